Background: an optimization exercise with open tools, aiming at small area, a short achievable clock period and few clock cycles. Do not read the settings as production practice. At most, simulation tests tie the RTL to the original design; equivalence was not proved. Runs are listed by start time; runs that overlapped did not see each other's results, and the first one shown may already differ from the original design. Some runs may be left out. An edit can pass the tests and still lose a function that they never use. The RTL of runs 2, 4, 6, 8, 12, 14, 15, 22, 23 and 26 was laid out without a check of its function.

## flow/design.v

```verilog
module Mult (
    input wire clk,                     
    input wire reset_total,            
    input wire reset_local,            
    input wire [31:0] operand_A_in,    
    input wire [31:0] operand_B_in,    
    output reg [31:0] product_Hi_out,  
    output reg [31:0] product_Lo_out,  
    output wire done                   
);
    reg [32:0] reg_M;                 
    reg [32:0] reg_A;                 
    reg [31:0] reg_Q;                 
    reg bit_Q0;                       
    reg [5:0] iteration_count;        
    reg [32:0] M_complement_two;      
    always @ (posedge clk) begin
        if (reset_total == 1'b1 || reset_local == 1'b1) begin
            reg_M = {operand_A_in[31], operand_A_in};               
            reg_Q = operand_B_in;                
            reg_A = 33'b0;                       
            bit_Q0 = 1'b0;                       
            iteration_count = 6'd32;             
            M_complement_two = ~reg_M + 1'b1;    
            product_Hi_out = 32'b0;              
            product_Lo_out = 32'b0;              
        end 
        else if (iteration_count != 6'd0) begin
            if (bit_Q0 == 1'b1 && reg_Q[0] == 1'b0) begin
                reg_A = reg_A + reg_M;
            end else if (bit_Q0 == 1'b0 && reg_Q[0] == 1'b1) begin
                reg_A = M_complement_two + reg_A;
            end
            {reg_A, reg_Q, bit_Q0} = {reg_A, reg_Q, bit_Q0} >>> 1'b1;
            if (reg_A[31] == 1'b1) begin
                reg_A[32] = 1'b1;
            end
            iteration_count = iteration_count - 1'b1;  
            if (iteration_count == 6'd0) begin
                product_Hi_out = reg_A[31:0];     
                product_Lo_out = reg_Q;      
            end
        end
    end
    assign done = (iteration_count == 6'd0);
endmodule
```

## flow/config.mk

```make
export PLATFORM = sky130hd
export DESIGN_NAME = Mult
export DESIGN_NICKNAME = Mult
export VERILOG_FILES = /design/flow/design.v
export SDC_FILE = /design/flow/constraint.sdc
export NUM_CORES = 4
export LEC_CHECK = 0
export CAP_MARGIN = 20
export CORE_MARGIN = 2
export CORE_UTILIZATION = 40
export SLEW_MARGIN = 20
```

## flow/constraint.sdc

```tcl
create_clock -name core_clock -period 4.0 [get_ports {clk}]
set_input_delay 0.8000 -clock core_clock [delete_from_list [all_inputs] [get_ports {clk}]]
set_output_delay 0.8000 -clock core_clock [all_outputs]
set_load 0.01 [all_outputs]
```

## flow/run.sh

```bash
#!/bin/bash
# synth_recipe.tcl (not shown) runs the flow's synth.tcl, then flattens the netlist and writes it again
# the make line also repeats each setting of config.mk as NAME=value (left out here)
make -C /OpenROAD-flow-scripts/flow DESIGN_CONFIG=/design/flow/config.mk WORK_HOME=/design/flow/orfs CLKGATE_MAP_FILE= SYNTH_SCRIPT=/design/flow/synth_recipe.tcl finish
```

==> impl_results.md, run 1 <==
- Max-slew headroom: 0.398
- Crit path max-delay family: compound AO/OA/AOI/OAI gates
- Via count: slightly below 10000
- FF+latch count, synth: approximately 200
- I/O pins: roughly 130
- Gr ovfl total: 0
- TritonRoute pass-1 iters: 5
- Top_reg_cell synth: dfxtp_1
- Max frequency: about 310 MHz
- Worst min-delay path category: reg2reg
- Slew Limit Fails: 0
- Status: no timing/DRC/antenna violations
- Max H-tree Level: 4
- R2R setup slack: ~770 ps
- Required time worst endpoint: 4310 ps
- Die area: 30200 um^2
- Max Cap Viol: 0
- Buffers and inverters on the worst path: 0
- Post-synthesis compound-gate area fraction: 0.209
- Fin crit share: 0.807
- CP Max Fanout: 4
- Mapped Cells: between 1000 and 1500
- Setup Crit Path Kind: reg2reg
- Largest family of logic cells by synthesized area: compound AO/OA/AOI/OAI gates
- Mux cell area share after synthesis: 0.00174
- Worst R2R Path Depth: 10
- Final nets: about 1600
- Hold_sp: product_Lo_out[16]$_SDFFE_PN0P_
- Final WL: 32500 um
- Antenna Cells: 0
- GRT Util Overall: 0.215
- # clock sinks: 199
- GPL Wtd Cong: ~0.90
- Drt via density: around 5.4
- Setup crit start: reg_M[1]$_DFFE_PN_
- Post-Synth Adder-Cell Area: 0.0728
- First-pass GRT wire length: between 50000 and 60000 um
- Synth Area per Inst: 8.64 um^2
- Residual DRC: 0
- Synth warnings: 1
- Core footprint: roughly 29000 um^2
- Starting DRT DRC Count: ~730
- Slew of the pin with the lowest slew margin: 903 ps
- Min Clock Period, post-route: about 3200 ps
- Clk latency of the worst-skew pair: between 400 and 500 ps
- Hold-critical path endpoint: product_Lo_out[16]$_SDFFE_PN0P_
- Largest net degree at the start of global routing: roughly 120
- Via count of the first global-routing pass: 9477
- Fraction of layout cells with a size suffix above 1: 0.0558
- Hold buffers post-CTS: 0
- Post-synthesis simple-gate area fraction: 0.188
- Asr flop ratio synth: 0
- Setup TNS: 0 ps
- Post-route antenna net violation count: 0
- RSZ-0062 raised after global routing: false
- Reg-to-reg endpoint: product_Hi_out[26]$_SDFFE_PN0P_
- Initial Util: 0.403
- IO Port Bufs: between 100 and 150
- CP arrival: 3540 ps
- CP endpoint kind: flip-flop
- P&R area growth vs syn: 20.8%
- Clock Skews: approximately 16 ps
- Setup Viol. Count Final: 0
- Startpoint types: flip-flop
- Crit-path slowest cell: a222oi_1
- Die W: ~170 um
- Die height: 174 um
- Clk slew on worst S/H paths: about 100 ps
- Synth cell types: roughly 80
- Delay of the slowest critical-path stage: about 510 ps
- Clock buffer count from CTS: 17
- Number of enable flip-flop cells after synthesis: 96
- RR Startpoint: reg_M[1]$_DFFE_PN_
- Row count: just over 60
- Seq/Total Area, Yosys: 0.429
- Synth Area in XOR/XNOR: 0.0685
- DR WL/cell: about 18 um
- Mapped Area: ~12000 um^2
- Final Hold Fails: 0
- Post_cts resized: 0
- Clock Path Buffers: 2
- Initial antenna violation count: 0
- Hpwl dp: about 24000 um
- Clk root buf: clkbuf_16
- Crit path cell chain: ha_1, a21o_1, nand3_1, a211o_1, a31oi_2, a31oi_4, o21ai_2, xor2_1, a222oi_1, a21oi_1
- CTS tree: built
- Number of cells on the worst hold path: 2
- Postcts setup bufs: 0
-- synthesized netlist by cell type (3+ instances only) --
| master | n | area, um^2 |
|---|---|---|
| or4_1 | 5 | 37.5 |
| a21oi_2 | 4 | 35.0 |
| a221o_1 | 3 | 30.0 |
| nand3_1 | 30 | 150 |
| edfxtp_1 | 96 | 2880 |
| or3_1 | 4 | 25.0 |
| nor4_1 | 7 | 43.8 |
| nand2_1 | 296 | 1110 |
| and3_1 | 8 | 50.1 |
| a221oi_1 | 11 | 96.3 |
| o41ai_1 | 4 | 35.0 |
| o21ai_0 | 51 | 255 |
| o211ai_1 | 6 | 45.0 |
| a311oi_1 | 3 | 26.3 |
| xnor2_1 | 60 | 526 |
| xor2_1 | 30 | 263 |
| a31oi_1 | 15 | 93.8 |
| clkbuf_1 | 60 | 225 |
| a21oi_1 | 154 | 771 |
| nand2b_1 | 4 | 25.0 |
| nor2_1 | 87 | 327 |
| inv_1 | 32 | 120 |
| dfxtp_1 | 103 | 2060 |
| o221ai_1 | 4 | 35.0 |
| nor3_1 | 27 | 135 |
| a21o_1 | 27 | 203 |
| and2_1 | 4 | 25.0 |
| a221oi_2 | 3 | 45.0 |
| o21a_1 | 6 | 45.0 |
| a211oi_1 | 7 | 52.6 |
| o21ai_1 | 18 | 90.1 |
| nor3b_1 | 4 | 30.0 |
| o22ai_1 | 9 | 56.3 |
| o21bai_1 | 9 | 67.6 |
| a41oi_1 | 4 | 35.0 |
| and4_1 | 3 | 26.3 |
| nor2b_1 | 6 | 37.5 |
| ha_1 | 67 | 838 |
| nand4_1 | 7 | 43.8 |
| or2_2 | 3 | 18.8 |
| a22oi_1 | 5 | 37.5 |
-- state kept, by name (all words and copies together), names as in the netlist --
name and cells:
M_complement_two 33, product_Hi_out 32, product_Lo_out 32, reg_A 32, reg_Q 32, reg_M 31, iteration_count 6, bit_Q0 1
-- metal layers --
metal / up-vias / GRT usage / share of wire
met5: - / 0 / 0
met4: 0 / 0.0553 / 0.016
met3: 32 / 0.0390 / 0.051
met2: 275 / 0.345 / 0.46
met1: 4641 / 0.301 / 0.47
li1: 5000 / - / -
-- layout make-up --
| type | count | area (um^2) |
|---|---|---|
| clock inverter | 15 | 231 |
| sequential | 199 | 4940 |
| fill | 2768 | 14600 |
| tap | 384 | 480 |
| timing repair buffer | 149 | 1470 |
| multi-input combinational | 1039 | 6230 |
| inverter | 33 | 129 |
| clock buffer | 17 | 425 |
-- logic make-up (layout without fill, tap and decap cells) --
family / count (synthesis) / after routing
simple gates: 504 / 504
flops: 199 / 199
buf+inv: 95 / 214
mux: 2 / 2
xor+xnor: 90 / 90
fa+ha+maj: 67 / 67
compound gates: 376 / 376
-- worst max path at each step --
| stage | endpoint | slack, ps | cells after the start |
|---|---|---|---|
| after CTS | M_complement_two[30]$_DFFE_PN_ | 760 | 8 |
| final | product_Hi_out[26]$_SDFFE_PN0P_ | 770 | 10 |
| after detailed placement | M_complement_two[30]$_DFFE_PN_ | 280 | 8 |
| after floorplan | M_complement_two[0]$_DFFE_PN_ | 380 | 4 |
| after global routing | product_Hi_out[30]$_SDFFE_PN0P_ | 550 | 10 |
| after global placement | M_complement_two[30]$_DFFE_PN_ | 290 | 8 |
-- placed cells by master (no fill, tap or decap), drive strengths merged, types with 7 or more instances in the layout --
cell type,synthesis,routed
nand4,7,7
and3,8,8
a221oi,14,14
o21bai,9,9
dfxtp,103,103
inv,32,42
a211oi,8,8
nor3,28,28
o21ai,70,70
nand3,30,30
ha,67,67
a21o,27,27
buf,2,18
a21oi,158,158
nand2,296,296
a31oi,18,18
edfxtp,96,96
nor2,88,88
nor4,8,8
xor2,30,30
o22ai,9,9
clkdlybuf4s50,0,131
xnor2,60,60
clkbuf,60,17
-- worst min-delay path, delay by kind of cell (launching register included) --
family | cells | cell delay [ps]
flip-flops | 1 | 320
AND/OR/NAND/NOR | 1 | 50
AO/OA/AOI/OAI | 1 | 50
-- per-stage QoR --
| step | instance area (um^2) | setup slack, ps | cells | hold WS [ps] | util |
|---|---|---|---|---|---|
| floorplan | 11500 | 379 | 1333 | 462 | - |
| CTS | 13900 | 761 | 1836 | 458 | 0.487 |
| global route | 13900 | 555 | 1836 | 479 | 0.487 |
| finish | 13900 | 771 | 1836 | 457 | 0.487 |
| global placement | 13300 | 293 | 1804 | 441 | 0.464 |
| detailed placement | 13300 | 278 | 1804 | 446 | 0.464 |
Testbench counts, summed over its fixed seeds: cycles 105,600.
Power of run 1 is not shown: the default activity estimate is doubtful for this run.
==> run 2, diff against run 1 <==
==> flow/design.v (replaced) <==
module Mult (
    input wire clk,
    input wire reset_total,
    input wire reset_local,
    input wire [31:0] operand_A_in,
    input wire [31:0] operand_B_in,
    output wire [31:0] product_Hi_out,
    output wire [31:0] product_Lo_out,
    output wire done
);
    localparam G  = 4;                 
    localparam W  = 2 * G;             
    localparam NG = (32 + W - 1) / W;  
    localparam NW = W + 33;            
    localparam NU = 64 - NW;           
    localparam NS = NW + 3;            
    reg  [NU-1:0] U;                   
    reg  [NS-1:0] S, C;                
    reg  [NG-1:0] R;                   
    reg           fin;                 
    reg           swap;                
    reg  [31:0]   M;                   
    reg  [G-1:0]  d_one, d_two, d_neg;  
    wire start = reset_local;
    wire busy  = |R;
    wire last  = ~busy & fin;
    wire [NG-1:0] TA, TB;
    assign TA[0] = |operand_A_in;
    assign TB[0] = |operand_B_in;
    genvar j, k;
    generate
        for (j = 1; j < NG; j = j + 1) begin : g_t
            wire [32-W*j:0] ha = operand_A_in[31:W*j-1];
            wire [32-W*j:0] hb = operand_B_in[31:W*j-1];
            assign TA[j] = ~(&ha | ~|ha);
            assign TB[j] = ~(&hb | ~|hb);
        end
    endgenerate
    wire [NG-1:0] T0    = TA & TB;
    wire          swap0 = |(TB & ~TA);
    wire [NG-1:0] Rn  = R >> 1;
    wire [NG-1:0] oh  = start ? (T0 & ~(T0 >> 1)) : (Rn & ~(Rn >> 1));
    wire [W*NG:0] ae  = {{(W*NG-32){operand_A_in[31]}}, operand_A_in, 1'b0};
    wire [W*NG:0] be  = {{(W*NG-32){operand_B_in[31]}}, operand_B_in, 1'b0};
    reg  [W:0]    ga, gb;
    integer i;
    always @(*) begin
        ga = {(W+1){1'b0}};
        gb = {(W+1){1'b0}};
        for (i = 0; i < NG; i = i + 1) begin
            ga = ga | ({(W+1){oh[i]}} & ae[W*i +: W+1]);
            gb = gb | ({(W+1){oh[i]}} & be[W*i +: W+1]);
        end
    end
    wire       sw  = start ? swap0 : swap;
    wire [W:0] grp = sw ? ga : gb;
    wire [G-1:0] n_one, n_two, n_neg;
    generate
        for (k = 0; k < G; k = k + 1) begin : g_dec
            wire b0 = grp[2*k], b1 = grp[2*k+1], b2 = grp[2*k+2];
            assign n_one[k] = b1 ^ b0;
            assign n_two[k] = (b2 & ~b1 & ~b0) | (~b2 & b1 & b0);
            assign n_neg[k] = b2;
        end
    endgenerate
    wire [33:0] m1 = {{2{M[31]}}, M};
    wire [33:0] m2 = {M[31], M, 1'b0};
    wire [NS-1:0] xs [0:G-1];
    reg  [W-1:0]  negbits;
    generate
        for (k = 0; k < G; k = k + 1) begin : g_pp
            wire [33:0] x = (({34{d_one[k]}} & m1) | ({34{d_two[k]}} & m2)) ^ {34{d_neg[k]}};
            wire [NS-1:0] xe = {{(NS-34){x[33]}}, x};
            assign xs[k] = xe << (2 * k);
        end
    endgenerate
    always @(*) begin
        negbits = {W{1'b0}};
        for (i = 0; i < G; i = i + 1) negbits[2*i] = d_neg[i];
    end
    wire [NS-1:0] a0 = {{3{1'b0}}, S[NW-W-1:0], negbits};
    wire [NS-1:0] a1 = {{3{1'b0}}, C[NW-W-1:0], {W{1'b0}}};
    reg  [NS-1:0] ns, nc;
    function [2*NS-1:0] csa;
        input [NS-1:0] x, y, z;
        csa = {x ^ y ^ z, ((x & y) | (x & z) | (y & z)) << 1};
    endfunction
    generate
        if (G == 4) begin : g_t4
            always @(*) begin : b_t4
                reg [NS-1:0] s1, c1, s2, c2, s3, c3;
                {s1, c1} = csa(xs[0], xs[1], xs[2]);
                {s2, c2} = csa(xs[3], a0, a1);
                {s3, c3} = csa(s1, c1, s2);
                {ns, nc} = csa(s3, c3, c2);
            end
        end else if (G == 3) begin : g_t3
            always @(*) begin : b_t3
                reg [NS-1:0] s1, c1, s2, c2;
                {s1, c1} = csa(xs[0], xs[1], xs[2]);
                {s2, c2} = csa(s1, c1, a0);
                {ns, nc} = csa(s2, c2, a1);
            end
        end else begin : g_t2
            always @(*) begin : b_t2
                reg [NS-1:0] s1, c1;
                {s1, c1} = csa(a0, a1, xs[0]);
                {ns, nc} = csa(s1, c1, xs[1]);
            end
        end
    endgenerate
    wire [2:0]    q3  = S[NS-1:NW] + C[NS-1:NW];
    wire [NU-1:0] uq0 = U + {{(NU-3){q3[2]}}, q3};
    wire [NU-1:0] uq1 = uq0 + 1'b1;
    wire [W:0]    hs  = S[NW-1:NW-W] + C[NW-1:NW-W];
    wire [NU-1:0] u_it = {(hs[W] ? uq1[NU-W-1:0] : uq0[NU-W-1:0]), hs[W-1:0]};
    wire [NW:0]   z   = S[NW-1:0] + C[NW-1:0];
    wire [NU-1:0] u_fn = z[NW] ? uq1 : uq0;
    always @(posedge clk) begin
        if (reset_total) begin
            R   <= {NG{1'b0}};
            fin <= 1'b0;
        end else if (start) begin
            R   <= T0;
            fin <= |T0;
        end else if (busy) begin
            R   <= Rn;
        end else if (fin) begin
            fin <= 1'b0;
        end
        if (start) begin
            U    <= {NU{1'b0}};
            S    <= {NS{1'b0}};
            C    <= {NS{1'b0}};
            swap <= swap0;
            M    <= swap0 ? operand_B_in : operand_A_in;
        end else if (busy) begin
            U    <= u_it;
            S    <= ns;
            C    <= nc;
        end else if (fin) begin
            U    <= u_fn;
            S    <= {3'b000, z[NW-1:0]};
            C    <= {NS{1'b0}};
        end
        if (start | busy) begin
            d_one <= n_one;
            d_two <= n_two;
            d_neg <= n_neg;
        end
    end
    assign done = ~busy & ~fin;
    wire [63:0] P = {U, S[NW-1:0]};
    assign product_Hi_out = P[63:32];
    assign product_Lo_out = P[31:0];
endmodule
==> run 2 against run 1 <==
Against the previous run:
- the layout now fails its checks (setup timing)
- critical endpoint is now U[20]$_SDFFE_PP0N_
- utilization increased by 1.4 points
- synthesized cell count up 50%
- setup slack worse by 1100 ps
- sequential cell count fell by 42
- wire length rose by 86%
==> impl_results.md, run 2 <==
- Status: finished with violations
- Layout check failures: setup timing
- Required time worst endpoint: 4360 ps (+50 ps)
- Drt via density: 5.80 (+7.0%)
- Post-synthesis compound-gate area fraction: 0.227 (+0.0182)
- Synth top area share: 0.157 (-0.0936)
- Synth warnings: 1 (unchanged)
- Commonest cells in the netlist: inv_1 (164), xnor2_1 (140), fa_1 (137), a22oi_1 (129), dfxtp_1 (113)
- CTS tree: built
- Hpwl dp: 47300 um (+100%)
- Most common cell after layout, fill and taps aside: buf_4
- Synth cell types: 85 (+9.0%)
- Synth Area per Inst: 8.77 um^2 (+1.6%)
- Largest family of logic cells by synthesized area: compound AO/OA/AOI/OAI gates
- Mapped Cells: 1994 (+50%)
- RR Startpoint: C[41]$_SDFFE_PP0N_
- Worst min-delay path category: reg2reg
- Final setup margin: -341 ps (-1110 ps)
- TritonRoute pass-1 iters: 6 (+1)
- Initial antenna violation count: 0 (unchanged)
- Mux cell area share after synthesis: 0.0362 (+0.0344)
- Setup Viol. Count Final: 8 (+8)
- Worst R2R Path Depth: 17 (+7)
- DR WL/cell: 21.4 um (+21%)
- GPL Wtd Cong: 1.00 (+12%)
- P&R area growth vs syn: 23.7%
- Slew of the pin with the lowest slew margin: 994 ps (+91.0 ps)
- Die area: 45400 um^2 (+51%)
- Residual DRC: 0 (unchanged)
- Core footprint: 43200 um^2 (+51%)
- Min Clock Period, post-route: 4340 ps (+1110 ps)
- Die W: 213 um (+23%)
- Post-Synth Adder-Cell Area: 0.213 (+0.140)
- Hold_sp: fin$_SDFFE_PP0P_
- Initial Util: 0.405 (+0.00193)
- Synth Area in XOR/XNOR: 0.102 (+0.0336)
- Setup Crit Path Kind: reg2reg
- IO Port Bufs: 131 (unchanged)
- Final Hold Fails: 0 (unchanged)
- Final design instance area without fill: 21700 um^2 (+56%)
- Most frequent cells in the layout: buf_4 (252), inv_1 (163), xnor2_1 (136), fa_1 (136), clkdlybuf4s50_1 (130)
- Setup crit start: C[41]$_SDFFE_PP0N_
- # clock sinks: 157 (-21%)
- Setup TNS: -1970 ps (-1970 ps)
- CP Max Fanout: 11 (+7)
- Max H-tree Level: 4 (unchanged)
- Area post-placement: 20600 um^2 (+56%)
- Clk root buf: clkbuf_16
- Post-synthesis simple-gate area fraction: 0.130 (-0.0579)
- FF+latch count, synth: 157 (-21%)
- Largest regs: S x43, C x41, M x32
- Row count: 76 (+23%)
- CP endpoint kind: flip-flop
- Clock Path Buffers: 2 (unchanged)
- Final hold slack: 480 ps (+23.4 ps)
- Slew Limit Fails: 0 (unchanged)
- Asr flop ratio synth: 0 (unchanged)
- Post-route antenna net violation count: 0 (unchanged)
- First-pass GRT wire length: 93400 um (+81%)
- Final WL: 60300 um (+86%)
- Die height: 213 um (+23%)
- RSZ-0062 raised after global routing: true
- Via count of the first global-routing pass: 15900 (+68%)
- Yosys top cell by area: fa_1
- Clock buffer count from CTS: 17 (unchanged)
- Mapped Area: 17500 um^2 (+52%)
- Number of cells on the worst hold path: 2 (unchanged)
- Area contributors post-synth: fa_1 (16%), dfxtp_1 (13%), edfxtp_1 (7.6%), xnor2_1 (7.0%), ha_1 (5.6%)
- Gr ovfl total: 0 (unchanged)
- Max-slew headroom: 0.337 (-0.0607)
- Most frequent cell after synthesis: inv_1
- Final nets: 2497 (+59%)
- I/O pins: 132 (unchanged)
- Seq/Total Area, Yosys: 0.205 (-0.225)
- Placed cell count: 2762 (+53%)
- Top_reg_cell synth: dfxtp_1
- Clock Skews: 15.2 ps (-1.21 ps)
- GRT Util Overall: 0.268 (+0.0528)
- Via count: 16300 (+64%)
- Startpoint types: flip-flop
- Clk latency of the worst-skew pair: 470 ps (about the same)
- Max Cap Viol: 0 (unchanged)
- Clk slew on worst S/H paths: 70 ps (-30 ps)
- Non-filler cells in the finished layout: 2812 (+53%)
- Starting DRT DRC Count: 1561 (+110%)
- Fraction of layout cells with a size suffix above 1: 0.181 (+0.125)
- Antenna Cells: 0 (unchanged)
- Largest net degree at the start of global routing: 72 (-38%)
- Fin crit share: 1.09 (+0.278)
- Max reg flops: 43 (+30%)
- Number of enable flip-flop cells after synthesis: 44 (-54%)
- Max frequency: 230 MHz (-26%)
- CP arrival: 4700 ps (+1160 ps)
run 2: cell types whose count changed after synthesis, sizes merged, moves of 33 or more:
cell    previous run  this run
buf                2        65
fa                 0       137
clkbuf            60       121
nand2            296        97
xor2              30        63
xnor2             60       140
a22oi              5       129
inv               32       164
a21oi            158        86
edfxtp            96        44
a22o               0        45
mux2               0        34
run 2: kinds of logic (layout without fill, tap and decap cells):
kind of cell / after synthesis / after routing
DFF: 157 / 157
adders and majority gates: 216 / 216
AOI/OAI and AO/OA: 558 / 558
xor gates and xnor gates: 203 / 203
buffers and inverters: 353 / 586
muxes: 59 / 59
and+or+nand+nor: 448 / 448
run 2: area by class of cell:
cell class / instances / area (um^2)
Tap cell: 585 / 732
Fill cell: 4146 / 21500
Sequential cell: 157 / 3590
Multi-Input combinational cell: 1484 / 12800
Inverter: 167 / 629
Timing Repair Buffer: 387 / 3290
Clock inverter: 14 / 123
Clock buffer: 18 / 439
run 2: worst max-delay path, stage by stage (launching register included):
cell	delay, ps
dfxtp_2	340
ha_4	150
fa_2	340
xor2_2	160
xnor2_2	240
inv_4	130
buf_12	160
ha_1	190
or3_4	400
or4_4	440
o21ai_4	80
o31ai_2	90
xnor2_1	170
buf_4	180
nor4_4	290
nand4_1	230
or4_1	440
and3_1	170
run 2: path summary, 6_finish.rpt:
path	endpoint	slack [ps]
setup / recovery	U[20]$_SDFFE_PP0N_	-340
hold / removal	fin$_SDFFE_PP0P_	480
setup reg to reg	U[20]$_SDFFE_PP0N_	-340
hold reg to reg	fin$_SDFFE_PP0P_	480
run 2: through the flow:
stage	utilization	setup WS (ps)
after floorplan	-	-384
after global placement	0.478	-415
after detailed placement	0.478	-500
after CTS	0.495	-257
after global routing	0.502	-433
final	0.502	-341
run 2: metal layers:
layer,up-vias,GRT usage,wire length [um]
met4,0,0.0812,1560
li1,7567,-,-
met1,8052,0.385,27700
met5,-,0,0
met2,602,0.421,27200
met3,80,0.0332,3770
run 2: what timing repair did:
item / 4_1_cts / 5_1_grt
gates resized for setup: 30 / 34
gates cloned: 0 / 0
pin swaps: 10 / 21
hold buffers: 0 / 0
setup buffers: 7 / 10
endpoints found under the setup margin: 11 / 19
Power of run 2 is not shown: the default activity estimate is doubtful for this run.
==> run 3, diff against run 2 <==
==> flow/design.v (replaced) <==
module Mult (
    input wire clk,
    input wire reset_total,
    input wire reset_local,
    input wire [31:0] operand_A_in,
    input wire [31:0] operand_B_in,
    output wire [31:0] product_Hi_out,
    output wire [31:0] product_Lo_out,
    output wire done
);
    localparam G  = 1;               
    localparam W  = 2 * G;           
    localparam NG = (32 + W - 1) / W;  
    localparam NW = W + 33;          
    localparam NU = 64 - NW;         
    reg  [63:0]   P;                 
    reg  [NG-1:0] R;                 
    reg           swap;              
    reg  [G-1:0]  d_one, d_two, d_neg;  
    wire start = reset_local;
    wire busy  = |R;
    wire [NG-1:0] TA, TB;
    assign TA[0] = |operand_A_in;
    assign TB[0] = |operand_B_in;
    genvar j, k;
    generate
        for (j = 1; j < NG; j = j + 1) begin : g_t
            wire [32-W*j:0] ha = operand_A_in[31:W*j-1];
            wire [32-W*j:0] hb = operand_B_in[31:W*j-1];
            assign TA[j] = ~(&ha | ~|ha);
            assign TB[j] = ~(&hb | ~|hb);
        end
    endgenerate
    wire [NG-1:0] T0    = TA & TB;
    wire          swap0 = |(TB & ~TA);
    wire [NG-1:0] Rn  = R >> 1;
    wire [NG-1:0] oh  = start ? (T0 & ~(T0 >> 1)) : (Rn & ~(Rn >> 1));
    wire [W*NG:0] ae  = {{(W*NG-32){operand_A_in[31]}}, operand_A_in, 1'b0};
    wire [W*NG:0] be  = {{(W*NG-32){operand_B_in[31]}}, operand_B_in, 1'b0};
    reg  [W:0]    ga, gb;
    integer i;
    always @(*) begin
        ga = {(W+1){1'b0}};
        gb = {(W+1){1'b0}};
        for (i = 0; i < NG; i = i + 1) begin
            ga = ga | ({(W+1){oh[i]}} & ae[W*i +: W+1]);
            gb = gb | ({(W+1){oh[i]}} & be[W*i +: W+1]);
        end
    end
    wire       sw  = start ? swap0 : swap;
    wire [W:0] grp = sw ? ga : gb;
    wire [G-1:0] n_one, n_two, n_neg;
    generate
        for (k = 0; k < G; k = k + 1) begin : g_dec
            wire b0 = grp[2*k], b1 = grp[2*k+1], b2 = grp[2*k+2];
            assign n_one[k] = b1 ^ b0;
            assign n_two[k] = (b2 & ~b1 & ~b0) | (~b2 & b1 & b0);
            assign n_neg[k] = b2;
        end
    endgenerate
    reg  [31:0] mcand;               
    wire [33:0] m1 = {{2{mcand[31]}}, mcand};
    wire [33:0] m2 = {mcand[31], mcand, 1'b0};
    wire [NW+1:0] xs [0:G-1];
    reg  [W-1:0]  negbits;
    generate
        for (k = 0; k < G; k = k + 1) begin : g_pp
            wire [33:0] x = (({34{d_one[k]}} & m1) | ({34{d_two[k]}} & m2)) ^ {34{d_neg[k]}};
            wire [NW+1:0] xe = {{(NW+2-34){x[33]}}, x};
            assign xs[k] = xe << (2 * k);
        end
    endgenerate
    always @(*) begin
        negbits = {W{1'b0}};
        for (i = 0; i < G; i = i + 1) negbits[2*i] = d_neg[i];
    end
    wire [NW+1:0] pl = {2'b00, P[NW-W-1:0], negbits};
    wire [NW+1:0] wsum;
    generate
        if (G == 1) begin : g_add1
            assign wsum = pl + xs[0];
        end else if (G == 2) begin : g_add2
            wire [NW+1:0] s = pl ^ xs[0] ^ xs[1];
            wire [NW+1:0] c = (pl & xs[0]) | (pl & xs[1]) | (xs[0] & xs[1]);
            assign wsum = s + {c[NW:0], 1'b0};
        end else begin : g_addn
            reg [NW+1:0] ops [0:G];
            reg [NW+1:0] s, c, t;
            integer n;
            always @(*) begin
                s = pl;
                c = xs[0];
                for (n = 1; n < G; n = n + 1) begin
                    t = s ^ c ^ xs[n];
                    c = ((s & c) | (s & xs[n]) | (c & xs[n])) << 1;
                    s = t;
                end
            end
            assign wsum = s + c;
        end
    endgenerate
    wire [NU-1:0] pu = P[63-W:NW-W];
    wire [1:0]    cw = wsum[NW+1:NW];
    wire [NU-1:0] pu_p1 = pu + 1'b1;
    wire [NU-1:0] pu_m1 = pu - 1'b1;
    reg  [NU-1:0] pu_n;
    always @(*) begin
        case (cw)
            2'b01:   pu_n = pu_p1;
            2'b11:   pu_n = pu_m1;
            default: pu_n = pu;
        endcase
    end
    always @(posedge clk) begin
        if (reset_total) begin
            R <= {NG{1'b0}};
        end else if (start) begin
            R <= T0;
        end else if (busy) begin
            R <= Rn;
        end
        if (start) begin
            P    <= 64'd0;
            swap <= swap0;
            mcand <= swap0 ? operand_B_in : operand_A_in;
        end else if (busy) begin
            P    <= {pu_n, wsum[NW-1:0]};
        end
        if (start | busy) begin
            d_one <= n_one;
            d_two <= n_two;
            d_neg <= n_neg;
        end
    end
    assign done = ~busy;
    assign product_Hi_out = P[63:32];
    assign product_Lo_out = P[31:0];
endmodule
==> run 3 against run 2 <==
Against the previous run:
- the layout still fails its checks (setup timing)
- synthesized cell count is 31% lower
- sequential share of layout area shrank 0.61 points
- die area is 39% lower
- register-to-register slack got worse by 640 ps
- cell count decreased by 22%
- synthesized area decreased by 40%
- clock skew down 2.8 ps
- non-clock buffer count increased by 157
- fmax decreased by 13%
- critical path depth increased by 6
- global-route usage is 2.1 points higher
==> impl_results.md, run 3 <==
- Delay of the slowest critical-path stage: 420 ps (-20 ps)
- CP arrival: 5300 ps (+600 ps)
- P&R area growth vs syn: 59.0%
- Slew Limit Fails: 0 (unchanged)
- Synth top area share: 0.154 (-0.00281)
- Top_reg_cell synth: dfxtp_1
- Max Cap Viol: 0 (unchanged)
- TritonRoute pass-1 iters: 8 (+2)
- Row count: 59 (-22%)
- Residual DRC: 0 (unchanged)
- Final WL: 42200 um (-30%)
- RSZ-0062 raised after global routing: true
- Mapped Cells: 1368 (-31%)
- Starting DRT DRC Count: 1074 (-31%)
- Crit path cell chain: buf_6, buf_12, a22oi_2, xnor2_2, ha_1, a21oi_2, o21ai_2, a211oi_2, o311ai_4, a211o_1, nor4_4, nor2_4, xnor2_2, ha_2, nand3_4, nor2_4, and2_4, nand2_4, or3_4, nand2_4, a21oi_2, or3_1, a32o_1
- Slew of the pin with the lowest slew margin: 908 ps (-86.7 ps)
- Setup Crit Path Kind: reg2reg
- Most frequent cells in the layout: buf_4 (394), nand2_1 (142), clkdlybuf4s50_1 (109), nor2_1 (107), dfxtp_1 (81)
- Area post-placement: 14800 um^2 (-28%)
- Setup Viol. Count Final: 27 (+19)
- Layout check failures: setup timing
- Largest net degree at the start of global routing: 54 (-25%)
- Die W: 166 um (-22%)
- CTS tree: built
- Max frequency: 201 MHz (-13%)
- Most frequent cell after synthesis: nand2_1
- Yosys top cell by area: dfxtp_1
- CP endpoint kind: flip-flop
- Synth warnings: 1 (unchanged)
- Status: finished with violations
- # clock sinks: 116 (-26%)
- Fin crit share: 1.24 (+0.160)
- Placed cell count: 2115 (-23%)
- Startpoint types: flip-flop
- Final setup margin: -979 ps (-638 ps)
- Commonest cells in the netlist: nand2_1 (146), nor2_1 (111), a21oi_1 (87), dfxtp_1 (81), o21ai_0 (69)
- Hpwl dp: 31400 um (-33%)
- Asr flop ratio synth: 0 (unchanged)
- Clk slew on worst S/H paths: 60 ps (about the same)
- Largest regs: P x64, mcand x32, R x16
- Die area: 27600 um^2 (-39%)
- Initial antenna violation count: 0 (unchanged)
- Area contributors post-synth: dfxtp_1 (15%), edfxtp_1 (10%), nand2_1 (5.2%), xnor2_1 (4.5%), ha_1 (4.4%)
- Core footprint: 26000 um^2 (-40%)
- Final nets: 1951 (-22%)
- Die height: 166 um (-22%)
- Crit-path slowest cell: edfxtp_1
- DR WL/cell: 19.2 um (-10%)
- Clk latency of the worst-skew pair: 430 ps (-40 ps)
- Min Clock Period, post-route: 4980 ps (+638 ps)
- First-pass GRT wire length: 64800 um (-31%)
- GRT Util Overall: 0.289 (+0.0212)
- Mapped Area: 10500 um^2 (-40%)
- IO Port Bufs: 131 (unchanged)
- Synth Area per Inst: 7.70 um^2 (-12%)
- Final Hold Fails: 0 (unchanged)
- Non-filler cells in the finished layout: 2195 (-22%)
- Synth cell types: 98 (+15%)
- Clk root buf: clkbuf_16
- Number of enable flip-flop cells after synthesis: 35 (-20%)
- Clock Skews: 12.3 ps (-2.85 ps)
- Post-route antenna net violation count: 0 (unchanged)
- Final design instance area without fill: 16700 um^2 (-23%)
- Gr ovfl total: 0 (unchanged)
- Drt via density: 5.87 (+1.3%)
- Via count of the first global-routing pass: 12300 (-22%)
- Required time worst endpoint: 4320 ps (-40 ps)
- Clock buffer count from CTS: 17 (unchanged)
- Antenna Cells: 0 (unchanged)
- Max reg flops: 64 (+49%)
- Most common cell after layout, fill and taps aside: buf_4
- Fraction of layout cells with a size suffix above 1: 0.344 (+0.163)
- Max H-tree Level: 4 (unchanged)
- Seq/Total Area, Yosys: 0.254 (+0.0489)
- Clock Path Buffers: 2 (unchanged)
- FF+latch count, synth: 116 (-26%)
- I/O pins: 132 (unchanged)
- CP Max Fanout: 5 (-6)
- GPL Wtd Cong: 0.960 (-4.0%)
- Via count: 12900 (-21%)
- Max-slew headroom: 0.393 (+0.0555)
- Initial Util: 0.405 (about the same)
- Worst min-delay path category: reg2reg
==> run 3: cell count changes after synthesis, moves of 16 or more <==
| cell | change |
|---|---|
| clkbuf_1 | -28 |
| clkbuf_2 | -26 |
| inv_1 | -123 |
| mux2i_1 | -17 |
| ha_1 | -42 |
| nand2_1 | +49 |
| a22o_1 | -39 |
| xor2_1 | -44 |
| buf_4 | -41 |
| fa_1 | -137 |
| a22oi_1 | -93 |
| nand3_1 | +16 |
| dfxtp_1 | -32 |
| xnor2_1 | -86 |
==> run 3: path summary, 6_finish.rpt <==
kind,from,end,slack (ps),depth (start not counted)
worst max-delay path,d_one$_DFFE_PP_,P[53]$_SDFFE_PP0N_,-980,23
worst min-delay path,R[12]$_SDFFE_PP0P_,R[11]$_SDFFE_PP0P_,470,2
worst min register to register,R[12]$_SDFFE_PP0P_,R[11]$_SDFFE_PP0P_,470,2
worst max register to register,d_one$_DFFE_PP_,P[53]$_SDFFE_PP0N_,-980,23
==> run 3: layout make-up <==
cell class              instances  area, um^2
multi-input cells            1127        8250
repair buffers                544        4590
flip-flops and latches        116        2670
clock inverters                12         204
clock buffers                  20         447
inverters                      41         154
fillers                      2307        9240
well taps                     335         419
==> run 3: what timing repair did <==
action                                 CTS  global route
hold buffers                             0             0
cloned                                   2             1
setup endpoints to repair               55            66
buffers inserted                        27            21
gates resized for setup                 82           129
pin swaps                               44            72
endpoints found under the hold margin    0             0
==> run 3: critical path, delay by kind of cell, from the launching register on <==
kind            cells  cell delay [ps]
simple gates        9             1710
compound gates      8             1630
fa+ha+maj           2              580
flops               1              420
buf+inv             2              310
xor+xnor            2              230
==> run 3: metal layers <==
layer / vias to the layer above / global-route usage / share of wire
met5: - / 0 / 0
li1: 6223 / - / -
met4: 0 / 0.125 / 0.041
met1: 6122 / 0.358 / 0.42
met3: 108 / 0.0317 / 0.041
met2: 432 / 0.509 / 0.49
==> run 3: logic make-up (layout without fill, tap and decap cells) <==
group | count (synthesis) | after routing | synth area share
and+or+nand+nor | 566 | 566 | 0.278
xor gates and xnor gates | 72 | 72 | 0.0599
buffers and inverters | 125 | 617 | 0.0458
muxes | 35 | 35 | 0.0368
adders and majority gates | 37 | 37 | 0.0439
DFF | 116 | 116 | 0.254
AOI/OAI and AO/OA | 417 | 417 | 0.282
==> run 3: stage by stage <==
stage           util  setup slack (ps)  hold slack [ps]  TNS (ps)
6_report       0.644              -979              473    -17870
5_1_grt        0.644             -1220              508    -24090
4_1_cts        0.618              -749              475    -10860
3_5_place_dp   0.570              -994              465    -33400
3_3_place_gp   0.570              -843              465    -30600
2_1_floorplan      -             -1050              449    -10660
Testbench counts for the RTL of run 3, summed over its fixed seeds: cycles 21,784.
Power of run 3 is not shown: the default activity estimate is doubtful for this run.
==> run 4, diff against run 3 <==
==> flow/design.v (replaced) <==
module Mult (
    input wire clk,
    input wire reset_total,
    input wire reset_local,
    input wire [31:0] operand_A_in,
    input wire [31:0] operand_B_in,
    output wire [31:0] product_Hi_out,
    output wire [31:0] product_Lo_out,
    output wire done
);
    localparam G  = 4;                 
    localparam W  = 2 * G;             
    localparam NG = (32 + W - 1) / W;  
    localparam NW = W + 33;            
    localparam NU = 64 - NW;           
    localparam NS = NW + 3;            
    reg  [NU-1:0] U;                   
    reg  [NS-1:0] S, C;                
    reg  [NG-1:0] R;                   
    reg           fin;                 
    reg           swap;                
    reg  [31:0]   M;                   
    reg  [G-1:0]  d_one, d_two, d_neg;  
    wire start = reset_local;
    wire busy  = |R;
    wire last  = ~busy & fin;
    wire [NG-1:0] TA, TB;
    assign TA[0] = |operand_A_in;
    assign TB[0] = |operand_B_in;
    genvar j, k;
    generate
        for (j = 1; j < NG; j = j + 1) begin : g_t
            wire [32-W*j:0] ha = operand_A_in[31:W*j-1];
            wire [32-W*j:0] hb = operand_B_in[31:W*j-1];
            assign TA[j] = ~(&ha | ~|ha);
            assign TB[j] = ~(&hb | ~|hb);
        end
    endgenerate
    wire [NG-1:0] T0    = TA & TB;
    wire          swap0 = |(TB & ~TA);
    wire [NG-1:0] Rn  = R >> 1;
    wire [NG-1:0] oh  = start ? (T0 & ~(T0 >> 1)) : (Rn & ~(Rn >> 1));
    wire [W*NG:0] ae  = {{(W*NG-32){operand_A_in[31]}}, operand_A_in, 1'b0};
    wire [W*NG:0] be  = {{(W*NG-32){operand_B_in[31]}}, operand_B_in, 1'b0};
    reg  [W:0]    ga, gb;
    integer i;
    always @(*) begin
        ga = {(W+1){1'b0}};
        gb = {(W+1){1'b0}};
        for (i = 0; i < NG; i = i + 1) begin
            ga = ga | ({(W+1){oh[i]}} & ae[W*i +: W+1]);
            gb = gb | ({(W+1){oh[i]}} & be[W*i +: W+1]);
        end
    end
    wire       sw  = start ? swap0 : swap;
    wire [W:0] grp = sw ? ga : gb;
    wire [G-1:0] n_one, n_two, n_neg;
    generate
        for (k = 0; k < G; k = k + 1) begin : g_dec
            wire b0 = grp[2*k], b1 = grp[2*k+1], b2 = grp[2*k+2];
            assign n_one[k] = b1 ^ b0;
            assign n_two[k] = (b2 & ~b1 & ~b0) | (~b2 & b1 & b0);
            assign n_neg[k] = b2;
        end
    endgenerate
    localparam [63:0] KC64 = 64'd0 - ((((64'd1 << (2 * G)) + 64'd8) / 64'd3) << 33);
    localparam [NS-1:0] KC = KC64[NS-1:0];
    wire [33:0] m1 = {{2{M[31]}}, M};
    wire [33:0] m2 = {M[31], M, 1'b0};
    wire [NS-1:0] xs [0:G-1];
    reg  [W-1:0]  negbits;
    generate
        for (k = 0; k < G; k = k + 1) begin : g_pp
            wire [33:0] x = (({34{d_one[k]}} & m1) | ({34{d_two[k]}} & m2)) ^ {34{d_neg[k]}};
            if (k == 0) begin : g_first
                assign xs[k] = KC | {{(NS-36){1'b0}}, ~x[33], x[33], x[33], x[32:0]};
            end else begin : g_rest
                wire [NS-1:0] xe = {{(NS-34){1'b0}}, ~x[33], x[32:0]};
                assign xs[k] = xe << (2 * k);
            end
        end
    endgenerate
    always @(*) begin
        negbits = {W{1'b0}};
        for (i = 0; i < G; i = i + 1) negbits[2*i] = d_neg[i];
    end
    wire [NS-1:0] a0 = {{3{1'b0}}, S[NW-W-1:0], negbits};
    wire [NS-1:0] a1 = {{3{1'b0}}, C[NW-W-1:0], {W{1'b0}}};
    reg  [NS-1:0] ns, nc;
    function [2*NS-1:0] csa;
        input [NS-1:0] x, y, z;
        csa = {x ^ y ^ z, ((x & y) | (x & z) | (y & z)) << 1};
    endfunction
    generate
        if (G == 4) begin : g_t4
            always @(*) begin : b_t4
                reg [NS-1:0] s1, c1, s2, c2, s3, c3;
                {s1, c1} = csa(xs[0], xs[1], xs[2]);
                {s2, c2} = csa(xs[3], a0, a1);
                {s3, c3} = csa(s1, c1, s2);
                {ns, nc} = csa(s3, c3, c2);
            end
        end else if (G == 3) begin : g_t3
            always @(*) begin : b_t3
                reg [NS-1:0] s1, c1, s2, c2;
                {s1, c1} = csa(xs[0], xs[1], xs[2]);
                {s2, c2} = csa(s1, c1, a0);
                {ns, nc} = csa(s2, c2, a1);
            end
        end else begin : g_t2
            always @(*) begin : b_t2
                reg [NS-1:0] s1, c1;
                {s1, c1} = csa(a0, a1, xs[0]);
                {ns, nc} = csa(s1, c1, xs[1]);
            end
        end
    endgenerate
    wire [2:0]    q3  = S[NS-1:NW] + C[NS-1:NW];
    wire [NU-5:0] uh  = U[NU-1:4];
    wire [NU-5:0] uhp = uh + 1'b1;
    wire [NU-5:0] uhm = uh - 1'b1;
    wire [NU-1:0] cand [0:5];
    generate
        for (k = 0; k < 6; k = k + 1) begin : g_cand
            wire [5:0] t = {2'b00, U[3:0]} + (k - 2);
            assign cand[k] = {(t[5] ? uhm : t[4] ? uhp : uh), t[3:0]};
        end
    endgenerate
    reg [NU-1:0] uq0, uq1;
    always @(*) begin
        case (q3)
            3'b110:  begin uq0 = cand[0]; uq1 = cand[1]; end
            3'b111:  begin uq0 = cand[1]; uq1 = cand[2]; end
            3'b001:  begin uq0 = cand[3]; uq1 = cand[4]; end
            3'b010:  begin uq0 = cand[4]; uq1 = cand[5]; end
            default: begin uq0 = cand[2]; uq1 = cand[3]; end
        endcase
    end
    wire [W:0]    hs;
    ks_add #(.N(W)) u_hs (.a(S[NW-1:NW-W]), .b(C[NW-1:NW-W]), .y(hs));
    wire [NU-1:0] u_it = {(hs[W] ? uq1[NU-W-1:0] : uq0[NU-W-1:0]), hs[W-1:0]};
    wire [NW:0]   z;
    ks_add #(.N(NW)) u_z (.a(S[NW-1:0]), .b(C[NW-1:0]), .y(z));
    wire [NU-1:0] u_fn = z[NW] ? uq1 : uq0;
    always @(posedge clk) begin
        if (reset_total) begin
            R   <= {NG{1'b0}};
            fin <= 1'b0;
        end else if (start) begin
            R   <= T0;
            fin <= |T0;
        end else if (busy) begin
            R   <= Rn;
        end else if (fin) begin
            fin <= 1'b0;
        end
        if (start) begin
            U    <= {NU{1'b0}};
            S    <= {NS{1'b0}};
            C    <= {NS{1'b0}};
            swap <= swap0;
            M    <= swap0 ? operand_B_in : operand_A_in;
        end else if (busy) begin
            U    <= u_it;
            S    <= ns;
            C    <= nc;
        end else if (fin) begin
            U    <= u_fn;
            S    <= {3'b000, z[NW-1:0]};
            C    <= {NS{1'b0}};
        end
        if (start | busy) begin
            d_one <= n_one;
            d_two <= n_two;
            d_neg <= n_neg;
        end
    end
    assign done = ~busy & ~fin;
    wire [63:0] P = {U, S[NW-1:0]};
    assign product_Hi_out = P[63:32];
    assign product_Lo_out = P[31:0];
endmodule
module ks_add #(parameter N = 8) (
    input  wire [N-1:0] a,
    input  wire [N-1:0] b,
    output wire [N:0]   y
);
    reg [N-1:0] g, p, g2, p2;
    integer i, d;
    always @(*) begin
        g = a & b;
        p = a | b;
        for (d = 1; d < N; d = d * 2) begin
            g2 = g;
            p2 = p;
            for (i = d; i < N; i = i + 1) begin
                g2[i] = g[i] | (p[i] & g[i-d]);
                p2[i] = p[i] & p[i-d];
            end
            g = g2;
            p = p2;
        end
    end
    assign y = {g[N-1], (a ^ b) ^ {g[N-2:0], 1'b0}};
endmodule
==> run 4 against run 3 <==
Against the previous run:
- critical path type unchanged
- wire length grew 78%
- the run now finishes clean
- critical path depth decreased by 8
- cell count rose by 40%
- setup slack better by 1300 ps
- critical endpoint is now U[19]$_SDFFE_PP0P_
- design area up 34%
==> impl_results.md, run 4 <==
- Delay of the slowest critical-path stage: 690 ps (+270 ps)
- Clock Path Buffers: 2 (unchanged)
- Hpwl dp: 57900 um (+84%)
- RSZ-0062 raised after global routing: false
- Via count: 18700 (+46%)
- Synth warnings: 3 (+2)
- DR WL/cell: 24.4 um (+27%)
- Synth top area share: 0.131 (-0.0233)
- Hold_sp: S[0]$_SDFFE_PP0P_
- Startpoint types: flip-flop
- Die W: 225 um (+35%)
- Most common cell after layout, fill and taps aside: inv_1
- Slew Limit Fails: 0 (unchanged)
- Drt via density: 6.11 (+4.1%)
- Crit path max-delay family: compound AO/OA/AOI/OAI gates
- Clk root buf: clkbuf_16
- Most frequent cell after synthesis: inv_1
- Postcts setup bufs: 0 (-100%)
- Fin crit share: 0.926 (-0.319)
- Required time worst endpoint: 4380 ps (+60 ps)
- CP endpoint kind: flip-flop
- Setup TNS: 0 ps (+17870 ps)
- Most frequent cells in the layout: inv_1 (182), nor2_1 (164), xnor2_1 (159), buf_4 (158), a21oi_1 (155)
- Residual DRC: 0 (unchanged)
- Clock buffer count from CTS: 17 (unchanged)
- First-pass GRT wire length: 114000 um (+76%)
- Post-route antenna net violation count: 0 (unchanged)
- Mapped Area: 19500 um^2 (+85%)
- Max H-tree Level: 4 (unchanged)
- I/O pins: 132 (unchanged)
- Crit path cell chain: ha_1, fa_1, nor2b_1, buf_4, nand2_1, buf_4, o21ai_0, buf_4, a21oi_1, a21oi_1, a221o_1, nor2_1, a21oi_1, a211oi_1, a211oi_2
- Setup crit start: C[41]$_SDFFE_PP0N_
- Synth cell types: 89 (-9.2%)
- Crit-path slowest cell: fa_1
- Die height: 225 um (+35%)
- Antenna Cells: 0 (unchanged)
- Area contributors post-synth: fa_1 (13%), dfxtp_1 (12%), xnor2_1 (7.2%), edfxtp_1 (6.8%), ha_1 (6.6%)
- P&R area growth vs syn: 15.6%
- Initial Util: 0.407 (+0.00147)
- Commonest cells in the netlist: inv_1 (182), nor2_1 (166), xnor2_1 (159), a21oi_1 (156), a22oi_1 (152)
- Final nets: 2738 (+40%)
- Min Clock Period, post-route: 3700 ps (-1280 ps)
- Final Hold Fails: 0 (unchanged)
- Setup Crit Path Kind: reg2reg
- Seq/Total Area, Yosys: 0.183 (-0.0707)
- Asr flop ratio synth: 0 (unchanged)
- CP Max Fanout: 9 (+4)
- Starting DRT DRC Count: 1837 (+71%)
- Final core utilization: 0.470 (-0.174)
- Clock Skews: 15.6 ps (+3.26 ps)
- Gr ovfl total: 0 (unchanged)
- RR Startpoint: C[41]$_SDFFE_PP0N_
- Max frequency: 270 MHz (+34%)
- Max-slew headroom: 0.381 (-0.0119)
- Yosys top cell by area: fa_1
- Clk latency of the worst-skew pair: 470 ps (+40 ps)
- Clk slew on worst S/H paths: 70 ps (about the same)
- Final WL: 75000 um (+78%)
- Row count: 80 (+36%)
- Via count of the first global-routing pass: 18600 (+51%)
- Largest net degree at the start of global routing: 85 (+57%)
- Core footprint: 47800 um^2 (+84%)
- Setup Viol. Count Final: 0 (-100%)
- FF+latch count, synth: 156 (+34%)
- GRT Util Overall: 0.297 (+0.00741)
- CP arrival: 4090 ps (-1210 ps)
- Slew of the pin with the lowest slew margin: 929 ps (+21.1 ps)
- IO Port Bufs: 131 (unchanged)
- Worst min-delay path category: reg2reg
- Initial antenna violation count: 0 (unchanged)
- Max Cap Viol: 0 (unchanged)
- TritonRoute pass-1 iters: 6 (-2)
- Status: no timing/DRC/antenna violations
- Die area: 50400 um^2 (+82%)
- Fraction of layout cells with a size suffix above 1: 0.109 (-0.235)
- # clock sinks: 156 (+34%)
- GPL Wtd Cong: 0.960 (about the same)
- Number of enable flip-flop cells after synthesis: 44 (+26%)
- Mapped Cells: 2359 (+72%)
- Buffers and inverters on the worst path: 3 (+1)
- Fill count: 4716 (+100%)
- CTS tree: built
- Top_reg_cell synth: dfxtp_1
- Max reg flops: 43 (-33%)
- Synth Area per Inst: 8.25 um^2 (+7.2%)
- Largest regs: S x43, C x40, M x32
run 4: area by class of cell:
class | instances | area [um^2] | area share
multi-input combinational | 1783 | 14200 | 0.629
sequential | 156 | 3570 | 0.159
timing repair buffer | 299 | 2710 | 0.120
tap | 615 | 769 | 0.0342
inverter | 185 | 694 | 0.0309
clock buffer | 22 | 497 | 0.0221
clock inverter | 9 | 106 | 0.00473
run 4: cells by family (layout without fill, tap and decap cells):
kind of cell / after synthesis / in the layout / share of synthesized area
AO/OA/AOI/OAI: 707 / 707 / 0.249
XOR/XNOR: 227 / 227 / 0.102
adder cells (fa/ha/maj): 231 / 231 / 0.197
buffers and inverters: 420 / 515 / 0.0919
flip-flops: 156 / 156 / 0.183
multiplexers: 79 / 79 / 0.0431
AND/OR/NAND/NOR: 539 / 539 / 0.134
run 4: per-stage QoR:
step | area (um^2) | instances | hold WS (ps) | setup slack [ps]
after floorplan | 19500 | 2359 | 429 | 778
after global placement | 21900 | 3037 | 446 | 3.21
after detailed placement | 21900 | 3038 | 451 | 82.3
after CTS | 22500 | 3069 | 480 | 209
after global routing | 22500 | 3069 | 504 | 81.1
final | 22500 | 3069 | 481 | 297
run 4: routing by layer:
layer | part of all wire | global-route usage | vias to the layer above
met5 | 0 | 0 | -
met4 | 0.040 | 0.127 | 0
met3 | 0.067 | 0.0426 | 141
met2 | 0.47 | 0.485 | 824
met1 | 0.43 | 0.392 | 9222
li1 | - | - | 8562
run 4: worst min-delay path, cell delays in order, from the launching register on:
cell	delay (ps)
dfxtp_1	330
nand2_1	60
a21oi_1	50
run 4: final timing paths:
check / to / slack (ps) / cells after the start
min reg2reg: S[0]$_SDFFE_PP0P_ / 480 / 2
min: S[0]$_SDFFE_PP0P_ / 480 / 2
max reg2reg: U[19]$_SDFFE_PP0P_ / 300 / 15
max: U[19]$_SDFFE_PP0P_ / 300 / 15
run 4: timing repair:
action	in CTS	in global routing
hold buffers	0	0
endpoints found under the hold margin	0	0
setup endpoints to repair	0	1
gates resized for setup	0	2
Power of run 4 is not shown: the default activity estimate is doubtful for this run.
==> run 5, diff against run 4 <==
--- a/flow/design.v
+++ b/flow/design.v
@@ -65,4 +65,2 @@
     endgenerate
-    localparam [63:0] KC64 = 64'd0 - ((((64'd1 << (2 * G)) + 64'd8) / 64'd3) << 33);
-    localparam [NS-1:0] KC = KC64[NS-1:0];
     wire [33:0] m1 = {{2{M[31]}}, M};
@@ -74,8 +72,4 @@
             wire [33:0] x = (({34{d_one[k]}} & m1) | ({34{d_two[k]}} & m2)) ^ {34{d_neg[k]}};
-            if (k == 0) begin : g_first
-                assign xs[k] = KC | {{(NS-36){1'b0}}, ~x[33], x[33], x[33], x[32:0]};
-            end else begin : g_rest
-                wire [NS-1:0] xe = {{(NS-34){1'b0}}, ~x[33], x[32:0]};
-                assign xs[k] = xe << (2 * k);
-            end
+            wire [NS-1:0] xe = {{(NS-34){x[33]}}, x};
+            assign xs[k] = xe << (2 * k);
         end
==> run 5 against run 4 <==
Against the previous run:
- still clean on timing, DRC and antenna
- utilization down 0.66 points
- sequential cell count up 1
- fmax down 3.4%
- design area up 0.24%
- synthesized area up 0.48%
- critical path depth down 2
- worst hold slack worse by 3.5 ps
- sequential share of layout area up 0.050 points
- cell count down 0.68%
- clock skew down 0.77 ps
- wire length down 2.0%
- critical path type unchanged
==> impl_results.md, run 5 <==
- Status: no timing/DRC/antenna violations
- Final setup margin: 167 ps (-131 ps)
- Most frequent cells in the layout: inv_1 (193), buf_4 (168), nand2_1 (148), nor2_1 (143), a22oi_1 (143)
- Via count of the first global-routing pass: 18600 (-0.25%)
- Mux cell area share after synthesis: 0.0438 (+0.000627)
- Area contributors post-synth: fa_1 (14%), dfxtp_1 (12%), edfxtp_1 (6.8%), ha_1 (6.5%), xnor2_1 (6.3%)
- Row count: 81 (+1.3%)
- Hold-critical path endpoint: S[41]$_SDFFE_PP0N_
- Final nets: 2717 (-0.77%)
- Die area: 50700 um^2 (+0.47%)
- Asr flop ratio synth: 0 (unchanged)
- Hpwl dp: 56500 um (-2.5%)
- Die W: 225 um (+0.23%)
- Synth cell types: 94 (+5.6%)
- Max-slew headroom: 0.374 (-0.00696)
- CP endpoint kind: flip-flop
- FF+latch count, synth: 157 (+0.64%)
- Mapped Area: 19600 um^2 (+0.48%)
- CTS tree: built
- Min Clock Period, post-route: 3830 ps (+131 ps)
- Top_reg_cell synth: dfxtp_1
- Starting DRT DRC Count: 2023 (+10%)
- TritonRoute pass-1 iters: 11 (+5)
- Max frequency: 261 MHz (-3.4%)
- Core footprint: 48600 um^2 (+1.7%)
- Largest regs: S x43, C x41, M x32
- Clk latency of the worst-skew pair: 470 ps (about the same)
- Required time worst endpoint: 4330 ps (-50 ps)
- Fraction of layout cells with a size suffix above 1: 0.116 (+0.00703)
- Clock Skews: 14.8 ps (-0.770 ps)
- Antenna Cells: 0 (unchanged)
- Clock buffer count from CTS: 17 (unchanged)
- GPL Wtd Cong: 0.991 (+3.2%)
- CP arrival: 4160 ps (+70 ps)
- Drt via density: 6.15 (+0.65%)
- Synth Area in XOR/XNOR: 0.0964 (-0.00573)
- Largest family of logic cells by synthesized area: compound AO/OA/AOI/OAI gates
- # clock sinks: 157 (+0.64%)
- Worst R2R Path Depth: 13 (-2)
- CP Max Fanout: 7 (-2)
- Initial Util: 0.402 (-0.00479)
- RSZ-0062 raised after global routing: false
- Commonest cells in the netlist: inv_1 (193), nand2_1 (148), nor2_1 (144), a22oi_1 (143), xnor2_1 (140)
- Most common cell after layout, fill and taps aside: inv_1
- Final core utilization: 0.464 (-0.00661)
- Largest net degree at the start of global routing: 80 (-5.9%)
- Worst min-delay path category: reg2reg
- DR WL/cell: 24.1 um (-1.3%)
- Clock Path Buffers: 2 (unchanged)
- Max H-tree Level: 4 (unchanged)
- Final Hold Fails: 0 (unchanged)
- Number of enable flip-flop cells after synthesis: 44 (unchanged)
- Seq/Total Area, Yosys: 0.183 (about the same)
- Synth warnings: 3 (unchanged)
- Clk root buf: clkbuf_16
- Post-synthesis simple-gate area fraction: 0.133 (-0.00115)
- Reg-to-reg endpoint: U[17]$_SDFFE_PP0P_
- RR Startpoint: S[26]$_SDFFE_PP0N_
- Yosys top cell by area: fa_1
- Setup TNS: 0 ps (unchanged)
- I/O pins: 132 (unchanged)
- Slew of the pin with the lowest slew margin: 936 ps (+6.98 ps)
- Fill count: 4763 (+1.0%)
- Most frequent cell after synthesis: inv_1
- Clk slew on worst S/H paths: 70 ps (about the same)
- Hold buffers post-CTS: 0 (unchanged)
- Via count: 18700 (-0.037%)
- Residual DRC: 0 (unchanged)
- Post-route antenna net violation count: 0 (unchanged)
- Setup Crit Path Kind: reg2reg
- Slew Limit Fails: 0 (unchanged)
- P&R area growth vs syn: 15.3%
- Hold_sp: S[41]$_SDFFE_PP0N_
- First-pass GRT wire length: 114000 um (about the same)
- Post-synthesis compound-gate area fraction: 0.246 (-0.00265)
- IO Port Bufs: 131 (unchanged)
- Max Cap Viol: 0 (unchanged)
- Synth Area per Inst: 8.40 um^2 (+1.8%)
- Gr ovfl total: 0 (unchanged)
- Die height: 225 um (+0.23%)
- Final WL: 73500 um (-2.0%)
- Fin crit share: 0.958 (+0.0326)
- Post-Synth Adder-Cell Area: 0.204 (+0.00662)
- Number of cells on the worst hold path: 2 (unchanged)
- Max reg flops: 43 (unchanged)
- Synth top area share: 0.139 (+0.00859)
- Initial antenna violation count: 1 (+1)
- R2R setup slack: 170 ps (-130 ps)
- DP Worst Slack: 34.0 ps (-48.3 ps)
- Mapped Cells: 2328 (-1.3%)
- Startpoint types: flip-flop
- Setup Viol. Count Final: 0 (unchanged)
- GRT Util Overall: 0.293 (-0.00406)
[run 5: changes by cell type after synthesis, sizes merged, moves of 9 or more]
cell,previous run,this run
xnor2,159,140
inv,182,194
o221ai,5,14
nor2,166,145
a222oi,8,19
nand2,132,148
nor2b,24,12
fa,127,136
a22oi,152,143
a211oi,53,36
a21oi,158,119
[run 5: layer usage]
metal / vias to the layer above / track usage / wire length [um]
met5: - / 0 / 59
met4: 2 / 0.0850 / 1850
met1: 9225 / 0.420 / 33100
li1: 8478 / - / -
met3: 128 / 0.0422 / 5280
met2: 909 / 0.456 / 33200
[run 5: through the flow]
stage	cells	hold WS [ps]	instance area [um^2]
after detailed placement	3015	467	21900
final	3048	478	22600
after global placement	3015	446	21900
after CTS	3047	482	22500
after floorplan	2328	429	19600
after global routing	3048	521	22600
[run 5: how the worst max path moves through the flow]
stage / depth (start not counted) / startpoint / endpoint
finish: 13 / S[26]$_SDFFE_PP0N_ / U[17]$_SDFFE_PP0P_
global route: 14 / S[25]$_SDFFE_PP0N_ / U[3]$_SDFFE_PP0N_
CTS: 9 / M[31]$_DFFE_PP_ / S[36]$_SDFFE_PP0N_
detailed placement: 12 / operand_B_in[28] / d_two[2]$_DFFE_PP_
global placement: 12 / operand_B_in[28] / d_two[2]$_DFFE_PP_
floorplan: 9 / d_neg[3]$_DFFE_PP_ / S[38]$_SDFFE_PP0N_
[run 5: timing repair]
action                     4_1_cts  5_1_grt
setup buffers                    0        1
setup endpoints to repair        0        6
resized for setup                0        4
[run 5: kinds of logic (layout without fill, tap and decap cells)]
kind of cell	after synthesis	count (layout)
XOR/XNOR	212	212
flip-flops	157	157
adder cells (fa/ha/maj)	237	237
AND/OR/NAND/NOR	535	535
buffers and inverters	430	528
AO/OA/AOI/OAI	676	676
multiplexers	81	81
[run 5: area by class of cell]
| cell class | instances | area [um^2] | area share |
|---|---|---|---|
| multi-input cells | 1741 | 14200 | 0.629 |
| repair buffers | 301 | 2620 | 0.116 |
| inverters | 195 | 732 | 0.0325 |
| clock inverters | 15 | 230 | 0.0102 |
| clock buffers | 17 | 425 | 0.0189 |
| well taps | 622 | 778 | 0.0345 |
| flip-flops and latches | 157 | 3590 | 0.159 |
[run 5: critical path: stages, from the launching register on]
cell	delay, ps
dfxtp_1	410
inv_1	140
ha_1	240
or3_1	420
or4_1	540
nor2_1	300
o21ai_2	180
a31oi_1	210
buf_4	160
o21a_2	140
buf_4	110
o211ai_1	330
a32oi_1	400
a211oi_2	100
Testbench counts for the RTL of run 5, summed over its fixed seeds: cycles 11,993.
Power of run 5 is not shown: the default activity estimate is doubtful for this run.
==> run 6, diff against run 5 <==
--- a/flow/design.v
+++ b/flow/design.v
@@ -19,3 +19,2 @@
     reg  [NG-1:0] R;                   
-    reg           fin;                 
     reg           swap;                
@@ -25,3 +24,2 @@
     wire busy  = |R;
-    wire last  = ~busy & fin;
     wire [NG-1:0] TA, TB;
@@ -65,2 +63,4 @@
     endgenerate
+    localparam [63:0] KC64 = 64'd0 - ((((64'd1 << (2 * G)) + 64'd8) / 64'd3) << 33);
+    localparam [NS-1:0] KC = KC64[NS-1:0];
     wire [33:0] m1 = {{2{M[31]}}, M};
@@ -72,4 +72,8 @@
             wire [33:0] x = (({34{d_one[k]}} & m1) | ({34{d_two[k]}} & m2)) ^ {34{d_neg[k]}};
-            wire [NS-1:0] xe = {{(NS-34){x[33]}}, x};
-            assign xs[k] = xe << (2 * k);
+            if (k == 0) begin : g_first
+                assign xs[k] = KC | {{(NS-36){1'b0}}, ~x[33], x[33], x[33], x[32:0]};
+            end else begin : g_rest
+                wire [NS-1:0] xe = {{(NS-34){1'b0}}, ~x[33], x[32:0]};
+                assign xs[k] = xe << (2 * k);
+            end
         end
@@ -141,10 +145,6 @@
             R   <= {NG{1'b0}};
-            fin <= 1'b0;
         end else if (start) begin
             R   <= T0;
-            fin <= |T0;
         end else if (busy) begin
             R   <= Rn;
-        end else if (fin) begin
-            fin <= 1'b0;
         end
@@ -160,6 +160,2 @@
             C    <= nc;
-        end else if (fin) begin
-            U    <= u_fn;
-            S    <= {3'b000, z[NW-1:0]};
-            C    <= {NS{1'b0}};
         end
@@ -171,4 +167,4 @@
     end
-    assign done = ~busy & ~fin;
-    wire [63:0] P = {U, S[NW-1:0]};
+    assign done = ~busy;
+    wire [63:0] P = {u_fn, z[NW-1:0]};
     assign product_Hi_out = P[63:32];
==> run 6 against run 5 <==
Against the previous run:
- the layout now fails its checks (setup timing)
- worst hold slack got worse by 13 ps
- via count rose by 7.4%
- count of clock-buffer cells in the layout rose by 4
- critical path depth rose by 2
- clock skew fell by 7.1 ps
- synthesized cell count rose by 3.5%
- non-clock buffer count rose by 341
- die area fell by 2.5%
- register-to-register slack improved by 140 ps
- synthesized area fell by 2.5%
- critical endpoint is now product_Hi_out[7]
==> impl_results.md, run 6 <==
- Status: finished with violations
- Layout check failures: setup timing
- DR WL/cell: 21.1 um (-12%)
- Max reg flops: 43 (unchanged)
- Initial Util: 0.408 (+0.00566)
- Area contributors post-synth: fa_1 (13%), dfxtp_1 (12%), edfxtp_1 (6.9%), ha_1 (6.7%), xor2_1 (6.5%)
- Slew of the pin with the lowest slew margin: 931 ps (-4.80 ps)
- FF+latch count, synth: 155 (-1.3%)
- Commonest cells in the netlist: nand2_1 (322), inv_1 (236), a21oi_1 (193), xor2_1 (141)
- Drt via density: 5.76 (-6.4%)
- Fill count: 4198 (-12%)
- Gr ovfl total: 0 (unchanged)
- GRT Util Overall: 0.293 (+0.000667)
- Fin crit share: 1.06 (+0.105)
- Setup Crit Path Kind: reg2out
- Synth cell types: 105 (+12%)
- Clock Path Buffers: 2 (unchanged)
- Die area: 49400 um^2 (-2.5%)
- IO Port Bufs: 131 (unchanged)
- Non-filler cells in the finished layout: 3497 (+15%)
- Max H-tree Level: 4 (unchanged)
- # clock sinks: 155 (-1.3%)
- Final core utilization: 0.565 (+0.102)
- Yosys top cell by area: fa_1
- Via count: 20100 (+7.4%)
- P&R area growth vs syn: 38.6%
- Synth Area per Inst: 7.91 um^2 (-5.8%)
- Hold-critical path endpoint: C[8]$_SDFFE_PP0N_
- Required time worst endpoint: 3200 ps (-1130 ps)
- R2R setup slack: 310 ps (+140 ps)
- Via count of the first global-routing pass: 20200 (+8.9%)
- GPL Wtd Cong: 1.02 (+2.7%)
- Clk slew on worst S/H paths: 70 ps (about the same)
- Min Clock Period, post-route: 4250 ps (+421 ps)
- Reg-to-reg endpoint: U[15]$_SDFFE_PP0N_
- Largest regs: S x43, C x40, M x32
- Mapped Cells: 2409 (+3.5%)
- CP endpoint kind: output port
- Core footprint: 46800 um^2 (-3.9%)
- Fraction of layout cells with a size suffix above 1: 0.317 (+0.201)
- Mapped Area: 19100 um^2 (-2.5%)
- Clk root buf: clkbuf_16
- Top sig layer: met4
- Final WL: 73900 um (+0.56%)
- Clock Skews: 7.68 ps (-7.12 ps)
- Setup Viol. Count Final: 17 (+17)
- Final Hold Fails: 0 (unchanged)
- Startpoint types: flip-flop
- I/O pins: 132 (unchanged)
- Max frequency: 235 MHz (-9.9%)
- Die W: 222 um (-1.3%)
- Metal-1 WL: 30800 um (-7.0%)
- Asr flop ratio synth: 0 (unchanged)
- Register area: 3590 um^2 (+0.21%)
- Worst min-delay path category: reg2reg
- Die height: 222 um (-1.3%)
- CP arrival: 3450 ps (-710 ps)
- CP Max Fanout: 3 (-4)
- Final setup margin: -254 ps (-421 ps)
- Most frequent cells in the layout: buf_4 (469), nand2_1 (313), inv_1 (209), a21oi_1 (172), xor2_1 (133)
- Number of enable flip-flop cells after synthesis: 44 (unchanged)
- Clk latency of the worst-skew pair: 470 ps (about the same)
- Synth top area share: 0.133 (-0.00582)
- Most common cell after layout, fill and taps aside: buf_4
- Wire length on met3: 4700 um (-11%)
- Max Cap Viol: 0 (unchanged)
- Hold_sp: C[8]$_SDFFE_PP0N_
- Number of cells on the worst hold path: 2 (unchanged)
- Final nets: 3173 (+17%)
- Post-route antenna net violation count: 0 (unchanged)
- Setup TNS: -1980 ps (-1980 ps)
- Clock buffer count from CTS: 17 (unchanged)
- First-pass GRT wire length: 114000 um (+0.15%)
- Seq/Total Area, Yosys: 0.186 (+0.00267)
- Max-slew headroom: 0.379 (+0.00551)
- Row count: 79 (-2.5%)
- Starting DRT DRC Count: 1924 (-4.9%)
- Area of the multi-input gates: 15300 um^2 (+7.7%)
- Final design instance area without fill: 26400 um^2 (+17%)
- Largest net degree at the start of global routing: 132 (+65%)
- TritonRoute pass-1 iters: 8 (-3)
- Residual DRC: 0 (unchanged)
- Area post-placement: 23700 um^2 (+8.4%)
- RR Startpoint: S[33]$_SDFFE_PP0N_
- Antenna Cells: 0 (unchanged)
- Slew Limit Fails: 0 (unchanged)
- Worst R2R Path Depth: 13 (unchanged)
- Wire length on met2: 34800 um (+5.0%)
- Synth warnings: 3 (unchanged)
- Most frequent cell after synthesis: nand2_1
- RSZ-0062 raised after global routing: true
- Placed cell count: 3385 (+12%)
- Hpwl dp: 55200 um (-2.2%)
- Initial antenna violation count: 0 (-1)
- CTS tree: built
- Top_reg_cell synth: dfxtp_1
run 6: changes by cell type in the layout (fill, tap and decap cells not counted), moves of 30 or more:
| cell | delta |
|---|---|
| clkdlybuf4s50_1 | -48 |
| o21ai_0 | -42 |
| dfxtp_1 | -36 |
| buf_4 | +301 |
| ha_1 | -30 |
| dfxtp_2 | +32 |
| xor2_1 | +63 |
| a22o_1 | -42 |
| nand2_1 | +165 |
| mux2i_1 | -35 |
| a21oi_1 | +53 |
| xnor2_1 | -64 |
run 6: metrics by stage:
stage | hold WS [ps] | worst slack, ps
after floorplan | 436 | 241
after global placement | 444 | -363
after detailed placement | 456 | -451
after CTS | 466 | -268
after global routing | 488 | -418
final | 465 | -254
run 6: cells by family after synthesis:
logic type,synth area share
adders and majority gates,0.201
xor gates and xnor gates,0.105
muxes,0.0265
buffers and inverters,0.0900
DFF,0.186
and+or+nand+nor,0.170
AOI/OAI and AO/OA,0.223
run 6: worst max-delay path by stage:
stage                          to               start  depth (start not counted)  slack (ps)
3_3_place_gp    product_Hi_out[8]  C[10]$_SDFFE_PP0N_                         13        -360
6_report        product_Hi_out[7]   C[4]$_SDFFE_PP0N_                         15        -250
5_1_grt         product_Hi_out[7]   C[4]$_SDFFE_PP0N_                         15        -420
3_5_place_dp    product_Hi_out[6]   C[2]$_SDFFE_PP0N_                         13        -450
4_1_cts         product_Hi_out[5]  S[18]$_SDFFE_PP0N_                         16        -270
2_1_floorplan  product_Hi_out[22]   U[1]$_SDFFE_PP0N_                         13         240
run 6: metal layers:
metal / global-route usage / up-vias
met5: 0 / -
met4: 0.140 / 0
met3: 0.0336 / 195
li1: - / 9273
met2: 0.491 / 903
met1: 0.377 / 9757
run 6: worst max-delay path, stage by stage (launching register included):
cell,delay [ps]
dfxtp_2,330
inv_2,70
ha_4,130
and3b_2,210
o21ai_2,180
a2111o_1,220
nand3_2,140
a211o_4,410
buf_6,130
a31oi_4,210
o31ai_4,80
buf_4,150
a221oi_4,280
nor4b_2,90
a211oi_2,190
buf_2,150
run 6: layout make-up:
| cell class | instances | share of cell area |
|---|---|---|
| multi-input combinational | 1821 | 0.578 |
| sequential | 155 | 0.136 |
| tap | 607 | 0.0287 |
| clock inverter | 11 | 0.00417 |
| timing repair buffer | 642 | 0.201 |
| inverter | 240 | 0.0343 |
| clock buffer | 21 | 0.0178 |
run 6: timing repair:
action | CTS | global route
hold buffers | 0 | 0
buffers inserted | 54 | 37
gates cloned | 1 | 1
pin swaps | 80 | 96
gates resized for setup | 410 | 167
endpoints found under the setup margin | 50 | 45
Power of run 6 is not shown: the default activity estimate is doubtful for this run.
==> run 7, diff against run 6 <==
--- a/flow/design.v
+++ b/flow/design.v
@@ -139,4 +139,10 @@
     wire [NU-1:0] u_it = {(hs[W] ? uq1[NU-W-1:0] : uq0[NU-W-1:0]), hs[W-1:0]};
-    wire [NW:0]   z;
-    ks_add #(.N(NW)) u_z (.a(S[NW-1:0]), .b(C[NW-1:0]), .y(z));
+    localparam NL = NW / 2;
+    localparam NH = NW - NL;
+    wire [NL:0]   zl;
+    wire [NH:0]   zh0, zh1;
+    ks_add #(.N(NL)) u_zl (.a(S[NL-1:0]), .b(C[NL-1:0]), .y(zl));
+    ks_add #(.N(NH)) u_zh0 (.a(S[NW-1:NL]), .b(C[NW-1:NL]), .y(zh0));
+    ks_add1 #(.N(NH)) u_zh1 (.a(S[NW-1:NL]), .b(C[NW-1:NL]), .y(zh1));
+    wire [NW:0]   z = {(zl[NL] ? zh1 : zh0), zl[NL-1:0]};
     wire [NU-1:0] u_fn = z[NW] ? uq1 : uq0;
@@ -195 +201,24 @@
 endmodule
+module ks_add1 #(parameter N = 8) (
+    input  wire [N-1:0] a,
+    input  wire [N-1:0] b,
+    output wire [N:0]   y
+);
+    reg [N-1:0] g, p, g2, p2;
+    integer i, d;
+    always @(*) begin
+        g = (a & b) | {{(N-1){1'b0}}, a[0] | b[0]};
+        p = a | b;
+        for (d = 1; d < N; d = d * 2) begin
+            g2 = g;
+            p2 = p;
+            for (i = d; i < N; i = i + 1) begin
+                g2[i] = g[i] | (p[i] & g[i-d]);
+                p2[i] = p[i] & p[i-d];
+            end
+            g = g2;
+            p = p2;
+        end
+    end
+    assign y = {g[N-1], (a ^ b) ^ {g[N-2:0], 1'b1}};
+endmodule
--- a/flow/config.mk
+++ b/flow/config.mk
@@ -7,2 +7,3 @@
 export LEC_CHECK = 0
+export ABC_AREA = 1
 export CAP_MARGIN = 20
==> run 7 against run 6 <==
Against the previous run:
- now clean on timing, DRC and antenna
- die area is 0.98% higher
- sequential share of layout area is 2.1 points higher
- utilization is 9.0 points lower
- first-iteration DRC count is 18% lower
- register-to-register slack better by 300 ps
- sequential cell count stayed put
- setup slack better by 340 ps
- critical path depth is 3 higher
==> impl_results.md, run 7 <==
- Mapped Area: 19300 um^2 (+1.0%)
- DR WL/cell: 19.5 um (-7.5%)
- Most common cell after layout, fill and taps aside: nand2_1
- Largest net degree at the start of global routing: 105 (-20%)
- First-pass GRT wire length: 107000 um (-5.9%)
- Hpwl dp: 53800 um (-2.6%)
- Number of cells on the worst hold path: 2 (unchanged)
- Placed cell count: 3462 (+2.3%)
- Die W: 223 um (+0.49%)
- TritonRoute pass-1 iters: 5 (-3)
- Die area: 49900 um^2 (+0.98%)
- Initial antenna violation count: 1 (+1)
- Seq/Total Area, Yosys: 0.184 (-0.00184)
- Clk root buf: clkbuf_16
- Clk slew on worst S/H paths: 70 ps (about the same)
- Row count: 80 (+1.3%)
- Most frequent cell after synthesis: nand2_1
- Area contributors post-synth: fa_1 (13%), dfxtp_1 (12%), nand2_1 (11%), xor2_1 (8.6%), inv_1 (7.8%)
- Crit path cell chain: ha_1, ha_1, nand3_1, nand2_2, a21oi_4, inv_2, nand2_1, nand2_4, nand2_8, nand2_8, nand2_2, nand4_2, nand2_4, buf_12, buf_6, o211ai_1, nand2_1, dlygate4sd2_1
- Synth top area share: 0.132 (-0.00132)
- Slew Limit Fails: 0 (unchanged)
- Starting DRT DRC Count: 1582 (-18%)
- Startpoint types: flip-flop
- Residual DRC: 0 (unchanged)
- Fraction of layout cells with a size suffix above 1: 0.108 (-0.209)
- Asr flop ratio synth: 0 (unchanged)
- Die height: 223 um (+0.49%)
- Largest family of logic cells by synthesized area: simple AND/OR/NAND/NOR gates
- Wire length on met2: 32700 um (-6.1%)
- CP Max Fanout: 11 (+8)
- Non-filler cells in the finished layout: 3520 (+0.66%)
- Number of enable flip-flop cells after synthesis: 44 (unchanged)
- Final WL: 68800 um (-6.9%)
- Commonest cells in the netlist: nand2_1 (580), inv_1 (401), nor2_1 (221), o21ai_0 (188), xor2_1 (188)
- Mux cell area share after synthesis: 0.00877 (-0.0177)
- Crit-path slowest cell: dfxtp_1
- Largest regs: S x43, C x40, M x32
- Worst R2R Path Depth: 10 (-3)
- Slew of the pin with the lowest slew margin: 677 ps (-254 ps)
- GRT Util Overall: 0.277 (-0.0167)
- Setup Crit Path Kind: reg2out
- Wire length on met3: 4380 um (-6.8%)
- GPL Wtd Cong: 0.994 (-2.3%)
- Clk latency of the worst-skew pair: 470 ps (about the same)
- IO Port Bufs: 131 (unchanged)
- Delay of the slowest critical-path stage: 310 ps (-100 ps)
- Gr ovfl total: 0 (unchanged)
- Top sig layer: met4
- Most frequent cells in the layout: nand2_1 (579), inv_1 (397), nor2_1 (213), xor2_1 (185), o21ai_0 (178)
- Max reg flops: 43 (unchanged)
- Setup Viol. Count Final: 0 (-17)
- FF+latch count, synth: 155 (unchanged)
- Via count: 19300 (-3.9%)
- Fill count: 4852 (+16%)
- Fin crit share: 0.979 (-0.0842)
- R2R setup slack: 610 ps (+300 ps)
- Initial Util: 0.404 (-0.00364)
- Clock buffer count from CTS: 17 (unchanged)
- Post-route antenna net violation count: 0 (unchanged)
- Mapped Cells: 2759 (+15%)
- Synth warnings: 5 (+2)
- Min Clock Period, post-route: 3920 ps (-337 ps)
- Top_reg_cell synth: dfxtp_1
- Drt via density: 5.50 (-4.5%)
- Clock Skews: 17.3 ps (+9.67 ps)
- Yosys top cell by area: fa_1
- Required time worst endpoint: 3200 ps (about the same)
- Clock Path Buffers: 2 (unchanged)
- CTS tree: built
- P&R area growth vs syn: 17.5%
- Max Cap Viol: 0 (unchanged)
- Final Hold Fails: 0 (unchanged)
- Max-slew headroom: 0.548 (+0.169)
- Post-Synth Adder-Cell Area: 0.198 (-0.00250)
- Synth Area per Inst: 6.98 um^2 (-12%)
- Post-synthesis compound-gate area fraction: 0.163 (-0.0593)
- RSZ-0062 raised after global routing: true
- Max H-tree Level: 4 (unchanged)
- CP endpoint kind: output port
- Post-synthesis simple-gate area fraction: 0.235 (+0.0657)
- Core footprint: 47600 um^2 (+1.9%)
- Status: no timing/DRC/antenna violations
- Worst min-delay path category: reg2reg
- Final nets: 3187 (+0.44%)
- CP arrival: 3120 ps (-330 ps)
- Metal-1 WL: 29100 um (-5.5%)
- Max frequency: 255 MHz (+8.6%)
- Final hold slack: 491 ps (+26.8 ps)
- I/O pins: 132 (unchanged)
- Synth cell types: 60 (-43%)
- Via count of the first global-routing pass: 19000 (-6.2%)
- Synth Area in XOR/XNOR: 0.0923 (-0.0125)
- # clock sinks: 155 (unchanged)
-- run 7: cell count changes in the layout (fill, tap and decap cells not counted), moves of 78 or more --
cell | before | now
buf_4 | 469 | 87
nand2_1 | 313 | 579
inv_1 | 209 | 397
o22ai_1 | 17 | 141
a22oi_1 | 130 | 7
o21ai_0 | 55 | 178
nor2_1 | 118 | 213
nand3_1 | 42 | 120
-- run 7: cells by family (layout without fill, tap and decap cells) --
logic type,after synthesis,in the layout
compound gates,545,545
xor+xnor,202,202
fa+ha+maj,229,229
buf+inv,563,707
flops,155,155
mux,15,15
other cells,0,1
simple gates,1050,1051
-- run 7: area by class of cell --
cell class	count	area, um^2	area share
Antenna cell	1	2.50	0.000111
Clock buffer	23	531	0.0235
Clock inverter	9	128	0.00564
Inverter	438	1700	0.0749
Multi-Input combinational cell	2042	13700	0.606
Sequential cell	155	3550	0.157
Tap cell	615	769	0.0340
Timing Repair Buffer	237	2240	0.0992
-- run 7: metrics by stage --
stage / setup TNS [ps] / util / setup slack [ps] / area (um^2)
finish: 0 / 0.475 / 82.8 / 22600
global route: -926 / 0.475 / -142 / 22600
CTS: -190 / 0.468 / -116 / 22300
detailed placement: 0 / 0.449 / 91.9 / 21400
global placement: 0 / 0.449 / 161 / 21400
floorplan: 0 / - / 886 / 19300
-- run 7: final timing paths --
check | startpoint | end
worst max-delay path | C[2]$_SDFFE_PP0N_ | product_Hi_out[29]
worst min-delay path | S[41]$_SDFFE_PP0N_ | S[41]$_SDFFE_PP0N_
worst max register to register | d_one[2]$_DFFE_PP_ | S[21]$_SDFFE_PP0N_
worst min register to register | S[41]$_SDFFE_PP0N_ | S[41]$_SDFFE_PP0N_
-- run 7: routing by layer --
metal | up-vias | global-route usage
li1 | 9169 | -
met1 | 9194 | 0.358
met2 | 839 | 0.472
met3 | 147 | 0.0367
met4 | 0 | 0.100
met5 | - | 0
-- run 7: repair_timing --
item,CTS,global route
buffers inserted,8,14
hold endpoints to repair,0,0
pin swaps,9,14
cloned,2,1
hold buffers,0,0
endpoints found under the setup margin,36,38
gates resized for setup,82,78
-- run 7: worst max-delay path: cells and delay by family (launching register included) --
kind	cells	cell delay, ps
compound gates	2	280
flops	1	310
fa+ha+maj	2	430
buf+inv	4	600
simple gates	10	1030
Testbench counts for the RTL of run 7, summed over its fixed seeds: cycles 9,022.
Power of run 7 is not shown: the default activity estimate is doubtful for this run.
==> run 8, diff against run 7 <==
--- a/flow/design.v
+++ b/flow/design.v
@@ -17,6 +17,6 @@
     reg  [NU-1:0] U;                   
-    reg  [NS-1:0] S, C;                
+    reg  [NW-1:0] S, C;                
+    reg  [2:0]    q;                   
     reg  [NG-1:0] R;                   
     reg           swap;                
-    reg  [31:0]   M;                   
     reg  [G-1:0]  d_one, d_two, d_neg;  
@@ -65,2 +65,3 @@
     localparam [NS-1:0] KC = KC64[NS-1:0];
+    wire [31:0] M  = swap ? operand_B_in : operand_A_in;  
     wire [33:0] m1 = {{2{M[31]}}, M};
@@ -86,2 +87,4 @@
     wire [NS-1:0] a1 = {{3{1'b0}}, C[NW-W-1:0], {W{1'b0}}};
+    wire [2:0]    nq;                  
+    assign        nq = ns[NS-1:NW] + nc[NS-1:NW];
     reg  [NS-1:0] ns, nc;
@@ -115,3 +118,2 @@
     endgenerate
-    wire [2:0]    q3  = S[NS-1:NW] + C[NS-1:NW];
     wire [NU-5:0] uh  = U[NU-1:4];
@@ -119,19 +121,6 @@
     wire [NU-5:0] uhm = uh - 1'b1;
-    wire [NU-1:0] cand [0:5];
-    generate
-        for (k = 0; k < 6; k = k + 1) begin : g_cand
-            wire [5:0] t = {2'b00, U[3:0]} + (k - 2);
-            assign cand[k] = {(t[5] ? uhm : t[4] ? uhp : uh), t[3:0]};
-        end
-    endgenerate
-    reg [NU-1:0] uq0, uq1;
-    always @(*) begin
-        case (q3)
-            3'b110:  begin uq0 = cand[0]; uq1 = cand[1]; end
-            3'b111:  begin uq0 = cand[1]; uq1 = cand[2]; end
-            3'b001:  begin uq0 = cand[3]; uq1 = cand[4]; end
-            3'b010:  begin uq0 = cand[4]; uq1 = cand[5]; end
-            default: begin uq0 = cand[2]; uq1 = cand[3]; end
-        endcase
-    end
+    wire [5:0]    t0  = {2'b00, U[3:0]} + {{3{q[2]}}, q};
+    wire [5:0]    t1  = {2'b00, U[3:0]} + {{3{q[2]}}, q} + 6'd1;
+    wire [NU-1:0] uq0 = {(t0[5] ? uhm : t0[4] ? uhp : uh), t0[3:0]};
+    wire [NU-1:0] uq1 = {(t1[5] ? uhm : t1[4] ? uhp : uh), t1[3:0]};
     wire [W:0]    hs;
@@ -158,10 +147,11 @@
             U    <= {NU{1'b0}};
-            S    <= {NS{1'b0}};
-            C    <= {NS{1'b0}};
+            S    <= {NW{1'b0}};
+            C    <= {NW{1'b0}};
+            q    <= 3'd0;
             swap <= swap0;
-            M    <= swap0 ? operand_B_in : operand_A_in;
         end else if (busy) begin
             U    <= u_it;
-            S    <= ns;
-            C    <= nc;
+            S    <= ns[NW-1:0];
+            C    <= nc[NW-1:0];
+            q    <= nq;
         end
==> run 8 against run 7 <==
Against the previous run:
- global-route usage is 1.4 points lower
- cell count fell by 9.6%
- highest routed layer unchanged
- still clean
- first-iteration DRC count shrank 34%
==> impl_results.md, run 8 <==
- Status: no timing/DRC/antenna violations
- Clock Path Buffers: 2 (unchanged)
- Final Hold Fails: 0 (unchanged)
- Non-filler cells in the finished layout: 3181 (-9.6%)
- Residual DRC: 0 (unchanged)
- Post-synthesis compound-gate area fraction: 0.179 (+0.0157)
- Initial antenna violation count: 0 (-1)
- Gr ovfl total: 0 (unchanged)
- CTS tree: built
- Slew Limit Fails: 0 (unchanged)
- Hold buffers post-CTS: 0 (unchanged)
- Largest family of logic cells by synthesized area: adder cells
- Fill count: 4238 (-13%)
- CP arrival: 3100 ps (-20 ps)
- Slew of the pin with the lowest slew margin: 1030 ps (+351 ps)
- Mapped Area: 16800 um^2 (-13%)
- Final nets: 2926 (-8.2%)
- Clk root buf: clkbuf_16
- Most frequent cell after synthesis: inv_1
- Starting DRT DRC Count: 1045 (-34%)
- GRT Util Overall: 0.262 (-0.0141)
- Clock buffer count from CTS: 17 (unchanged)
- Yosys top cell by area: fa_1
- Post-synthesis simple-gate area fraction: 0.195 (-0.0400)
- I/O pins: 132 (unchanged)
- Row count: 75 (-6.3%)
- Post-Synth Adder-Cell Area: 0.227 (+0.0291)
- Worst R2R Path Depth: 11 (+1)
- Synth Area in XOR/XNOR: 0.112 (+0.0197)
- Min Clock Period, post-route: 3900 ps (-17.4 ps)
- Final WL: 56700 um (-18%)
- Largest net degree at the start of global routing: 109 (+3.8%)
- Synth warnings: 5 (unchanged)
- DR WL/cell: 17.8 um (-8.7%)
- Die height: 209 um (-6.5%)
- Area contributors post-synth: fa_1 (15%), dfxtp_1 (13%), xor2_1 (10%), inv_1 (10%), nand2_1 (8.7%)
- Most frequent cells in the layout: inv_1 (440), nand2_1 (378), nor2_1 (199), xor2_1 (193), a21oi_1 (152)
- Area post-placement: 19400 um^2 (-9.3%)
- Max Cap Viol: 0 (unchanged)
- Initial Util: 0.403 (-0.00107)
- IO Port Bufs: 131 (unchanged)
- RR Startpoint: swap$_DFF_P_
- Max reg flops: 41 (-4.7%)
- Setup Crit Path Kind: reg2out
- Largest regs: S x41, C x38, U x23
- Synth cell types: 59 (-1.7%)
- Mux cell area share after synthesis: 0.000596 (-0.00818)
- Max frequency: 256 MHz (+0.45%)
- First-pass GRT wire length: 90600 um (-16%)
- CP Max Fanout: 6 (-5)
- Synth Area per Inst: 6.93 um^2 (-0.69%)
- GPL Wtd Cong: 0.980 (-1.5%)
- Die area: 43600 um^2 (-13%)
- Seq/Total Area, Yosys: 0.151 (-0.0326)
- P&R area growth vs syn: 21.6%
- TritonRoute pass-1 iters: 5 (unchanged)
- Clk latency of the worst-skew pair: 440 ps (-30 ps)
- Required time worst endpoint: 3200 ps (about the same)
- Max-slew headroom: 0.314 (-0.233)
- # clock sinks: 121 (-22%)
- Antenna Cells: 0 (-1)
- Top_reg_cell synth: dfxtp_1
- Via count of the first global-routing pass: 16700 (-12%)
- Asr flop ratio synth: 0 (unchanged)
- Placed cell count: 3124 (-9.8%)
- Die W: 209 um (-6.5%)
- Commonest cells in the netlist: inv_1 (448), nand2_1 (391), nor2_1 (199), xor2_1 (196), a21oi_1 (155)
- Fin crit share: 0.975 (-0.00435)
- Via count: 16400 (-15%)
- Clk slew on worst S/H paths: 60 ps (about the same)
- Core footprint: 41700 um^2 (-13%)
- Setup Viol. Count Final: 0 (unchanged)
- Hpwl dp: 45600 um (-15%)
- Number of enable flip-flop cells after synthesis: 12 (-73%)
- Post-route antenna net violation count: 0 (unchanged)
- Synth top area share: 0.151 (+0.0194)
- Mapped Cells: 2423 (-12%)
- Worst min-delay path category: reg2reg
- Fraction of layout cells with a size suffix above 1: 0.123 (+0.0152)
- Most common cell after layout, fill and taps aside: inv_1
- Reg-to-reg endpoint: S[36]$_SDFFE_PP0N_
- CP endpoint kind: output port
- Final design instance area without fill: 20400 um^2 (-9.8%)
- Drt via density: 5.17 (-5.9%)
- R2R setup slack: 320 ps (-290 ps)
- Startpoint types: flip-flop
- CP endpoint: product_Hi_out[16]
- Max H-tree Level: 4 (unchanged)
- FF+latch count, synth: 121 (-22%)
- Clock Skews: 12.4 ps (-4.91 ps)
- Setup crit start: q[0]$_SDFFE_PP0N_
-- run 8: layout make-up --
type,instances,area [um^2],area share
clock buffers,21,450,0.0221
clock inverters,10,101,0.00497
inverters,462,1750,0.0857
multi-input cells,1734,12200,0.599
flip-flops and latches,121,2550,0.125
well taps,539,674,0.0330
repair buffers,293,2660,0.130
repair inverters,1,8.76,0.000429
-- run 8: critical path, stage by stage, from the launching register on --
cell and delay, ps:
dfxtp_2 350, ha_4 140, inv_2 40, fa_2 410, xnor2_2 190, inv_2 80, nor3_4 220, nand2_1 90
o21ai_2 150, nand2_2 150, buf_6 170, inv_6 80, buf_4 130, nand2_1 60, nand2_2 100, nand2_1 70
nand2_2 80, buf_2 140
-- run 8: per-layer routing --
| metal | vias up | wire, um | track usage |
|---|---|---|---|
| met4 | 0 | 1270 | 0.0700 |
| met5 | - | 0 | 0 |
| met3 | 78 | 2340 | 0.0224 |
| met1 | 7748 | 24600 | 0.333 |
| met2 | 480 | 28500 | 0.477 |
| li1 | 8141 | - | - |
-- run 8: cell families (layout without fill, tap and decap cells) --
family,count (synthesis),count (layout)
muxes,1,1
buffers and inverters,569,787
xor gates and xnor gates,213,213
adders and majority gates,229,229
DFF,121,121
AOI/OAI and AO/OA,526,526
and+or+nand+nor,764,765
-- run 8: repair_timing --
action                                  4_1_cts  5_1_grt
setup buffers                                11       12
endpoints found under the setup margin       39       40
pin swaps                                     4       24
gates resized for setup                      67       89
cloned                                        3        0
-- run 8: metrics by stage --
step           worst slack [ps]  setup TNS [ps]  hold slack [ps]   util
5_1_grt                   -49.2            -353              523  0.490
4_1_cts                    -158            -546              487  0.484
3_3_place_gp              -42.8            -216              468  0.465
3_5_place_dp              -81.5            -471              479  0.465
6_report                    100               0              484  0.490
2_1_floorplan               407               0              451      -
-- run 8: worst min-delay path by stage --
stage,from,to,slack [ps],cells past startpoint
2_1_floorplan,S[32]$_SDFFE_PP0N_,S[32]$_SDFFE_PP0N_,450,2
4_1_cts,C[39]$_SDFFE_PP0N_,C[39]$_SDFFE_PP0N_,490,2
3_5_place_dp,C[39]$_SDFFE_PP0N_,C[39]$_SDFFE_PP0N_,480,2
3_3_place_gp,S[37]$_SDFFE_PP0N_,S[37]$_SDFFE_PP0N_,470,2
6_report,C[39]$_SDFFE_PP0N_,C[39]$_SDFFE_PP0N_,480,2
5_1_grt,S[39]$_SDFFE_PP0N_,S[39]$_SDFFE_PP0N_,520,2
Power of run 8 is not shown: the default activity estimate is doubtful for this run.
==> run 9, diff against run 8 <==
--- a/flow/design.v
+++ b/flow/design.v
@@ -121,6 +121,16 @@
     wire [NU-5:0] uhm = uh - 1'b1;
-    wire [5:0]    t0  = {2'b00, U[3:0]} + {{3{q[2]}}, q};
-    wire [5:0]    t1  = {2'b00, U[3:0]} + {{3{q[2]}}, q} + 6'd1;
-    wire [NU-1:0] uq0 = {(t0[5] ? uhm : t0[4] ? uhp : uh), t0[3:0]};
-    wire [NU-1:0] uq1 = {(t1[5] ? uhm : t1[4] ? uhp : uh), t1[3:0]};
+    wire [3:0]    ul  = U[3:0];
+    wire          qm2 = (q == 3'b110);
+    wire          qm1 = (q == 3'b111);
+    wire          qz  = (q == 3'b000);
+    wire          qp1 = (q == 3'b001);
+    wire          qp2 = (q == 3'b010);
+    wire          b0  = (qm1 & (ul == 4'd0)) | (qm2 & (ul <= 4'd1));
+    wire          c0  = (qp1 & (ul == 4'd15)) | (qp2 & (ul >= 4'd14));
+    wire          b1  = qm2 & (ul == 4'd0);
+    wire          c1  = (qz & (ul == 4'd15)) | (qp1 & (ul >= 4'd14)) | (qp2 & (ul >= 4'd13));
+    wire [3:0]    l0  = ul + {q[2], q};
+    wire [3:0]    l1  = ul + {q[2], q} + 4'd1;
+    wire [NU-1:0] uq0 = {(b0 ? uhm : c0 ? uhp : uh), l0};
+    wire [NU-1:0] uq1 = {(b1 ? uhm : c1 ? uhp : uh), l1};
     wire [W:0]    hs;
--- a/flow/config.mk
+++ b/flow/config.mk
@@ -11,2 +11,3 @@
 export CORE_UTILIZATION = 40
+export SETUP_SLACK_MARGIN = 0.3
 export SLEW_MARGIN = 20
==> run 9 against run 8 <==
Against the previous run:
- critical path type unchanged
- non-clock buffer count shrank 6
- largest cell class unchanged
- design area shrank 0.59%
- cell count down 2.2%
==> impl_results.md, run 9 <==
- GRT Util Overall: 0.274 (+0.0111)
- Setup Viol. Count Final: 0 (unchanged)
- Antenna Cells: 0 (unchanged)
- Asr flop ratio synth: 0 (unchanged)
- # clock sinks: 121 (unchanged)
- Final nets: 2861 (-2.2%)
- Number of enable flip-flop cells after synthesis: 12 (unchanged)
- Starting DRT DRC Count: 1019 (-2.5%)
- Slew Limit Fails: 0 (unchanged)
- Max-slew headroom: 0.270 (-0.0440)
- Die area: 42600 um^2 (-2.5%)
- Clock Skews: 12.9 ps (+0.473 ps)
- Most frequent cells in the layout: inv_1 (414), nand2_1 (401), nor2_1 (204), xor2_1 (184)
- Largest net degree at the start of global routing: 107 (-1.8%)
- Most common cell after layout, fill and taps aside: inv_1
- Initial antenna violation count: 0 (unchanged)
- Max Cap Viol: 0 (unchanged)
- Via count of the first global-routing pass: 16200 (-2.9%)
- Setup Crit Path Kind: reg2out
- DR WL/cell: 18.4 um (+2.9%)
- Clock Path Buffers: 2 (unchanged)
- Row count: 74 (-1.3%)
- Seq/Total Area, Yosys: 0.155 (+0.00392)
- I/O pins: 132 (unchanged)
- Worst min-delay path category: reg2reg
- Drt via density: 5.18 (+0.10%)
- Clk slew on worst S/H paths: 60 ps (about the same)
- Die height: 206 um (-1.2%)
- TritonRoute pass-1 iters: 6 (+1)
- Via count: 16100 (-2.1%)
- Area contributors post-synth: fa_1 (16%), dfxtp_1 (13%), xor2_1 (10%), inv_1 (10%), nand2_1 (9.5%)
- P&R area growth vs syn: 24.0%
- Largest regs: S x41, C x38, U x23
- Synth Area per Inst: 6.95 um^2 (+0.29%)
- Synth warnings: 5 (unchanged)
- Gr ovfl total: 0 (unchanged)
- Hpwl dp: 45200 um (-0.92%)
- Placed cell count: 3037 (-2.8%)
- CP endpoint kind: output port
- Met2 usage: 0.472 (-0.00469)
- Initial Util: 0.403 (about the same)
- Met3 GRT Util: 0.0306 (+0.00820)
- Commonest cells in the netlist: inv_1 (437), nand2_1 (413), nor2_1 (214), xor2_1 (188), o22ai_1 (143)
- First-pass GRT wire length: 89600 um (-1.1%)
- Synth cell types: 54 (-8.5%)
- Mapped Cells: 2355 (-2.8%)
- Slew of the pin with the lowest slew margin: 1090 ps (+66.0 ps)
- Final WL: 57100 um (+0.66%)
- Fraction of layout cells with a size suffix above 1: 0.151 (+0.0281)
- Post-route antenna net violation count: 0 (unchanged)
- Fin crit share: 0.931 (-0.0442)
- Most frequent cell after synthesis: inv_1
- Residual DRC: 0 (unchanged)
- Die W: 206 um (-1.2%)
- Required time worst endpoint: 3200 ps (about the same)
- GPL Wtd Cong: 0.955 (-2.5%)
- Clk latency of the worst-skew pair: 440 ps (about the same)
- GR peak layer: met2
- Max frequency: 269 MHz (+4.7%)
- Final hold slack: 499 ps (+14.7 ps)
- CP Max Fanout: 7 (+1)
- CP arrival: 2920 ps (-180 ps)
- IO Port Bufs: 131 (unchanged)
- Startpoint types: flip-flop
- M1 GR Usage: 0.348 (+0.0149)
- Core footprint: 40600 um^2 (-2.4%)
- CTS tree: built
- Min Clock Period, post-route: 3720 ps (-177 ps)
- Max H-tree Level: 4 (unchanged)
- Synth top area share: 0.155 (+0.00392)
- FF+latch count, synth: 121 (unchanged)
- Non-filler cells in the finished layout: 3112 (-2.2%)
- Mapped Area: 16400 um^2 (-2.5%)
- Status: no timing/DRC/antenna violations
- Final Hold Fails: 0 (unchanged)
- Max reg flops: 41 (unchanged)
- Clock buffer count from CTS: 17 (unchanged)
- Top_reg_cell synth: dfxtp_1
- Clk root buf: clkbuf_16
- Yosys top cell by area: fa_1
- RSZ-0062 raised after global routing: true
run 9: worst max-delay path, cell delays in order, from the launching register on:
cell and delay (ps):
dfxtp_2 320, inv_2 80, ha_4 160, inv_4 40
a21oi_2 130, nand2_2 90, a21oi_4 160, inv_2 50
nand2_2 70, nand2_4 70, nand2_4 80, nand2_8 50
buf_12 150, o211ai_4 90, nand4_4 120, buf_12 170
buf_12 120, buf_16 130, buf_6 110, nand3b_1 60
nand2_1 70, buf_2 140
run 9: final timing paths:
| kind | startpoint | cells past startpoint | slack [ps] | endpoint |
|---|---|---|---|---|
| setup / recovery | S[5]$_SDFFE_PP0N_ | 21 | 280 | product_Hi_out[13] |
| hold / removal | C[35]$_SDFFE_PP0N_ | 2 | 500 | C[35]$_SDFFE_PP0N_ |
| setup reg to reg | d_neg[3]$_DFFE_PP_ | 9 | 590 | S[34]$_SDFFE_PP0N_ |
| hold reg to reg | C[35]$_SDFFE_PP0N_ | 2 | 500 | C[35]$_SDFFE_PP0N_ |
run 9: cell families after synthesis:
logic type | Yosys count | share of synthesized area
and+or+nand+nor | 804 | 0.210
DFF | 121 | 0.155
AOI/OAI and AO/OA | 440 | 0.158
muxes | 7 | 0.00428
adders and majority gates | 227 | 0.232
buffers and inverters | 552 | 0.132
xor gates and xnor gates | 204 | 0.109
run 9: area by class of cell:
cell class,instances,area [um^2]
fillers,4092,20400
inverters,456,1730
flip-flops and latches,121,2560
well taps,532,666
clock inverters,12,194
multi-input cells,1684,12100
repair buffers,287,2550
clock buffers,20,468
run 9: metrics by stage:
stage               instance area (um^2)  utilization  TNS, ps  setup slack [ps]
global route                       20300        0.499        0               139
finish                             20300        0.499        0               277
global placement                   18800        0.463     -926              -189
detailed placement                 18800        0.463    -1250              -228
CTS                                20000        0.492        0               217
floorplan                          16400            -        0               477
run 9: layer usage:
layer	routed length, um	share of wire
met2	27500	0.48
met3	2690	0.047
met1	24700	0.43
met4	2180	0.038
met5	0	0
run 9: what timing repair did:
action                                  in CTS  in global routing
hold buffers                                 0                  0
resized for setup                          205                 88
endpoints found under the setup margin      52                 57
pin swaps                                   15                 27
setup buffers                               25                 13
cloned                                       5                  0
Testbench counts for the RTL of run 9, summed over its fixed seeds: cycles 9,022.
Power of run 9 is not shown: the default activity estimate is doubtful for this run.
==> run 10, diff against run 9 <==
--- a/flow/config.mk
+++ b/flow/config.mk
@@ -11,3 +11,2 @@
 export CORE_UTILIZATION = 40
-export SETUP_SLACK_MARGIN = 0.3
 export SLEW_MARGIN = 20
==> run 10 against run 9 <==
Against the previous run:
- first-iteration DRC count unchanged
- clock skew fell by 0.73 ps
- sequential cell count unchanged
- cell count down 1.3%
- die area is the same
- critical path type unchanged
- global-route usage fell by 0.47 points
- wire length shrank 1.9%
- sequential share of layout area is 0.35 points higher
- register-to-register slack worse by 170 ps
- worst hold slack improved by 1.0 ps
- still clean
- synthesized cell count unchanged
- setup slack lost 110 ps
- largest cell class unchanged
==> impl_results.md, run 10 <==
- Crit path cell chain: ha_2, ha_1, nand3_1, nand2_2, a21oi_4, inv_2, nand2_1, nand2_4, nand2_4, nand2_8, clkinv_4, o211ai_4, nand4_4, buf_12, buf_12, nand3_1, nand2_1, dlygate4sd2_1
- Row count: 74 (unchanged)
- Startpoint types: flip-flop
- First-pass GRT wire length: 88200 um (-1.6%)
- Register area: 2550 um^2 (-0.44%)
- Synth top area share: 0.155 (unchanged)
- Max frequency: 261 MHz (-2.8%)
- Antenna Cells: 0 (unchanged)
- Slew of the pin with the lowest slew margin: 1090 ps (-8.56 ps)
- CP arrival: 3030 ps (+110 ps)
- Mapped Area: 16400 um^2 (unchanged)
- Clk slew on worst S/H paths: 60 ps (about the same)
- GPL Wtd Cong: 0.955 (unchanged)
- Die height: 206 um (unchanged)
- DR WL/cell: 18.2 um (-0.63%)
- Required time worst endpoint: 3200 ps (about the same)
- Hold_sp: C[35]$_SDFFE_PP0N_
- Final design instance area without fill: 19700 um^2 (-3.2%)
- CP endpoint kind: output port
- Delay of the slowest critical-path stage: 320 ps (about the same)
- Post-route antenna net violation count: 0 (unchanged)
- Min Clock Period, post-route: 3830 ps (+108 ps)
- Clk root buf: clkbuf_16
- RR Startpoint: swap$_DFF_P_
- GRT Util Overall: 0.269 (-0.00472)
- TritonRoute pass-1 iters: 6 (unchanged)
- Clock buffer count from CTS: 17 (unchanged)
- Area of the multi-input gates: 11800 um^2 (-2.7%)
- Largest regs: S x41, C x38, U x23
- # clock sinks: 121 (unchanged)
- FF+latch count, synth: 121 (unchanged)
- Max-slew headroom: 0.276 (+0.00571)
- Setup Viol. Count Final: 0 (unchanged)
- Worst min-delay path category: reg2reg
- IO Port Bufs: 131 (unchanged)
- Synth warnings: 5 (unchanged)
- Die area: 42600 um^2 (unchanged)
- Via count of the first global-routing pass: 16000 (-1.6%)
- Most common cell after layout, fill and taps aside: inv_1
- Max reg flops: 41 (unchanged)
- Starting DRT DRC Count: 1019 (unchanged)
- Synth Area per Inst: 6.95 um^2 (unchanged)
- Initial antenna violation count: 0 (unchanged)
- Fraction of layout cells with a size suffix above 1: 0.0925 (-0.0587)
- Via count: 15900 (-1.1%)
- Crit path max-delay family: simple AND/OR/NAND/NOR gates
- Commonest cells in the netlist: inv_1 (437), nand2_1 (413), nor2_1 (214), xor2_1 (188), o22ai_1 (143)
- Mapped Cells: 2355 (unchanged)
- Fill count: 4155 (+1.5%)
- Gr ovfl total: 0 (unchanged)
- Clock Path Buffers: 2 (unchanged)
- CP Max Fanout: 12 (+5)
- Buffers and inverters on the worst path: 5 (-4)
- Core footprint: 40600 um^2 (unchanged)
- Residual DRC: 0 (unchanged)
- Setup Crit Path Kind: reg2out
- P&R area growth vs syn: 20.1%
- Area contributors post-synth: fa_1 (16%), dfxtp_1 (13%), xor2_1 (10%), inv_1 (10%), nand2_1 (9.5%)
- Most frequent cell after synthesis: inv_1
- RSZ-0062 raised after global routing: true
- Max Cap Viol: 0 (unchanged)
- CTS tree: built
- Fin crit share: 0.958 (+0.0270)
- I/O pins: 132 (unchanged)
- Clock Skews: 12.2 ps (-0.726 ps)
- Die W: 206 um (unchanged)
- Max H-tree Level: 4 (unchanged)
- Top_reg_cell synth: dfxtp_1
- Seq/Total Area, Yosys: 0.155 (unchanged)
- Yosys top cell by area: fa_1
- Status: no timing/DRC/antenna violations
- Clk latency of the worst-skew pair: 440 ps (about the same)
- Crit-path slowest cell: dfxtp_1
- Synth cell types: 54 (unchanged)
- Final nets: 2822 (-1.4%)
- Initial Util: 0.403 (unchanged)
- Hpwl dp: 45200 um (unchanged)
- Drt via density: 5.18 (+0.16%)
- Slew Limit Fails: 0 (unchanged)
- Area post-placement: 18800 um^2 (unchanged)
- Setup crit start: C[2]$_SDFFE_PP0N_
- Asr flop ratio synth: 0 (unchanged)
- Largest net degree at the start of global routing: 107 (unchanged)
- Final Hold Fails: 0 (unchanged)
- Number of enable flip-flop cells after synthesis: 12 (unchanged)
- Final WL: 56000 um (-1.9%)
- Most frequent cells in the layout: inv_1 (432), nand2_1 (411), nor2_1 (212), xor2_1 (188), o22ai_1 (143)
## run 10: changes by cell type in the layout (fill, tap and decap cells not counted), sizes merged
cell and change:
clkbuf -8, buf -65, clkdlybuf4s50 +8, nand2 -1
dlygate4sd2 +23, dlymetal6s2s +4
## run 10: path summary, 6_finish.rpt
| check | slack [ps] | cells past startpoint | end |
|---|---|---|---|
| worst min-delay path | 500 | 2 | C[35]$_SDFFE_PP0N_ |
| worst min register to register | 500 | 2 | C[35]$_SDFFE_PP0N_ |
| worst max register to register | 420 | 14 | S[33]$_SDFFE_PP0N_ |
| worst max-delay path | 170 | 18 | product_Hi_out[20] |
## run 10: area by class of cell
| class | count | area share |
|---|---|---|
| clock inverter | 12 | 0.00987 |
| tap | 532 | 0.0339 |
| multi-input combinational | 1683 | 0.600 |
| inverter | 456 | 0.0874 |
| clock buffer | 20 | 0.0238 |
| timing repair buffer | 249 | 0.115 |
| sequential | 121 | 0.130 |
## run 10: cell families (layout without fill, tap and decap cells)
family                   count (synthesis)  after routing  synth area share
adder cells (fa/ha/maj)                227            227             0.232
flip-flops                             121            121             0.155
buffers and inverters                  552            737             0.132
AO/OA/AOI/OAI                          440            440             0.158
multiplexers                             7              7           0.00428
AND/OR/NAND/NOR                        804            805             0.210
XOR/XNOR                               204            204             0.109
## run 10: per-stage QoR
step	util	hold slack, ps	instances	setup WS, ps	setup TNS [ps]
floorplan	-	457	2355	477	0
global placement	0.463	478	3037	-189	-926
detailed placement	0.463	489	3037	-228	-1250
CTS	0.482	500	3073	14.4	0
global route	0.483	517	3073	-35.8	-35.8
finish	0.483	500	3073	169	0
## run 10: repair_timing
item | in CTS | in global routing
buffers inserted | 2 | 0
hold buffers | 0 | 0
gates resized for setup | 52 | 19
pin swaps | 2 | 3
setup endpoints to repair | 43 | 35
gates cloned | 2 | 0
## run 10: routing by layer
metal / GRT usage / vias up / wire length (um)
met5: 0 / - / 0
met4: 0.0974 / 0 / 1840
met1: 0.344 / 7469 / 24300
met3: 0.0293 / 72 / 2960
met2: 0.466 / 563 / 26900
li1: - / 7827 / -
## run 10: worst register-to-register path, stage by stage, from the launching register on
cell,delay [ps]
dfxtp_2,320
buf_4,370
nand2_1,100
o21ai_0,160
inv_1,150
o21ai_0,120
xor2_1,370
buf_4,210
fa_1,410
inv_1,130
fa_1,430
inv_1,80
fa_1,400
nand2_1,70
o21ai_0,80
Power of run 10 is not shown: the default activity estimate is doubtful for this run.
==> run 11, diff against run 10 <==
--- a/flow/config.mk
+++ b/flow/config.mk
@@ -10,3 +10,3 @@
 export CORE_MARGIN = 2
-export CORE_UTILIZATION = 40
+export CORE_UTILIZATION = 60
 export SLEW_MARGIN = 20
==> run 11 against run 10 <==
Against the previous run:
- critical path depth stayed put
- first-iteration DRC count grew 55%
- clock skew fell by 1.0 ps
- via count grew 3.0%
- utilization increased by 24 points
- sequential share of layout area rose by 0.22 points
- still clean on timing, DRC and antenna
==> impl_results.md, run 11 <==
- Residual DRC: 0 (unchanged)
- CTS tree: built
- Area contributors post-synth: fa_1 (16%), dfxtp_1 (13%), xor2_1 (10%), inv_1 (10%), nand2_1 (9.5%)
- CP Max Fanout: 11 (-1)
- Synth Area per Inst: 6.95 um^2 (unchanged)
- I/O pins: 132 (unchanged)
- Yosys top cell by area: fa_1
- Hpwl dp: 40800 um (-9.9%)
- Die area: 28600 um^2 (-33%)
- Fraction of layout cells with a size suffix above 1: 0.0935 (+0.000971)
- Mapped Cells: 2355 (unchanged)
- GRT Util Overall: 0.365 (+0.0960)
- Clock buffer count from CTS: 17 (unchanged)
- Final Hold Fails: 0 (unchanged)
- GPL Wtd Cong: 1.08 (+13%)
- FF+latch count, synth: 121 (unchanged)
- Max reg flops: 41 (unchanged)
- Clk latency of the worst-skew pair: 440 ps (about the same)
- Post-Synth Adder-Cell Area: 0.232 (unchanged)
- Largest family of logic cells by synthesized area: adder cells
- Antenna Cells: 0 (unchanged)
- Worst min-delay path category: reg2reg
- P&R area growth vs syn: 18.1%
- Setup TNS: 0 ps (unchanged)
- DR WL/cell: 18.2 um (-0.43%)
- Seq/Total Area, Yosys: 0.155 (unchanged)
- Largest net degree at the start of global routing: 101 (-5.6%)
- Top_reg_cell synth: dfxtp_1
- Core footprint: 26900 um^2 (-34%)
- Placed cell count: 2834 (-6.7%)
- First-pass GRT wire length: 83200 um (-5.7%)
- Clock Skews: 11.2 ps (-1.02 ps)
- Most frequent cell after synthesis: inv_1
- Largest regs: S x41, C x38, U x23
- Gr ovfl total: 0 (unchanged)
- Fill count: 2300 (-45%)
- Most frequent cells in the layout: inv_1 (432), nand2_1 (409), nor2_1 (212), xor2_1 (188), o22ai_1 (143)
- Mapped Area: 16400 um^2 (unchanged)
- Fin crit share: 0.971 (+0.0128)
- Final hold slack: 495 ps (-4.57 ps)
- Hold buffers post-CTS: 0 (unchanged)
- Row count: 60 (-19%)
- Via count: 16400 (+3.0%)
- Clk root buf: clkbuf_16
- Max-slew headroom: 0.507 (+0.231)
- Synth cell types: 54 (unchanged)
- Max frequency: 258 MHz (-1.3%)
- Register area: 2550 um^2 (about the same)
- # clock sinks: 121 (unchanged)
- CP endpoint kind: output port
- Area of the multi-input gates: 11800 um^2 (+0.40%)
- Min Clock Period, post-route: 3880 ps (+51.1 ps)
- Clock Path Buffers: 2 (unchanged)
- Startpoint types: flip-flop
- Die W: 169 um (-18%)
- Commonest cells in the netlist: inv_1 (437), nand2_1 (413), nor2_1 (214), xor2_1 (188), o22ai_1 (143)
- Synth top area share: 0.155 (unchanged)
- Final nets: 2817 (-0.18%)
- Final WL: 52200 um (-6.8%)
- TritonRoute pass-1 iters: 6 (unchanged)
- Setup Viol. Count Final: 0 (unchanged)
- Drt via density: 5.71 (+10%)
- Post-synthesis simple-gate area fraction: 0.210 (unchanged)
- Most common cell after layout, fill and taps aside: inv_1
- Post-synthesis compound-gate area fraction: 0.158 (unchanged)
- Required time worst endpoint: 3200 ps (about the same)
- Max H-tree Level: 4 (unchanged)
- Area post-placement: 18500 um^2 (-1.7%)
- Final design instance area without fill: 19300 um^2 (-1.6%)
- Post-route antenna net violation count: 0 (unchanged)
- Slew Limit Fails: 0 (unchanged)
- Initial Util: 0.609 (+0.206)
- Setup Crit Path Kind: reg2out
- Initial antenna violation count: 0 (unchanged)
- Synth warnings: 5 (unchanged)
- Clk slew on worst S/H paths: 60 ps (about the same)
- IO Port Bufs: 131 (unchanged)
- Mux cell area share after synthesis: 0.00428 (unchanged)
- Starting DRT DRC Count: 1579 (+55%)
- Asr flop ratio synth: 0 (unchanged)
- Number of enable flip-flop cells after synthesis: 12 (unchanged)
- Slew of the pin with the lowest slew margin: 738 ps (-348 ps)
- CP arrival: 3080 ps (+50 ps)
- Synth Area in XOR/XNOR: 0.109 (unchanged)
- Non-filler cells in the finished layout: 2877 (-6.4%)
- Via count of the first global-routing pass: 16100 (+0.50%)
- Die height: 169 um (-18%)
- Max Cap Viol: 0 (unchanged)
- Status: no timing/DRC/antenna violations
[run 11: cell counts after synthesis]
No cell type changed its count.
[run 11: metal layers]
metal  up-vias  wire length [um]  global-route usage
met5         -                 0                   0
met4         0              2120               0.140
met3       154              3580              0.0459
met2       795             25400               0.629
met1      7646             21100               0.468
li1       7819                 -                   -
[run 11: timing repair]
action,4_1_cts,5_1_grt
pin swaps,2,5
resized for setup,56,39
gates cloned,3,0
setup buffers,5,3
endpoints found under the setup margin,38,34
[run 11: final cells by class]
cell class,instances,area share
clock buffer,20,0.0231
tap,341,0.0221
clock inverter,12,0.00641
sequential,121,0.132
timing repair buffer,243,0.115
inverter,456,0.0888
multi-input combinational,1684,0.613
[run 11: kinds of logic after synthesis]
logic type	after synthesis
compound gates	440
xor+xnor	204
fa+ha+maj	227
buf+inv	552
flops	121
mux	7
simple gates	804
[run 11: path summary, 6_finish.rpt]
| kind | cells after the start | start | to | slack (ps) |
|---|---|---|---|---|
| worst max-delay path | 18 | C[2]$_SDFFE_PP0N_ | product_Hi_out[16] | 120 |
| worst min-delay path | 2 | C[38]$_SDFFE_PP0N_ | C[38]$_SDFFE_PP0N_ | 500 |
| worst max register to register | 12 | swap$_DFF_P_ | S[18]$_SDFFE_PP0N_ | 540 |
| worst min register to register | 2 | C[38]$_SDFFE_PP0N_ | C[38]$_SDFFE_PP0N_ | 500 |
[run 11: metrics by stage]
stage / setup WS [ps] / util
floorplan: 477 / -
global placement: 91.3 / 0.689
detailed placement: 71.2 / 0.689
CTS: -115 / 0.716
global route: -31.2 / 0.720
finish: 118 / 0.720
[run 11: critical path, cell delays in order (launching register included)]
cell and delay, ps:
dfxtp_1 370, ha_4 170, ha_2 180, nand3_1 90
nand2_2 120, a21oi_4 80, inv_2 60, nand2_2 60
nand2_4 110, nand2_4 80, nand2_8 110, clkinv_4 90
o211ai_4 110, nand4_4 140, buf_4 180, bufbuf_16 280
nand3b_1 80, nand2_1 50, dlygate4sd2_1 270
Power of run 11 is not shown: the default activity estimate is doubtful for this run.
==> run 12, diff against run 11 <==
--- a/flow/design.v
+++ b/flow/design.v
@@ -17,3 +17,4 @@
     reg  [NU-1:0] U;                   
-    reg  [NW-1:0] S, C;                
+    reg  [NW-1:0] Sn, Cn;              
+    wire [NW-1:0] S = ~Sn, C = ~Cn;    
     reg  [2:0]    q;                   
@@ -157,4 +158,4 @@
             U    <= {NU{1'b0}};
-            S    <= {NW{1'b0}};
-            C    <= {NW{1'b0}};
+            Sn   <= {NW{1'b1}};
+            Cn   <= {NW{1'b1}};
             q    <= 3'd0;
@@ -163,4 +164,4 @@
             U    <= u_it;
-            S    <= ns[NW-1:0];
-            C    <= nc[NW-1:0];
+            Sn   <= ~ns[NW-1:0];
+            Cn   <= ~nc[NW-1:0];
             q    <= nq;
--- a/flow/config.mk
+++ b/flow/config.mk
@@ -10,3 +10,3 @@
 export CORE_MARGIN = 2
-export CORE_UTILIZATION = 60
+export CORE_UTILIZATION = 40
 export SLEW_MARGIN = 20
==> run 12 against run 11 <==
Against the previous run:
- fmax up 1.2%
- global-route usage down 8.8 points
- utilization down 22 points
- cell count up 4.5%
- critical path type unchanged
- sequential cell count up 1
==> impl_results.md, run 12 <==
- DR WL/cell: 18.7 um (+3.2%)
- Worst R2R Path Depth: 15 (+3)
- CP Max Fanout: 6 (-5)
- Commonest cells in the netlist: inv_1 (369), nand2_1 (359), nor2_1 (240), xor2_1 (196), o22ai_1 (144)
- Max H-tree Level: 4 (unchanged)
- Initial Util: 0.405 (-0.204)
- Starting DRT DRC Count: 1280 (-19%)
- Startpoint types: flip-flop
- Reg-to-reg endpoint: Sn[35]$_SDFFE_PP1N_
- Final nets: 2764 (-1.9%)
- Largest net degree at the start of global routing: 72 (-29%)
- Via count: 15900 (-2.8%)
- Fraction of layout cells with a size suffix above 1: 0.116 (+0.0230)
- Delay of the slowest critical-path stage: 430 ps (+60 ps)
- CP arrival: 3040 ps (-40 ps)
- Worst min-delay path category: reg2reg
- Seq/Total Area, Yosys: 0.159 (+0.00384)
- P&R area growth vs syn: 22.4%
- Area of the multi-input gates: 11800 um^2 (about the same)
- R2R setup slack: 550 ps (about the same)
- RR Startpoint: swap$_DFF_P_
- CTS tree: built
- Gr ovfl total: 0 (unchanged)
- Setup Crit Path Kind: reg2out
- Antenna Cells: 0 (unchanged)
- Setup TNS: 0 ps (unchanged)
- Min Clock Period, post-route: 3840 ps (-44.2 ps)
- WP depth: 13 (-5)
- Asr flop ratio synth: 0 (unchanged)
- Fill count: 4058 (+76%)
- Hold buffers post-CTS: 0 (unchanged)
- Setup Viol. Count Final: 0 (unchanged)
- Top_reg_cell synth: dfxtp_1
- Max frequency: 261 MHz (+1.2%)
- Final Hold Fails: 0 (unchanged)
- Setup crit start: Sn[25]$_SDFFE_PP1N_
- Buffers and inverters on the worst path: 5 (unchanged)
- Final hold slack: 485 ps (-10.0 ps)
- Die W: 205 um (+21%)
- Clk root buf: clkbuf_16
- Clk slew on worst S/H paths: 60 ps (about the same)
- Mapped Area: 16100 um^2 (-1.6%)
- Clock Skews: 17.0 ps (+5.89 ps)
- Core footprint: 39700 um^2 (+48%)
- Most frequent cells in the layout: inv_1 (366), nand2_1 (355), nor2_1 (238), xor2_1 (195), o22ai_1 (144)
- Max reg flops: 41 (unchanged)
- Row count: 73 (+22%)
- Max Cap Viol: 0 (unchanged)
- Drt via density: 5.31 (-7.0%)
- Slew Limit Fails: 0 (unchanged)
- Fin crit share: 0.959 (-0.0111)
- Yosys top cell by area: fa_1
- Crit-path slowest cell: dfxtp_1
- Die area: 41900 um^2 (+46%)
- Register area: 2580 um^2 (+1.4%)
- First-pass GRT wire length: 89800 um (+8.0%)
- CP endpoint: product_Hi_out[27]
- GPL Wtd Cong: 1.01 (-6.3%)
- Slew of the pin with the lowest slew margin: 733 ps (-5.22 ps)
- Number of enable flip-flop cells after synthesis: 12 (unchanged)
- Most common cell after layout, fill and taps aside: inv_1
- Initial antenna violation count: 0 (unchanged)
- Synth top area share: 0.158 (+0.00260)
- Max-slew headroom: 0.508 (+0.000746)
- IO Port Bufs: 131 (unchanged)
- Area contributors post-synth: fa_1 (16%), dfxtp_1 (14%), xor2_1 (11%), inv_1 (8.6%), nand2_1 (8.4%)
- Clock buffer count from CTS: 17 (unchanged)
- Synth warnings: 5 (unchanged)
- Via count of the first global-routing pass: 16300 (+1.6%)
- Most frequent cell after synthesis: inv_1
- Status: no timing/DRC/antenna violations
- GRT Util Overall: 0.277 (-0.0875)
- Die height: 205 um (+21%)
- Synth Area per Inst: 7.13 um^2 (+2.6%)
- Largest regs: Sn x41, Cn x38, U x23
- Required time worst endpoint: 3200 ps (about the same)
- FF+latch count, synth: 122 (+0.83%)
- Clock Path Buffers: 2 (unchanged)
- Mapped Cells: 2257 (-4.2%)
- Post-route antenna net violation count: 0 (unchanged)
- Residual DRC: 0 (unchanged)
- Hpwl dp: 45200 um (+11%)
- Synth cell types: 53 (-1.9%)
- CP endpoint kind: output port
- Crit path max-delay family: compound AO/OA/AOI/OAI gates
- # clock sinks: 122 (+0.83%)
- I/O pins: 132 (unchanged)
- Final WL: 56400 um (+7.9%)
- Crit path cell chain: inv_1, ha_1, a21oi_1, inv_1, a21oi_1, o21ai_0, a21oi_4, buf_12, buf_12, nand2_4, nand2_1, nand2_1, dlygate4sd2_1
- Clk latency of the worst-skew pair: 450 ps (about the same)
- TritonRoute pass-1 iters: 6 (unchanged)
==> run 12: cell count changes after synthesis, sizes merged, moves of 8 or more <==
cell / previous run / this run
nand2: 433 / 374
a22oi: 4 / 29
nor3: 9 / 21
a21oi: 94 / 134
o21ai: 146 / 77
xor2: 188 / 196
nor2: 223 / 252
inv: 453 / 380
==> run 12: through the flow <==
stage	util	area, um^2	worst slack (ps)	instances
6_report	0.496	19700	162	3006
5_1_grt	0.496	19700	-0.462	3006
4_1_cts	0.493	19600	8.36	3004
3_5_place_dp	0.473	18800	-14.3	2963
3_3_place_gp	0.473	18800	44.7	2963
2_1_floorplan	-	16100	488	2257
==> run 12: worst min path at each step <==
stage,startpoint,depth (start not counted),endpoint
after global routing,Sn[37]$_SDFFE_PP1N_,2,Sn[37]$_SDFFE_PP1N_
after floorplan,Cn[32]$_SDFFE_PP1N_,2,Cn[32]$_SDFFE_PP1N_
final,Sn[39]$_SDFFE_PP1N_,2,Sn[39]$_SDFFE_PP1N_
after global placement,Sn[39]$_SDFFE_PP1N_,2,Sn[39]$_SDFFE_PP1N_
after CTS,Sn[39]$_SDFFE_PP1N_,2,Sn[39]$_SDFFE_PP1N_
after detailed placement,Sn[39]$_SDFFE_PP1N_,2,Sn[39]$_SDFFE_PP1N_
==> run 12: repair_timing <==
item | in CTS | in global routing
gates cloned | 5 | 0
pin swaps | 7 | 5
buffers inserted | 4 | 2
gates resized for setup | 59 | 45
setup endpoints to repair | 45 | 44
==> run 12: area by class of cell <==
cell class	instances	share of cell area
clock inverter	15	0.00991
tap	525	0.0334
multi-input combinational	1660	0.601
timing repair buffer	280	0.129
clock buffer	17	0.0216
inverter	387	0.0738
sequential	122	0.131
==> run 12: logic make-up after synthesis <==
family / after synthesis / synth area share
AOI/OAI and AO/OA: 429 / 0.159
and+or+nand+nor: 773 / 0.203
buffers and inverters: 478 / 0.117
muxes: 13 / 0.00808
adders and majority gates: 229 / 0.237
xor gates and xnor gates: 213 / 0.116
DFF: 122 / 0.159
==> run 12: worst register-to-register path, stage by stage, from the launching register on <==
cell,delay (ps)
dfxtp_1,350
buf_12,210
clkinv_1,100
buf_4,200
nand2_1,80
o21ai_1,60
buf_4,170
o22ai_1,210
xor2_1,120
fa_1,510
inv_1,60
fa_1,550
inv_1,50
fa_1,480
nor2_1,50
a21oi_1,160
==> run 12: routing by layer <==
layer | global-route usage | part of all wire | vias to the layer above
li1 | - | - | 7689
met1 | 0.358 | 0.43 | 7481
met2 | 0.464 | 0.47 | 654
met3 | 0.0356 | 0.058 | 124
met4 | 0.119 | 0.042 | 0
met5 | 0 | 0 | -
Power of run 12 is not shown: the default activity estimate is doubtful for this run.
==> run 13, diff against run 12 <==
--- a/flow/design.v
+++ b/flow/design.v
@@ -17,4 +17,3 @@
     reg  [NU-1:0] U;                   
-    reg  [NW-1:0] Sn, Cn;              
-    wire [NW-1:0] S = ~Sn, C = ~Cn;    
+    reg  [NW-1:0] S, C;                
     reg  [2:0]    q;                   
@@ -158,4 +157,4 @@
             U    <= {NU{1'b0}};
-            Sn   <= {NW{1'b1}};
-            Cn   <= {NW{1'b1}};
+            S    <= {NW{1'b0}};
+            C    <= {NW{1'b0}};
             q    <= 3'd0;
@@ -164,4 +163,4 @@
             U    <= u_it;
-            Sn   <= ~ns[NW-1:0];
-            Cn   <= ~nc[NW-1:0];
+            S    <= ns[NW-1:0];
+            C    <= nc[NW-1:0];
             q    <= nq;
--- a/flow/config.mk
+++ b/flow/config.mk
@@ -7,3 +7,2 @@
 export LEC_CHECK = 0
-export ABC_AREA = 1
 export CAP_MARGIN = 20
==> run 13 against run 12 <==
Against the previous run:
- the layout now fails its checks (setup timing)
- worst hold slack lost 14 ps
- highest routed layer is now met5
- sequential share of layout area shrank 0.53 points
- count of clock-buffer cells in the layout grew 5
==> impl_results.md, run 13 <==
- Status: finished with violations
- Layout check failures: setup timing
- Largest net degree at the start of global routing: 72 (unchanged)
- Synth cell types: 80 (+51%)
- Hpwl dp: 38700 um (-14%)
- First-pass GRT wire length: 78500 um (-13%)
- Synth top area share: 0.168 (+0.0105)
- RR Startpoint: swap$_DFF_P_
- Max-slew headroom: 0.494 (-0.0138)
- Worst min-delay path category: reg2reg
- Row count: 71 (-2.7%)
- FF+latch count, synth: 121 (-0.82%)
- Placed cell count: 2664 (-10%)
- Synth Area per Inst: 8.17 um^2 (+15%)
- Asr flop ratio synth: 0 (unchanged)
- Initial Util: 0.403 (-0.00167)
- Post-route antenna net violation count: 0 (unchanged)
- Mapped Area: 15100 um^2 (-6.3%)
- Synth warnings: 5 (unchanged)
- Seq/Total Area, Yosys: 0.168 (+0.00930)
- Non-filler cells in the finished layout: 2736 (-9.0%)
- GPL Wtd Cong: 0.966 (-4.2%)
- Setup crit start: S[7]$_SDFFE_PP0N_
- Initial antenna violation count: 1 (+1)
- Most frequent cells in the layout: buf_4 (305), inv_1 (254), nand2_1 (218), a22oi_1 (137), fa_1 (127)
- Clock buffer count from CTS: 17 (unchanged)
- Residual DRC: 0 (unchanged)
- TritonRoute pass-1 iters: 8 (+2)
- Startpoint types: flip-flop
- Final nets: 2506 (-9.3%)
- Setup Viol. Count Final: 37 (+37)
- Slew Limit Fails: 0 (unchanged)
- Clk root buf: clkbuf_16
- Mapped Cells: 1846 (-18%)
- Setup TNS: -18720 ps (-18720 ps)
- Register area: 2550 um^2 (-1.2%)
- GRT Util Overall: 0.255 (-0.0220)
- CP arrival: 3900 ps (+860 ps)
- Final design instance area without fill: 20300 um^2 (+3.0%)
- P&R area growth vs syn: 34.5%
- DR WL/cell: 18.0 um (-3.7%)
- Yosys top cell by area: fa_1
- Top_reg_cell synth: dfxtp_1
- Most frequent cell after synthesis: inv_1
- Starting DRT DRC Count: 976 (-24%)
- Antenna Cells: 0 (unchanged)
- Die W: 198 um (-3.1%)
- Via count of the first global-routing pass: 14900 (-8.4%)
- Most common cell after layout, fill and taps aside: buf_4
- CTS tree: built
- Slew of the pin with the lowest slew margin: 753 ps (+20.5 ps)
- Max frequency: 213 MHz (-18%)
- Fin crit share: 1.17 (+0.215)
- CP Max Fanout: 4 (-2)
- Required time worst endpoint: 3200 ps (about the same)
- RSZ-0062 raised after global routing: true
- Final Hold Fails: 0 (unchanged)
- Hold_sp: S[4]$_SDFFE_PP0N_
- Fraction of layout cells with a size suffix above 1: 0.244 (+0.128)
- Gr ovfl total: 0 (unchanged)
- Clock Path Buffers: 2 (unchanged)
- Min Clock Period, post-route: 4700 ps (+859 ps)
- Via count: 14300 (-10%)
- Setup Crit Path Kind: reg2out
- Max reg flops: 41 (unchanged)
- Final setup margin: -697 ps (-859 ps)
- Area post-placement: 18800 um^2 (+0.12%)
- Final WL: 49400 um (-12%)
- Largest regs: S x41, C x38, U x23
- Area contributors post-synth: fa_1 (17%), dfxtp_1 (14%), ha_1 (8.3%), xnor2_1 (7.5%), a22oi_1 (6.8%)
- Number of enable flip-flop cells after synthesis: 12 (unchanged)
- I/O pins: 132 (unchanged)
- Die height: 198 um (-3.1%)
- CP endpoint kind: output port
- Area of the multi-input gates: 11600 um^2 (-1.6%)
- IO Port Bufs: 131 (unchanged)
- # clock sinks: 121 (-0.82%)
- Clock Skews: 8.17 ps (-8.88 ps)
- Commonest cells in the netlist: inv_1 (262), nand2_1 (218), a22oi_1 (137), a21oi_1 (132), xnor2_1 (129)
- Max H-tree Level: 4 (unchanged)
- Core footprint: 37400 um^2 (-5.9%)
- Fill count: 3504 (-14%)
- Die area: 39300 um^2 (-6.1%)
- Clk latency of the worst-skew pair: 440 ps (about the same)
- Max Cap Viol: 0 (unchanged)
- Drt via density: 5.24 (-1.3%)
- Clk slew on worst S/H paths: 60 ps (about the same)
[run 13: cell types whose count changed after synthesis, moves of 42 or more]
cell and delta:
nor2_1 -152, nand2_1 -141, o22ai_1 -127, xor2_1 -113, xnor2_1 +112, a22oi_1 +108
inv_1 -107, nand3_1 -66, clkbuf_1 +44, mux2_2 +42
[run 13: what timing repair did]
| action | in CTS | in global routing |
|---|---|---|
| hold buffers | 0 | 0 |
| pin swaps | 40 | 27 |
| endpoints found under the setup margin | 51 | 54 |
| cloned | 1 | 0 |
| setup buffers | 24 | 18 |
| endpoints found under the hold margin | 0 | 0 |
| resized for setup | 276 | 75 |
[run 13: area by class of cell]
cell class | count | area share
Multi-Input combinational cell | 1350 | 0.574
Timing Repair Buffer | 460 | 0.185
Sequential cell | 121 | 0.126
Inverter | 262 | 0.0485
Tap cell | 511 | 0.0315
Clock buffer | 22 | 0.0244
Clock inverter | 10 | 0.0103
[run 13: per-stage QoR]
step	util	hold WS (ps)	setup slack [ps]
2_1_floorplan	-	449	55.4
3_3_place_gp	0.503	457	-933
3_5_place_dp	0.503	466	-990
4_1_cts	0.533	472	-620
5_1_grt	0.543	491	-804
6_report	0.543	471	-697
[run 13: path summary, 6_finish.rpt]
check / slack (ps) / to / cells after the start
max: -700 / product_Hi_out[28] / 16
min: 470 / S[4]$_SDFFE_PP0N_ / 2
max reg2reg: 570 / S[12]$_SDFFE_PP0N_ / 10
min reg2reg: 470 / S[4]$_SDFFE_PP0N_ / 2
[run 13: metal layers]
metal | routed length, um | track usage | share of wire
met1 | 20700 | 0.313 | 0.42
met2 | 24600 | 0.450 | 0.50
met3 | 2350 | 0.0354 | 0.048
met4 | 1780 | 0.102 | 0.036
met5 | 18 | 0 | 0.00036
[run 13: critical path, cell delays in order, from the launching register on]
cell and delay [ps]:
dfxtp_2 330, inv_2 50, ha_4 150, or3_4 380, o211a_4 250, o31ai_4 330
a21oi_2 110, o2111a_2 340, buf_4 160, o21ai_4 190, a211oi_4 100, nor3_4 200
buf_12 160, buf_8 110, mux2i_2 220, xor2_1 210, buf_2 160
[run 13: cells by family after synthesis]
kind of cell	synth area share
flops	0.168
buf+inv	0.0944
xor+xnor	0.123
fa+ha+maj	0.252
mux	0.0493
compound gates	0.183
simple gates	0.130
Testbench counts for the RTL of run 13, summed over its fixed seeds: cycles 9,022.
Power of run 13 is not shown: the default activity estimate is doubtful for this run.
==> run 14, diff against run 13 <==
--- a/flow/design.v
+++ b/flow/design.v
@@ -138,10 +138,16 @@
     wire [NU-1:0] u_it = {(hs[W] ? uq1[NU-W-1:0] : uq0[NU-W-1:0]), hs[W-1:0]};
-    localparam NL = NW / 2;
-    localparam NH = NW - NL;
-    wire [NL:0]   zl;
-    wire [NH:0]   zh0, zh1;
-    ks_add #(.N(NL)) u_zl (.a(S[NL-1:0]), .b(C[NL-1:0]), .y(zl));
-    ks_add #(.N(NH)) u_zh0 (.a(S[NW-1:NL]), .b(C[NW-1:NL]), .y(zh0));
-    ks_add1 #(.N(NH)) u_zh1 (.a(S[NW-1:NL]), .b(C[NW-1:NL]), .y(zh1));
-    wire [NW:0]   z = {(zl[NL] ? zh1 : zh0), zl[NL-1:0]};
+    localparam N0 = 14;
+    localparam N1 = 14;
+    localparam N2 = NW - N0 - N1;
+    wire [N0:0]   z0;
+    wire [N1:0]   z10, z11;
+    wire [N2:0]   z20, z21;
+    ks_add  #(.N(N0)) u_z0  (.a(S[N0-1:0]), .b(C[N0-1:0]), .y(z0));
+    ks_add  #(.N(N1)) u_z10 (.a(S[N0+N1-1:N0]), .b(C[N0+N1-1:N0]), .y(z10));
+    ks_add1 #(.N(N1)) u_z11 (.a(S[N0+N1-1:N0]), .b(C[N0+N1-1:N0]), .y(z11));
+    ks_add  #(.N(N2)) u_z20 (.a(S[NW-1:N0+N1]), .b(C[NW-1:N0+N1]), .y(z20));
+    ks_add1 #(.N(N2)) u_z21 (.a(S[NW-1:N0+N1]), .b(C[NW-1:N0+N1]), .y(z21));
+    wire [N1:0]   z1 = z0[N0] ? z11 : z10;
+    wire [N2:0]   z2 = z1[N1] ? z21 : z20;
+    wire [NW:0]   z  = {z2, z1[N1-1:0], z0[N0-1:0]};
     wire [NU-1:0] u_fn = z[NW] ? uq1 : uq0;
--- a/flow/config.mk
+++ b/flow/config.mk
@@ -7,2 +7,3 @@
 export LEC_CHECK = 0
+export ABC_AREA = 1
 export CAP_MARGIN = 20
==> run 14 against run 13 <==
Against the previous run:
- now clean on timing, DRC and antenna
- register-to-register slack worse by 80 ps
- count of clock-buffer cells in the layout up 1
- clock skew up 8.5 ps
- fmax up 18%
- sequential share of layout area up 0.49 points
- first-iteration DRC count up 17%
- die area up 7.6%
- utilization down 5.3 points
- worst hold slack better by 27 ps
- non-clock buffer count down 191
- synthesized area up 7.7%
- critical path depth up 1
- critical path type unchanged
- highest routed layer is now met4
==> impl_results.md, run 14 <==
- # clock sinks: 121 (unchanged)
- Clock Path Buffers: 2 (unchanged)
- Required time worst endpoint: 3200 ps (about the same)
- Synth Area per Inst: 6.96 um^2 (-15%)
- Setup Viol. Count Final: 0 (-100%)
- Startpoint types: flip-flop
- GPL Wtd Cong: 0.908 (-6.0%)
- Non-filler cells in the finished layout: 3069 (+12%)
- Drt via density: 5.20 (-0.65%)
- Number of enable flip-flop cells after synthesis: 12 (unchanged)
- Synth warnings: 6 (+1)
- CP arrival: 3170 ps (-730 ps)
- Antenna Cells: 0 (unchanged)
- Setup Crit Path Kind: reg2out
- Clock Skews: 16.6 ps (+8.48 ps)
- Clk slew on worst S/H paths: 60 ps (about the same)
- Min Clock Period, post-route: 3970 ps (-730 ps)
- Placed cell count: 3015 (+13%)
- Max Cap Viol: 0 (unchanged)
- Final Hold Fails: 0 (unchanged)
- Top_reg_cell synth: dfxtp_1
- Status: no timing/DRC/antenna violations
- Die area: 42300 um^2 (+7.6%)
- Final setup margin: 33.5 ps (+730 ps)
- Clk latency of the worst-skew pair: 450 ps (about the same)
- GRT Util Overall: 0.259 (+0.00376)
- Fill count: 3992 (+14%)
- Max H-tree Level: 4 (unchanged)
- Slew Limit Fails: 0 (unchanged)
- IO Port Bufs: 131 (unchanged)
- DP Worst Slack: -19.8 ps (+970 ps)
- Max-slew headroom: 0.341 (-0.153)
- Final nets: 2825 (+13%)
- Hold buffers post-CTS: 0 (unchanged)
- Area of the multi-input gates: 11800 um^2 (+1.5%)
- FF+latch count, synth: 121 (unchanged)
- First-pass GRT wire length: 85900 um (+9.5%)
- Seq/Total Area, Yosys: 0.156 (-0.0121)
- Largest regs: S x41, C x38, U x23
- Fraction of layout cells with a size suffix above 1: 0.108 (-0.136)
- Final hold slack: 498 ps (+27.5 ps)
- Largest net degree at the start of global routing: 99 (+38%)
- Initial antenna violation count: 0 (-1)
- Register area: 2550 um^2 (unchanged)
- Mapped Area: 16300 um^2 (+7.7%)
- Synth cell types: 49 (-39%)
- P&R area growth vs syn: 20.2%
- Initial Util: 0.407 (+0.00376)
- Hpwl dp: 42200 um (+9.1%)
- Synth top area share: 0.156 (-0.0121)
- Die W: 206 um (+3.7%)
- Gr ovfl total: 0 (unchanged)
- Max reg flops: 41 (unchanged)
- Final WL: 53400 um (+8.1%)
- Via count of the first global-routing pass: 16000 (+6.9%)
- Residual DRC: 0 (unchanged)
- Commonest cells in the netlist: nand2_1 (462), inv_1 (398), nor2_1 (205), xor2_1 (186), o22ai_1 (140)
- Most frequent cell after synthesis: nand2_1
- Clock buffer count from CTS: 17 (unchanged)
- RSZ-0062 raised after global routing: true
- Yosys top cell by area: fa_1
- Most common cell after layout, fill and taps aside: nand2_1
- Max frequency: 252 MHz (+18%)
- TritonRoute pass-1 iters: 6 (-2)
- Post-route antenna net violation count: 0 (unchanged)
- Mapped Cells: 2334 (+26%)
- CP endpoint kind: output port
- Die height: 206 um (+3.7%)
- Asr flop ratio synth: 0 (unchanged)
- CTS tree: built
- Slew of the pin with the lowest slew margin: 988 ps (+235 ps)
- Area contributors post-synth: fa_1 (16%), dfxtp_1 (13%), nand2_1 (11%), xor2_1 (10%), inv_1 (9.2%)
- Most frequent cells in the layout: nand2_1 (460), inv_1 (387), nor2_1 (202), xor2_1 (186), o22ai_1 (140)
- DR WL/cell: 17.4 um (-3.7%)
- Via count: 16000 (+11%)
- Starting DRT DRC Count: 1144 (+17%)
- Row count: 73 (+2.8%)
- CP Max Fanout: 5 (+1)
- I/O pins: 132 (unchanged)
- Worst min-delay path category: reg2reg
- Clk root buf: clkbuf_16
- Core footprint: 39900 um^2 (+6.7%)
- Fin crit share: 0.992 (-0.183)
-- run 14: through the flow --
| stage | setup TNS [ps] | util | instance area (um^2) |
|---|---|---|---|
| after floorplan | 0 | - | 16300 |
| after global placement | 0 | 0.470 | 18700 |
| after detailed placement | -19.8 | 0.470 | 18700 |
| after CTS | 0 | 0.488 | 19500 |
| after global routing | -567 | 0.489 | 19500 |
| final | 0 | 0.489 | 19500 |
-- run 14: final cells by class --
class	count	share of cell area
Timing Repair Buffer	269	0.120
Sequential cell	121	0.131
Tap cell	525	0.0336
Clock inverter	9	0.00442
Multi-Input combinational cell	1707	0.605
Inverter	415	0.0799
Clock buffer	23	0.0256
-- run 14: routing by layer --
layer  routed length [um]  GRT usage  part of all wire
met5                    0          0                 0
met4                 1390     0.0786             0.026
met3                 2740     0.0339             0.051
met2                24100      0.416              0.45
met1                25100      0.362              0.47
-- run 14: timing repair --
| action | in CTS | in global routing |
|---|---|---|
| buffers inserted | 8 | 11 |
| gates cloned | 3 | 0 |
| setup endpoints to repair | 36 | 41 |
| pin swaps | 10 | 9 |
| gates resized for setup | 60 | 73 |
-- run 14: kinds of logic (layout without fill, tap and decap cells) --
group,Yosys count,after routing,synth area share
buffers and inverters,508,716,0.123
xor gates and xnor gates,198,198,0.107
adders and majority gates,227,227,0.233
muxes,17,17,0.0105
AOI/OAI and AO/OA,398,398,0.143
DFF,121,121,0.156
and+or+nand+nor,865,867,0.227
-- run 14: final timing paths --
check | to | slack, ps | start | cells after the start
worst max-delay path | product_Hi_out[14] | 30 | C[11]$_SDFFE_PP0N_ | 17
worst min register to register | R[1]$_SDFFE_PP0P_ | 500 | R[2]$_SDFFE_PP0P_ | 2
worst min-delay path | R[1]$_SDFFE_PP0P_ | 500 | R[2]$_SDFFE_PP0P_ | 2
worst max register to register | S[23]$_SDFFE_PP0N_ | 490 | swap$_DFF_P_ | 13
-- run 14: critical path, stage by stage (launching register included) --
cell and delay [ps]:
dfxtp_2 330, inv_2 60, ha_1 210, inv_2 70, nand2_1 70, nor3_2 190, nand4_1 230, nand4_1 310
nand3_4 180, nand2_4 110, inv_2 30, nand2_2 70, nand3_4 110, buf_12 180, buf_4 150, nand3b_1 80
nand2_1 70, dlygate4sd2_1 280
Power of run 14 is not shown: the default activity estimate is doubtful for this run.
==> run 15, diff against run 14 <==
==> flow/flow/run.sh (new file) <==
#!/bin/bash
# The standard layout, with the smallest buffer on the ports instead of the
# delay-cell buffers buffer_ports picks by default.
set -e
cp standard.sh standard.sh.txt
export BUFFER_PORTS_ARGS="-buffer_cell sky130_fd_sc_hd__buf_1"
bash standard.sh > standard.log 2>&1
==> flow/standard.sh (new file) <==
#!/bin/bash
# synth_recipe.tcl (not shown) runs the flow's synth.tcl, then flattens the netlist and writes it again
# the make line also repeats each setting of config.mk as NAME=value (left out here)
make -C /OpenROAD-flow-scripts/flow DESIGN_CONFIG=/design/flow/config.mk WORK_HOME=/design/flow/orfs CLKGATE_MAP_FILE= SYNTH_SCRIPT=/design/flow/synth_recipe.tcl "${@:-finish}"
removed: flow/run.sh
==> run 15 against run 14 <==
Against the previous run:
- still clean
- critical path depth unchanged
- register-to-register slack got worse by 190 ps
- worst hold slack improved by 4.7 ps
- utilization down 3.0 points
- cell count down 1.8%
- critical path type unchanged
==> impl_results.md, run 15 <==
- Synth Area per Inst: 6.96 um^2 (unchanged)
- Startpoint types: flip-flop
- IO Port Bufs: 131 (unchanged)
- Area post-placement: 17500 um^2 (-6.5%)
- Clock buffer count from CTS: 17 (unchanged)
- Setup Crit Path Kind: reg2out
- DR WL/cell: 17.4 um (+0.30%)
- Hpwl dp: 40900 um (-3.1%)
- Clk latency of the worst-skew pair: 450 ps (about the same)
- Synth top area share: 0.156 (unchanged)
- Mapped Cells: 2334 (unchanged)
- Die height: 206 um (unchanged)
- Yosys top cell by area: fa_1
- Row count: 73 (unchanged)
- Via count of the first global-routing pass: 15700 (-1.7%)
- TritonRoute pass-1 iters: 6 (unchanged)
- Clock Path Buffers: 2 (unchanged)
- Worst min-delay path category: reg2reg
- Commonest cells in the netlist: nand2_1 (462), inv_1 (398), nor2_1 (205), xor2_1 (186), o22ai_1 (140)
- Min Clock Period, post-route: 3890 ps (-76.0 ps)
- CP endpoint kind: output port
- Required time worst endpoint: 3200 ps (about the same)
- Worst R2R Path Depth: 12 (-1)
- Final WL: 52500 um (-1.5%)
- Final design instance area without fill: 18300 um^2 (-6.1%)
- Fin crit share: 0.973 (-0.0190)
- Clk slew on worst S/H paths: 60 ps (about the same)
- Clk root buf: clkbuf_16
- Synth warnings: 6 (unchanged)
- Max H-tree Level: 4 (unchanged)
- P&R area growth vs syn: 12.8%
- Crit-path slowest cell: dfxtp_1
- Via count: 16000 (+0.20%)
- Crit path max-delay family: simple AND/OR/NAND/NOR gates
- CP arrival: 3090 ps (-80 ps)
- Initial Util: 0.407 (unchanged)
- Seq/Total Area, Yosys: 0.156 (unchanged)
- Die W: 206 um (unchanged)
- Clock Skews: 14.2 ps (-2.46 ps)
- Reg-to-reg endpoint: S[19]$_SDFFE_PP0N_
- Setup Viol. Count Final: 0 (unchanged)
- Core footprint: 39900 um^2 (unchanged)
- CP Max Fanout: 6 (+1)
- DP Worst Slack: 133 ps (+153 ps)
- Max Cap Viol: 0 (unchanged)
- Hold_sp: R[2]$_SDFFE_PP0P_
- Status: no timing/DRC/antenna violations
- Final Hold Fails: 0 (unchanged)
- Residual DRC: 0 (unchanged)
- RR Startpoint: swap$_DFF_P_
- Die area: 42300 um^2 (unchanged)
- Most frequent cell after synthesis: nand2_1
- FF+latch count, synth: 121 (unchanged)
- Setup crit start: C[10]$_SDFFE_PP0N_
- Initial antenna violation count: 0 (unchanged)
- Max frequency: 257 MHz (+2.0%)
- Gr ovfl total: 0 (unchanged)
- First-pass GRT wire length: 83600 um (-2.7%)
- Delay of the slowest critical-path stage: 330 ps (about the same)
- GPL Wtd Cong: 0.913 (+0.47%)
- Slew of the pin with the lowest slew margin: 1120 ps (+133 ps)
- Number of cells on the worst hold path: 2 (unchanged)
- Synth cell types: 49 (unchanged)
- R2R setup slack: 300 ps (-190 ps)
- Fraction of layout cells with a size suffix above 1: 0.0707 (-0.0374)
- Final nets: 2769 (-2.0%)
- Post-route antenna net violation count: 0 (unchanged)
- Largest regs: S x41, C x38, U x23
- Area contributors post-synth: fa_1 (16%), dfxtp_1 (13%), nand2_1 (11%), xor2_1 (10%), inv_1 (9.2%)
- Hold-critical path endpoint: R[1]$_SDFFE_PP0P_
- Hold buffers post-CTS: 0 (unchanged)
- Antenna Cells: 0 (unchanged)
- GRT Util Overall: 0.253 (-0.00632)
- # clock sinks: 121 (unchanged)
- Max reg flops: 41 (unchanged)
- Buffers and inverters on the worst path: 5 (-1)
- Starting DRT DRC Count: 1296 (+13%)
- Largest net degree at the start of global routing: 111 (+12%)
- Crit path cell chain: inv_1, ha_1, inv_1, nand2_1, nor3_2, nand4_1, nand4_1, nand3_4, nand2_4, inv_2, nand2_2, nand3_4, buf_12, nand2_4, nand2_1, nand2_1, buf_1
- Number of enable flip-flop cells after synthesis: 12 (unchanged)
- Most used cell along the critical path: nand2_1
- Most frequent cells in the layout: nand2_1 (461), inv_1 (394), nor2_1 (204), xor2_1 (186), o22ai_1 (140)
- CTS tree: built
- Final setup margin: 110 ps (+76.0 ps)
- Max-slew headroom: 0.252 (-0.0887)
- Mapped Area: 16300 um^2 (unchanged)
- Drt via density: 5.31 (+2.1%)
- Slew Limit Fails: 0 (unchanged)
- Top_reg_cell synth: dfxtp_1
- Asr flop ratio synth: 0 (unchanged)
- Most common cell after layout, fill and taps aside: nand2_1
- I/O pins: 132 (unchanged)
run 15: cell families after synthesis:
group | Yosys count | synth area share
and+or+nand+nor | 865 | 0.227
buffers and inverters | 508 | 0.123
AOI/OAI and AO/OA | 398 | 0.143
xor gates and xnor gates | 198 | 0.107
muxes | 17 | 0.0105
adders and majority gates | 227 | 0.233
DFF | 121 | 0.156
run 15: cell type report:
class	instances	area [um^2]
fillers	4145	21600
clock buffers	22	494
multi-input cells	1707	11800
well taps	525	657
clock inverters	10	159
repair buffers	213	1150
flip-flops and latches	121	2550
inverters	415	1560
run 15: how the worst max path moves through the flow:
| stage | to | slack (ps) | depth (start not counted) |
|---|---|---|---|
| after floorplan | S[35]$_SDFFE_PP0N_ | 480 | 12 |
| after global placement | S[19]$_SDFFE_PP0N_ | 160 | 12 |
| after detailed placement | S[36]$_SDFFE_PP0N_ | 130 | 12 |
| after CTS | product_Hi_out[22] | 10 | 16 |
| after global routing | product_Hi_out[19] | -1 | 17 |
| final | product_Hi_out[14] | 110 | 17 |
run 15: per-layer routing:
metal / global-route usage / share of wire / vias up
met1: 0.353 / 0.46 / 7590
met5: 0 / 0 / -
met3: 0.0345 / 0.067 / 100
met4: 0.0976 / 0.032 / 0
met2: 0.395 / 0.44 / 582
li1: - / - / 7726
run 15: what timing repair did:
item                                    4_1_cts  5_1_grt
gates cloned                                  1        1
endpoints found under the setup margin       23       32
gates resized for setup                       6       12
setup buffers                                 2        7
pin swaps                                     4        7
run 15: metrics by stage:
| step | hold WS (ps) | instances | TNS [ps] | utilization |
|---|---|---|---|---|
| after floorplan | 457 | 2334 | 0 | - |
| after global placement | 482 | 2970 | 0 | 0.439 |
| after detailed placement | 497 | 2970 | 0 | 0.439 |
| after CTS | 506 | 3005 | 0 | 0.457 |
| after global routing | 531 | 3013 | -1.32 | 0.459 |
| final | 503 | 3013 | 0 | 0.459 |
run 15: worst reg2reg max path: cells and delay by family (launching register included):
family	cells	cell delay [ps]
adder cells (fa/ha/maj)	3	1540
buffers and inverters	4	680
flip-flops	1	550
multiplexers	1	340
AO/OA/AOI/OAI	2	190
XOR/XNOR	1	180
AND/OR/NAND/NOR	1	80
Power of run 15 is not shown: the default activity estimate is doubtful for this run.
==> run 16, diff against run 15 <==
--- a/flow/design.v
+++ b/flow/design.v
@@ -138,16 +138,10 @@
     wire [NU-1:0] u_it = {(hs[W] ? uq1[NU-W-1:0] : uq0[NU-W-1:0]), hs[W-1:0]};
-    localparam N0 = 14;
-    localparam N1 = 14;
-    localparam N2 = NW - N0 - N1;
-    wire [N0:0]   z0;
-    wire [N1:0]   z10, z11;
-    wire [N2:0]   z20, z21;
-    ks_add  #(.N(N0)) u_z0  (.a(S[N0-1:0]), .b(C[N0-1:0]), .y(z0));
-    ks_add  #(.N(N1)) u_z10 (.a(S[N0+N1-1:N0]), .b(C[N0+N1-1:N0]), .y(z10));
-    ks_add1 #(.N(N1)) u_z11 (.a(S[N0+N1-1:N0]), .b(C[N0+N1-1:N0]), .y(z11));
-    ks_add  #(.N(N2)) u_z20 (.a(S[NW-1:N0+N1]), .b(C[NW-1:N0+N1]), .y(z20));
-    ks_add1 #(.N(N2)) u_z21 (.a(S[NW-1:N0+N1]), .b(C[NW-1:N0+N1]), .y(z21));
-    wire [N1:0]   z1 = z0[N0] ? z11 : z10;
-    wire [N2:0]   z2 = z1[N1] ? z21 : z20;
-    wire [NW:0]   z  = {z2, z1[N1-1:0], z0[N0-1:0]};
+    localparam NL = NW / 2;
+    localparam NH = NW - NL;
+    wire [NL:0]   zl;
+    wire [NH:0]   zh0, zh1;
+    ks_add #(.N(NL)) u_zl (.a(S[NL-1:0]), .b(C[NL-1:0]), .y(zl));
+    ks_add #(.N(NH)) u_zh0 (.a(S[NW-1:NL]), .b(C[NW-1:NL]), .y(zh0));
+    ks_add1 #(.N(NH)) u_zh1 (.a(S[NW-1:NL]), .b(C[NW-1:NL]), .y(zh1));
+    wire [NW:0]   z = {(zl[NL] ? zh1 : zh0), zl[NL-1:0]};
     wire [NU-1:0] u_fn = z[NW] ? uq1 : uq0;
==> flow/flow/run.sh (replaced) <==
#!/bin/bash
# The standard layout, with the smallest buffer on the ports instead of the
# delay-cell buffers buffer_ports picks by default, and with the gates off
# the critical paths downsized after global routing (ORFS power recovery).
set -e
cp standard.sh standard.sh.txt
export BUFFER_PORTS_ARGS="-buffer_cell sky130_fd_sc_hd__buf_1"
export RECOVER_POWER=100
bash standard.sh > standard.log 2>&1
==> run 16 against run 15 <==
Against the previous run:
- still clean
- fmax rose by 1.0%
- die area is 0.67% higher
- wire length grew 4.3%
- utilization down 0.58 points
- synthesized cell count is 0.90% higher
- critical path type is now reg2reg
==> impl_results.md, run 16 <==
- Status: no timing/DRC/antenna violations
- I/O pins: 132 (unchanged)
- Final WL: 54800 um (+4.3%)
- Largest net degree at the start of global routing: 113 (+1.8%)
- Residual DRC: 0 (unchanged)
- Worst R2R Path Depth: 11 (-1)
- Area post-placement: 17600 um^2 (+0.70%)
- Startpoint types: flip-flop
- Reg-to-reg endpoint: S[25]$_SDFFE_PP0N_
- First-pass GRT wire length: 85300 um (+2.0%)
- Setup Crit Path Kind: reg2reg
- Top sig layer: met4
- Largest family of logic cells by synthesized area: adder cells
- Wire length on met3: 3220 um (-8.6%)
- Asr flop ratio synth: 0 (unchanged)
- Initial antenna violation count: 0 (unchanged)
- IO Port Bufs: 131 (unchanged)
- TritonRoute pass-1 iters: 5 (-1)
- Most frequent cell after synthesis: inv_1
- Hpwl dp: 43700 um (+6.8%)
- Die W: 206 um (+0.34%)
- Setup Viol. Count Final: 0 (unchanged)
- Via count of the first global-routing pass: 15500 (-1.2%)
- Row count: 74 (+1.4%)
- Post-synthesis simple-gate area fraction: 0.210 (-0.0170)
- CP arrival: 4140 ps (+1050 ps)
- Fin crit share: 0.963 (-0.00973)
- Yosys top cell by area: fa_1
- FF+latch count, synth: 121 (unchanged)
- Final nets: 2780 (+0.40%)
- Required time worst endpoint: 4290 ps (+1090 ps)
- Clock Skews: 12.0 ps (-2.21 ps)
- Most frequent cells in the layout: inv_1 (433), nand2_1 (418), nor2_1 (213), xor2_1 (188), o22ai_1 (143)
- Antenna Cells: 0 (unchanged)
- Metal-1 WL: 24200 um (+0.90%)
- Clk slew on worst S/H paths: 60 ps (about the same)
- P&R area growth vs syn: 12.7%
- Hold-critical path endpoint: C[37]$_SDFFE_PP0N_
- Synth warnings: 5 (-1)
- Slew Limit Fails: 0 (unchanged)
- Largest regs: S x41, C x38, U x23
- Commonest cells in the netlist: inv_1 (437), nand2_1 (413), nor2_1 (214), xor2_1 (188), o22ai_1 (143)
- DR WL/cell: 18.1 um (+3.6%)
- Area contributors post-synth: fa_1 (16%), dfxtp_1 (13%), xor2_1 (10%), inv_1 (10%), nand2_1 (9.5%)
- Post-synthesis compound-gate area fraction: 0.158 (+0.0142)
- Max H-tree Level: 4 (unchanged)
- GPL Wtd Cong: 0.983 (+7.7%)
- Setup TNS: 0 ps (unchanged)
- Synth Area in XOR/XNOR: 0.109 (+0.00248)
- Fraction of layout cells with a size suffix above 1: 0.0704 (-0.000311)
- Hold_sp: C[37]$_SDFFE_PP0N_
- Die area: 42600 um^2 (+0.67%)
- Final Hold Fails: 0 (unchanged)
- Synth Area per Inst: 6.95 um^2 (-0.21%)
- R2R setup slack: 150 ps (-150 ps)
- Gr ovfl total: 0 (unchanged)
- Wire length on met2: 25300 um (+8.4%)
- Via count: 15800 (-1.5%)
- Min Clock Period, post-route: 3850 ps (-38.9 ps)
- Clk latency of the worst-skew pair: 460 ps (about the same)
- Core footprint: 40600 um^2 (+1.8%)
- Post-route antenna net violation count: 0 (unchanged)
- # clock sinks: 121 (unchanged)
- Max Cap Viol: 0 (unchanged)
- Number of enable flip-flop cells after synthesis: 12 (unchanged)
- Synth top area share: 0.155 (-0.00106)
- Max frequency: 260 MHz (+1.0%)
- Max reg flops: 41 (unchanged)
- GRT Util Overall: 0.261 (+0.00784)
- Number of cells on the worst hold path: 2 (unchanged)
- Final core utilization: 0.454 (-0.00581)
- RR Startpoint: swap$_DFF_P_
- Mapped Area: 16400 um^2 (+0.69%)
- Most common cell after layout, fill and taps aside: inv_1
- Synth cell types: 54 (+10%)
- Drt via density: 5.20 (-2.1%)
- Initial Util: 0.403 (-0.00459)
- Final design instance area without fill: 18400 um^2 (+0.55%)
- Max-slew headroom: 0.170 (-0.0823)
- Seq/Total Area, Yosys: 0.155 (-0.00106)
- Mux cell area share after synthesis: 0.00428 (-0.00619)
- CP Max Fanout: 37 (+31)
- Die height: 206 um (+0.34%)
- Starting DRT DRC Count: 1018 (-21%)
- CP endpoint kind: flip-flop
- Mapped Cells: 2355 (+0.90%)
- Clock Path Buffers: 2 (unchanged)
- Clk root buf: clkbuf_16
- Top_reg_cell synth: dfxtp_1
- RSZ-0062 raised after global routing: false
- Post-Synth Adder-Cell Area: 0.232 (-0.00159)
- Worst min-delay path category: reg2reg
- Slew of the pin with the lowest slew margin: 1240 ps (+123 ps)
- CTS tree: built
- Clock buffer count from CTS: 17 (unchanged)
-- run 16: cell types whose count changed after synthesis, moves of 9 or more --
cell | previous run | this run
mux2i_1 | 17 | 7
o21ai_0 | 129 | 115
inv_1 | 398 | 437
o21ai_1 | 15 | 31
a21oi_1 | 58 | 91
nand2_2 | 4 | 16
nand2_1 | 462 | 413
nor2_1 | 205 | 214
nand3_1 | 130 | 95
-- run 16: worst max-delay path by stage --
stage                              end  depth (start not counted)         startpoint  slack, ps
global route        product_Hi_out[12]                         18  C[2]$_SDFFE_PP0N_          5
detailed placement  S[30]$_SDFFE_PP0N_                         13   operand_A_in[23]        180
CTS                 product_Hi_out[27]                         17  C[2]$_SDFFE_PP0N_          4
global placement    S[30]$_SDFFE_PP0N_                         13   operand_A_in[23]        220
finish              S[25]$_SDFFE_PP0N_                         11       swap$_DFF_P_        150
floorplan           S[35]$_SDFFE_PP0N_                         12   operand_A_in[31]        480
-- run 16: cell families (layout without fill, tap and decap cells) --
group,count (synthesis),in the layout
and+or+nand+nor,804,806
buffers and inverters,552,694
AOI/OAI and AO/OA,440,440
adders and majority gates,227,227
xor gates and xnor gates,204,204
DFF,121,121
muxes,7,7
-- run 16: what timing repair did --
action                                  CTS  global route
hold buffers                              0             0
buffers inserted                          0             3
endpoints found under the setup margin   21            36
pin swaps                                 0             4
gates cloned                              0             3
gates resized for setup                   3            28
-- run 16: area by class of cell --
| class | count | area (um^2) |
|---|---|---|
| clock buffer | 21 | 460 |
| clock inverter | 11 | 191 |
| fill | 4199 | 22200 |
| inverter | 456 | 1720 |
| multi-input combinational | 1684 | 11700 |
| sequential | 121 | 2540 |
| tap | 532 | 666 |
| timing repair buffer | 206 | 1120 |
-- run 16: metal layers --
metal  up-vias  track usage
met5         -            0
met4         0        0.107
met3        96       0.0304
met2       575        0.434
met1      7348        0.342
li1       7739            -
-- run 16: through the flow --
step                setup slack [ps]  hold WS (ps)  std cells
CTS                             4.18           493       3025
global placement                 217           475       2993
detailed placement               176           483       2993
finish                           148           493       3031
floorplan                        477           457       2355
global route                    5.37           520       3031
-- run 16: worst max-delay path, stage by stage, from the launching register on --
cell     delay [ps]
dfxtp_2         450
buf_12          230
o21ai_0         810
o22ai_1         190
xor2_1          200
fa_1            590
inv_1            60
fa_1            480
inv_1            50
fa_1            440
nand2_1          80
o21ai_0          90
Testbench counts for the RTL of run 16, summed over its fixed seeds: cycles 9,022.
Power of run 16 is not shown: the default activity estimate is doubtful for this run.
==> run 17, diff against run 16 <==
==> flow/flow/run.sh (replaced) <==
#!/bin/bash
# The standard layout, with the smallest buffer on the ports instead of the
# delay-cell buffers buffer_ports picks by default.
set -e
cp standard.sh standard.sh.txt
export BUFFER_PORTS_ARGS="-buffer_cell sky130_fd_sc_hd__buf_1"
bash standard.sh > standard.log 2>&1
==> run 17 against run 16 <==
Against the previous run:
- critical path depth up 7
- utilization up 0.10 points
- cell count unchanged
- synthesized area unchanged
- count of clock-buffer cells in the layout unchanged
- worst hold slack about the same
- still clean on timing, DRC and antenna
==> impl_results.md, run 17 <==
- Final WL: 54800 um (about the same)
- Final Hold Fails: 0 (unchanged)
- GRT Util Overall: 0.261 (unchanged)
- Synth top area share: 0.155 (unchanged)
- Synth cell types: 54 (unchanged)
- Most common cell after layout, fill and taps aside: inv_1
- I/O pins: 132 (unchanged)
- Largest net degree at the start of global routing: 113 (unchanged)
- IO Port Bufs: 131 (unchanged)
- Top_reg_cell synth: dfxtp_1
- First-pass GRT wire length: 85300 um (unchanged)
- Number of enable flip-flop cells after synthesis: 12 (unchanged)
- Max H-tree Level: 4 (unchanged)
- Initial antenna violation count: 0 (unchanged)
- RSZ-0062 raised after global routing: false
- Fraction of layout cells with a size suffix above 1: 0.0760 (+0.00560)
- Clk slew on worst S/H paths: 60 ps (about the same)
- Startpoint types: flip-flop
- Status: no timing/DRC/antenna violations
- Mapped Cells: 2355 (unchanged)
- Most frequent cells in the layout: inv_1 (432), nand2_1 (412), nor2_1 (213), xor2_1 (188), o22ai_1 (143)
- Fin crit share: 0.956 (-0.00685)
- Clock Skews: 11.1 ps (-0.905 ps)
- Clk latency of the worst-skew pair: 460 ps (about the same)
- Final nets: 2780 (unchanged)
- CP endpoint kind: output port
- Most frequent cell after synthesis: inv_1
- Gr ovfl total: 0 (unchanged)
- Placed cell count: 2993 (unchanged)
- Max frequency: 262 MHz (+0.72%)
- Residual DRC: 0 (unchanged)
- # clock sinks: 121 (unchanged)
- P&R area growth vs syn: 12.9%
- Commonest cells in the netlist: inv_1 (437), nand2_1 (413), nor2_1 (214), xor2_1 (188), o22ai_1 (143)
- Seq/Total Area, Yosys: 0.155 (unchanged)
- Core footprint: 40600 um^2 (unchanged)
- Worst min-delay path category: reg2reg
- Starting DRT DRC Count: 1008 (-0.98%)
- CTS tree: built
- Antenna Cells: 0 (unchanged)
- Mapped Area: 16400 um^2 (unchanged)
- Die area: 42600 um^2 (unchanged)
- Max reg flops: 41 (unchanged)
- Drt via density: 5.22 (+0.38%)
- Final setup margin: 176 ps (+27.4 ps)
- Final design instance area without fill: 18500 um^2 (+0.22%)
- CP Max Fanout: 13 (-65%)
- DR WL/cell: 18.1 um (about the same)
- Row count: 74 (unchanged)
- Hpwl dp: 43700 um (unchanged)
- Slew of the pin with the lowest slew margin: 956 ps (-289 ps)
- Die height: 206 um (unchanged)
- Setup Viol. Count Final: 0 (unchanged)
- Non-filler cells in the finished layout: 3031 (unchanged)
- Slew Limit Fails: 0 (unchanged)
- Via count: 15800 (+0.38%)
- Largest regs: S x41, C x38, U x23
- FF+latch count, synth: 121 (unchanged)
- Synth Area per Inst: 6.95 um^2 (unchanged)
- TritonRoute pass-1 iters: 5 (unchanged)
- DP Worst Slack: 176 ps (unchanged)
- Max Cap Viol: 0 (unchanged)
- CP arrival: 3020 ps (-1120 ps)
- Clk root buf: clkbuf_16
- Clock buffer count from CTS: 17 (unchanged)
- Clock Path Buffers: 2 (unchanged)
- Required time worst endpoint: 3200 ps (-1090 ps)
- Area post-placement: 17600 um^2 (unchanged)
- GPL Wtd Cong: 0.983 (unchanged)
- Die W: 206 um (unchanged)
- Initial Util: 0.403 (unchanged)
- Via count of the first global-routing pass: 15500 (unchanged)
- Asr flop ratio synth: 0 (unchanged)
- Setup TNS: 0 ps (unchanged)
- Setup Crit Path Kind: reg2out
- Yosys top cell by area: fa_1
- Max-slew headroom: 0.345 (+0.175)
- Post-route antenna net violation count: 0 (unchanged)
- Area contributors post-synth: fa_1 (16%), dfxtp_1 (13%), xor2_1 (10%), inv_1 (10%), nand2_1 (9.5%)
- Min Clock Period, post-route: 3820 ps (-27.4 ps)
- Synth warnings: 5 (unchanged)
## run 17: cell counts after synthesis
No cell type changed its count.
## run 17: layout make-up
cell class | instances | area, um^2
fill | 4195 | 22200
multi-input combinational | 1684 | 11800
sequential | 121 | 2540
inverter | 456 | 1720
timing repair buffer | 206 | 1140
tap | 532 | 666
clock buffer | 21 | 460
clock inverter | 11 | 191
## run 17: final timing paths
check                          start            endpoint  slack (ps)  cells after the start
hold reg to reg   C[37]$_SDFFE_PP0N_  C[37]$_SDFFE_PP0N_         490                      2
setup / recovery   C[2]$_SDFFE_PP0N_  product_Hi_out[20]         180                     18
setup reg to reg        swap$_DFF_P_  S[20]$_SDFFE_PP0N_         280                     10
hold / removal    C[37]$_SDFFE_PP0N_  C[37]$_SDFFE_PP0N_         490                      2
## run 17: cells by family after synthesis
family / Yosys count / synth area share
simple gates: 804 / 0.210
buf+inv: 552 / 0.132
compound gates: 440 / 0.158
fa+ha+maj: 227 / 0.232
xor+xnor: 204 / 0.109
flops: 121 / 0.155
mux: 7 / 0.00428
## run 17: layer usage
metal | up-vias | global-route usage | wire length (um)
li1 | 7739 | - | -
met1 | 7398 | 0.342 | 24200
met2 | 580 | 0.434 | 25400
met3 | 101 | 0.0304 | 3150
met4 | 0 | 0.107 | 2030
met5 | - | 0 | 0
## run 17: repair_timing
item	4_1_cts	5_1_grt
cloned	0	3
pin swaps	0	4
setup buffers	0	3
endpoints found under the setup margin	21	36
resized for setup	3	28
hold endpoints to repair	0	0
hold buffers	0	0
## run 17: per-stage QoR
stage | util | hold slack (ps)
5_1_grt | 0.455 | 520
3_5_place_dp | 0.434 | 483
6_report | 0.455 | 493
2_1_floorplan | - | 457
4_1_cts | 0.451 | 493
3_3_place_gp | 0.434 | 475
## run 17: critical path: stages, from the launching register on
cell      delay [ps]
dfxtp_1          310
ha_2             210
ha_1             210
nand3_1          100
nand2_2           90
a21oi_4          200
inv_2             40
nand2_1           70
nand2_2          110
nand2_4          100
nand2_8          100
inv_6            100
o211ai_4         100
nand4_4          140
buf_12           160
buf_12           150
nand3_1           70
nand2_1          130
clkbuf_2         150
Power of run 17 is not shown: the default activity estimate is doubtful for this run.
==> run 18, diff against run 17 <==
--- a/flow/config.mk
+++ b/flow/config.mk
@@ -8,5 +8,5 @@
 export ABC_AREA = 1
-export CAP_MARGIN = 20
+export CAP_MARGIN = 0
 export CORE_MARGIN = 2
 export CORE_UTILIZATION = 40
-export SLEW_MARGIN = 20
+export SLEW_MARGIN = 0
==> run 18 against run 17 <==
Against the previous run:
- setup slack barely moved
- via count hardly changed
- sequential cell count unchanged
- fmax about the same
- die area stayed put
- critical path type unchanged
- highest routed layer unchanged
==> impl_results.md, run 18 <==
- Die height: 206 um (unchanged)
- Most frequent cell after synthesis: inv_1
- CP endpoint kind: output port
- Startpoint types: flip-flop
- Slew Limit Fails: 0 (unchanged)
- IO Port Bufs: 131 (unchanged)
- Gr ovfl total: 0 (unchanged)
- Fill count: 4195 (unchanged)
- Starting DRT DRC Count: 1008 (unchanged)
- Largest regs: S x41, C x38, U x23
- GRT Util Overall: 0.261 (unchanged)
- FF+latch count, synth: 121 (unchanged)
- Final nets: 2780 (unchanged)
- Die W: 206 um (unchanged)
- Number of enable flip-flop cells after synthesis: 12 (unchanged)
- Hold buffers post-CTS: 0 (unchanged)
- Largest net degree at the start of global routing: 113 (unchanged)
- Core footprint: 40600 um^2 (unchanged)
- Synth top area share: 0.155 (unchanged)
- Clk slew on worst S/H paths: 60 ps (about the same)
- Max reg flops: 41 (unchanged)
- Synth warnings: 5 (unchanged)
- Area contributors post-synth: fa_1 (16%), dfxtp_1 (13%), xor2_1 (10%), inv_1 (10%), nand2_1 (9.5%)
- DR WL/cell: 18.1 um (about the same)
- Clock buffer count from CTS: 17 (unchanged)
- Slew of the pin with the lowest slew margin: 1170 ps (+210 ps)
- Mapped Area: 16400 um^2 (unchanged)
- Mapped Cells: 2355 (unchanged)
- Post-route antenna net violation count: 0 (unchanged)
- Setup Viol. Count Final: 0 (unchanged)
- CTS tree: built
- First-pass GRT wire length: 85300 um (unchanged)
- Asr flop ratio synth: 0 (unchanged)
- TritonRoute pass-1 iters: 5 (unchanged)
- Seq/Total Area, Yosys: 0.155 (unchanged)
- DP Worst Slack: 176 ps (unchanged)
- Residual DRC: 0 (unchanged)
- Fin crit share: 0.956 (about the same)
- Clk root buf: clkbuf_16
- Max frequency: 262 MHz (about the same)
- Status: no timing/DRC/antenna violations
- Most common cell after layout, fill and taps aside: inv_1
- Yosys top cell by area: fa_1
- Antenna Cells: 0 (unchanged)
- Top_reg_cell synth: dfxtp_1
- Synth cell types: 54 (unchanged)
- Worst min-delay path category: reg2reg
- Hpwl dp: 43700 um (unchanged)
- Final setup margin: 176 ps (+0.116 ps)
- # clock sinks: 121 (unchanged)
- Setup TNS: 0 ps (unchanged)
- Setup Crit Path Kind: reg2out
- Required time worst endpoint: 3200 ps (about the same)
- Clock Skews: 11.1 ps (+0.000400 ps)
- Final WL: 54800 um (about the same)
- Final hold slack: 493 ps (unchanged)
- GPL Wtd Cong: 0.983 (unchanged)
- CP arrival: 3020 ps (about the same)
- CP Max Fanout: 13 (unchanged)
- Max Cap Viol: 0 (unchanged)
- Max H-tree Level: 4 (unchanged)
- Via count of the first global-routing pass: 15500 (unchanged)
- Synth Area per Inst: 6.95 um^2 (unchanged)
- Final core utilization: 0.455 (about the same)
- P&R area growth vs syn: 12.9% (about the same)
- Final Hold Fails: 0 (unchanged)
- Initial Util: 0.403 (unchanged)
- I/O pins: 132 (unchanged)
- Via count: 15800 (+0.025%)
- Drt via density: 5.22 (about the same)
- Clk latency of the worst-skew pair: 460 ps (about the same)
- Most frequent cells in the layout: inv_1 (432), nand2_1 (412), nor2_1 (213), xor2_1 (188), o22ai_1 (143)
- Initial antenna violation count: 0 (unchanged)
- Min Clock Period, post-route: 3820 ps (-0.116 ps)
- Die area: 42600 um^2 (unchanged)
- RSZ-0062 raised after global routing: false
- Max-slew headroom: 0.223 (-0.122)
- Row count: 74 (unchanged)
- Commonest cells in the netlist: inv_1 (437), nand2_1 (413), nor2_1 (214), xor2_1 (188), o22ai_1 (143)
- Clock Path Buffers: 2 (unchanged)
- Fraction of layout cells with a size suffix above 1: 0.0760 (unchanged)
-- run 18: repair_timing --
item	CTS	global route
endpoints found under the setup margin	21	36
pin swaps	0	4
endpoints found under the hold margin	0	0
cloned	0	3
gates resized for setup	3	28
buffers inserted	0	3
-- run 18: layer usage --
layer / wire, um / GRT usage
met1: 24200 / 0.342
met2: 25400 / 0.434
met3: 3150 / 0.0304
met4: 2040 / 0.107
met5: 0 / 0
-- run 18: cell families (layout without fill, tap and decap cells) --
logic type,Yosys count,count (layout),share of synthesized area
fa+ha+maj,227,227,0.232
xor+xnor,204,204,0.109
buf+inv,552,694,0.132
mux,7,7,0.00428
simple gates,804,806,0.210
compound gates,440,440,0.158
flops,121,121,0.155
-- run 18: path summary, 6_finish.rpt --
path	depth (start not counted)	slack, ps	from	endpoint
worst min-delay path	2	490	C[37]$_SDFFE_PP0N_	C[37]$_SDFFE_PP0N_
worst max register to register	10	260	swap$_DFF_P_	S[19]$_SDFFE_PP0N_
worst min register to register	2	490	C[37]$_SDFFE_PP0N_	C[37]$_SDFFE_PP0N_
worst max-delay path	18	180	C[2]$_SDFFE_PP0N_	product_Hi_out[20]
-- run 18: worst max-delay path, cell delays in order (launching register included) --
cell      delay [ps]
dfxtp_1          310
ha_2             210
ha_1             210
nand3_1          100
nand2_2           90
a21oi_4          200
inv_2             40
nand2_1           70
nand2_2          110
nand2_4          100
nand2_8          100
inv_6            100
o211ai_4         100
nand4_4          140
buf_12           160
buf_12           150
nand3_1           70
nand2_1          130
clkbuf_2         150
-- run 18: cell type report --
class | count | area, um^2 | share of cell area
Clock buffer | 21 | 460 | 0.0249
Clock inverter | 11 | 191 | 0.0104
Inverter | 456 | 1720 | 0.0929
Multi-Input combinational cell | 1684 | 11800 | 0.637
Sequential cell | 121 | 2540 | 0.138
Tap cell | 532 | 666 | 0.0360
Timing Repair Buffer | 206 | 1140 | 0.0615
-- run 18: stage by stage --
step	std cells	cell area, um^2
after global placement	2993	17600
after floorplan	2355	16400
after global routing	3031	18500
after detailed placement	2993	17600
final	3031	18500
after CTS	3025	18300
Power of run 18 is not shown: the default activity estimate is doubtful for this run.
==> run 19, diff against run 18 <==
--- a/flow/design.v
+++ b/flow/design.v
@@ -22,2 +22,3 @@
     reg  [G-1:0]  d_one, d_two, d_neg;  
+    reg           first;               
     wire start = reset_local;
@@ -63,5 +64,18 @@
     endgenerate
+    wire [G-1:0] b_one, b_two, b_neg;
+    wire [W:0]   blo = {operand_B_in[W-1:0], 1'b0};
+    generate
+        for (k = 0; k < G; k = k + 1) begin : g_bdec
+            wire b0 = blo[2*k], b1 = blo[2*k+1], b2 = blo[2*k+2];
+            assign b_one[k] = b1 ^ b0;
+            assign b_two[k] = (b2 & ~b1 & ~b0) | (~b2 & b1 & b0);
+            assign b_neg[k] = b2;
+        end
+    endgenerate
+    wire [G-1:0] c_one = start ? b_one : d_one;
+    wire [G-1:0] c_two = start ? b_two : d_two;
+    wire [G-1:0] c_neg = start ? b_neg : d_neg;
     localparam [63:0] KC64 = 64'd0 - ((((64'd1 << (2 * G)) + 64'd8) / 64'd3) << 33);
     localparam [NS-1:0] KC = KC64[NS-1:0];
-    wire [31:0] M  = swap ? operand_B_in : operand_A_in;  
+    wire [31:0] M  = (swap & ~start) ? operand_B_in : operand_A_in;  
     wire [33:0] m1 = {{2{M[31]}}, M};
@@ -72,3 +86,3 @@
         for (k = 0; k < G; k = k + 1) begin : g_pp
-            wire [33:0] x = (({34{d_one[k]}} & m1) | ({34{d_two[k]}} & m2)) ^ {34{d_neg[k]}};
+            wire [33:0] x = (({34{c_one[k]}} & m1) | ({34{c_two[k]}} & m2)) ^ {34{c_neg[k]}};
             if (k == 0) begin : g_first
@@ -83,9 +97,12 @@
         negbits = {W{1'b0}};
-        for (i = 0; i < G; i = i + 1) negbits[2*i] = d_neg[i];
-    end
-    wire [NS-1:0] a0 = {{3{1'b0}}, S[NW-W-1:0], negbits};
-    wire [NS-1:0] a1 = {{3{1'b0}}, C[NW-W-1:0], {W{1'b0}}};
-    wire [2:0]    nq;                  
-    assign        nq = ns[NS-1:NW] + nc[NS-1:NW];
+        for (i = 0; i < G; i = i + 1) negbits[2*i] = c_neg[i];
+    end
+    wire          clr = start | first;
+    wire [NW-W-1:0] sl = clr ? {(NW-W){1'b0}} : S[NW-W-1:0];
+    wire [NW-W-1:0] cl = clr ? {(NW-W){1'b0}} : C[NW-W-1:0];
+    wire [NS-1:0] a0 = {{3{1'b0}}, sl, negbits};
+    wire [NS-1:0] a1 = {{3{1'b0}}, cl, {W{1'b0}}};
     reg  [NS-1:0] ns, nc;
+    wire [2:0]    nq = ns[NS-1:NW] + nc[NS-1:NW];   
+    wire [2:0]    nq0 = {3{~nc[NW]}};
     function [2*NS-1:0] csa;
@@ -151,3 +168,3 @@
         end else if (start) begin
-            R   <= T0;
+            R   <= TB[1] ? T0 : {NG{1'b0}};
         end else if (busy) begin
@@ -156,9 +173,14 @@
         if (start) begin
+            first <= 1'b1;
+            swap  <= swap0;
+        end else if (busy) begin
+            first <= 1'b0;
+        end
+        if (start) begin
             U    <= {NU{1'b0}};
-            S    <= {NW{1'b0}};
-            C    <= {NW{1'b0}};
-            q    <= 3'd0;
-            swap <= swap0;
+            S    <= ns[NW-1:0];
+            C    <= nc[NW-1:0];
+            q    <= nq0;
         end else if (busy) begin
-            U    <= u_it;
+            U    <= first ? {NU{1'b0}} : u_it;
             S    <= ns[NW-1:0];
--- a/flow/config.mk
+++ b/flow/config.mk
@@ -8,5 +8,5 @@
 export ABC_AREA = 1
-export CAP_MARGIN = 0
+export CAP_MARGIN = 20
 export CORE_MARGIN = 2
 export CORE_UTILIZATION = 40
-export SLEW_MARGIN = 0
+export SLEW_MARGIN = 20
==> run 19 against run 18 <==
Against the previous run:
- first-iteration DRC count rose by 36%
- wire length decreased by 0.13%
- largest cell class unchanged
- count of clock-buffer cells in the layout is 3 lower
- via count is 1.4% higher
- critical path type unchanged
==> impl_results.md, run 19 <==
- Max reg flops: 41 (unchanged)
- IO Port Bufs: 131 (unchanged)
- GPL Wtd Cong: 0.949 (-3.4%)
- DR WL/cell: 18.0 um (-0.55%)
- Clock Skews: 14.2 ps (+3.12 ps)
- Final setup margin: 155 ps (-21.0 ps)
- Asr flop ratio synth: 0 (unchanged)
- Synth cell types: 61 (+13%)
- Number of enable flip-flop cells after synthesis: 94 (+82)
- Max Cap Viol: 0 (unchanged)
- Status: no timing/DRC/antenna violations
- Seq/Total Area, Yosys: 0.198 (+0.0429)
- CP endpoint kind: output port
- Most frequent cells in the layout: nand2_1 (439), inv_1 (430), nor2_1 (227), xor2_1 (183), o22ai_1 (136)
- Gr ovfl total: 0 (unchanged)
- Area contributors post-synth: edfxtp_1 (16%), fa_1 (15%), nand2_1 (9.7%), inv_1 (9.4%), xor2_1 (9.3%)
- Mapped Area: 17200 um^2 (+4.9%)
- DP Worst Slack: -117 ps (-292 ps)
- Via count: 16000 (+1.4%)
- Initial antenna violation count: 0 (unchanged)
- Synth warnings: 5 (unchanged)
- Yosys top cell by area: edfxtp_1
- Clock buffer count from CTS: 17 (unchanged)
- Worst min-delay path category: reg2reg
- Final WL: 54800 um (-0.13%)
- First-pass GRT wire length: 86000 um (+0.74%)
- Final nets: 2787 (+0.25%)
- TritonRoute pass-1 iters: 6 (+1)
- Synth top area share: 0.164 (+0.00906)
- CP Max Fanout: 8 (-5)
- CP arrival: 3040 ps (+20 ps)
- Fraction of layout cells with a size suffix above 1: 0.109 (+0.0334)
- Commonest cells in the netlist: nand2_1 (443), inv_1 (430), nor2_1 (229), xor2_1 (183), o22ai_1 (136)
- Min Clock Period, post-route: 3840 ps (+21.0 ps)
- GRT Util Overall: 0.248 (-0.0129)
- Most frequent cell after synthesis: nand2_1
- # clock sinks: 123 (+1.7%)
- I/O pins: 132 (unchanged)
- Row count: 75 (+1.4%)
- Via count of the first global-routing pass: 15900 (+2.7%)
- Die W: 211 um (+2.4%)
- Most common cell after layout, fill and taps aside: nand2_1
- Clk root buf: clkbuf_16
- Max-slew headroom: 0.625 (+0.402)
- Slew Limit Fails: 0 (unchanged)
- Clk latency of the worst-skew pair: 440 ps (-20 ps)
- Die area: 44600 um^2 (+4.8%)
- Setup Crit Path Kind: reg2out
- Setup Viol. Count Final: 0 (unchanged)
- Drt via density: 5.27 (+0.94%)
- Final Hold Fails: 0 (unchanged)
- Die height: 211 um (+2.4%)
- Required time worst endpoint: 3200 ps (about the same)
- Fin crit share: 0.961 (+0.00525)
- Mapped Cells: 2315 (-1.7%)
- Hold buffers post-CTS: 0 (unchanged)
- Hpwl dp: 43800 um (+0.23%)
- Post-route antenna net violation count: 0 (unchanged)
- Largest regs: S x41, C x38, U x23
- Synth Area per Inst: 7.42 um^2 (+6.7%)
- RSZ-0062 raised after global routing: true
- Slew of the pin with the lowest slew margin: 562 ps (-604 ps)
- Startpoint types: flip-flop
- Initial Util: 0.408 (+0.00485)
- P&R area growth vs syn: 15.2%
- Starting DRT DRC Count: 1371 (+36%)
- CTS tree: built
- FF+latch count, synth: 123 (+1.7%)
- Residual DRC: 0 (unchanged)
- Largest net degree at the start of global routing: 73 (-35%)
- Clk slew on worst S/H paths: 60 ps (about the same)
- Clock Path Buffers: 2 (unchanged)
- Top_reg_cell synth: edfxtp_1
- Max frequency: 260 MHz (-0.55%)
- Max H-tree Level: 4 (unchanged)
- Antenna Cells: 0 (unchanged)
- Core footprint: 42100 um^2 (+3.7%)
-- run 19: cell types whose count changed after synthesis, moves of 8 or more --
cell      change
a21oi_2      +10
buf_1         -8
buf_2        +17
clkbuf_1     -21
dfxtp_1      -80
edfxtp_1     +82
nand2_1      +30
nand3_1      -23
nor2_1       +15
nor3_1       +13
o21ai_0      -62
o21ai_1      -29
o21ai_2      +21
o221ai_1     +11
-- run 19: cell families after synthesis --
kind of cell               count (synthesis)  share of synthesized area
and+or+nand+nor                          844                      0.210
buffers and inverters                    537                      0.125
AOI/OAI and AO/OA                        372                      0.138
adders and majority gates                229                      0.221
xor gates and xnor gates                 201                      0.103
DFF                                      123                      0.198
muxes                                      9                    0.00539
-- run 19: per-layer routing --
| metal | up-vias | global-route usage | wire [um] | share of wire |
|---|---|---|---|---|
| met5 | - | 0 | 0 | 0 |
| met4 | 0 | 0.0920 | 1890 | 0.035 |
| met3 | 122 | 0.0352 | 3060 | 0.056 |
| met2 | 556 | 0.414 | 26100 | 0.48 |
| met1 | 7632 | 0.326 | 23700 | 0.43 |
| li1 | 7730 | - | - | - |
-- run 19: timing repair --
action,in CTS,in global routing
resized for setup,11,18
pin swaps,3,4
gates cloned,2,0
buffers inserted,4,4
setup endpoints to repair,28,31
-- run 19: worst paths after layout --
kind,slack [ps],start,cells after the start,end
setup reg to reg,700,d_one[0]$_DFFE_PP_,13,S[13]$_DFFE_PP_
hold / removal,520,R[2]$_SDFFE_PP0P_,2,R[1]$_SDFFE_PP0P_
hold reg to reg,520,R[2]$_SDFFE_PP0P_,2,R[1]$_SDFFE_PP0P_
setup / recovery,160,S[2]$_DFFE_PP_,17,product_Hi_out[31]
-- run 19: cell type report --
cell class | count | area, um^2
Inverter | 448 | 1680
Sequential cell | 123 | 3400
Fill cell | 4218 | 22400
Timing Repair Buffer | 246 | 1640
Tap cell | 539 | 674
Clock buffer | 18 | 429
Clock inverter | 14 | 151
Multi-Input combinational cell | 1656 | 11800
-- run 19: worst max-delay path, cell delays in order (launching register included) --
cell       delay, ps
edfxtp_1         440
ha_4             200
ha_1             200
nand3_1          100
nand2_2           90
a21oi_4          180
inv_2             40
nand2_1           90
nand2_4           80
nand2_4           90
nand2_8           80
o211ai_2         140
nand4_4          150
buf_12           180
bufbuf_16        270
nand3_1           80
nand2_1           50
buf_2            130
-- run 19: metrics by stage --
step	instances	utilization	TNS, ps	area (um^2)	hold slack [ps]
final	3044	0.469	0	19800	517
after floorplan	2315	-	0	17200	454
after detailed placement	3002	0.450	-1240	19000	512
after global placement	3002	0.450	-268	19000	503
after CTS	3040	0.467	0	19700	518
after global routing	3044	0.469	-97.5	19800	579
Testbench counts for the RTL of run 19, summed over its fixed seeds: cycles 8,404.
Power of run 19 is not shown: the default activity estimate is doubtful for this run.
==> run 20, diff against run 19 <==
==> flow/design.v: back to that of run 9 <==
--- a/flow/config.mk
+++ b/flow/config.mk
@@ -11,2 +11,3 @@
 export CORE_UTILIZATION = 40
+export CTS_BUF_LIST = sky130_fd_sc_hd__clkbuf_8
 export SLEW_MARGIN = 20
==> run 20 against run 19 <==
Against the previous run:
- utilization down 1.9 points
- worst hold slack lost 21 ps
- setup slack improved by 21 ps
- cell count fell by 0.43%
- die area fell by 4.6%
- register-to-register slack got worse by 370 ps
- wire length hardly changed
- via count shrank 1.9%
- synthesized cell count grew 1.7%
- global-route usage grew 1.2 points
- critical path depth decreased by 4
- sequential share of layout area decreased by 3.3 points
==> impl_results.md, run 20 <==
- Hpwl dp: 43700 um (-0.23%)
- Commonest cells in the netlist: inv_1 (437), nand2_1 (413), nor2_1 (214), xor2_1 (188), o22ai_1 (143)
- Most frequent cells in the layout: inv_1 (433), nand2_1 (409), nor2_1 (213), xor2_1 (188), o22ai_1 (143)
- Status: no timing/DRC/antenna violations
- Most common cell after layout, fill and taps aside: inv_1
- Setup TNS: 0 ps (unchanged)
- Seq/Total Area, Yosys: 0.155 (-0.0429)
- Drt via density: 5.19 (-1.5%)
- RSZ-0062 raised after global routing: false
- Via count of the first global-routing pass: 15500 (-2.3%)
- DP Worst Slack: 176 ps (+292 ps)
- Synth Area per Inst: 6.95 um^2 (-6.3%)
- FF+latch count, synth: 121 (-1.6%)
- Die height: 206 um (-2.3%)
- Die W: 206 um (-2.3%)
- Max H-tree Level: 4 (unchanged)
- Most used cell along the critical path: inv_1
- Final Hold Fails: 0 (unchanged)
- Max frequency: 262 MHz (+0.55%)
- Clock buffer count from CTS: 17 (unchanged)
- GPL Wtd Cong: 0.983 (+3.5%)
- Initial antenna violation count: 0 (unchanged)
- Mapped Cells: 2355 (+1.7%)
- TritonRoute pass-1 iters: 8 (+2)
- I/O pins: 132 (unchanged)
- Clk slew on worst S/H paths: 80 ps (+20 ps)
- Clock Path Buffers: 2 (unchanged)
- Max-slew headroom: 0.379 (-0.246)
- Most frequent cell after synthesis: inv_1
- Row count: 74 (-1.3%)
- Final nets: 2780 (-0.25%)
- Largest regs: S x41, C x38, U x23
- Min Clock Period, post-route: 3820 ps (-21.1 ps)
- Buffers and inverters on the worst path: 6 (+2)
- Slew of the pin with the lowest slew margin: 905 ps (+343 ps)
- Number of enable flip-flop cells after synthesis: 12 (-87%)
- Delay of the slowest critical-path stage: 410 ps (-30 ps)
- Crit path cell chain: inv_1, ha_1, inv_1, a21oi_1, inv_1, a21oi_1, o211ai_2, nand4_4, buf_12, buf_12, nand3b_1, nand2_1, clkbuf_2
- Starting DRT DRC Count: 1010 (-26%)
- Startpoint types: flip-flop
- Clk latency of the worst-skew pair: 480 ps (+40 ps)
- DR WL/cell: 18.1 um (+0.52%)
- IO Port Bufs: 131 (unchanged)
- Fin crit share: 0.956 (-0.00528)
- Gr ovfl total: 0 (unchanged)
- Post-route antenna net violation count: 0 (unchanged)
- Die area: 42600 um^2 (-4.6%)
- First-pass GRT wire length: 85200 um (-0.88%)
- Yosys top cell by area: fa_1
- Synth warnings: 5 (unchanged)
- Crit path max-delay family: compound AO/OA/AOI/OAI gates
- Residual DRC: 0 (unchanged)
- P&R area growth vs syn: 11.9%
- Largest net degree at the start of global routing: 113 (+55%)
- Antenna Cells: 0 (unchanged)
- Crit-path slowest cell: a21oi_1
- Synth cell types: 54 (-11%)
- Clk root buf: clkbuf_8
- # clock sinks: 121 (-1.6%)
- Clock Skews: 18.2 ps (+3.99 ps)
- CTS tree: built
- CP Max Fanout: 12 (+4)
- Asr flop ratio synth: 0 (unchanged)
- Max Cap Viol: 0 (unchanged)
- Final WL: 54800 um (about the same)
- Slew Limit Fails: 0 (unchanged)
- Mapped Area: 16400 um^2 (-4.7%)
- Synth top area share: 0.155 (-0.00906)
- GRT Util Overall: 0.260 (+0.0121)
- Initial Util: 0.403 (-0.00485)
- Max reg flops: 41 (unchanged)
- Top_reg_cell synth: dfxtp_1
- Area contributors post-synth: fa_1 (16%), dfxtp_1 (13%), xor2_1 (10%), inv_1 (10%), nand2_1 (9.5%)
- Hold buffers post-CTS: 0 (unchanged)
- Setup Crit Path Kind: reg2out
- CP endpoint kind: output port
- Setup Viol. Count Final: 0 (unchanged)
- Fraction of layout cells with a size suffix above 1: 0.0788 (-0.0305)
- Core footprint: 40600 um^2 (-3.5%)
- CP arrival: 3020 ps (-20 ps)
- Worst min-delay path category: reg2reg
- Final setup margin: 176 ps (+21.1 ps)
- Via count: 15700 (-1.9%)
- Required time worst endpoint: 3200 ps (about the same)
[run 20: metal layers]
metal / part of all wire / GRT usage / up-vias
met2: 0.46 / 0.432 / 590
met4: 0.039 / 0.106 / 0
met1: 0.44 / 0.341 / 7307
met3: 0.064 / 0.0326 / 109
li1: - / - / 7730
met5: 0 / 0 / -
[run 20: kinds of logic (layout without fill, tap and decap cells)]
family	Yosys count	after routing	synth area share
buf+inv	552	694	0.132
mux	7	7	0.00428
fa+ha+maj	227	227	0.232
xor+xnor	204	204	0.109
compound gates	440	440	0.158
flops	121	121	0.155
simple gates	804	806	0.210
[run 20: final cells by class]
| class | count | area [um^2] |
|---|---|---|
| fillers | 4218 | 22300 |
| multi-input cells | 1684 | 11800 |
| flip-flops and latches | 121 | 2540 |
| inverters | 456 | 1720 |
| repair buffers | 206 | 1140 |
| well taps | 532 | 666 |
| clock buffers | 19 | 262 |
| clock inverters | 13 | 199 |
[run 20: worst min-delay path, delay by kind of cell (launching register included)]
kind            cells  cell delay [ps]
compound gates      1               60
buf+inv             1               70
flops               1              320
[run 20: final timing paths]
path	slack, ps	startpoint	endpoint	cells past startpoint
min reg2reg	500	C[37]$_SDFFE_PP0N_	C[37]$_SDFFE_PP0N_	2
max	180	S[22]$_SDFFE_PP0N_	product_Hi_out[18]	13
max reg2reg	330	swap$_DFF_P_	S[20]$_SDFFE_PP0N_	10
min	500	C[37]$_SDFFE_PP0N_	C[37]$_SDFFE_PP0N_	2
[run 20: stage by stage]
stage | std cells | instance area (um^2) | hold slack (ps) | util
after CTS | 3025 | 18100 | 497 | 0.446
after global placement | 2993 | 17600 | 475 | 0.434
after detailed placement | 2993 | 17600 | 483 | 0.434
after global routing | 3031 | 18300 | 523 | 0.450
after floorplan | 2355 | 16400 | 457 | -
final | 3031 | 18300 | 496 | 0.450
[run 20: repair_timing]
item,4_1_cts,5_1_grt
cloned,0,3
buffers inserted,0,3
pin swaps,0,4
resized for setup,5,34
setup endpoints to repair,23,30
Testbench counts for the RTL of run 20, summed over its fixed seeds: cycles 9,022.
Power of run 20 is not shown: the default activity estimate is doubtful for this run.
==> run 21, diff against run 20 <==
==> flow/design.v: back to that of run 19 <==
==> run 21 against run 20 <==
Against the previous run:
- still clean on timing, DRC and antenna
- clock skew grew 2.4 ps
- synthesized cell count fell by 1.7%
- synthesized area rose by 4.9%
- first-iteration DRC count is 36% higher
- sequential share of layout area is 3.4 points higher
- critical endpoint is now product_Hi_out[24]
- highest routed layer unchanged
==> impl_results.md, run 21 <==
- Status: no timing/DRC/antenna violations
- Commonest cells in the netlist: nand2_1 (443), inv_1 (430), nor2_1 (229), xor2_1 (183), o22ai_1 (136)
- Mapped Area: 17200 um^2 (+4.9%)
- Die W: 211 um (+2.4%)
- Synth warnings: 5 (unchanged)
- Hold buffers post-CTS: 0 (unchanged)
- Max frequency: 261 MHz (-0.25%)
- FF+latch count, synth: 123 (+1.7%)
- GPL Wtd Cong: 0.949 (-3.4%)
- Delay of the slowest critical-path stage: 440 ps (+30 ps)
- Max reg flops: 41 (unchanged)
- Initial Util: 0.408 (+0.00485)
- CP endpoint kind: output port
- Post-route antenna net violation count: 0 (unchanged)
- Most common cell after layout, fill and taps aside: nand2_1
- Non-filler cells in the finished layout: 3051 (+0.66%)
- R2R setup slack: 690 ps (+360 ps)
- Initial antenna violation count: 0 (unchanged)
- Final design instance area without fill: 19700 um^2 (+7.4%)
- Clock Path Buffers: 2 (unchanged)
- Yosys top cell by area: edfxtp_1
- Starting DRT DRC Count: 1375 (+36%)
- Most frequent cells in the layout: nand2_1 (438), inv_1 (431), nor2_1 (227), xor2_1 (183), o22ai_1 (136)
- Antenna Cells: 0 (unchanged)
- Placed cell count: 3002 (+0.30%)
- First-pass GRT wire length: 85600 um (+0.51%)
- # clock sinks: 123 (+1.7%)
- Setup Viol. Count Final: 0 (unchanged)
- Via count: 16100 (+2.4%)
- Slew of the pin with the lowest slew margin: 571 ps (-334 ps)
- Fin crit share: 0.958 (+0.00244)
- Clk slew on worst S/H paths: 70 ps (about the same)
- CTS tree: built
- Max Cap Viol: 0 (unchanged)
- Max H-tree Level: 4 (unchanged)
- Max-slew headroom: 0.617 (+0.238)
- Clk latency of the worst-skew pair: 500 ps (+20 ps)
- Gr ovfl total: 0 (unchanged)
- DR WL/cell: 17.9 um (-0.82%)
- CP Max Fanout: 8 (-4)
- DP Worst Slack: -117 ps (-292 ps)
- IO Port Bufs: 131 (unchanged)
- Number of cells on the worst hold path: 2 (unchanged)
- Clk root buf: clkbuf_8
- Number of enable flip-flop cells after synthesis: 94 (+82)
- Die area: 44600 um^2 (+4.8%)
- Clock Skews: 20.6 ps (+2.43 ps)
- Largest net degree at the start of global routing: 73 (-35%)
- Top_reg_cell synth: edfxtp_1
- Final WL: 54700 um (-0.17%)
- Synth cell types: 61 (+13%)
- Final Hold Fails: 0 (unchanged)
- Synth top area share: 0.164 (+0.00906)
- Drt via density: 5.28 (+1.8%)
- Row count: 75 (+1.4%)
- RSZ-0062 raised after global routing: true
- Clock buffer count from CTS: 17 (unchanged)
- Fraction of layout cells with a size suffix above 1: 0.113 (+0.0342)
- Final setup margin: 166 ps (-9.74 ps)
- Required time worst endpoint: 3200 ps (about the same)
- Final nets: 2794 (+0.50%)
- Asr flop ratio synth: 0 (unchanged)
- Startpoint types: flip-flop
- GRT Util Overall: 0.247 (-0.0131)
- Worst min-delay path category: reg2reg
- Seq/Total Area, Yosys: 0.198 (+0.0429)
- Area contributors post-synth: edfxtp_1 (16%), fa_1 (15%), nand2_1 (9.7%), inv_1 (9.4%), xor2_1 (9.3%)
- Crit-path slowest cell: edfxtp_1
- Mapped Cells: 2315 (-1.7%)
- Worst R2R Path Depth: 10 (unchanged)
- CP arrival: 3030 ps (about the same)
- Residual DRC: 0 (unchanged)
- Setup TNS: 0 ps (unchanged)
- Most frequent cell after synthesis: nand2_1
- I/O pins: 132 (unchanged)
- Synth Area per Inst: 7.42 um^2 (+6.7%)
- Core footprint: 42100 um^2 (+3.7%)
- Crit path cell chain: ha_4, ha_1, nand3_1, nand2_2, a21oi_4, inv_2, nand2_2, nand2_4, nand2_4, nand2_8, inv_6, o211ai_4, nand4_4, buf_12, bufbuf_16, nand3_1, nand2_1, buf_2
- Hpwl dp: 43800 um (+0.23%)
- Setup Crit Path Kind: reg2out
- Die height: 211 um (+2.4%)
- Min Clock Period, post-route: 3830 ps (+9.74 ps)
- Largest regs: S x41, C x38, U x23
- Slew Limit Fails: 0 (unchanged)
- TritonRoute pass-1 iters: 5 (-3)
- Area post-placement: 19000 um^2 (+7.5%)
- Via count of the first global-routing pass: 15800 (+1.9%)
- P&R area growth vs syn: 14.5%
run 21: changes by cell type after synthesis, sizes merged, moves of 13 or more:
cell / previous run / this run
nand2: 433 / 468
clkbuf: 63 / 43
edfxtp: 12 / 94
o21ai: 146 / 76
dfxtp: 109 / 29
nor2: 223 / 242
nor3: 9 / 22
nand3: 96 / 75
buf: 33 / 46
run 21: logic make-up after synthesis:
group	share of synthesized area
and+or+nand+nor	0.210
buffers and inverters	0.125
adders and majority gates	0.221
xor gates and xnor gates	0.103
AOI/OAI and AO/OA	0.138
DFF	0.198
muxes	0.00539
run 21: final timing paths:
kind / startpoint / end
worst max-delay path: S[2]$_DFFE_PP_ / product_Hi_out[24]
worst min-delay path: R[2]$_SDFFE_PP0P_ / R[1]$_SDFFE_PP0P_
worst min register to register: R[2]$_SDFFE_PP0P_ / R[1]$_SDFFE_PP0P_
worst max register to register: swap$_DFF_P_ / C[11]$_DFFE_PP_
run 21: timing repair:
action / CTS / global route
pin swaps: 3 / 8
gates resized for setup: 18 / 18
setup buffers: 6 / 9
cloned: 2 / 0
hold endpoints to repair: 0 / 0
setup endpoints to repair: 34 / 34
run 21: worst max-delay path: cells and delay by family, from the launching register on:
family / cells / cell delay, ps
adder cells (fa/ha/maj): 2 / 400
buffers and inverters: 5 / 670
AND/OR/NAND/NOR: 9 / 750
flip-flops: 1 / 440
AO/OA/AOI/OAI: 2 / 270
run 21: final cells by class:
| type | count | area (um^2) |
|---|---|---|
| multi-input combinational | 1656 | 11800 |
| clock inverter | 15 | 155 |
| clock buffer | 17 | 234 |
| fill | 4224 | 22500 |
| sequential | 123 | 3400 |
| inverter | 448 | 1690 |
| timing repair buffer | 253 | 1700 |
| tap | 539 | 674 |
run 21: routing by layer:
metal | GRT usage | up-vias | part of all wire
met3 | 0.0311 | 104 | 0.054
met2 | 0.416 | 555 | 0.48
met1 | 0.326 | 7705 | 0.44
met5 | 0 | - | 0
met4 | 0.0862 | 0 | 0.031
li1 | - | 7756 | -
run 21: per-stage QoR:
| step | utilization | hold WS [ps] |
|---|---|---|
| CTS | 0.463 | 520 |
| global route | 0.467 | 582 |
| finish | 0.467 | 518 |
| floorplan | - | 454 |
| global placement | 0.450 | 503 |
| detailed placement | 0.450 | 512 |
Testbench counts for the RTL of run 21, summed over its fixed seeds: cycles 8,404.
Power of run 21 is not shown: the default activity estimate is doubtful for this run.
==> run 22, diff against run 21 <==
--- a/flow/design.v
+++ b/flow/design.v
@@ -163,3 +163,5 @@
     wire [NW:0]   z = {(zl[NL] ? zh1 : zh0), zl[NL-1:0]};
-    wire [NU-1:0] u_fn = z[NW] ? uq1 : uq0;
+    wire [NU-1:0] u_f0 = zh0[NH] ? uq1 : uq0;
+    wire [NU-1:0] u_f1 = zh1[NH] ? uq1 : uq0;
+    wire [NU-1:0] u_fn = zl[NL] ? u_f1 : u_f0;
     always @(posedge clk) begin
==> run 22 against run 21 <==
Against the previous run:
- fmax shrank 0.66%
- synthesized area shrank 1.4%
- still clean on timing, DRC and antenna
- highest routed layer unchanged
- sequential share of layout area grew 0.19 points
- critical path depth shrank 3
- critical path type unchanged
- design area shrank 1.0%
- first-iteration DRC count grew 2.8%
- clock skew shrank 0.68 ps
- sequential cell count is the same
- count of clock-buffer cells in the layout grew 2
- global-route usage is essentially flat
- synthesized cell count shrank 3.0%
- non-clock buffer count grew 3
==> impl_results.md, run 22 <==
- Mapped Area: 16900 um^2 (-1.4%)
- Clock Path Buffers: 2 (unchanged)
- Antenna Cells: 0 (unchanged)
- Gr ovfl total: 0 (unchanged)
- Required time worst endpoint: 3200 ps (about the same)
- Worst R2R Path Depth: 12 (+2)
- Final Hold Fails: 0 (unchanged)
- Slew of the pin with the lowest slew margin: 626 ps (+54.7 ps)
- GPL Wtd Cong: 0.949 (about the same)
- Top_reg_cell synth: edfxtp_1
- # clock sinks: 123 (unchanged)
- Clock Skews: 19.9 ps (-0.676 ps)
- Asr flop ratio synth: 0 (unchanged)
- Die height: 210 um (-0.70%)
- Synth top area share: 0.167 (+0.00236)
- Hold buffers post-CTS: 0 (unchanged)
- Initial antenna violation count: 0 (unchanged)
- Final WL: 54100 um (-1.0%)
- CP endpoint: product_Hi_out[10]
- Synth Area per Inst: 7.54 um^2 (+1.7%)
- Most frequent cell after synthesis: inv_1
- CP arrival: 3060 ps (+30 ps)
- Final hold slack: 492 ps (-25.6 ps)
- Yosys top cell by area: edfxtp_1
- Slew Limit Fails: 0 (unchanged)
- I/O pins: 132 (unchanged)
- FF+latch count, synth: 123 (unchanged)
- Max Cap Viol: 0 (unchanged)
- Die W: 210 um (-0.70%)
- CP endpoint kind: output port
- Final nets: 2734 (-2.1%)
- Crit path cell chain: ha_4, fa_2, inv_1, o21ai_2, nand2_1, and2_4, inv_2, nor2_2, nand2_1, nand2_4, nand2_8, inv_2, nor2_1, nor2_1, buf_1
- Fraction of layout cells with a size suffix above 1: 0.116 (+0.00317)
- Clk root buf: clkbuf_8
- Setup Viol. Count Final: 0 (unchanged)
- First-pass GRT wire length: 84900 um (-0.90%)
- Row count: 75 (unchanged)
- Core footprint: 41900 um^2 (-0.67%)
- DP Worst Slack: -98.3 ps (+18.4 ps)
- Status: no timing/DRC/antenna violations
- Startpoint types: flip-flop
- Max H-tree Level: 4 (unchanged)
- P&R area growth vs syn: 15.0%
- Starting DRT DRC Count: 1413 (+2.8%)
- DR WL/cell: 18.1 um (+0.94%)
- R2R setup slack: 580 ps (-110 ps)
- Fin crit share: 0.965 (+0.00635)
- CP Max Fanout: 9 (+1)
- Via count: 15600 (-3.0%)
- Reg-to-reg endpoint: S[21]$_DFFE_PP_
- GR peak layer: met2
- Worst min-delay path category: reg2reg
- Largest regs: S x41, C x38, U x23
- Largest net degree at the start of global routing: 76 (+4.1%)
- Delay of the slowest critical-path stage: 450 ps (about the same)
- Synth warnings: 5 (unchanged)
- Max frequency: 259 MHz (-0.66%)
- Area contributors post-synth: edfxtp_1 (17%), fa_1 (15%), xor2_1 (9.7%), inv_1 (9.1%), nand2_1 (8.8%)
- Final setup margin: 141 ps (-25.4 ps)
- Met3 GRT Util: 0.0341 (+0.00304)
- Residual DRC: 0 (unchanged)
- Drt via density: 5.23 (-1.1%)
- Crit-path slowest cell: edfxtp_1
- Clk latency of the worst-skew pair: 500 ps (about the same)
- Initial Util: 0.404 (-0.00306)
- Mapped Cells: 2245 (-3.0%)
- Setup crit start: S[33]$_DFFE_PP_
- Most common cell after layout, fill and taps aside: inv_1
- GRT Util Overall: 0.247 (about the same)
- CTS tree: built
- Met2 usage: 0.421 (+0.00540)
- Setup Crit Path Kind: reg2out
- Hpwl dp: 43100 um (-1.7%)
- Seq/Total Area, Yosys: 0.201 (+0.00284)
- Clock buffer count from CTS: 17 (unchanged)
- Max-slew headroom: 0.583 (-0.0341)
- Most frequent cells in the layout: inv_1 (410), nand2_1 (391), nor2_1 (206), xor2_1 (187), o22ai_1 (130)
- Number of enable flip-flop cells after synthesis: 94 (unchanged)
- Commonest cells in the netlist: inv_1 (412), nand2_1 (399), nor2_1 (210), xor2_1 (188), o22ai_1 (130)
- Die area: 44000 um^2 (-1.4%)
- Post-route antenna net violation count: 0 (unchanged)
- RR Startpoint: swap$_DFF_P_
- TritonRoute pass-1 iters: 6 (+1)
- Clk slew on worst S/H paths: 80 ps (about the same)
- Max reg flops: 41 (unchanged)
- IO Port Bufs: 131 (unchanged)
- M1 GR Usage: 0.322 (-0.00395)
- Synth cell types: 54 (-11%)
- Via count of the first global-routing pass: 15500 (-1.9%)
- Min Clock Period, post-route: 3860 ps (+25.4 ps)
==> run 22: layout make-up <==
type                    instances  area, um^2
well taps                     539         674
fillers                      4199       22400
clock buffers                  19         262
multi-input cells            1616       11700
inverters                     425        1610
clock inverters                13         139
flip-flops and latches        123        3400
repair buffers                256        1710
==> run 22: cells by family after synthesis <==
kind of cell | synth area share
AOI/OAI and AO/OA | 0.125
xor gates and xnor gates | 0.106
adders and majority gates | 0.224
buffers and inverters | 0.122
DFF | 0.201
muxes | 0.0178
and+or+nand+nor | 0.205
==> run 22: worst min path at each step <==
stage / start / endpoint / slack [ps] / cells after the start
after global placement: R[2]$_SDFFE_PP0P_ / R[1]$_SDFFE_PP0P_ / 500 / 2
after detailed placement: R[2]$_SDFFE_PP0P_ / R[1]$_SDFFE_PP0P_ / 490 / 2
final: R[2]$_SDFFE_PP0P_ / R[1]$_SDFFE_PP0P_ / 490 / 2
after CTS: R[2]$_SDFFE_PP0P_ / R[1]$_SDFFE_PP0P_ / 490 / 2
after global routing: reset_total / R[3]$_SDFFE_PP0P_ / 540 / 2
after floorplan: R[2]$_SDFFE_PP0P_ / R[1]$_SDFFE_PP0P_ / 460 / 2
==> run 22: routing by layer <==
layer | part of all wire | up-vias | wire length, um
met4 | 0.027 | 0 | 1460
met2 | 0.48 | 532 | 26200
met5 | 0 | - | 0
met3 | 0.054 | 98 | 2900
met1 | 0.44 | 7450 | 23600
li1 | - | 7556 | -
==> run 22: worst max-delay path: cells and delay by family, from the launching register on <==
kind	cells	cell delay, ps
buffers and inverters	4	510
AO/OA/AOI/OAI	1	100
adder cells (fa/ha/maj)	2	590
flip-flops	1	450
AND/OR/NAND/NOR	8	900
==> run 22: what timing repair did <==
action | in CTS | in global routing
pin swaps | 2 | 8
endpoints found under the setup margin | 43 | 42
hold endpoints to repair | 0 | 0
gates cloned | 2 | 0
buffers inserted | 2 | 8
gates resized for setup | 28 | 22
==> run 22: per-stage QoR <==
stage | util | std cells | instance area, um^2 | setup TNS [ps]
after floorplan | - | 2245 | 16900 | 0
after global placement | 0.449 | 2947 | 18800 | -58.0
after detailed placement | 0.449 | 2947 | 18800 | -280
after CTS | 0.462 | 2983 | 19300 | 0
after global routing | 0.465 | 2991 | 19500 | -68.9
final | 0.465 | 2991 | 19500 | 0
Power of run 22 is not shown: the default activity estimate is doubtful for this run.
==> run 23, diff against run 22 <==
--- a/flow/design.v
+++ b/flow/design.v
@@ -64,4 +64,5 @@
     endgenerate
+    wire         tb1 = TB[1];
     wire [G-1:0] b_one, b_two, b_neg;
-    wire [W:0]   blo = {operand_B_in[W-1:0], 1'b0};
+    wire [W:0]   blo = tb1 ? {operand_A_in[W-1:0], 1'b0} : {operand_B_in[W-1:0], 1'b0};
     generate
@@ -79,3 +80,4 @@
     localparam [NS-1:0] KC = KC64[NS-1:0];
-    wire [31:0] M  = (swap & ~start) ? operand_B_in : operand_A_in;  
+    wire        msw = start ? tb1 : swap;
+    wire [31:0] M  = msw ? operand_B_in : operand_A_in;  
     wire [33:0] m1 = {{2{M[31]}}, M};
@@ -163,5 +165,3 @@
     wire [NW:0]   z = {(zl[NL] ? zh1 : zh0), zl[NL-1:0]};
-    wire [NU-1:0] u_f0 = zh0[NH] ? uq1 : uq0;
-    wire [NU-1:0] u_f1 = zh1[NH] ? uq1 : uq0;
-    wire [NU-1:0] u_fn = zl[NL] ? u_f1 : u_f0;
+    wire [NU-1:0] u_fn = z[NW] ? uq1 : uq0;
     always @(posedge clk) begin
@@ -170,3 +170,3 @@
         end else if (start) begin
-            R   <= TB[1] ? T0 : {NG{1'b0}};
+            R   <= (TB[1] & TA[1]) ? T0 : {NG{1'b0}};
         end else if (busy) begin
==> run 23 against run 22 <==
Against the previous run:
- now fails the layout checks on setup timing
- synthesized cell count grew 16%
- global-route usage grew 2.6 points
- highest routed layer unchanged
- synthesized area rose by 5.6%
- largest cell class unchanged
==> impl_results.md, run 23 <==
- Seq/Total Area, Yosys: 0.190 (-0.0107)
- Synth cell types: 57 (+5.6%)
- Crit path max-delay family: adder cells
- GPL Wtd Cong: 0.972 (+2.4%)
- Synth Area per Inst: 6.86 um^2 (-9.0%)
- IO Port Bufs: 131 (unchanged)
- Buffers and inverters on the worst path: 7 (+3)
- Final hold slack: 499 ps (+7.28 ps)
- CP arrival: 4430 ps (+1370 ps)
- Clock buffer count from CTS: 17 (unchanged)
- Starting DRT DRC Count: 1770 (+25%)
- Most common cell after layout, fill and taps aside: nand2_1
- Hpwl dp: 50500 um (+17%)
- Core footprint: 44100 um^2 (+5.4%)
- Clk slew on worst S/H paths: 80 ps (about the same)
- Synth warnings: 5 (unchanged)
- Final setup margin: -160 ps (-301 ps)
- Row count: 77 (+2.7%)
- Commonest cells in the netlist: nand2_1 (719), inv_1 (494), nor2_1 (184), nand3_1 (151), xor2_1 (140)
- Clk root buf: clkbuf_8
- Min Clock Period, post-route: 4160 ps (+301 ps)
- CP endpoint kind: flip-flop
- Max Cap Viol: 0 (unchanged)
- GRT Util Overall: 0.272 (+0.0255)
- Asr flop ratio synth: 0 (unchanged)
- Clock Skews: 25.8 ps (+5.91 ps)
- TritonRoute pass-1 iters: 6 (unchanged)
- Max-slew headroom: 0.520 (-0.0624)
- Final nets: 3274 (+20%)
- Crit-path slowest cell: fa_1
- Gr ovfl total: 0 (unchanged)
- Clock Path Buffers: 2 (unchanged)
- Die height: 215 um (+2.7%)
- I/O pins: 132 (unchanged)
- Non-filler cells in the finished layout: 3587 (+20%)
- Max H-tree Level: 4 (unchanged)
- Fin crit share: 1.04 (+0.0753)
- P&R area growth vs syn: 33.9%
- Mapped Area: 17900 um^2 (+5.6%)
- Final Hold Fails: 0 (unchanged)
- Area of the multi-input gates: 13500 um^2 (+16%)
- Register area: 3410 um^2 (+0.15%)
- Antenna Cells: 0 (unchanged)
- # clock sinks: 123 (unchanged)
- Die area: 46400 um^2 (+5.5%)
- Hold buffers post-CTS: 0 (unchanged)
- Setup Viol. Count Final: 29 (+29)
- Largest regs: S x41, C x38, U x23
- FF+latch count, synth: 123 (unchanged)
- Layout check failures: setup timing
- Status: finished with violations
- Most frequent cells in the layout: nand2_1 (609), inv_1 (445), buf_4 (241), nor2_1 (171), nand3_1 (130)
- Setup Crit Path Kind: in2reg
- Final core utilization: 0.543 (+0.0776)
- Clk latency of the worst-skew pair: 530 ps (+30 ps)
- Yosys top cell by area: edfxtp_1
- Slew of the pin with the lowest slew margin: 719 ps (+93.6 ps)
- Fraction of layout cells with a size suffix above 1: 0.260 (+0.144)
- RSZ-0062 raised after global routing: true
- Startpoint types: input port
- Worst min-delay path category: reg2reg
- Slew Limit Fails: 0 (unchanged)
- Most frequent cell after synthesis: nand2_1
- Max frequency: 240 MHz (-7.2%)
- Post-route antenna net violation count: 0 (unchanged)
- Synth top area share: 0.158 (-0.00889)
- Via count of the first global-routing pass: 17600 (+13%)
- Largest net degree at the start of global routing: 59 (-22%)
- Required time worst endpoint: 4270 ps (+1070 ps)
- Fill count: 4287 (+2.1%)
- Drt via density: 5.20 (-0.47%)
- Max reg flops: 41 (unchanged)
- Number of enable flip-flop cells after synthesis: 94 (unchanged)
- Crit path cell chain: buf_4, buf_6, clkinv_4, nand2_2, nor2_2, nand2_2, nor2_4, nand2_4, nand2_8, buf_8, nand2_4, nand2_4, nor2_2, nand2_2, nand3_4, buf_12, o22ai_1, xor2_1, fa_1, inv_2, fa_2, inv_1, fa_2
- Initial Util: 0.405 (+0.000780)
- CP Max Fanout: 26 (+17)
- Die W: 215 um (+2.7%)
- Residual DRC: 0 (unchanged)
- Final WL: 67400 um (+25%)
- CTS tree: built
- Delay of the slowest critical-path stage: 460 ps (about the same)
- Area contributors post-synth: edfxtp_1 (16%), nand2_1 (15%), fa_1 (14%), inv_1 (10%), ha_1 (7.1%)
- Placed cell count: 3475 (+18%)
- First-pass GRT wire length: 98200 um (+16%)
- Via count: 18700 (+19%)
- DR WL/cell: 18.8 um (+3.8%)
- Top_reg_cell synth: edfxtp_1
- Mapped Cells: 2607 (+16%)
- Initial antenna violation count: 0 (unchanged)
run 23: cell types whose count changed after synthesis, moves of 26 or more:
cell	previous run	this run
o21ai_1	9	46
mux2i_1	29	0
nand3_1	92	151
xor2_1	188	140
a21oi_1	77	103
o22ai_1	130	63
nor2_1	210	184
nand2_1	399	719
inv_1	412	494
run 23: stage by stage:
| stage | setup WS [ps] | setup TNS, ps | area, um^2 |
|---|---|---|---|
| 2_1_floorplan | -139 | -2800 | 18200 |
| 3_3_place_gp | -665 | -39480 | 20800 |
| 3_5_place_dp | -732 | -43980 | 20800 |
| 4_1_cts | -63.9 | -712 | 22200 |
| 5_1_grt | -234 | -6070 | 23900 |
| 6_report | -160 | -1290 | 23900 |
run 23: metal layers:
layer | global-route usage | routed length, um | up-vias | part of all wire
li1 | - | - | 8944 | -
met1 | 0.357 | 28300 | 8786 | 0.42
met2 | 0.466 | 32200 | 738 | 0.48
met3 | 0.0366 | 3970 | 195 | 0.059
met4 | 0.0839 | 3000 | 0 | 0.044
met5 | 0 | 0 | - | 0
run 23: cell families (layout without fill, tap and decap cells):
kind of cell | after synthesis | count (layout) | share of synthesized area
adder cells (fa/ha/maj) | 225 | 225 | 0.209
AND/OR/NAND/NOR | 1167 | 1167 | 0.275
XOR/XNOR | 155 | 155 | 0.0759
buffers and inverters | 600 | 988 | 0.137
flip-flops | 123 | 123 | 0.190
AO/OA/AOI/OAI | 337 | 337 | 0.113
run 23: worst register-to-register path, cell delays in order, from the launching register on:
cell,delay (ps)
dfxtp_1,350
nand2_1,140
nand2_8,160
buf_4,150
nand2_1,60
o21ai_0,100
buf_4,180
clkinvlp_4,160
o22ai_4,210
xor2_2,130
fa_1,550
inv_1,50
fa_1,530
inv_1,50
fa_1,440
run 23: cell type report:
| cell class | count | share of cell area |
|---|---|---|
| sequential | 123 | 0.142 |
| timing repair buffer | 450 | 0.160 |
| inverter | 506 | 0.0832 |
| clock buffer | 17 | 0.00977 |
| multi-input combinational | 1884 | 0.565 |
| clock inverter | 15 | 0.00883 |
| tap | 592 | 0.0309 |
run 23: worst paths after layout:
path	slack [ps]	end	cells after the start	start
max reg2reg	480	S[20]$_DFFE_PP_	14	swap$_DFF_P_
min	500	first$_SDFFE_PP1N_	2	first$_SDFFE_PP1N_
max	-160	S[16]$_DFFE_PP_	23	operand_B_in[26]
min reg2reg	500	first$_SDFFE_PP1N_	2	first$_SDFFE_PP1N_
run 23: what timing repair did:
| item | CTS | global route |
|---|---|---|
| buffers inserted | 28 | 29 |
| gates resized for setup | 136 | 336 |
| cloned | 7 | 21 |
| setup endpoints to repair | 99 | 113 |
| pin swaps | 54 | 132 |
Power of run 23 is not shown: the default activity estimate is doubtful for this run.
==> run 24, diff against run 23 <==
--- a/flow/design.v
+++ b/flow/design.v
@@ -64,5 +64,4 @@
     endgenerate
-    wire         tb1 = TB[1];
     wire [G-1:0] b_one, b_two, b_neg;
-    wire [W:0]   blo = tb1 ? {operand_A_in[W-1:0], 1'b0} : {operand_B_in[W-1:0], 1'b0};
+    wire [W:0]   blo = {operand_B_in[W-1:0], 1'b0};
     generate
@@ -80,4 +79,3 @@
     localparam [NS-1:0] KC = KC64[NS-1:0];
-    wire        msw = start ? tb1 : swap;
-    wire [31:0] M  = msw ? operand_B_in : operand_A_in;  
+    wire [31:0] M  = (swap & ~start) ? operand_B_in : operand_A_in;  
     wire [33:0] m1 = {{2{M[31]}}, M};
@@ -170,3 +168,3 @@
         end else if (start) begin
-            R   <= (TB[1] & TA[1]) ? T0 : {NG{1'b0}};
+            R   <= TB[1] ? T0 : {NG{1'b0}};
         end else if (busy) begin
--- a/flow/config.mk
+++ b/flow/config.mk
@@ -13 +13,3 @@
 export SLEW_MARGIN = 20
+export SYNTH_HIERARCHICAL = 1
+export SYNTH_MINIMUM_KEEP_SIZE = 0
==> run 24 against run 23 <==
Against the previous run:
- the run now finishes clean
- setup slack improved by 230 ps
- utilization down 7.8 points
- count of clock-buffer cells in the layout increased by 1
- via count shrank 1.1%
- synthesized cell count grew 4.6%
- synthesized area grew 9.3%
==> impl_results.md, run 24 <==
- Status: no timing/DRC/antenna violations
- IO Port Bufs: 131 (unchanged)
- Crit path cell chain: buf_4, ha_2, nand2_1, nand2_2, clkinv_1, nand2_2, o21ai_2, nand2_1, nand2_1, nand2_1, inv_1, nand2_2, o21ai_4, clkinvlp_4, buf_6, a221oi_4, a21oi_2, buf_2
- Register area: 3400 um^2 (-0.18%)
- Die height: 225 um (+4.5%)
- Setup TNS: 0 ps (+1290 ps)
- Final Hold Fails: 0 (unchanged)
- # clock sinks: 123 (unchanged)
- Setup Viol. Count Final: 0 (-100%)
- DP Worst Slack: -235 ps (+497 ps)
- Clk root buf: clkbuf_8
- Gr ovfl total: 0 (unchanged)
- FF+latch count, synth: 123 (unchanged)
- CP Max Fanout: 5 (-81%)
- Slew of the pin with the lowest slew margin: 796 ps (+76.6 ps)
- Fraction of layout cells with a size suffix above 1: 0.134 (-0.127)
- Startpoint types: flip-flop
- Number of enable flip-flop cells after synthesis: 94 (unchanged)
- Initial antenna violation count: 1 (+1)
- Mapped Area: 19500 um^2 (+9.3%)
- Slew Limit Fails: 0 (unchanged)
- Most used cell along the critical path: nand2_1
- CP endpoint kind: output port
- CTS tree: built
- Clock Path Buffers: 2 (unchanged)
- RSZ-0062 raised after global routing: true
- Final WL: 62100 um (-7.9%)
- Delay of the slowest critical-path stage: 530 ps (+70 ps)
- Most common cell after layout, fill and taps aside: nand2_1
- Area of the multi-input gates: 14000 um^2 (+3.8%)
- Seq/Total Area, Yosys: 0.174 (-0.0162)
- Die area: 50600 um^2 (+9.1%)
- Largest regs: S x41, C x38, U x23
- Most frequent cells in the layout: nand2_1 (588), inv_1 (525), nor2_1 (216), xor2_1 (186), ha_1 (150)
- Final hold slack: 499 ps (-0.363 ps)
- Final setup margin: 67.2 ps (+227 ps)
- Initial Util: 0.403 (-0.00265)
- Drt via density: 5.15 (-0.94%)
- Required time worst endpoint: 3200 ps (-1070 ps)
- Max-slew headroom: 0.468 (-0.0523)
- CP arrival: 3130 ps (-1300 ps)
- GRT Util Overall: 0.244 (-0.0281)
- Worst min-delay path category: reg2reg
- TritonRoute pass-1 iters: 6 (unchanged)
- Commonest cells in the netlist: nand2_1 (603), inv_1 (536), nor2_1 (227), xor2_1 (186), ha_1 (166)
- Core footprint: 48500 um^2 (+10%)
- Setup Crit Path Kind: reg2out
- Placed cell count: 3508 (+0.95%)
- Clk latency of the worst-skew pair: 500 ps (-30 ps)
- Final nets: 3306 (+0.98%)
- Area contributors post-synth: edfxtp_1 (14%), fa_1 (13%), nand2_1 (12%), ha_1 (11%), inv_1 (10%)
- Most frequent cell after synthesis: nand2_1
- P&R area growth vs syn: 15.5%
- Fill count: 4888 (+14%)
- Synth top area share: 0.144 (-0.0134)
- I/O pins: 132 (unchanged)
- Clk slew on worst S/H paths: 90 ps (about the same)
- Clock Skews: 22.0 ps (-3.80 ps)
- Max frequency: 254 MHz (+5.8%)
- Non-filler cells in the finished layout: 3580 (-0.20%)
- Mapped Cells: 2727 (+4.6%)
- Row count: 81 (+5.2%)
- Clock buffer count from CTS: 17 (unchanged)
- R2R setup slack: 630 ps (+150 ps)
- Die W: 225 um (+4.5%)
- Post-route antenna net violation count: 0 (unchanged)
- Antenna Cells: 0 (unchanged)
- Synth warnings: 11 (+6)
- Hold buffers post-CTS: 0 (unchanged)
- Max H-tree Level: 4 (unchanged)
- Residual DRC: 0 (unchanged)
- Largest net degree at the start of global routing: 61 (+3.4%)
- Synth Area per Inst: 7.17 um^2 (+4.5%)
- Fin crit share: 0.983 (-0.0568)
- Asr flop ratio synth: 0 (unchanged)
- Synth cell types: 57 (unchanged)
- Max Cap Viol: 0 (unchanged)
- Yosys top cell by area: edfxtp_1
- First-pass GRT wire length: 96900 um (-1.3%)
- Starting DRT DRC Count: 1492 (-16%)
- Min Clock Period, post-route: 3930 ps (-227 ps)
- Via count of the first global-routing pass: 18000 (+2.3%)
- Hpwl dp: 49400 um (-2.1%)
- Max reg flops: 41 (unchanged)
- DR WL/cell: 17.3 um (-7.8%)
- Top_reg_cell synth: edfxtp_1
- GPL Wtd Cong: 0.977 (+0.44%)
- Crit-path slowest cell: edfxtp_1
- Via count: 18500 (-1.1%)
-- run 24: cell count changes after synthesis, sizes merged, moves of 29 or more --
| cell | previous run | this run |
|---|---|---|
| nand2 | 738 | 640 |
| inv | 504 | 553 |
| nor2 | 190 | 250 |
| a21oi | 104 | 75 |
| buf | 60 | 29 |
| xor2 | 140 | 186 |
| o22ai | 63 | 127 |
| ha | 102 | 166 |
| o21ai | 107 | 67 |
-- run 24: cells by family after synthesis --
kind of cell               after synthesis  synth area share
buffers and inverters                  636             0.126
and+or+nand+nor                       1081             0.237
AOI/OAI and AO/OA                      332             0.104
other                                    1          0.000192
adders and majority gates              294             0.237
DFF                                    123             0.174
xor gates and xnor gates               209            0.0937
muxes                                   51            0.0276
-- run 24: final cells by class --
cell class / instances / area share
clock buffer: 18 / 0.0110
multi-input combinational: 1972 / 0.622
clock inverter: 14 / 0.00815
sequential: 123 / 0.151
timing repair buffer: 273 / 0.0805
tap: 622 / 0.0345
inverter: 558 / 0.0930
-- run 24: final timing paths --
| path | cells after the start | start | endpoint |
|---|---|---|---|
| max reg2reg | 11 | d_one[1]$_DFFE_PP_ | S[14]$_DFFE_PP_ |
| max | 18 | S[23]$_DFFE_PP_ | product_Hi_out[24] |
| min reg2reg | 2 | R[2]$_SDFFE_PP0P_ | R[1]$_SDFFE_PP0P_ |
| min | 2 | R[2]$_SDFFE_PP0P_ | R[1]$_SDFFE_PP0P_ |
-- run 24: through the flow --
step,instance area (um^2),util
2_1_floorplan,19600,-
3_3_place_gp,21500,0.443
3_5_place_dp,21500,0.443
4_1_cts,22100,0.454
5_1_grt,22600,0.465
6_report,22600,0.465
-- run 24: timing repair --
action,CTS,global route
gates cloned,0,1
resized for setup,13,96
pin swaps,6,22
endpoints found under the setup margin,44,25
setup buffers,12,27
-- run 24: critical path: cells and delay by family (launching register included) --
kind,cells,cell delay (ps)
buffers and inverters,6,790
AO/OA/AOI/OAI,4,650
flip-flops,1,530
AND/OR/NAND/NOR,7,490
adder cells (fa/ha/maj),1,170
-- run 24: metal layers --
layer / global-route usage / share of wire / vias to the layer above
met5: 0 / 0.00013 / -
met4: 0.0718 / 0.023 / 2
met3: 0.0297 / 0.057 / 79
met2: 0.415 / 0.47 / 630
met1: 0.325 / 0.44 / 8735
li1: - / - / 9006
Testbench counts for the RTL of run 24, summed over its fixed seeds: cycles 8,404.
Power of run 24 is not shown: the default activity estimate is doubtful for this run.
==> run 25, diff against run 24 <==
--- a/flow/config.mk
+++ b/flow/config.mk
@@ -12,4 +12,3 @@
 export CTS_BUF_LIST = sky130_fd_sc_hd__clkbuf_8
+export SETUP_SLACK_MARGIN = 0.15
 export SLEW_MARGIN = 20
-export SYNTH_HIERARCHICAL = 1
-export SYNTH_MINIMUM_KEEP_SIZE = 0
==> run 25 against run 24 <==
Against the previous run:
- cell count down 14%
- utilization up 1.7 points
- non-clock buffer count is 5 higher
- global-route usage grew 0.54 points
- first-iteration DRC count shrank 3.8%
- worst hold slack gained 20 ps
- critical path depth is 4 lower
- critical path type unchanged
- highest routed layer is now met4
==> impl_results.md, run 25 <==
- DR WL/cell: 18.2 um (+5.0%)
- I/O pins: 132 (unchanged)
- Die W: 211 um (-6.2%)
- Synth Area per Inst: 7.42 um^2 (+3.5%)
- Wire length on met3: 3130 um (-12%)
- Largest regs: S x41, C x38, U x23
- Most common cell after layout, fill and taps aside: nand2_1
- CTS tree: built
- RSZ-0062 raised after global routing: true
- IO Port Bufs: 131 (unchanged)
- Final nets: 2819 (-15%)
- Seq/Total Area, Yosys: 0.198 (+0.0241)
- Startpoint types: flip-flop
- Hpwl dp: 44200 um (-11%)
- Largest net degree at the start of global routing: 60 (-1.6%)
- Final setup margin: 227 ps (+160 ps)
- Setup Crit Path Kind: reg2out
- Gr ovfl total: 0 (unchanged)
- GRT Util Overall: 0.250 (+0.00539)
- Core footprint: 42100 um^2 (-13%)
- Area contributors post-synth: edfxtp_1 (16%), fa_1 (15%), nand2_1 (9.7%), inv_1 (9.4%), xor2_1 (9.3%)
- CP arrival: 2970 ps (-160 ps)
- Synth top area share: 0.164 (+0.0200)
- Synth cell types: 61 (+7.0%)
- Via count of the first global-routing pass: 16000 (-11%)
- Slew of the pin with the lowest slew margin: 964 ps (+168 ps)
- Metal-1 WL: 24000 um (-13%)
- Clock buffer count from CTS: 17 (unchanged)
- Clock Path Buffers: 2 (unchanged)
- Initial Util: 0.408 (+0.00493)
- CP endpoint kind: output port
- Max-slew headroom: 0.352 (-0.116)
- Worst min-delay path category: reg2reg
- Clk root buf: clkbuf_8
- Clock Skews: 18.2 ps (-3.87 ps)
- # clock sinks: 123 (unchanged)
- Crit path cell chain: ha_2, o21bai_1, a21oi_1, nor2_1, nor3_2, nand2_8, inv_4, o211ai_4, nand4_4, buf_12, buf_8, nand3b_1, nand2_2, clkbuf_2
- R2R setup slack: 570 ps (-60 ps)
- Mapped Area: 17200 um^2 (-12%)
- Drt via density: 5.26 (+2.0%)
- Area post-placement: 19300 um^2 (-10%)
- Synth warnings: 5 (-6)
- Clk latency of the worst-skew pair: 490 ps (about the same)
- Die area: 44600 um^2 (-12%)
- DP Worst Slack: -280 ps (-45.0 ps)
- Yosys top cell by area: edfxtp_1
- Status: no timing/DRC/antenna violations
- Max Cap Viol: 0 (unchanged)
- Setup TNS: 0 ps (unchanged)
- Final hold slack: 519 ps (+20.1 ps)
- Final WL: 56000 um (-9.7%)
- Max reg flops: 41 (unchanged)
- Mapped Cells: 2315 (-15%)
- Post-route antenna net violation count: 0 (unchanged)
- Fin crit share: 0.943 (-0.0399)
- Commonest cells in the netlist: nand2_1 (443), inv_1 (430), nor2_1 (229), xor2_1 (183), o22ai_1 (136)
- Top sig layer: met4
- Wire length on met2: 27100 um (-8.2%)
- Fraction of layout cells with a size suffix above 1: 0.145 (+0.0115)
- Clk slew on worst S/H paths: 70 ps (-20 ps)
- Row count: 75 (-7.4%)
- Antenna Cells: 0 (unchanged)
- Max frequency: 265 MHz (+4.2%)
- Min Clock Period, post-route: 3770 ps (-160 ps)
- Slew Limit Fails: 0 (unchanged)
- GPL Wtd Cong: 0.926 (-5.2%)
- Crit-path slowest cell: edfxtp_1
- Top_reg_cell synth: edfxtp_1
- P&R area growth vs syn: 18.4%
- Final design instance area without fill: 20300 um^2 (-10%)
- Final Hold Fails: 0 (unchanged)
- Starting DRT DRC Count: 1436 (-3.8%)
- Required time worst endpoint: 3200 ps (about the same)
- Delay of the slowest critical-path stage: 450 ps (-80 ps)
- Residual DRC: 0 (unchanged)
- Asr flop ratio synth: 0 (unchanged)
- Max H-tree Level: 4 (unchanged)
- CP Max Fanout: 6 (+1)
- FF+latch count, synth: 123 (unchanged)
- Number of enable flip-flop cells after synthesis: 94 (unchanged)
- Via count: 16200 (-12%)
- Most frequent cells in the layout: nand2_1 (430), inv_1 (426), nor2_1 (227), xor2_1 (181), o22ai_1 (134)
- Most frequent cell after synthesis: nand2_1
- Setup Viol. Count Final: 0 (unchanged)
- TritonRoute pass-1 iters: 6 (unchanged)
- Initial antenna violation count: 0 (-1)
- First-pass GRT wire length: 86500 um (-11%)
- Die height: 211 um (-6.2%)
[run 25: changes by cell type after synthesis, sizes merged, moves of 9 or more]
cell / delta
nand3: -65
nand2: -172
ha: -63
inv: -106
a21oi: +22
o22ai: +9
o221ai: +14
o21ai: +9
mux2i: -21
buf: +17
mux2: -21
nand4: +12
[run 25: metal layers]
metal	vias up	track usage
met4	0	0.0881
met3	113	0.0290
met5	-	0
met1	7707	0.331
li1	7785	-
met2	570	0.421
[run 25: metrics by stage]
step | utilization | cells
after global placement | 0.459 | 3021
final | 0.482 | 3076
after CTS | 0.474 | 3062
after global routing | 0.482 | 3076
after detailed placement | 0.459 | 3021
after floorplan | - | 2315
[run 25: path summary, 6_finish.rpt]
kind | cells after the start | from | endpoint
hold / removal | 2 | first$_SDFFE_PP1N_ | first$_SDFFE_PP1N_
setup / recovery | 14 | C[13]$_DFFE_PP_ | product_Hi_out[14]
setup reg to reg | 11 | swap$_DFF_P_ | S[18]$_DFFE_PP_
hold reg to reg | 2 | first$_SDFFE_PP1N_ | first$_SDFFE_PP1N_
[run 25: area by class of cell]
type / count / area [um^2]
Inverter: 448 / 1680
Tap cell: 539 / 674
Clock inverter: 15 / 158
Multi-Input combinational cell: 1656 / 12100
Timing Repair Buffer: 278 / 2080
Fill cell: 4165 / 21800
Sequential cell: 123 / 3410
Clock buffer: 17 / 234
[run 25: logic make-up (layout without fill, tap and decap cells)]
group / after synthesis / count (layout) / share of synthesized area
and+or+nand+nor: 844 / 845 / 0.210
DFF: 123 / 123 / 0.198
muxes: 9 / 9 / 0.00539
xor gates and xnor gates: 201 / 201 / 0.103
buffers and inverters: 537 / 758 / 0.125
AOI/OAI and AO/OA: 372 / 372 / 0.138
adders and majority gates: 229 / 229 / 0.221
[run 25: what timing repair did]
action,4_1_cts,5_1_grt
gates resized for setup,29,72
gates cloned,2,2
endpoints found under the setup margin,40,41
buffers inserted,7,12
hold buffers,0,0
pin swaps,9,23
[run 25: critical path: cells and delay by family (launching register included)]
| kind | cells | cell delay, ps |
|---|---|---|
| AOI/OAI and AO/OA | 3 | 470 |
| adders and majority gates | 1 | 220 |
| buffers and inverters | 4 | 530 |
| DFF | 1 | 450 |
| and+or+nand+nor | 6 | 820 |
Power of run 25 is not shown: the default activity estimate is doubtful for this run.
==> run 26, diff against run 25 <==
--- a/flow/design.v
+++ b/flow/design.v
@@ -22,3 +22,2 @@
     reg  [G-1:0]  d_one, d_two, d_neg;  
-    reg           first;               
     wire start = reset_local;
@@ -99,5 +98,4 @@
     end
-    wire          clr = start | first;
-    wire [NW-W-1:0] sl = clr ? {(NW-W){1'b0}} : S[NW-W-1:0];
-    wire [NW-W-1:0] cl = clr ? {(NW-W){1'b0}} : C[NW-W-1:0];
+    wire [NW-W-1:0] sl = start ? {(NW-W){1'b0}} : S[NW-W-1:0];
+    wire [NW-W-1:0] cl = start ? {(NW-W){1'b0}} : C[NW-W-1:0];
     wire [NS-1:0] a0 = {{3{1'b0}}, sl, negbits};
@@ -164,2 +162,3 @@
     wire [NU-1:0] u_fn = z[NW] ? uq1 : uq0;
+    wire keep = ~TB[1];
     always @(posedge clk) begin
@@ -168,3 +167,3 @@
         end else if (start) begin
-            R   <= TB[1] ? T0 : {NG{1'b0}};
+            R   <= keep ? {NG{1'b0}} : T0;
         end else if (busy) begin
@@ -173,8 +172,10 @@
         if (start) begin
-            first <= 1'b1;
             swap  <= swap0;
-        end else if (busy) begin
-            first <= 1'b0;
-        end
-        if (start) begin
+        end
+        if (start & ~keep) begin
+            U    <= {NU{1'b0}};
+            S    <= {NW{1'b0}};
+            C    <= {NW{1'b0}};
+            q    <= 3'd0;
+        end else if (start) begin
             U    <= {NU{1'b0}};
@@ -184,3 +185,3 @@
         end else if (busy) begin
-            U    <= first ? {NU{1'b0}} : u_it;
+            U    <= u_it;
             S    <= ns[NW-1:0];
--- a/flow/config.mk
+++ b/flow/config.mk
@@ -12,3 +12,2 @@
 export CTS_BUF_LIST = sky130_fd_sc_hd__clkbuf_8
-export SETUP_SLACK_MARGIN = 0.15
 export SLEW_MARGIN = 20
==> run 26 against run 25 <==
Against the previous run:
- worst hold slack worse by 4.3 ps
- largest cell class unchanged
- register-to-register slack worse by 90 ps
- wire length up 3.9%
- global-route usage up 0.85 points
- design area down 1.3%
- sequential cell count down 1
- cell count up 9.5%
- sequential share of layout area down 3.9 points
- via count up 7.8%
- non-clock buffer count down 10
==> impl_results.md, run 26 <==
- IO Port Bufs: 131 (unchanged)
- I/O pins: 132 (unchanged)
- Residual DRC: 0 (unchanged)
- Setup crit start: C[13]$_SDFFE_PP0P_
- Clock Path Buffers: 2 (unchanged)
- Worst min-delay path category: reg2reg
- Clk root buf: clkbuf_8
- Slew Limit Fails: 0 (unchanged)
- Clk slew on worst S/H paths: 90 ps (+20 ps)
- Max Cap Viol: 0 (unchanged)
- Starting DRT DRC Count: 1591 (+11%)
- Status: no timing/DRC/antenna violations
- Mapped Cells: 2591 (+12%)
- Largest regs: S x41, C x38, U x23
- Synth cell types: 56 (-8.2%)
- Initial Util: 0.405 (-0.00230)
- Min Clock Period, post-route: 3860 ps (+85.1 ps)
- Setup Crit Path Kind: reg2out
- Max-slew headroom: 0.285 (-0.0668)
- TritonRoute pass-1 iters: 5 (-1)
- Required time worst endpoint: 3200 ps (about the same)
- Clock Skews: 19.7 ps (+1.58 ps)
- Core footprint: 43000 um^2 (+2.0%)
- Max frequency: 259 MHz (-2.2%)
- Synth top area share: 0.144 (-0.0207)
- Startpoint types: flip-flop
- Antenna Cells: 0 (unchanged)
- CP Max Fanout: 12 (+6)
- CP endpoint kind: output port
- Seq/Total Area, Yosys: 0.147 (-0.0511)
- Final Hold Fails: 0 (unchanged)
- Final nets: 3066 (+8.8%)
- Max H-tree Level: 4 (unchanged)
- RR Startpoint: swap$_DFF_P_
- FF+latch count, synth: 122 (-0.81%)
- Gr ovfl total: 0 (unchanged)
- P&R area growth vs syn: 15.2%
- Number of enable flip-flop cells after synthesis: 12 (-87%)
- Most frequent cell after synthesis: inv_1
- Die W: 213 um (+0.70%)
- First-pass GRT wire length: 91200 um (+5.4%)
- Clock buffer count from CTS: 17 (unchanged)
- Area contributors post-synth: fa_1 (14%), dfxtp_1 (13%), inv_1 (11%), nand2_1 (10%), xor2_1 (9.4%)
- Via count: 17400 (+7.8%)
- Fraction of layout cells with a size suffix above 1: 0.0934 (-0.0517)
- CTS tree: built
- Fin crit share: 0.965 (+0.0213)
- Mapped Area: 17400 um^2 (+1.4%)
- Synth warnings: 5 (unchanged)
- Yosys top cell by area: fa_1
- CP arrival: 3060 ps (+90 ps)
- Drt via density: 5.18 (-1.5%)
- Die area: 45200 um^2 (+1.4%)
- Post-route antenna net violation count: 0 (unchanged)
- Synth Area per Inst: 6.72 um^2 (-9.4%)
- Final WL: 58200 um (+3.9%)
- Commonest cells in the netlist: inv_1 (503), nand2_1 (478), nor2_1 (296), xor2_1 (186), o22ai_1 (141)
- Most frequent cells in the layout: inv_1 (498), nand2_1 (477), nor2_1 (292), xor2_1 (186), o22ai_1 (141)
- Setup Viol. Count Final: 0 (unchanged)
- Asr flop ratio synth: 0 (unchanged)
- Initial antenna violation count: 0 (unchanged)
- Largest net degree at the start of global routing: 111 (+85%)
- DR WL/cell: 17.3 um (-5.1%)
- Die height: 213 um (+0.70%)
- Hold_sp: S[2]$_SDFFE_PP0P_
- Clk latency of the worst-skew pair: 510 ps (+20 ps)
- Row count: 76 (+1.3%)
- Hpwl dp: 46000 um (+4.1%)
- GPL Wtd Cong: 1.01 (+9.2%)
- GRT Util Overall: 0.258 (+0.00851)
- Top_reg_cell synth: dfxtp_1
- Via count of the first global-routing pass: 16700 (+4.4%)
- Most common cell after layout, fill and taps aside: inv_1
- Max reg flops: 41 (unchanged)
- # clock sinks: 122 (-0.81%)
- Slew of the pin with the lowest slew margin: 1070 ps (+108 ps)
- Final core utilization: 0.467 (-0.0158)
-- run 26: final cells by class --
type                       count  area [um^2]
clock buffer                  17          234
fill                        4478        22900
tap                          585          732
sequential                   122         2570
timing repair buffer         268         1790
clock inverter                15          189
inverter                     514         1940
multi-input combinational   1848        12600
-- run 26: per-layer routing --
metal | wire length, um | share of wire | GRT usage
met5 | 0 | 0 | 0
met4 | 1500 | 0.026 | 0.0832
met3 | 2790 | 0.048 | 0.0266
met2 | 27500 | 0.47 | 0.431
met1 | 26500 | 0.45 | 0.350
-- run 26: logic make-up after synthesis --
family | count (synthesis) | share of synthesized area
AND/OR/NAND/NOR | 957 | 0.227
buffers and inverters | 624 | 0.141
AO/OA/AOI/OAI | 435 | 0.152
adder cells (fa/ha/maj) | 229 | 0.218
XOR/XNOR | 203 | 0.102
flip-flops | 122 | 0.147
multiplexers | 21 | 0.0121
-- run 26: what timing repair did --
| action | in CTS | in global routing |
|---|---|---|
| endpoints found under the setup margin | 27 | 27 |
| pin swaps | 4 | 4 |
| buffers inserted | 1 | 5 |
| gates cloned | 1 | 3 |
| resized for setup | 14 | 36 |
| hold buffers | 0 | 0 |
-- run 26: worst paths after layout --
kind / endpoint / slack, ps / cells after the start
worst max register to register: S[19]$_SDFFE_PP0P_ / 480 / 13
worst min-delay path: S[2]$_SDFFE_PP0P_ / 520 / 2
worst max-delay path: product_Hi_out[14] / 140 / 15
worst min register to register: S[2]$_SDFFE_PP0P_ / 520 / 2
-- run 26: stage by stage --
stage / hold slack [ps] / setup TNS [ps] / setup WS (ps) / instance area [um^2] / std cells
2_1_floorplan: 462 / 0 / 16.5 / 17400 / 2591
3_3_place_gp: 500 / -2060 / -151 / 19400 / 3327
3_5_place_dp: 521 / -2870 / -165 / 19400 / 3327
4_1_cts: 507 / 0 / 3.73 / 19900 / 3361
5_1_grt: 536 / -8.24 / -3.65 / 20100 / 3369
6_report: 515 / 0 / 142 / 20100 / 3369
-- run 26: worst max-delay path: stages (launching register included) --
cell and delay, ps:
dfxtp_1 340, ha_1 230, o21bai_1 190, a21oi_2 210, nor2_2 70, nor3_4 220
buf_12 140, nand2_8 90, inv_6 90, nand2_2 70, nand2_4 90, or2_4 280
buf_12 180, nand3_1 80, nand2_1 110, clkbuf_2 140
Power of run 26 is not shown: the default activity estimate is doubtful for this run.
==> run 27, diff against run 26 <==
--- a/flow/design.v
+++ b/flow/design.v
@@ -22,2 +22,3 @@
     reg  [G-1:0]  d_one, d_two, d_neg;  
+    reg           first;               
     wire start = reset_local;
@@ -98,4 +99,5 @@
     end
-    wire [NW-W-1:0] sl = start ? {(NW-W){1'b0}} : S[NW-W-1:0];
-    wire [NW-W-1:0] cl = start ? {(NW-W){1'b0}} : C[NW-W-1:0];
+    wire          clr = start | first;
+    wire [NW-W-1:0] sl = clr ? {(NW-W){1'b0}} : S[NW-W-1:0];
+    wire [NW-W-1:0] cl = clr ? {(NW-W){1'b0}} : C[NW-W-1:0];
     wire [NS-1:0] a0 = {{3{1'b0}}, sl, negbits};
@@ -162,3 +164,2 @@
     wire [NU-1:0] u_fn = z[NW] ? uq1 : uq0;
-    wire keep = ~TB[1];
     always @(posedge clk) begin
@@ -167,3 +168,3 @@
         end else if (start) begin
-            R   <= keep ? {NG{1'b0}} : T0;
+            R   <= TB[1] ? T0 : {NG{1'b0}};
         end else if (busy) begin
@@ -172,10 +173,8 @@
         if (start) begin
+            first <= 1'b1;
             swap  <= swap0;
-        end
-        if (start & ~keep) begin
-            U    <= {NU{1'b0}};
-            S    <= {NW{1'b0}};
-            C    <= {NW{1'b0}};
-            q    <= 3'd0;
-        end else if (start) begin
+        end else if (busy) begin
+            first <= 1'b0;
+        end
+        if (start) begin
             U    <= {NU{1'b0}};
@@ -185,3 +184,3 @@
         end else if (busy) begin
-            U    <= u_it;
+            U    <= first ? {NU{1'b0}} : u_it;
             S    <= ns[NW-1:0];
--- a/flow/config.mk
+++ b/flow/config.mk
@@ -12,2 +12,3 @@
 export CTS_BUF_LIST = sky130_fd_sc_hd__clkbuf_8
+export PLACE_DENSITY = 0.75
 export SLEW_MARGIN = 20
==> run 27 against run 26 <==
Against the previous run:
- still clean on timing, DRC and antenna
- cell count decreased by 10%
- count of clock-buffer cells in the layout unchanged
- sequential share of layout area increased by 4.8 points
- die area decreased by 1.4%
- critical path depth increased by 2
- utilization decreased by 0.79 points
- global-route usage decreased by 0.89 points
- largest cell class unchanged
==> impl_results.md, run 27 <==
- RR Startpoint: swap$_DFF_P_
- Final Hold Fails: 0 (unchanged)
- I/O pins: 132 (unchanged)
- Die area: 44600 um^2 (-1.4%)
- Hpwl dp: 43500 um (-5.3%)
- Row count: 75 (-1.3%)
- Setup Crit Path Kind: reg2out
- Slew of the pin with the lowest slew margin: 764 ps (-308 ps)
- Clock Path Buffers: 2 (unchanged)
- Reg-to-reg endpoint: S[13]$_DFFE_PP_
- Most common cell after layout, fill and taps aside: nand2_1
- Clk root buf: clkbuf_8
- TritonRoute pass-1 iters: 6 (+1)
- Post-Synth Adder-Cell Area: 0.221 (+0.00313)
- R2R setup slack: 620 ps (+140 ps)
- Via count of the first global-routing pass: 16200 (-3.1%)
- Status: no timing/DRC/antenna violations
- Largest net degree at the start of global routing: 64 (-42%)
- CP arrival: 3080 ps (+20 ps)
- Residual DRC: 0 (unchanged)
- First-pass GRT wire length: 87200 um (-4.3%)
- Mapped Cells: 2315 (-11%)
- Clock Skews: 25.5 ps (+5.80 ps)
- Gr ovfl total: 0 (unchanged)
- # clock sinks: 123 (+0.82%)
- Area contributors post-synth: edfxtp_1 (16%), fa_1 (15%), nand2_1 (9.7%), inv_1 (9.4%), xor2_1 (9.3%)
- Asr flop ratio synth: 0 (unchanged)
- FF+latch count, synth: 123 (+0.82%)
- Initial antenna violation count: 0 (unchanged)
- Max-slew headroom: 0.490 (+0.205)
- Die height: 211 um (-0.70%)
- Max H-tree Level: 4 (unchanged)
- Final WL: 54800 um (-6.0%)
- Drt via density: 5.36 (+3.6%)
- Mapped Area: 17200 um^2 (-1.4%)
- Largest regs: S x41, C x38, U x23
- Required time worst endpoint: 3200 ps (about the same)
- Setup Viol. Count Final: 0 (unchanged)
- Synth warnings: 5 (unchanged)
- Die W: 211 um (-0.70%)
- DR WL/cell: 18.1 um (+4.8%)
- Core footprint: 42100 um^2 (-2.0%)
- Top_reg_cell synth: edfxtp_1
- Antenna Cells: 0 (unchanged)
- Synth Area per Inst: 7.42 um^2 (+10%)
- Post-route antenna net violation count: 0 (unchanged)
- Max reg flops: 41 (unchanged)
- Synth top area share: 0.164 (+0.0207)
- Via count: 16200 (-7.1%)
- Post-synthesis compound-gate area fraction: 0.138 (-0.0148)
- Hold_sp: first$_SDFFE_PP1N_
- CTS tree: built
- Final nets: 2765 (-9.8%)
- Worst R2R Path Depth: 9 (-4)
- Hold buffers post-CTS: 0 (unchanged)
- P&R area growth vs syn: 12.6%
- Most frequent cell after synthesis: nand2_1
- Largest family of logic cells by synthesized area: adder cells
- Post-synthesis simple-gate area fraction: 0.210 (-0.0166)
- Fill count: 4125 (-7.9%)
- Clk latency of the worst-skew pair: 490 ps (-20 ps)
- Number of cells on the worst hold path: 2 (unchanged)
- Starting DRT DRC Count: 1439 (-9.6%)
- Synth cell types: 61 (+8.9%)
- CP endpoint kind: output port
- Commonest cells in the netlist: nand2_1 (443), inv_1 (430), nor2_1 (229), xor2_1 (183), o22ai_1 (136)
- GPL Wtd Cong: 0.979 (-3.2%)
- Max Cap Viol: 0 (unchanged)
- Initial Util: 0.408 (+0.00230)
- Max frequency: 257 MHz (-0.68%)
- Synth Area in XOR/XNOR: 0.103 (+0.000445)
- Min Clock Period, post-route: 3880 ps (+26.6 ps)
- Worst min-delay path category: reg2reg
- Seq/Total Area, Yosys: 0.198 (+0.0511)
- IO Port Bufs: 131 (unchanged)
- Yosys top cell by area: edfxtp_1
- Clk slew on worst S/H paths: 90 ps (about the same)
- Startpoint types: flip-flop
- Final hold slack: 531 ps (+16.0 ps)
- Mux cell area share after synthesis: 0.00539 (-0.00668)
- GRT Util Overall: 0.249 (-0.00892)
- Fin crit share: 0.971 (+0.00665)
- Number of enable flip-flop cells after synthesis: 94 (+82)
- Clock buffer count from CTS: 17 (unchanged)
- Slew Limit Fails: 0 (unchanged)
- Hold-critical path endpoint: first$_SDFFE_PP1N_
- Most frequent cells in the layout: nand2_1 (436), inv_1 (432), nor2_1 (227), xor2_1 (182), o22ai_1 (136)
- CP Max Fanout: 12 (unchanged)
- Final core utilization: 0.459 (-0.00793)
- Fraction of layout cells with a size suffix above 1: 0.106 (+0.0125)
run 27: cell types whose count changed after synthesis, sizes merged, moves of 14 or more:
| cell | change |
|---|---|
| nand2 | -28 |
| inv | -60 |
| o221ai | +14 |
| mux2i | -14 |
| nor2 | -59 |
| a21oi | +30 |
| edfxtp | +82 |
| nand3 | -29 |
| a31oi | -63 |
| o21ai | -25 |
| dfxtp | -81 |
run 27: area by class of cell:
| cell class | instances | area (um^2) | area share |
|---|---|---|---|
| clock inverter | 15 | 103 | 0.00531 |
| multi-input combinational | 1657 | 11800 | 0.610 |
| timing repair buffer | 223 | 1430 | 0.0740 |
| inverter | 448 | 1690 | 0.0873 |
| sequential | 123 | 3400 | 0.176 |
| tap | 539 | 674 | 0.0349 |
| clock buffer | 17 | 234 | 0.0121 |
run 27: how the worst max path moves through the flow:
stage,start,cells past startpoint,slack (ps),to
4_1_cts,C[2]$_DFFE_PP_,18,1,product_Hi_out[9]
6_report,C[17]$_DFFE_PP_,17,120,product_Hi_out[19]
3_5_place_dp,reset_local,11,-170,S[13]$_DFFE_PP_
3_3_place_gp,reset_local,13,-70,S[26]$_DFFE_PP_
5_1_grt,C[17]$_DFFE_PP_,17,-70,product_Lo_out[31]
2_1_floorplan,reset_local,11,50,S[34]$_DFFE_PP_
run 27: what timing repair did:
action,4_1_cts,5_1_grt
gates resized for setup,8,31
buffers inserted,3,7
setup endpoints to repair,28,39
pin swaps,2,3
gates cloned,2,0
run 27: through the flow:
stage	instances	setup slack (ps)	cell area [um^2]	TNS (ps)
CTS	3015	1.42	19200	0
global placement	2978	-73.0	18700	-693
finish	3022	115	19300	0
floorplan	2315	45.2	17200	0
detailed placement	2978	-166	18700	-4120
global route	3022	-71.1	19300	-1410
run 27: cell families (layout without fill, tap and decap cells):
family / Yosys count / in the layout
and+or+nand+nor: 844 / 846
xor gates and xnor gates: 201 / 201
buffers and inverters: 537 / 703
adders and majority gates: 229 / 229
AOI/OAI and AO/OA: 372 / 372
DFF: 123 / 123
muxes: 9 / 9
run 27: metal layers:
layer,global-route usage,vias to the layer above,wire [um],share of wire
met5,0,-,0,0
met4,0.0787,0,1420,0.026
met3,0.0373,115,3750,0.068
met2,0.422,702,26500,0.48
met1,0.327,7721,23100,0.42
li1,-,7669,-,-
run 27: worst max-delay path, stage by stage, from the launching register on:
cell and delay (ps):
edfxtp_1 470, inv_1 100, ha_1 220, inv_1 70, a21oi_1 190, nor2_1 60, nor2_1 120, nor2_1 80
nor3_2 190, nand2_4 130, inv_6 90, o211ai_4 100, nand4_4 100, buf_12 160, buf_8 160, nand3_1 80
nand2_1 100, clkbuf_2 140
Testbench counts for the RTL of run 27, summed over its fixed seeds: cycles 8,404.
Power of run 27 is not shown: the default activity estimate is doubtful for this run.
==> run 28, diff against run 27 <==
--- a/flow/config.mk
+++ b/flow/config.mk
@@ -12,3 +12,3 @@
 export CTS_BUF_LIST = sky130_fd_sc_hd__clkbuf_8
-export PLACE_DENSITY = 0.75
+export PLACE_DENSITY = 0.45
 export SLEW_MARGIN = 20
==> run 28 against run 27 <==
Against the previous run:
- still clean
- register-to-register slack lost 50 ps
- wire length grew 9.2%
- synthesized area is the same
- worst hold slack lost 11 ps
- utilization grew 2.4 points
- sequential share of layout area shrank 0.86 points
- sequential cell count is the same
- die area is the same
- fmax grew 1.9%
- synthesized cell count is the same
- critical path depth is the same
- clock skew shrank 4.2 ps
==> impl_results.md, run 28 <==
- Die height: 211 um (unchanged)
- Worst min-delay path category: reg2reg
- Min Clock Period, post-route: 3810 ps (-71.2 ps)
- Fraction of layout cells with a size suffix above 1: 0.140 (+0.0342)
- Most common cell after layout, fill and taps aside: nand2_1
- DR WL/cell: 19.3 um (+6.4%)
- Most used cell along the critical path: nor2_1
- Clk slew on worst S/H paths: 90 ps (about the same)
- CTS tree: built
- Synth Area per Inst: 7.42 um^2 (unchanged)
- CP Max Fanout: 6 (-6)
- R2R setup slack: 570 ps (-50 ps)
- Setup Crit Path Kind: reg2out
- Required time worst endpoint: 3200 ps (about the same)
- Final WL: 59800 um (+9.2%)
- Number of enable flip-flop cells after synthesis: 94 (unchanged)
- Worst R2R Path Depth: 12 (+3)
- GRT Util Overall: 0.269 (+0.0202)
- Setup TNS: 0 ps (unchanged)
- Initial antenna violation count: 0 (unchanged)
- Gr ovfl total: 0 (unchanged)
- Most frequent cells in the layout: nand2_1 (433), inv_1 (427), nor2_1 (226), xor2_1 (182), o22ai_1 (136)
- Fill count: 4333 (+5.0%)
- Status: no timing/DRC/antenna violations
- FF+latch count, synth: 123 (unchanged)
- Reg-to-reg endpoint: S[16]$_DFFE_PP_
- Synth Area in XOR/XNOR: 0.103 (unchanged)
- Synth cell types: 61 (unchanged)
- Max frequency: 262 MHz (+1.9%)
- Setup Viol. Count Final: 0 (unchanged)
- Max Cap Viol: 0 (unchanged)
- Max-slew headroom: 0.576 (+0.0864)
- Starting DRT DRC Count: 1194 (-17%)
- Delay of the slowest critical-path stage: 500 ps (+30 ps)
- Post-synthesis compound-gate area fraction: 0.138 (unchanged)
- IO Port Bufs: 131 (unchanged)
- First-pass GRT wire length: 90900 um (+4.3%)
- Commonest cells in the netlist: nand2_1 (443), inv_1 (430), nor2_1 (229), xor2_1 (183), o22ai_1 (136)
- Mapped Cells: 2315 (unchanged)
- Crit-path slowest cell: edfxtp_1
- Die W: 211 um (unchanged)
- # clock sinks: 123 (unchanged)
- Hold_sp: first$_SDFFE_PP1N_
- TritonRoute pass-1 iters: 5 (-1)
- Hold-critical path endpoint: first$_SDFFE_PP1N_
- Final Hold Fails: 0 (unchanged)
- Residual DRC: 0 (unchanged)
- Largest family of logic cells by synthesized area: adder cells
- Synth top area share: 0.164 (unchanged)
- Seq/Total Area, Yosys: 0.198 (unchanged)
- Max reg flops: 41 (unchanged)
- Clock Path Buffers: 2 (unchanged)
- Die area: 44600 um^2 (unchanged)
- Initial Util: 0.408 (unchanged)
- GPL Wtd Cong: 0.911 (-6.9%)
- Post-synthesis simple-gate area fraction: 0.210 (unchanged)
- Antenna Cells: 0 (unchanged)
- Mapped Area: 17200 um^2 (unchanged)
- Clk latency of the worst-skew pair: 500 ps (about the same)
- Via count of the first global-routing pass: 15800 (-2.7%)
- Via count: 15900 (-1.8%)
- Most frequent cell after synthesis: nand2_1
- Largest net degree at the start of global routing: 52 (-19%)
- Clk root buf: clkbuf_8
- Clock buffer count from CTS: 17 (unchanged)
- Slew of the pin with the lowest slew margin: 635 ps (-129 ps)
- CP endpoint kind: output port
- Largest regs: S x41, C x38, U x23
- Row count: 75 (unchanged)
- Synth warnings: 5 (unchanged)
- Crit path cell chain: inv_2, ha_4, inv_1, a21oi_2, nor2_1, nor2_1, nor2_1, nor3_2, nand2_8, buf_6, or2_0, nand2_1, inv_2, nand2_1, nand2_2, xor2_2, buf_2
- Post-route antenna net violation count: 0 (unchanged)
- RR Startpoint: swap$_DFF_P_
- Post-Synth Adder-Cell Area: 0.221 (unchanged)
- P&R area growth vs syn: 18.4%
- Drt via density: 5.13 (-4.3%)
- Max H-tree Level: 4 (unchanged)
- Mux cell area share after synthesis: 0.00539 (unchanged)
- Slew Limit Fails: 0 (unchanged)
- I/O pins: 132 (unchanged)
- Final nets: 2844 (+2.9%)
- Startpoint types: flip-flop
- Fin crit share: 0.953 (-0.0178)
- Yosys top cell by area: edfxtp_1
- Asr flop ratio synth: 0 (unchanged)
- Top_reg_cell synth: edfxtp_1
- Clock Skews: 21.4 ps (-4.18 ps)
- Number of cells on the worst hold path: 2 (unchanged)
- Hpwl dp: 47500 um (+9.1%)
- Core footprint: 42100 um^2 (unchanged)
- Area contributors post-synth: edfxtp_1 (16%), fa_1 (15%), nand2_1 (9.7%), inv_1 (9.4%), xor2_1 (9.3%)
- CP arrival: 3010 ps (-70 ps)
## run 28: cell counts after synthesis
No cell type changed its count.
## run 28: worst max-delay path: cells and delay by family (launching register included)
kind	cells	cell delay, ps
compound gates	1	120
xor+xnor	1	180
buf+inv	5	510
simple gates	9	1070
fa+ha+maj	1	120
flops	1	500
## run 28: layer usage
layer / track usage / part of all wire
met1: 0.358 / 0.45
met2: 0.454 / 0.49
met3: 0.0409 / 0.044
met4: 0.0767 / 0.021
met5: 0 / 0
## run 28: worst max path at each step
| stage | start | end | slack (ps) |
|---|---|---|---|
| 6_report | S[17]$_DFFE_PP_ | product_Hi_out[0] | 190 |
| 5_1_grt | S[17]$_DFFE_PP_ | product_Lo_out[30] | -20 |
| 4_1_cts | C[2]$_DFFE_PP_ | product_Hi_out[0] | 2 |
| 3_5_place_dp | reset_local | S[16]$_DFFE_PP_ | -230 |
| 3_3_place_gp | reset_local | S[16]$_DFFE_PP_ | -180 |
| 2_1_floorplan | reset_local | S[34]$_DFFE_PP_ | 50 |
## run 28: what timing repair did
action,in CTS,in global routing
pin swaps,4,11
endpoints found under the setup margin,37,32
gates resized for setup,23,39
gates cloned,2,1
buffers inserted,4,17
hold buffers,0,0
## run 28: cell families after synthesis
logic type,Yosys count
mux,9
buf+inv,537
flops,123
fa+ha+maj,229
simple gates,844
compound gates,372
xor+xnor,201
## run 28: layout make-up
| type | instances | area, um^2 | share of cell area |
|---|---|---|---|
| Multi-Input combinational cell | 1657 | 11900 | 0.584 |
| Sequential cell | 123 | 3400 | 0.167 |
| Timing Repair Buffer | 302 | 2270 | 0.112 |
| Inverter | 448 | 1690 | 0.0830 |
| Tap cell | 539 | 674 | 0.0332 |
| Clock buffer | 18 | 248 | 0.0122 |
| Clock inverter | 14 | 168 | 0.00825 |
## run 28: metrics by stage
| step | util | cell area [um^2] | hold WS (ps) | instances | setup WS (ps) |
|---|---|---|---|---|---|
| CTS | 0.476 | 20100 | 522 | 3083 | 2.18 |
| global placement | 0.463 | 19500 | 502 | 3045 | -178 |
| floorplan | - | 17200 | 454 | 2315 | 45.2 |
| detailed placement | 0.463 | 19500 | 507 | 3045 | -235 |
| finish | 0.482 | 20300 | 520 | 3101 | 186 |
| global route | 0.482 | 20300 | 564 | 3101 | -22.1 |
Power of run 28 is not shown: the default activity estimate is doubtful for this run.

## re-timing with driven ports
No port has a modelled driver above. Below, the same layouts with a new extraction and two added sets of constraints.
Step 1 assumes that a clkbuf_16 drives the clock port and a buf_2 every other input.
Step 2 also shifts input and output timing later by t, the mid clock arrival at the registers, as if the neighbouring blocks saw the same clock.
a / b / c = ideal / step 1 / step 2; a / b = the first two.
run | t, ns | setup slack, ns | hold slack, ns | pins driven straight from the clock port
run 1 | 0.496 | 0.771 / 0.771 / 0.303 | 0.457 / 0.457 / 0.457 | 1
run 2 | 0.518 | -0.341 / -0.341 / -0.341 | 0.480 / 0.480 / 0.480 | 1
run 3 | 0.472 | -0.979 / -0.979 / -0.979 | 0.473 / 0.473 / 0.473 | 1
run 4 | 0.516 | 0.297 / 0.297 / 0.084 | 0.481 / 0.481 / 0.481 | 1
run 5 | 0.516 | 0.167 / 0.167 / -0.054 | 0.478 / 0.478 / 0.478 | 1
run 6 | 0.523 | -0.254 / -0.315 / -0.126 | 0.465 / 0.465 / 0.465 | 1
run 7 | 0.516 | 0.083 / 0.026 / 0.467 | 0.491 / 0.491 / 0.491 | 1
run 8 | 0.490 | 0.100 / 0.049 / -0.179 | 0.484 / 0.484 / 0.484 | 1
run 9 | 0.489 | 0.277 / 0.221 / -0.023 | 0.499 / 0.499 / 0.499 | 1
run 10 | 0.490 | 0.169 / 0.112 / -0.190 | 0.500 / 0.500 / 0.500 | 1
run 11 | 0.483 | 0.118 / 0.067 / -0.001 | 0.495 / 0.495 / 0.495 | 1
run 12 | 0.502 | 0.162 / 0.103 / -0.064 | 0.485 / 0.485 / 0.485 | 1
run 13 | 0.485 | -0.697 / -0.750 / -0.318 | 0.471 / 0.471 / 0.471 | 1
run 14 | 0.504 | 0.034 / -0.024 / -0.040 | 0.498 / 0.498 / 0.498 | 1
run 15 | 0.495 | 0.110 / 0.057 / 0.118 | 0.503 / 0.503 / 0.503 | 1
run 16 | 0.514 | 0.148 / 0.117 / -0.104 | 0.493 / 0.493 / 0.493 | 1
run 17 | 0.512 | 0.176 / 0.114 / 0.094 | 0.493 / 0.493 / 0.493 | 1
run 18 | 0.512 | 0.176 / 0.114 / 0.080 | 0.493 / 0.493 / 0.493 | 1
run 19 | 0.491 | 0.155 / 0.101 / -0.127 | 0.517 / 0.517 / 0.517 | 1
run 20 | 0.530 | 0.176 / 0.122 / 0.157 | 0.496 / 0.496 / 0.496 | 1
run 21 | 0.538 | 0.166 / 0.115 / -0.120 | 0.518 / 0.518 / 0.518 | 1
run 22 | 0.541 | 0.141 / 0.091 / -0.109 | 0.492 / 0.492 / 0.492 | 1
run 23 | 0.572 | -0.160 / -0.137 / -0.709 | 0.499 / 0.500 / 0.500 | 1
run 24 | 0.538 | 0.067 / 0.016 / -0.280 | 0.499 / 0.499 / 0.499 | 1
run 25 | 0.528 | 0.227 / 0.176 / -0.255 | 0.519 / 0.519 / 0.519 | 1
run 26 | 0.561 | 0.142 / 0.086 / -0.173 | 0.515 / 0.515 / 0.515 | 1
run 27 | 0.530 | 0.115 / 0.066 / -0.174 | 0.531 / 0.531 / 0.531 | 1
run 28 | 0.546 | 0.186 / 0.131 / -0.213 | 0.520 / 0.520 / 0.520 | 1
With both steps, setup timing fails in 16 of these runs, where it was met with ideal ports. For run 23, which loses most, drivers alone change the setup slack by +0.023 ns; drivers and shift together by -0.549 ns.
